Source: an optimization exercise on an open RTL-to-GDS flow (aim: small area, a short achievable clock period and few clock cycles). Production flows keep margins and buffers that such runs may drop.
At most, simulation tests tie the RTL to the original design; equivalence was not proved.
The runs stand in the order in which they began. Some may have run side by side, so a run need not build on the results above it, and the first need not be the original design.
Not every run is shown, and edits may drop behaviour that the tests do not exercise.
For runs 4 to 15, only the layout was checked, not whether the RTL still works.
Power and IR drop assume default switching activity.

## design/flow/design.v

```verilog
`timescale 1ns/10ps
module  ATCONV(
	input		clk,
	input		reset,
	output	reg	busy,	
	input		ready,	
	output reg	[11:0]	iaddr,
	input signed [12:0]	idata,
	output	reg 	cwr,
	output  reg	[11:0]	caddr_wr,
	output  reg [12:0] 	cdata_wr,
	output	reg 	crd,
	output reg	[11:0] 	caddr_rd,
	input 	[12:0] 	cdata_rd,
	output reg 	csel
	);
reg [5:0] row,col;
reg [12:0] mutiqueue[8:0];
reg [11:0]  L0;
reg [4:0] 	count;
reg [3:0] state,nextState;
parameter S0=0, S1=1, S2=2 ,S3=3,S4=4,S5=5,S6=6,S7=7,S8=8,S9=9;
wire [12:0] w0=col-2+(row-2<<6);
wire [12:0] w1=col+(row-2<<6);
wire [12:0] w2=col+2+(row-2<<6);
wire [12:0] w3=col-2+(row<<6);
wire [12:0] w4=col+(row<<6);
wire [12:0] w5=col+2+(row<<6);
wire [12:0] w6=col-2+(row+2<<6);
wire [12:0] w7=col+(row+2<<6);
wire [12:0] w8=col+2+(row+2<<6);
wire [12:0] w9=col+2;
wire [12:0] w10=col-2;
wire [12:0] w11=(row<<7)+(col<<1);
wire [12:0] w12=w11+12'd64;
wire [12:0] w13,w14,w15;
assign w13=mutiqueue[0]>mutiqueue[1]?mutiqueue[0]:mutiqueue[1];
assign w14=mutiqueue[2]>mutiqueue[3]?mutiqueue[2]:mutiqueue[3];
assign w15=w13>w14?w13:w14;
always @(*) begin
    case(state)
        S0:begin
			if(~reset & ready)nextState<=S1;
            else nextState <= S0;
        end
        S1:begin
            nextState = S2;
        end
        S2:begin
			if(count==9) nextState = S3;
            else nextState = S2;
        end
		S3:begin
			nextState = S4;
        end
		S4:begin
			nextState = S5;
        end
		S5:begin
			if(&L0) nextState = S6;
		 	else	nextState = S1;
		end
		S6:begin
			nextState = S7;
        end
		S7:begin
            if(count==4) nextState = S8;
		 	else	nextState = S7;
        end
		S8:begin
			if(L0==1023) nextState = S9;
		 	else	nextState = S6;
		end
        default:begin
            nextState = S0;
        end
    endcase
end
always @(posedge clk or posedge reset) begin
    if(reset) state <= S0;
    else state <= nextState;
end
always @(posedge clk) begin
	case (state)
		S0:begin 
			busy<=0;
			iaddr<=0;
			crd<=0;caddr_rd<=0;
			cwr<=0;caddr_wr<=0;cdata_wr<=0;
			crd<=0;caddr_rd<=0;
			csel<=0;
			row<=0;col<=0;
			L0<=0;count<=0;
			if(~reset & ready)busy<=1 ;								
		end
		S1:begin
			case (row)
				0,1:begin
					case (col)
						0,1:begin
							mutiqueue[0]<=0;
							mutiqueue[2]<=w9;
							mutiqueue[3]<=w4-col;
							mutiqueue[5]<=w5;
							mutiqueue[6]<=w7-col;
							mutiqueue[8]<=w8;																
						end
						62,63:begin
							mutiqueue[0]<=w10;
							mutiqueue[2]<=63;
							mutiqueue[3]<=w3;
							mutiqueue[5]<=w4+{7'b0,(~col)};
							mutiqueue[6]<=w6;
							mutiqueue[8]<=w7+{7'b0,(~col)};
						end						
						default:begin
							mutiqueue[0]<=w10;
							mutiqueue[2]<=w9;
							mutiqueue[3]<=w3;
							mutiqueue[5]<=w5;
							mutiqueue[6]<=w6;
							mutiqueue[8]<=w8;
						end 
					endcase	
					mutiqueue[1]<=col;
					mutiqueue[7]<=w7;				
				end
				62,63:begin
					case (col)
						0,1:begin
							mutiqueue[0]<=w1-col;
							mutiqueue[2]<=w2;
							mutiqueue[3]<=w4-col;
							mutiqueue[5]<=w5;
							mutiqueue[6]<=4032;
							mutiqueue[8]<=4034+col;																
						end
						62,63:begin
							mutiqueue[0]<=w0;
							mutiqueue[2]<=w1+{7'b0,(~col)};
							mutiqueue[3]<=w3;
							mutiqueue[5]<=w4+{7'b0,(~col)};
							mutiqueue[6]<=4030+col;
							mutiqueue[8]<=4095;
						end						
						default:begin
							mutiqueue[0]<=w0;
							mutiqueue[2]<=w2;
							mutiqueue[3]<=w3;
							mutiqueue[5]<=w5;
							mutiqueue[6]<=4030+col;
							mutiqueue[8]<=4034+col;
						end 
					endcase	
					mutiqueue[1]<=w1;
					mutiqueue[7]<=col+4032;	
				end 
				default:begin
					case (col)
						0,1:begin
							mutiqueue[0]<=w1-col;
							mutiqueue[2]<=w2;
							mutiqueue[3]<=w4-col;
							mutiqueue[5]<=w5;
							mutiqueue[6]<=w7-col;
							mutiqueue[8]<=w8;																
						end
						62,63:begin
							mutiqueue[0]<=w0;
							mutiqueue[2]<=w1+{7'b0,(~col)};
							mutiqueue[3]<=w3;
							mutiqueue[5]<=w4+{7'b0,(~col)};
							mutiqueue[6]<=w6;
							mutiqueue[8]<=w7+{7'b0,(~col)};							
						end						
						default:begin
							mutiqueue[0]<=w0;
							mutiqueue[2]<=w2;
							mutiqueue[3]<=w3;
							mutiqueue[5]<=w5;
							mutiqueue[6]<=w6;
							mutiqueue[8]<=w8;							
						end 
					endcase	
					mutiqueue[1]<=w1;
					mutiqueue[7]<=w7;
				end 
			endcase	
			mutiqueue[4]<=w4;
		end
		S2:begin
			if (count<9) begin
				iaddr<=mutiqueue[count];
			end			
			count<=count+5'b1;
			if (count) begin
				mutiqueue[count-1]<=idata;
			end
		end
		S3:begin
			cdata_wr<=~(((mutiqueue[0][12:4])+(mutiqueue[2][12:4])+
					   (mutiqueue[6][12:4])+(mutiqueue[8][12:4]))+
					  ((mutiqueue[1][12:3])+(mutiqueue[7][12:3]))+
					  ((mutiqueue[3][12:2])+(mutiqueue[5][12:2]))+13'b1100)+
					    mutiqueue[4]+13'b1;
		end
		S4:begin
			if (cdata_wr[12]) begin
				cdata_wr<=0;
			end
			cwr<=1;csel<=0;caddr_wr<=L0;
		end
		S5:begin
			cwr<=0;
			L0<=L0+1;
			count<=0;
			if (col==63)begin
				col<=0;
				row<=row+13'b1;
			end 
			else begin
				col<=col+13'b1;
			end
		end
		S6:begin
			cwr<=0;
			mutiqueue[0]<=w11;
			mutiqueue[1]<=w11+1;
			mutiqueue[2]<=w12;
			mutiqueue[3]<=w12+1;
		end
		S7:begin
			crd<=1;
			csel<=0;
			caddr_rd<=mutiqueue[count];
			if (count) begin
				mutiqueue[count-1]<=cdata_rd;
			end
			count<=count+1;
		end
		S8:begin
			cwr<=1;
			crd<=0;
			csel<=1;
			caddr_wr<=L0;
			L0<=L0+1;
			count<=0;
			if(col==31)begin
				col<=0;
				row<=row+1;
			end 
			else begin
				col<=col+1;
			end				
			if (w15[3:0]) begin
				cdata_wr<= (w15&13'h1ff0)+13'b10000;
			end
			else cdata_wr<=w15&13'h1ff0;
		end
		S9:begin
			busy<=0;
		end
	endcase
end
endmodule
```

## design/flow/run.sh

```bash
#!/bin/bash
# synth_recipe.tcl (not shown) runs the flow's synth.tcl, then flattens the netlist and writes it again
# the make line also repeats each setting of config.mk as NAME=value (left out here)
make -C /OpenROAD-flow-scripts/flow DESIGN_CONFIG=/design/flow/config.mk WORK_HOME=/design/flow/orfs CLKGATE_MAP_FILE= SYNTH_SCRIPT=/design/flow/synth_recipe.tcl finish
```

## design/flow/constraint.sdc

```tcl
create_clock -name core_clock -period 6.5 [get_ports {clk}]
set_input_delay 1.3000 -clock core_clock [delete_from_list [all_inputs] [get_ports {clk}]]
set_output_delay 1.3000 -clock core_clock [all_outputs]
set_load 0.01 [all_outputs]
```

## design/flow/config.mk

```make
export PLATFORM = sky130hd
export DESIGN_NAME = ATCONV
export DESIGN_NICKNAME = ATCONV
export VERILOG_FILES = /design/flow/design.v
export SDC_FILE = /design/flow/constraint.sdc
export NUM_CORES = 4
export LEC_CHECK = 0
export CAP_MARGIN = 20
export CORE_MARGIN = 2
export CORE_UTILIZATION = 40
export SLEW_MARGIN = 20
```

==> results of run 1 <==
==> logic make-up (layout without fill, tap and decap cells) <==
family	count (synthesis)	count (layout)	share of synthesized area, %
muxes	97	97	8.719
buffers and inverters	275	384	5.346
AOI/OAI and AO/OA	379	379	12.05
and+or+nand+nor	501	501	12.03
xor gates and xnor gates	103	103	4.529
adders and majority gates	183	183	13.76
DFF	291	291	43.57
==> worst reg2reg max path, stage by stage (launching register included) <==
cell,delay (ns)
edfxtp_1,0.50
fa_1,0.61
fa_1,0.45
fa_1,0.51
inv_1,0.06
fa_1,0.58
inv_1,0.06
ha_1,0.28
a21o_1,0.18
a21oi_1,0.21
o21ai_0,0.12
a21oi_1,0.23
nor2b_1,0.07
o21a_1,0.18
nor2_1,0.12
xor2_1,0.17
ha_1,0.31
and4_1,0.19
a2111oi_2,0.48
o2bb2ai_1,0.19
xnor2_1,0.13
o22ai_1,0.09
==> routing by layer <==
layer	track usage [%]	part of all wire, %	up-vias
met2	39.17	45	733
met3	3.717	8.4	104
met4	8.054	3.3	2
li1	-	-	6755
met1	35.95	43	7451
met5	0	0.020	-
==> cell usage after synthesis (5+ instances only) <==
library cell	instances
edfxtp_1	283
inv_1	194
nor2_1	147
nand2_1	145
ha_1	123
o21ai_0	109
a21oi_1	104
xnor2_1	63
fa_1	60
mux4_2	60
clkbuf_1	58
nand3_1	48
xor2_1	40
and2_1	34
and3_1	28
mux2i_1	28
nor3_1	27
o211ai_1	21
o22ai_1	21
a21o_1	20
nor2b_1	19
a31oi_1	15
buf_2	10
o221ai_1	10
buf_1	8
mux2_2	8
nand4_1	8
nand2b_1	7
a211oi_1	6
o21a_1	6
o21ai_1	6
o21bai_1	6
a22oi_1	5
and4_1	5
o2111ai_1	5
or4_1	5
==> worst paths after layout <==
kind	from	end	slack, ns	depth (start not counted)
worst min register to register	L0[10]	state[3]	0.61	1
worst min-delay path	L0[10]	state[3]	0.61	1
min in group asynchronous	reset	state[3]	1.02	2
worst max-delay path	mutiqueue[2][7]	cdata_wr[12]	0.51	21
worst max register to register	mutiqueue[2][7]	cdata_wr[12]	0.51	21
max in group asynchronous	reset	state[2]	5.31	2
==> stage by stage <==
| step | area [um2] | hold WS (ns) | setup slack (ns) | utilization, % | cells |
|---|---|---|---|---|---|
| detailed placement | 21610 | 0.6001 | 0.5545 | 44.05 | 2542 |
| floorplan | 19920 | 0.5256 | 0.9803 | - | 1829 |
| CTS | 22720 | 0.6090 | 0.5144 | 46.33 | 2602 |
| global placement | 21600 | 0.5926 | 0.6473 | 44.03 | 2542 |
| global route | 22730 | 0.6400 | 0.1298 | 46.34 | 2602 |
| finish | 22730 | 0.6092 | 0.5116 | 46.34 | 2602 |
==> layout make-up <==
class / instances / area share [%]
timing repair buffer: 129 / 5.152
clock inverter: 15 / 0.8091
sequential: 291 / 38.19
inverter: 195 / 3.220
tap: 664 / 3.655
clock buffer: 45 / 4.106
multi-input combinational: 1263 / 44.87
==> sequential cells by signal, summed over array words and instances (netlist names), 4 cells and up, named ones only <==
name       flops
row            6
iaddr         12
mutiqueue    201
caddr_wr      12
cdata_wr      13
count          5
caddr_rd      12
state          4
col            6
L0            12
==> out/results.ini, run 1 <==
[routing]
drc_errors = 0
ant_nets = 0
dr.first_iter.drc_count = 1800
dr.pass1.iters = 7
dr_total_vias = 15050
routedWlPerCell_um = 24.50
routed_via_density = 5.782
drt-total-wl_um = 63760

[cts]
root_buffer = clkbuf_16
cts_buffers = 34
cts.htree.levels = 2
clock_sinks = 291
ctsResizeCount = 0
cts_hold_buf = 0
cts_max_path_buffers = 3
clk_pin_slew_ns = 0.06
cts_tree = yes
post-cts-setup-buffer-count = 0
worstSkewPairLatency_ns = 0.54

[placed_design]
io_buffers = 81
place_congestion = 0.9793
post-dp-hpwl_um = 49000

[finish]
fill_cells = 4559
regArea_mm2 = 0.008681
layout_common_cells = 283 x edfxtp_1, 194 x inv_1, 145 x nand2_1
n_antenna_cell = 0
final_layout_size_suffix_gt1_share_pct = 10.58
final_common_cell = edfxtp_1
multi_input_area_mm2 = 0.01020
syn_to_final_growth_pct = 14.13
nNetsFinal = 2126

[sta]
period_share_pct = 92.13
finClkSkew_ns = 0.01386
fmax_mhz = 167.0
fin_tns_setup_ns = 0
fin_crit_ns = 5.988
final-hold-violation-count = 0
drv_slew = 0
rsz0062_at_grt = false
worst_pin_slew_ns = 0.9974
slew_headroom_pct = 31.61
setup_viol = 0

[run_status]
outcome = complete, no violations

[critical_path]
critPathBufInv = 2
cpLargestDelayFamily = adder cells
critPathRequiredTime_ns = 6.76
slowest_delay_ns = 0.61
cp-start-kind = flip-flop
crit_type = flip-flop to flip-flop
end_kind = flip-flop
arrival_ns = 6.25
cp_max_fo = 6
worst_path_most_repeated_cell = fa_1
cp_slowest_cell = fa_1
cp_cell_sequence = fa_1, fa_1, fa_1, inv_1, fa_1, inv_1, ha_1, a21o_1, a21oi_1, o21ai_0, a21oi_1, nor2b_1, o21a_1, nor2_1, xor2_1, ha_1, and4_1, a2111oi_2, o2bb2ai_1, xnor2_1, o22ai_1

[floorplan]
pin_count = 82
dieArea_mm2 = 0.05159
die_w_um = 227.1
initial_core_util_pct = 40.61
die_y_um = 227.1
rows = 81
core_mm2 = 0.04905

[job]
max_cap_violations = 0

[grt]
grt_pass1_vias = 14730
gr-total-overflow = 0
grt_max_degree = 49
grt_pass1_wl_um = 95400
antenna_found_initial = 2
grt.total_usage_pct = 25.08

[synth]
syn_area_mm2 = 0.01992
postSynthCellCount = 1829
synth_top_area_share_pct = 42.67
synth_cell_types = 85
synth_area_leaders = edfxtp_1 43%, ha_1 7.7%, mux4_2 6.8%
ys_warn_count = 1
ys_seq_elements = 291
ys.flop_type = edfxtp_1
synth_top_cell_by_area = edfxtp_1
seq_area_frac_synth_pct = 43.57
synth_edf_count = 283
synth-async-reset-ratio_pct = 1.375
synth_nets = 2041
syn_area_per_cell_um2 = 10.89

[worst_hold_path]
hold_path.class = flip-flop to flip-flop

Testbench counts, summed over its fixed seeds: cycles 1,032,240.
Power of run 1 is not shown: the default activity estimate is doubtful for this run.
==> run 2, diff against run 1 <==
==> design/flow/design.v (replaced) <==
`timescale 1ns/10ps
module  ATCONV(
	input		clk,
	input		reset,
	output	reg	busy,
	input		ready,
	output reg	[11:0]	iaddr,
	input signed [12:0]	idata,
	output	reg 	cwr,
	output  reg	[11:0]	caddr_wr,
	output  reg [12:0] 	cdata_wr,
	output	reg 	crd,
	output reg	[11:0] 	caddr_rd,
	input 	[12:0] 	cdata_rd,
	output reg 	csel
	);
reg [4:0] s;
reg [6:0] g;
reg [2:0] p;
always @(posedge clk or posedge reset) begin
	if (reset) begin
		busy <= 1'b0;
		s <= 5'd31; g <= 7'd67; p <= 3'd4;
	end else if (!busy) begin
		s <= 5'd31; g <= 7'd67; p <= 3'd4;
		if (ready) busy <= 1'b1;
	end else begin
		if (s == 5'd16 && g == 7'd1 && p == 3'd2) busy <= 1'b0;
		if (p == 3'd5) begin
			p <= 3'd0;
			if (g == 7'd67) begin g <= 7'd0; s <= s + 5'd1; end
			else g <= g + 7'd1;
		end else p <= p + 3'd1;
	end
end
wire        pr    = p[2];                  
wire        wrapr = pr & (g == 7'd67);     
wire [4:0]  sr    = s + {4'd0, wrapr};
wire [2:0]  j     = pr ? {2'b0, p[0]} : p + 3'd2;
wire [6:0]  rowp  = {1'b0, sr[3:1], 3'b0} + {6'b0, sr[0]} + {3'b0, j, 1'b0};
wire [6:0]  colp  = wrapr ? 7'd0 : (pr ? g + 7'd1 : g);
wire [5:0]  rowc  = (rowp < 7'd2) ? 6'd0 : (rowp > 7'd65 ? 6'd63 : rowp[5:0] - 6'd2);
wire [5:0]  colc  = (colp < 7'd2) ? 6'd0 : (colp > 7'd65 ? 6'd63 : colp[5:0] - 6'd2);
always @(posedge clk) iaddr <= {rowc, colc};
reg [11:0] D  [0:12];
reg [11:2] Dh [13:25];
reg [10:0] E;
reg [12:0] Q;
integer k;
always @(posedge clk) begin
	D[0] <= idata[11:0];
	for (k = 1; k <= 12; k = k + 1) D[k] <= D[k-1];
	Dh[13] <= D[12][11:2];
	for (k = 14; k <= 25; k = k + 1) Dh[k] <= Dh[k-1];
	E <= {3'b0, idata[11:4]} + {1'b0, D[0][11:2]} + {3'b0, D[1][11:4]};
	Q <= {1'b0, D[12]} - {4'b0, D[11][11:3]} - {4'b0, Dh[13][11:3]}
	   - {5'b0, Dh[23][11:4]} - {3'b0, Dh[24][11:2]} - {5'b0, Dh[25][11:4]} - 13'd12;
end
wire [12:0] V    = Q - {2'b0, E};
wire [12:0] relu = V[12] ? 13'd0 : V;
wire        gA   = (g >= 7'd5);
wire [4:0]  lsA  = gA ? s : s - 5'd1;
wire [6:0]  lgA  = gA ? g - 7'd5 : g + 7'd63;
wire        gW   = (g >= 7'd6);
wire [4:0]  lsW  = gW ? s : s - 5'd1;
wire [6:0]  lgW  = gW ? g - 7'd6 : g + 7'd62;
wire        validW = ~lsW[4] & ~lgW[6];
wire        firstW = ~lsW[0];
reg [11:0] accA, accB, heldA;
wire [2:0] pc = (p == 3'd0) ? 3'd5 : p - 3'd1;    
wire [11:0] rd = cdata_rd[11:0];
always @(posedge clk) begin
	case (pc)
		3'd1: heldA <= rd;
		3'd2: accA <= rd;
		3'd3: if (rd > accA) accA <= rd;
		3'd4: accB <= rd;
		3'd5: if (rd > accB) accB <= rd;
		default: ;
	endcase
end
function [12:0] rnd16(input [11:0] m);
	rnd16 = {{1'b0, m[11:4]} + {8'b0, |m[3:0]}, 4'b0};
endfunction
wire [11:0] mA = (heldA > accA) ? heldA : accA;
wire [11:0] mB = (rd > accB) ? rd : accB;
wire [12:0] VA = firstW ? {1'b0, accA} : rnd16(mA);
wire [12:0] VB = firstW ? {1'b0, accB} : rnd16(mB);
always @(posedge clk) begin
	crd <= 1'b1;
	if (!busy) begin
		cwr <= 1'b0;
	end else if (p == 3'd0) begin
		cwr <= validW; csel <= 1'b1;
		caddr_wr <= {2'b0, lsW[3:1], lgW[0], 1'b0, lgW[5:1]};
		caddr_rd <= {2'b0, lsW[3:1], lgW[0], 1'b1, lgW[5:1]};
		cdata_wr <= VA;
	end else if (p == 3'd1) begin
		cwr <= validW; csel <= 1'b1;
		caddr_wr <= {2'b0, lsW[3:1], lgW[0], 1'b1, lgW[5:1]};
		caddr_rd <= {2'b0, lsA[3:1], lgA[0], 1'b0, lgA[5:1]};
		cdata_wr <= VB;
	end else begin
		cwr <= ~s[4] & (g >= 7'd4); csel <= 1'b0;
		caddr_wr <= {s[3:1], p[1:0] - 2'd2, s[0], g[5:0] - 6'd4};
		caddr_rd <= {lsA[3:1], lgA[0], p[2], lsA[0], lgA[5:1], p[0]};
		cdata_wr <= relu;
	end
end
endmodule
==> run 2 against run 1 <==
  * Critical path depth is 8 lower
  * Die area shrank 21%
  * Highest routed layer is now met4
  * Global-route usage is 9.6 points lower
  * Synthesized cell count down 26%
  * Critical path type is now input pin to flip-flop
  * Clock skew is 0.0030 ns higher
==> out/results.ini, run 2 <==
[sta]
fin_tns_setup_ns = 0  ; unchanged
period_share_pct = 77.74  ; -14 points
slew_headroom_pct = 44.57  ; +13 points
rsz0062_at_grt = false
setup_viol = 0  ; unchanged
fmax_mhz = 197.9  ; +19%
fin_crit_ns = 5.053  ; -0.9355 ns
final-hold-violation-count = 0  ; unchanged
finClkSkew_ns = 0.01691  ; +0.003049 ns
drv_slew = 0  ; unchanged
worst_pin_slew_ns = 0.8227  ; -0.1746 ns

[critical_path]
arrival_ns = 5.31  ; -0.94 ns
worst_path_most_repeated_cell = o21ai_0
cp_max_fo = 13  ; +7
slowest_delay_ns = 0.74  ; +0.13 ns
critPathRequiredTime_ns = 6.76  ; about the same
cp-start-kind = input pin
end_kind = flip-flop
cp_slowest_cell = a221oi_1
cp_cell_sequence = clkdlybuf4s50_1, ha_1, a21oi_1, o21ai_0, a221oi_1, a21oi_2, o21ai_0, ha_1, nand2_1, xnor2_1, mux2_2, o21ai_0, o211ai_1
crit_type = input pin to flip-flop

[floorplan]
die_y_um = 202.5  ; -11%
core_mm2 = 0.03874  ; -21%
rows = 72  ; -11%
dieArea_mm2 = 0.04101  ; -21%
die_w_um = 202.5  ; -11%
initial_core_util_pct = 40.69  ; +0.089 points
pin_count = 82  ; unchanged

[routing]
ant_nets = 0  ; unchanged
routedWlPerCell_um = 15.56  ; -36%
dr_total_vias = 9850  ; -35%
routed_via_density = 4.903  ; -15%
dr.pass1.iters = 5  ; -2
dr.first_iter.drc_count = 542  ; -70%
drc_errors = 0  ; unchanged
drt-total-wl_um = 31260  ; -51%

[job]
max_cap_violations = 0  ; unchanged

[placed_design]
post-dp-hpwl_um = 22470  ; -54%
placedCellCount = 1933  ; -24%
io_buffers = 78  ; -3.7%
place_congestion = 0.8451  ; -14%

[cts]
ctsResizeCount = 0  ; unchanged
cts_max_path_buffers = 3  ; unchanged
root_buffer = clkbuf_16
cts.htree.levels = 2  ; unchanged
cts_hold_buf = 0  ; unchanged
clock_sinks = 411  ; +41%
worstSkewPairLatency_ns = 0.55  ; about the same
post-cts-setup-buffer-count = 0  ; unchanged
cts_tree = yes
cts_buffers = 41  ; +21%
clk_pin_slew_ns = 0.07  ; about the same

[finish]
final_common_cell = dfxtp_1
regMostFlops = D
nNetsFinal = 1636  ; -23%
layout_common_cells = 321 x dfxtp_1, 153 x inv_1, 104 x ha_1
reg_top3 = D: 156 flops, Dh: 128 flops
n_antenna_cell = 0  ; unchanged
largest_register_ffs = 156  ; -22%
final_layout_size_suffix_gt1_share_pct = 8.317  ; -2.3 points
fin_cells = 2009  ; -23%
syn_to_final_growth_pct = 17.74

[synth]
postSynthCellCount = 1357  ; -26%
seq_area_frac_synth_pct = 57.47  ; +14 points
synth_nets = 1535  ; -25%
synth_commonest_cells = 321 x dfxtp_1, 153 x inv_1, 104 x ha_1
synth_top_cell_by_area = dfxtp_1
synth_top_area_share_pct = 40.77  ; -1.9 points
post-synth-top-count-cell = dfxtp_1
synth_edf_count = 74  ; -74%
syn_area_mm2 = 0.01576  ; -21%
syn_area_per_cell_um2 = 11.62  ; +6.7%
ys_seq_elements = 411  ; +41%
synth_area_leaders = dfxtp_1 41%, edfxtp_1 14%, ha_1 8.3%
synth-async-reset-ratio_pct = 3.893  ; +2.5 points
ys.flop_type = dfxtp_1
ys_warn_count = 3  ; +2
synth_cell_types = 75  ; -12%

[worst_hold_path]
hold_path.class = flip-flop to flip-flop

[pwr]
ir_drop_v = 0.0002698
p_per_area_mw_per_mm2 = 521.0
p_leak_nw = 7.909

[grt]
grt.total_usage_pct = 15.50  ; -9.6 points
grt_pass1_vias = 9757  ; -34%
grt_max_degree = 57  ; +16%
grt_pass1_wl_um = 51030  ; -47%
antenna_found_initial = 2  ; unchanged
gr-total-overflow = 0  ; unchanged

[run_status]
outcome = complete, no violations

[run 2: cell count changes in the layout (fill, tap and decap cells not counted), moves of 32 or more]
| cell | delta |
|---|---|
| a21oi_1 | -33 |
| dfxtp_1 | +319 |
| edfxtp_1 | -209 |
| inv_1 | -41 |
| mux4_2 | -60 |
| nand2_1 | -72 |
| nor2_1 | -85 |
| o21ai_0 | -63 |
| xnor2_1 | -32 |
[run 2: critical path, delay by kind of cell]
kind	cells	cell delay, ns
xor+xnor	1	0.17
compound gates	7	2.12
fa+ha+maj	2	0.84
simple gates	1	0.15
mux	1	0.27
buf+inv	1	0.47
[run 2: area by class of cell]
cell class                 instances  area [um2]
inverter                         156       585.6
timing repair buffer              96       915.9
multi-input combinational        752        5972
clock inverter                    15       141.4
clock buffer                      61        1236
tap                              518       648.1
sequential                       411        9061
fill                            3550       20180
[run 2: path summary, 6_finish.rpt]
check,from,to,slack (ns),cells past startpoint
setup / recovery,cdata_rd[7],cdata_wr[8],1.45,13
hold / removal,D[5][0],D[6][0],0.32,0
setup reg to reg,Dh[23][7],Q[11],2.11,15
hold reg to reg,D[5][0],D[6][0],0.32,0
max in group asynchronous,reset,busy,4.87,2
min in group asynchronous,reset,p[0],1.16,2
[run 2: metrics by stage]
stage	instance area (um2)	total power, W	hold slack, ns	worst slack, ns	utilization, %
floorplan	15760	0.006139	0.3096	2.056	-
global placement	17180	0.007310	0.3096	0.9143	44.35
detailed placement	17180	0.007355	0.3121	0.8391	44.35
CTS	18560	0.009766	0.3185	1.388	47.90
global route	18560	0.01040	0.3160	1.109	47.91
finish	18560	0.009671	0.3170	1.447	47.91
[run 2: metal layers]
metal  up-vias  global-route usage [%]  routed length [um]
met5         -                       0                   0
met4         0                   5.292                 754
met3        61                   3.242                1948
met2       248                   23.68               13750
met1      4689                   21.87               14820
li1       4852                       -                   -
[run 2: power breakdown]
group / switching [W] / leakage, nW / internal, W
sequential: 0.000329 / 3.64 / 0.00320
combinational: 0.00215 / 3.60 / 0.00164
clock: 0.000982 / 0.673 / 0.00137
[run 2: logic make-up (layout without fill, tap and decap cells)]
| group | count (synthesis) | after routing | share of synthesized area, % |
|---|---|---|---|
| mux | 25 | 25 | 1.691 |
| buf+inv | 194 | 328 | 4.786 |
| fa+ha+maj | 150 | 150 | 14.04 |
| flops | 411 | 411 | 57.47 |
| simple gates | 270 | 270 | 8.525 |
| compound gates | 248 | 248 | 10.24 |
| other cells | 1 | 1 | 0.02379 |
| xor+xnor | 58 | 58 | 3.222 |
Testbench counts for the RTL of run 2, summed over its fixed seeds: cycles 104,656.
==> run 3, diff against run 2 <==
==> design/flow/design.v (replaced) <==
`timescale 1ns/10ps
module  ATCONV(
	input		clk,
	input		reset,
	output	reg	busy,
	input		ready,
	output reg	[11:0]	iaddr,
	input signed [12:0]	idata,
	output	reg 	cwr,
	output  reg	[11:0]	caddr_wr,
	output  reg [12:0] 	cdata_wr,
	output	reg 	crd,
	output reg	[11:0] 	caddr_rd,
	input 	[12:0] 	cdata_rd,
	output reg 	csel
	);
reg [4:0] s;
reg       par;
reg [5:0] q;
reg [2:0] p;
always @(posedge clk or posedge reset) begin
	if (reset) begin
		busy <= 1'b0;
		s <= 5'd31; par <= 1'b1; q <= 6'd33; p <= 3'd4;
	end else if (!busy) begin
		s <= 5'd31; par <= 1'b1; q <= 6'd33; p <= 3'd4;
		if (ready) busy <= 1'b1;
	end else begin
		if (s == 5'd16 && q == 6'd32 && p == 3'd2) busy <= 1'b0;
		if (p == 3'd5) begin
			p <= 3'd0;
			if (q == 6'd33) begin
				q <= 6'd0; par <= ~par;
				if (par) s <= s + 5'd1;
			end else q <= q + 6'd1;
		end else p <= p + 3'd1;
	end
end
wire        pr   = p[2];
wire        endq = (q == 6'd33);
wire        wrs  = pr & endq & par;            
wire [4:0]  sr   = s + {4'd0, wrs};
wire [2:0]  j    = pr ? {2'b0, p[0]} : p + 3'd2;
wire [6:0]  rowp = {1'b0, sr[3:1], 3'b0} + {6'b0, sr[0]} + {3'b0, j, 1'b0};
wire [6:0]  colp = !pr ? {q, par} : (endq ? {6'd0, ~par} : {q + 6'd1, par});
wire [5:0]  rowc = (rowp < 7'd2) ? 6'd0 : (rowp > 7'd65 ? 6'd63 : rowp[5:0] - 6'd2);
wire [5:0]  colc = (colp < 7'd2) ? 6'd0 : (colp > 7'd65 ? 6'd63 : colp[5:0] - 6'd2);
always @(posedge clk) iaddr <= {rowc, colc};
reg [11:0] D  [0:6];
reg [11:2] Dh [7:13];
reg [10:0] E;
reg [12:0] Q;
integer k;
always @(posedge clk) begin
	D[0] <= idata[11:0];
	for (k = 1; k <= 6; k = k + 1) D[k] <= D[k-1];
	Dh[7] <= D[6][11:2];
	for (k = 8; k <= 13; k = k + 1) Dh[k] <= Dh[k-1];
	E <= {3'b0, idata[11:4]} + {1'b0, D[0][11:2]} + {3'b0, D[1][11:4]};
	Q <= {1'b0, D[6]} - {4'b0, D[5][11:3]} - {4'b0, Dh[7][11:3]}
	   - {5'b0, Dh[11][11:4]} - {3'b0, Dh[12][11:2]} - {5'b0, Dh[13][11:4]} - 13'd12;
end
wire [12:0] V    = Q - {2'b0, E};
wire [12:0] relu = V[12] ? 13'd0 : V;
wire        actA = par ? (q >= 6'd2) : (q <= 6'd31);
wire [4:0]  lsA  = par ? s : s - 5'd1;
wire [5:0]  lgA  = par ? q - 6'd2 : q + 6'd32;
wire        actW = par ? (q >= 6'd3) : (q <= 6'd32);
wire [4:0]  lsW  = par ? s : s - 5'd1;
wire [5:0]  lgW  = par ? q - 6'd3 : q + 6'd31;
wire        validW = actW & ~lsW[4];
wire        firstW = ~lsW[0];
reg [11:0] accA, accB, heldA;
wire [2:0] pc = (p == 3'd0) ? 3'd5 : p - 3'd1;    
wire [11:0] rd = cdata_rd[11:0];
always @(posedge clk) begin
	case (pc)
		3'd1: heldA <= rd;
		3'd2: accA <= rd;
		3'd3: if (rd > accA) accA <= rd;
		3'd4: accB <= rd;
		3'd5: if (rd > accB) accB <= rd;
		default: ;
	endcase
end
function [12:0] rnd16(input [11:0] m);
	rnd16 = {{1'b0, m[11:4]} + {8'b0, |m[3:0]}, 4'b0};
endfunction
wire [11:0] mA = (heldA > accA) ? heldA : accA;
wire [11:0] mB = (rd > accB) ? rd : accB;
wire [12:0] VA = firstW ? {1'b0, accA} : rnd16(mA);
wire [12:0] VB = firstW ? {1'b0, accB} : rnd16(mB);
always @(posedge clk) begin
	crd <= 1'b1;
	if (p == 3'd0) begin
		cwr <= busy & validW; csel <= 1'b1;
		caddr_wr <= {2'b0, lsW[3:1], lgW[0], 1'b0, lgW[5:1]};
		caddr_rd <= {2'b0, lsW[3:1], lgW[0], 1'b1, lgW[5:1]};
		cdata_wr <= VA;
	end else if (p == 3'd1) begin
		cwr <= busy & validW; csel <= 1'b1;
		caddr_wr <= {2'b0, lsW[3:1], lgW[0], 1'b1, lgW[5:1]};
		caddr_rd <= {2'b0, lsA[3:1], lgA[0], 1'b0, lgA[5:1]};
		cdata_wr <= VB;
	end else begin
		cwr <= busy & ~s[4] & (q >= 6'd2); csel <= 1'b0;
		caddr_wr <= {s[3:1], p[1:0] - 2'd2, s[0], q[4:0] - 5'd2, par};
		caddr_rd <= {lsA[3:1], lgA[0], p[2], lsA[0], lgA[5:1], p[0]};
		cdata_wr <= relu;
	end
end
endmodule
==> run 3 against run 2 <==
  * Still clean
  * Clock-buffer cell count is 21 lower
  * Synthesized cell count is 11% lower
  * Clock skew is 0.0077 ns lower
  * Power is 19% lower
  * Non-clock buffer count is 6 lower
  * Routed wire length is 18% lower
  * Worst hold slack better by 0.0067 ns
  * Register-to-register slack worse by 0.05 ns
==> out/results.ini, run 3 <==
[run_status]
outcome = complete, no violations

[finish]
syn_to_final_growth_pct = 18.01
reg_top3 = D: 84 flops, Dh: 68 flops
largest_register_ffs = 84  ; -46%
n_antenna_cell = 0  ; unchanged
fin_util_pct = 48.05  ; +0.14 points
regMostFlops = D
nNetsFinal = 1468  ; -10%
final_layout_size_suffix_gt1_share_pct = 6.849  ; -1.5 points
layout_common_cells = 227 x dfxtp_1, 142 x inv_1, 100 x ha_1
final_common_cell = dfxtp_1

[floorplan]
core_mm2 = 0.03067  ; -21%
die_y_um = 180.7  ; -11%
rows = 64  ; -11%
initial_core_util_pct = 40.72  ; about the same
die_w_um = 180.7  ; -11%
pin_count = 82  ; unchanged
dieArea_mm2 = 0.03265  ; -20%

[grt]
grt.total_usage_pct = 15.89  ; +0.40 points
grt_max_degree = 30  ; -47%
grt_pass1_vias = 8298  ; -15%
gr-total-overflow = 0  ; unchanged
antenna_found_initial = 0  ; -2
grt_pass1_wl_um = 42610  ; -16%

[sta]
rsz0062_at_grt = false
finClkSkew_ns = 0.009187  ; -0.007718 ns
drv_slew = 0  ; unchanged
setup_viol = 0  ; unchanged
slew_headroom_pct = 52.59  ; +8.0 points
fmax_mhz = 224.5  ; +13%
hold_ws_ns = 0.3237  ; +0.006719 ns
final-hold-violation-count = 0  ; unchanged
worst_pin_slew_ns = 0.7104  ; -0.1123 ns
fin_tns_setup_ns = 0  ; unchanged
fin_crit_ns = 4.454  ; -0.5992 ns
period_share_pct = 68.52  ; -9.2 points

[pwr]
ir_drop_v = 0.0002566  ; -4.9%
p_per_area_mw_per_mm2 = 532.0  ; +2.1%
finalPower_w = 0.007840  ; -19%
p_leak_nw = 6.446  ; -19%

[cts]
cts_tree = yes
cts_hold_buf = 0  ; unchanged
root_buffer = clkbuf_16
clk_pin_slew_ns = 0.06  ; about the same
cts_buffers = 30  ; -27%
cts.htree.levels = 1  ; -1
clock_sinks = 279  ; -32%
ctsResizeCount = 0  ; unchanged
worstSkewPairLatency_ns = 0.57  ; +0.02 ns
post-cts-setup-buffer-count = 0  ; unchanged
cts_max_path_buffers = 3  ; unchanged

[placed_design]
io_buffers = 78  ; unchanged
place_congestion = 0.8429  ; -0.26%
post-dp-hpwl_um = 18910  ; -16%

[routing]
dr.first_iter.drc_count = 452  ; -17%
drc_errors = 0  ; unchanged
dr.pass1.iters = 5  ; unchanged
dr_total_vias = 8549  ; -13%
routedWlPerCell_um = 15.03  ; -3.4%
ant_nets = 0  ; unchanged
routed_via_density = 4.999  ; +2.0%
drt-total-wl_um = 25710  ; -18%

[synth]
synth-async-reset-ratio_pct = 5.735  ; +1.8 points
post-synth-top-count-cell = dfxtp_1
postSynthCellCount = 1211  ; -11%
ys.flop_type = dfxtp_1
syn_area_per_cell_um2 = 10.31  ; -11%
ys_seq_elements = 279  ; -32%
synth_nets = 1385  ; -9.8%
ys_warn_count = 3  ; unchanged
synth_edf_count = 36  ; -51%
synth_cell_types = 71  ; -5.3%
syn_area_mm2 = 0.01249  ; -21%
synth_top_cell_by_area = dfxtp_1
synth_area_leaders = dfxtp_1 36%, ha_1 10%, edfxtp_1 8.7%
synth_top_area_share_pct = 36.39  ; -4.4 points
seq_area_frac_synth_pct = 48.34  ; -9.1 points
synth_commonest_cells = 227 x dfxtp_1, 142 x inv_1, 100 x ha_1

[critical_path]
ff2ff_path_depth = 16  ; +1
crit_type = input pin to flip-flop
cp-start-kind = input pin
worstSetupStartpoint = cdata_rd[10]
arrival_ns = 4.91  ; -0.40 ns
end_kind = flip-flop
rr_endpoint = Q[12]
reg2reg_slack_ns = 2.06  ; -0.05 ns
critPathRequiredTime_ns = 6.96  ; +0.20 ns
r2r_start = Dh[11][7]
cp_max_fo = 10  ; -3

[worst_hold_path]
hold_path.class = flip-flop to flip-flop
min_from = Dh[10][4]
min_path_cells = 0  ; unchanged
holdPathEnd = Dh[11][4]

[job]
max_cap_violations = 0  ; unchanged

==> run 3: changes by cell type after synthesis, sizes merged, moves of 8 or more <==
cell,delta
dfxtp,-94
edfxtp,-38
nand2,+24
mux2,-9
buf,+8
inv,-8
==> run 3: cell families (layout without fill, tap and decap cells) <==
family	after synthesis	after routing	synth area share [%]
simple gates	296	296	11.59
flops	279	279	48.34
compound gates	229	229	11.44
buf+inv	184	287	5.801
fa+ha+maj	145	145	17.23
xor+xnor	65	65	4.559
mux	12	12	1.002
other cells	1	1	0.03003
==> run 3: stage by stage <==
stage | cell area [um2] | worst slack [ns] | instances
global placement | 13680 | 1.585 | 1658
global route | 14740 | 1.759 | 1710
CTS | 14740 | 1.993 | 1710
detailed placement | 13680 | 1.523 | 1658
floorplan | 12490 | 2.174 | 1211
finish | 14740 | 2.046 | 1710
==> run 3: worst max path at each step <==
stage / endpoint / slack, ns / depth (start not counted)
CTS: Q[12] / 1.99 / 16
global route: cdata_wr[11] / 1.76 / 12
finish: cdata_wr[11] / 2.05 / 14
floorplan: cdata_wr[11] / 2.17 / 15
detailed placement: cdata_wr[11] / 1.52 / 12
global placement: cdata_wr[11] / 1.59 / 12
==> run 3: layout make-up <==
cell class | instances | area (um2)
Clock buffer | 40 | 860.8
Clock inverter | 12 | 190.2
Fill cell | 2824 | 15930
Inverter | 145 | 546.8
Multi-Input combinational cell | 748 | 5737
Sequential cell | 279 | 6037
Tap cell | 396 | 495.5
Timing Repair Buffer | 90 | 870.8
==> run 3: worst max-delay path, stage by stage <==
cell and delay [ns]:
clkdlybuf4s50_1 0.41, buf_4 0.18, ha_1 0.33, a21oi_1 0.15
nand2_1 0.06, a221o_1 0.36, o22a_1 0.26, o21ai_0 0.37
ha_1 0.45, nand3_1 0.18, nor4_1 0.26, xnor2_1 0.15
o21ai_0 0.11, a221o_1 0.34
==> run 3: per-layer routing <==
metal,up-vias,GRT usage (%),wire length [um]
met3,43,3.185,1506
met5,-,0,0
met4,0,4.419,487
met1,4053,22.58,12310
li1,4270,-,-
met2,183,24.62,11400
==> run 3: power by group <==
part | total, W | internal (W) | switching (W) | leakage, nW
registers | 0.00259 | 0.00225 | 0.000340 | 2.43
clock network | 0.00177 | 0.00109 | 0.000687 | 0.514
logic | 0.00348 | 0.00152 | 0.00196 | 3.50
Testbench counts for the RTL of run 3, summed over its fixed seeds: cycles 107,632.
==> run 4, diff against run 3 <==
--- a/design/flow/design.v
+++ b/design/flow/design.v
@@ -48,8 +48,8 @@
 always @(posedge clk) iaddr <= {rowc, colc};
 reg [11:0] D  [0:6];
 reg [11:2] Dh [7:13];
-reg [10:0] E;
-reg [12:0] Q;
+reg [10:0] E, Eb;
+reg [12:0] Ga;
 integer k;
 always @(posedge clk) begin
 	D[0] <= idata[11:0];
@@ -57,10 +57,10 @@
 	Dh[7] <= D[6][11:2];
 	for (k = 8; k <= 13; k = k + 1) Dh[k] <= Dh[k-1];
 	E <= {3'b0, idata[11:4]} + {1'b0, D[0][11:2]} + {3'b0, D[1][11:4]};
-	Q <= {1'b0, D[6]} - {4'b0, D[5][11:3]} - {4'b0, Dh[7][11:3]}
-	   - {5'b0, Dh[11][11:4]} - {3'b0, Dh[12][11:2]} - {5'b0, Dh[13][11:4]} - 13'd12;
+	Ga <= {1'b0, D[6]} - {4'b0, D[5][11:3]} - {4'b0, Dh[7][11:3]} - 13'd12;
+	Eb <= {3'b0, Dh[11][11:4]} + {1'b0, Dh[12][11:2]} + {3'b0, Dh[13][11:4]};
 end
-wire [12:0] V    = Q - {2'b0, E};
+wire [12:0] V    = Ga - {2'b0, E} - {2'b0, Eb};
 wire [12:0] relu = V[12] ? 13'd0 : V;
 wire        actA = par ? (q >= 6'd2) : (q <= 6'd31);
 wire [4:0]  lsA  = par ? s : s - 5'd1;
@@ -70,12 +70,13 @@
 wire [5:0]  lgW  = par ? q - 6'd3 : q + 6'd31;
 wire        validW = actW & ~lsW[4];
 wire        firstW = ~lsW[0];
-reg [11:0] accA, accB, heldA;
+reg [11:0] accA, accB;
+reg [12:0] heldA;
 wire [2:0] pc = (p == 3'd0) ? 3'd5 : p - 3'd1;    
 wire [11:0] rd = cdata_rd[11:0];
 always @(posedge clk) begin
 	case (pc)
-		3'd1: heldA <= rd;
+		3'd1: heldA <= cdata_rd;
 		3'd2: accA <= rd;
 		3'd3: if (rd > accA) accA <= rd;
 		3'd4: accB <= rd;
@@ -86,10 +87,10 @@
 function [12:0] rnd16(input [11:0] m);
 	rnd16 = {{1'b0, m[11:4]} + {8'b0, |m[3:0]}, 4'b0};
 endfunction
-wire [11:0] mA = (heldA > accA) ? heldA : accA;
-wire [11:0] mB = (rd > accB) ? rd : accB;
-wire [12:0] VA = firstW ? {1'b0, accA} : rnd16(mA);
-wire [12:0] VB = firstW ? {1'b0, accB} : rnd16(mB);
+wire [12:0] rA = rnd16(accA);
+wire [12:0] rB = rnd16(accB);
+wire [12:0] VA = (!firstW && heldA > rA) ? heldA : rA;
+wire [12:0] VB = (!firstW && cdata_rd > rB) ? cdata_rd : rB;
 always @(posedge clk) begin
 	crd <= 1'b1;
 	if (p == 3'd0) begin
==> run 4 against run 3 <==
  * Critical path type is now flip-flop to flip-flop
  * Via count fell by 8.3%
  * Largest power group unchanged
  * Area after synthesis fell by 1.4%
  * Cell count fell by 5.1%
  * Highest routed layer unchanged
  * Final area fell by 0.77%
  * Maximum frequency rose by 9.3%
  * Clock-buffer cell count rose by 2
  * Register-to-register slack improved by 0.37 ns
  * Setup slack improved by 0.38 ns
  * Still clean on timing, DRC and antenna
==> out/results.ini, run 4 <==
[run_status]
outcome = complete, no violations

[floorplan]
rows = 64  ; unchanged
die_w_um = 179.4  ; -0.69%
initial_core_util_pct = 40.46  ; -0.26 points
pin_count = 82  ; unchanged
die_y_um = 179.4  ; -0.69%
dieArea_mm2 = 0.03220  ; -1.4%
core_mm2 = 0.03043  ; -0.78%

[sta]
fin_crit_ns = 4.073  ; -0.3804 ns
fin_tns_setup_ns = 0  ; unchanged
rsz0062_at_grt = false
drv_slew = 0  ; unchanged
period_share_pct = 62.67  ; -5.9 points
setup_viol = 0  ; unchanged
slew_headroom_pct = 35.69  ; -17 points
finClkSkew_ns = 0.01980  ; +0.01061 ns
worst_pin_slew_ns = 0.9572  ; +0.2468 ns
final-hold-violation-count = 0  ; unchanged
fmax_mhz = 245.5  ; +9.3%

[routing]
ant_nets = 0  ; unchanged
dr.pass1.iters = 5  ; unchanged
dr.first_iter.drc_count = 370  ; -18%
drt-total-wl_um = 23480  ; -8.7%
routedWlPerCell_um = 14.48  ; -3.7%
dr_total_vias = 7843  ; -8.3%
drc_errors = 0  ; unchanged
routed_via_density = 4.835  ; -3.3%

[critical_path]
critPathRequiredTime_ns = 6.94  ; -0.02 ns
rr_endpoint = cdata_wr[5]
slowest_delay_ns = 0.75  ; +0.30 ns
reg2reg_slack_ns = 2.43  ; +0.37 ns
crit_type = flip-flop to flip-flop
cp_slowest_cell = a211oi_1
cp-start-kind = flip-flop
arrival_ns = 4.51  ; -0.40 ns
r2r_start = accA[2]
ff2ff_path_depth = 14  ; -2
end_kind = flip-flop
cp_max_fo = 7  ; -3
cp_cell_sequence = or4_1, ha_1, ha_1, nand3_1, nor3_1, xnor2_1, ha_1, o21ai_0, a21oi_1, o21ai_0, a211oi_1, mux2_2, a22oi_1, o21ai_0
cp-endpoint = cdata_wr[5]
worstSetupStartpoint = accA[2]

[finish]
layout_common_cells = 238 x dfxtp_1, 121 x inv_1, 111 x ha_1
syn_to_final_growth_pct = 18.78
fin_cells = 1622  ; -5.1%
nNetsFinal = 1380  ; -6.0%
reg_top3 = D: 84 flops, Dh: 68 flops
largest_register_ffs = 84  ; unchanged
final_common_cell = dfxtp_1
final_layout_size_suffix_gt1_share_pct = 6.362  ; -0.49 points
regMostFlops = D
n_antenna_cell = 0  ; unchanged

[synth]
synth_edf_count = 37  ; +2.8%
synth_area_leaders = dfxtp_1 39%, ha_1 11%, edfxtp_1 9.0%
synth_top_cell_by_area = dfxtp_1
seq_area_frac_synth_pct = 51.07  ; +2.7 points
ys_seq_elements = 291  ; +4.3%
synth-async-reset-ratio_pct = 5.498  ; -0.24 points
synth_nets = 1293  ; -6.6%
synth_commonest_cells = 238 x dfxtp_1, 121 x inv_1, 111 x ha_1
syn_area_mm2 = 0.01231  ; -1.4%
syn_area_per_cell_um2 = 11.05  ; +7.2%
postSynthCellCount = 1114  ; -8.0%
synth_cell_types = 68  ; -4.2%
synth_top_area_share_pct = 38.70  ; +2.3 points
ys.flop_type = dfxtp_1
ys_warn_count = 3  ; unchanged
post-synth-top-count-cell = dfxtp_1

[grt]
grt_max_degree = 26  ; -13%
grt_pass1_vias = 7683  ; -7.4%
gr-total-overflow = 0  ; unchanged
antenna_found_initial = 0  ; unchanged
grt_pass1_wl_um = 38760  ; -9.0%
grt.total_usage_pct = 14.52  ; -1.4 points

[cts]
cts_tree = yes
cts.htree.levels = 1  ; unchanged
cts_buffers = 31  ; +3.3%
clock_sinks = 291  ; +4.3%
post-cts-setup-buffer-count = 0  ; unchanged
clk_pin_slew_ns = 0.06  ; about the same
ctsResizeCount = 0  ; unchanged
cts_max_path_buffers = 3  ; unchanged
root_buffer = clkbuf_16
cts_hold_buf = 0  ; unchanged
worstSkewPairLatency_ns = 0.57  ; about the same

[placed_design]
place_congestion = 0.8633  ; +2.4%
post-dp-hpwl_um = 17750  ; -6.2%
placedCellCount = 1564  ; -5.7%
io_buffers = 79  ; +1.3%

[pwr]
ir_drop_v = 0.0003039  ; +18%
p_leak_nw = 6.313  ; -2.1%
finalPower_w = 0.007785  ; -0.70%
p_per_area_mw_per_mm2 = 532.4  ; about the same

[job]
max_cap_violations = 0  ; unchanged

[worst_hold_path]
hold_path.class = flip-flop to flip-flop

[run 4: changes by cell type after synthesis, moves of 6 or more]
cell,previous run,this run
nor3_1,26,20
a21oi_1,77,64
xnor2_1,38,46
nand3_1,30,17
a31oi_1,10,4
dfxtp_1,227,238
nor2_1,52,46
ha_1,100,111
nand2_1,97,52
clkbuf_1,20,14
inv_1,142,121
fa_1,45,39
[run 4: report_power, final]
part           internal [W]  total (W)  switching, W  leakage (nW)
Clock               0.00116    0.00188      0.000717         0.546
Combinational       0.00148    0.00329       0.00182          3.24
Sequential          0.00231    0.00261      0.000304          2.53
[run 4: cell families (layout without fill, tap and decap cells)]
logic type,after synthesis,after routing,share of synthesized area (%)
adder cells (fa/ha/maj),150,150,17.62
multiplexers,17,17,1.423
AND/OR/NAND/NOR,220,220,9.086
AO/OA/AOI/OAI,212,212,10.78
flip-flops,291,291,51.07
buffers and inverters,151,263,4.756
other,1,1,0.03046
XOR/XNOR,72,72,5.234
[run 4: per-stage QoR]
step,utilization [%],cell area (um2),setup slack [ns],hold WS [ns]
2_1_floorplan,-,12310,1.728,0.3096
3_3_place_gp,44.36,13500,2.314,0.3098
3_5_place_dp,44.36,13500,2.290,0.3121
4_1_cts,48.06,14620,2.423,0.3184
5_1_grt,48.06,14620,2.065,0.3311
6_report,48.06,14620,2.427,0.3156
[run 4: how the worst min path moves through the flow]
stage | start | depth (start not counted) | to
global placement | D[4][10] | 0 | D[5][10]
CTS | Dh[11][2] | 0 | Dh[12][2]
global route | D[2][0] | 0 | D[3][0]
finish | Dh[11][2] | 0 | Dh[12][2]
floorplan | D[0][0] | 0 | D[1][0]
detailed placement | D[2][0] | 0 | D[3][0]
[run 4: routing by layer]
metal	routed length [um]	share of wire [%]	up-vias	track usage, %
met5	0	0	-	0
met4	722	3.1	0	4.683
met3	940	4.0	48	2.512
met2	10720	46	153	23.98
met1	11100	47	3663	19.41
li1	-	-	3979	-
[run 4: layout make-up]
class / instances / area, um2
Clock buffer: 42 / 890.9
Timing Repair Buffer: 81 / 805.8
Fill cell: 2771 / 15810
Sequential cell: 291 / 6287
Clock inverter: 16 / 234.0
Inverter: 124 / 465.4
Tap cell: 396 / 495.5
Multi-Input combinational cell: 672 / 5445
[run 4: critical path, delay by kind of cell (launching register included)]
family	cells	cell delay (ns)
xor+xnor	1	0.16
mux	1	0.41
simple gates	3	0.76
compound gates	6	1.43
flops	1	0.38
fa+ha+maj	3	0.80
==> run 5, diff against run 4 <==
--- a/design/flow/config.mk
+++ b/design/flow/config.mk
@@ -8,4 +8,5 @@
 export CAP_MARGIN = 20
 export CORE_MARGIN = 2
 export CORE_UTILIZATION = 40
+export SETUP_SLACK_MARGIN = 3.0
 export SLEW_MARGIN = 20
==> run 5 against run 4 <==
  * Final area increased by 2.8%
  * Setup slack improved by 0.63 ns
  * Maximum frequency up 18%
  * Worst hold slack worse by 0.0068 ns
  * First-iteration DRC count is 4.1% higher
  * Die area did not move
  * Sequential cell count unchanged
  * Area after synthesis is the same
  * Sequential share of layout area is 1.2 points lower
  * Sequential power about the same
  * Largest cell class unchanged
==> out/results.ini, run 5 <==
[cts]
worstSkewPairLatency_ns = 0.56  ; about the same
cts_buffers = 29  ; -6.5%
cts.htree.levels = 1  ; unchanged
clock_sinks = 291  ; unchanged
cts_tree = yes
root_buffer = clkbuf_16
clk_pin_slew_ns = 0.06  ; about the same
cts_max_path_buffers = 3  ; unchanged

[critical_path]
cp_max_fo = 4  ; -3
rr_endpoint = cdata_wr[8]
r2r_start = accA[1]
ff2ff_path_depth = 15  ; +1
cp-endpoint = cdata_wr[8]
cp_num_cells = 15  ; +1
cp_cell_sequence = or4_4, ha_4, and3_4, nand3_4, nor3_4, xnor2_2, ha_1, nand2_2, a21oi_2, o21ai_2, a211oi_4, buf_6, mux2i_1, a32oi_1, o21ai_1
critPathRequiredTime_ns = 6.92  ; -0.02 ns
reg2reg_slack_ns = 3.06  ; +0.63 ns
crit_type = flip-flop to flip-flop
worstSetupStartpoint = accA[1]
cp_slowest_cell = or4_4
slowest_delay_ns = 0.57  ; -0.18 ns
critPathBufInv = 1  ; +1
end_kind = flip-flop
arrival_ns = 3.86  ; -0.65 ns
cpLargestDelayFamily = compound AO/OA/AOI/OAI gates
cp-start-kind = flip-flop

[floorplan]
rows = 64  ; unchanged
core_mm2 = 0.03043  ; unchanged
dieArea_mm2 = 0.03220  ; unchanged
initial_core_util_pct = 40.46  ; unchanged
die_w_um = 179.4  ; unchanged
pin_count = 82  ; unchanged
die_y_um = 179.4  ; unchanged

[routing]
drc_errors = 0  ; unchanged
routedWlPerCell_um = 14.61  ; +0.90%
dr.first_iter.drc_count = 385  ; +4.1%
dr.pass1.iters = 5  ; unchanged
dr_total_vias = 7989  ; +1.9%
ant_nets = 0  ; unchanged
routed_via_density = 4.877  ; +0.87%
drt-total-wl_um = 23930  ; +1.9%

[synth]
synth_top_area_share_pct = 38.70  ; unchanged
syn_area_mm2 = 0.01231  ; unchanged
seq_area_frac_synth_pct = 51.07  ; unchanged
syn_area_per_cell_um2 = 11.05  ; unchanged
synth_top_cell_by_area = dfxtp_1
synth-async-reset-ratio_pct = 5.498  ; unchanged
postSynthCellCount = 1114  ; unchanged
synth_edf_count = 37  ; unchanged
post-synth-top-count-cell = dfxtp_1
ys_warn_count = 3  ; unchanged
synth_commonest_cells = 238 x dfxtp_1, 121 x inv_1, 111 x ha_1
ys_seq_elements = 291  ; unchanged
ys.flop_type = dfxtp_1
synth_area_leaders = dfxtp_1 39%, ha_1 11%, edfxtp_1 9.0%
synth_nets = 1293  ; unchanged
synth_cell_types = 68  ; unchanged

[grt]
antenna_found_initial = 0  ; unchanged
grt_pass1_wl_um = 38290  ; -1.2%
grt.total_usage_pct = 14.32  ; -0.21 points
grt_max_degree = 26  ; unchanged
grt_pass1_vias = 7774  ; +1.2%
gr-total-overflow = 0  ; unchanged

[sta]
rsz0062_at_grt = false
finClkSkew_ns = 0.02131  ; +0.001515 ns
setup_viol = 0  ; unchanged
final-hold-violation-count = 0  ; unchanged
drv_slew = 0  ; unchanged
fin_crit_ns = 3.442  ; -0.6314 ns
period_share_pct = 52.95  ; -9.7 points
slew_headroom_pct = 36.65  ; +0.96 points
fmax_mhz = 290.5  ; +18%
fin_tns_setup_ns = 0  ; unchanged
worst_pin_slew_ns = 0.9430  ; -0.01422 ns

[placed_design]
place_congestion = 0.8795  ; +1.9%
post-dp-hpwl_um = 17650  ; -0.52%
io_buffers = 79  ; unchanged

[finish]
reg_top3 = D: 84 flops, Dh: 68 flops
final_common_cell = dfxtp_1
largest_register_ffs = 84  ; unchanged
regMostFlops = D
final_layout_size_suffix_gt1_share_pct = 10.95  ; +4.6 points
n_antenna_cell = 0  ; unchanged
nNetsFinal = 1398  ; +1.3%
layout_common_cells = 238 x dfxtp_1, 118 x inv_1, 105 x ha_1
syn_to_final_growth_pct = 22.09

[pwr]
ir_drop_v = 0.0002409  ; -21%
p_per_area_mw_per_mm2 = 532.0  ; about the same
p_leak_nw = 6.440  ; +2.0%
finalPower_w = 0.007997  ; +2.7%

[worst_hold_path]
hold_path.class = flip-flop to flip-flop

[job]
max_cap_violations = 0  ; unchanged

[run_status]
outcome = complete, no violations

[run 5: cell counts after synthesis]
Identical to the previous run, type by type.
[run 5: metal layers]
layer  vias up  wire (um)  global-route usage (%)
met1      3772      11190                   19.16
met2       155      11300                   23.97
li1       4022          -                       -
met4         0        523                   4.293
met3        40        917                   2.188
met5         -          0                       0
[run 5: worst min-delay path by stage]
stage,from,endpoint,slack (ns),cells past startpoint
after floorplan,D[0][0],D[1][0],0.31,0
final,Dh[10][9],Dh[11][9],0.31,0
after global placement,D[4][10],D[5][10],0.31,0
after detailed placement,D[0][1],D[1][1],0.31,0
after global routing,Dh[10][9],Dh[11][9],0.32,0
after CTS,Dh[10][9],Dh[11][9],0.32,0
[run 5: cell type report]
type                       instances  area [um2]
timing repair inverter             1       5.005
timing repair buffer             100       999.7
sequential                       291        6289
clock buffer                      42       868.3
multi-input combinational        672        5767
inverter                         124       473.0
clock inverter                    12       135.1
fill                            2719       15400
tap                              396       495.5
[run 5: cells by family after synthesis]
kind of cell	count (synthesis)	synth area share, %
xor gates and xnor gates	72	5.234
muxes	17	1.423
AOI/OAI and AO/OA	212	10.78
buffers and inverters	151	4.756
and+or+nand+nor	220	9.086
other	1	0.03046
DFF	291	51.07
adders and majority gates	150	17.62
[run 5: where the power goes]
part           leakage [nW]  internal (W)  total, W  switching [W]
Clock                 0.500       0.00102   0.00170       0.000687
Combinational          3.41       0.00171   0.00366        0.00195
Sequential             2.53       0.00231   0.00263       0.000321
Total                  6.44       0.00504   0.00800        0.00296
[run 5: per-stage QoR]
stage	hold slack, ns	cells	utilization, %	cell area [um2]	setup slack (ns)
detailed placement	0.3121	1564	44.40	13510	1.957
floorplan	0.3096	1114	-	12330	3.111
global route	0.3237	1638	49.40	15030	2.923
global placement	0.3096	1564	44.40	13510	1.971
finish	0.3088	1638	49.40	15030	3.058
CTS	0.3166	1631	48.48	14750	3.005
[run 5: repair_timing]
item | in CTS | in global routing
endpoints found under the hold margin | 0 | 0
buffers inserted | 13 | 6
resized for setup | 23 | 53
endpoints found under the setup margin | 25 | 43
gates cloned | 0 | 1
pin swaps | 8 | 19
hold buffers | 0 | 0
==> run 6, diff against run 5 <==
==> design/flow/design.v (replaced) <==
`timescale 1ns/10ps
module  ATCONV(
	input		clk,
	input		reset,
	output	reg	busy,
	input		ready,
	output reg	[11:0]	iaddr,
	input signed [12:0]	idata,
	output	reg 	cwr,
	output  reg	[11:0]	caddr_wr,
	output  reg [12:0] 	cdata_wr,
	output	reg 	crd,
	output reg	[11:0] 	caddr_rd,
	input 	[12:0] 	cdata_rd,
	output reg 	csel
	);
reg       run;
reg [4:0] s;
reg       par;
reg [5:0] q;
reg [2:0] p;
always @(posedge clk or posedge reset) begin
	if (reset) begin
		busy <= 1'b0; run <= 1'b0;
		s <= 5'd31; par <= 1'b1; q <= 6'd33; p <= 3'd4;
	end else if (!run) begin
		s <= 5'd31; par <= 1'b1; q <= 6'd33; p <= 3'd4;
		if (ready) begin busy <= 1'b1; run <= 1'b1; end
	end else begin
		if (s[4] && !s[0] && q == 6'd32 && p == 3'd2) begin busy <= 1'b0; run <= 1'b0; end
		if (p == 3'd5) begin
			p <= 3'd0;
			if (q == 6'd33) begin
				q <= 6'd0; par <= ~par;
				if (par) s <= s + 5'd1;
			end else q <= q + 6'd1;
		end else p <= p + 3'd1;
	end
end
wire        pr   = p[2];
wire        q0   = (q == 6'd0);
wire        q32  = (q == 6'd32);
wire        q33  = (q == 6'd33);
wire [3:0]  sr   = s[3:0] + {3'd0, pr & q33 & par};
wire [2:0]  S    = sr[3:1];
reg  [5:0]  rowc;
always @(*) begin
	case (p)
		3'd4:    rowc = (S == 3'd0) ? 6'd0 : {S - 3'd1, 2'd3, sr[0]};   
		3'd5:    rowc = {S, 2'd0, sr[0]};                              
		3'd0:    rowc = {S, 2'd1, sr[0]};
		3'd1:    rowc = {S, 2'd2, sr[0]};
		3'd2:    rowc = {S, 2'd3, sr[0]};
		default: rowc = (S == 3'd7) ? 6'd63 : {S + 3'd1, 2'd0, sr[0]};   
	endcase
end
wire [5:0]  colc = pr ? (q33 ? 6'd0  : (q32 ? 6'd63 : {q[4:0], par}))
                      : (q0  ? 6'd0  : (q33 ? 6'd63 : {q[4:0] - 5'd1, par}));
always @(posedge clk) iaddr <= {rowc, colc};
reg [11:0] D  [0:6];
reg [11:2] Dh [7:13];
reg [10:0] Eb;
reg [12:0] Ga;
integer k;
always @(posedge clk) begin
	D[0] <= idata[11:0];
	for (k = 1; k <= 6; k = k + 1) D[k] <= D[k-1];
	Dh[7] <= D[6][11:2];
	for (k = 8; k <= 13; k = k + 1) Dh[k] <= Dh[k-1];
	Ga <= {1'b0, D[6]} - {4'b0, D[5][11:3]} - {4'b0, Dh[7][11:3]}
	    - {3'b0, D[0][11:2]} - {5'b0, D[1][11:4]} - 13'd12;
	Eb <= {3'b0, Dh[11][11:4]} + {1'b0, Dh[12][11:2]} + {3'b0, Dh[13][11:4]};
end
wire [12:0] V    = Ga - {2'b0, Eb} - {5'b0, D[0][11:4]};
wire [12:0] relu = V[12] ? 13'd0 : V;
wire [3:0]  sm1  = s[3:0] - 4'd1;
wire [3:0]  lsA  = par ? s[3:0] : sm1;
wire        hA   = q[0];
wire [4:0]  CA   = par ? q[5:1] - 5'd1 : {1'b1, q[4:1]};
wire [3:0]  lsW  = par ? s[3:0] : sm1;
wire        hW   = ~q[0];
wire [5:0]  qW   = par ? q - 6'd3 : q + 6'd31;
wire [4:0]  CW   = qW[5:1];
wire        actW = par ? (q >= 6'd3) : (q <= 6'd32);
wire        validW = actW & (par ? ~s[4] : (s[4:0] != 5'd0 && s[4:0] != 5'd31));
wire        firstW = ~lsW[0];
reg [12:0] accA, accB, heldA;
wire [2:0]  pc  = (p == 3'd0) ? 3'd5 : p - 3'd1;    
wire [11:0] rd  = cdata_rd[11:0];
wire [12:0] rdr = {{1'b0, rd[11:4]} + {8'b0, |rd[3:0]}, 4'b0};
always @(posedge clk) begin
	case (pc)
		3'd1: heldA <= cdata_rd;
		3'd2: accA <= rdr;
		3'd3: if ({1'b0, rd} > accA) accA <= rdr;
		3'd4: accB <= rdr;
		3'd5: if ({1'b0, rd} > accB) accB <= rdr;
		default: ;
	endcase
end
wire [12:0] VA = (!firstW && heldA > accA) ? heldA : accA;
wire [12:0] VB = (!firstW && cdata_rd > accB) ? cdata_rd : accB;
always @(posedge clk) begin
	crd <= 1'b1;
	if (p == 3'd0) begin
		cwr <= run & validW; csel <= 1'b1;
		caddr_wr <= {2'b0, lsW[3:1], hW, 1'b0, CW};
		caddr_rd <= {2'b0, lsW[3:1], hW, 1'b1, CW};
		cdata_wr <= VA;
	end else if (p == 3'd1) begin
		cwr <= run & validW; csel <= 1'b1;
		caddr_wr <= {2'b0, lsW[3:1], hW, 1'b1, CW};
		caddr_rd <= {2'b0, lsA[3:1], hA, 1'b0, CA};
		cdata_wr <= VB;
	end else begin
		cwr <= run & ~s[4] & (q >= 6'd2); csel <= 1'b0;
		caddr_wr <= {s[3:1], p[1:0] - 2'd2, s[0], q[4:0] - 5'd2, par};
		caddr_rd <= {lsA[3:1], hA, p[2], lsA[0], CA, p[0]};
		cdata_wr <= relu;
	end
end
endmodule
--- a/design/flow/config.mk
+++ b/design/flow/config.mk
@@ -5,8 +5,9 @@
 export SDC_FILE = /design/flow/constraint.sdc
 export NUM_CORES = 4
 export LEC_CHECK = 0
+export ABC_CLOCK_PERIOD_IN_PS = 3000
 export CAP_MARGIN = 20
 export CORE_MARGIN = 2
 export CORE_UTILIZATION = 40
-export SETUP_SLACK_MARGIN = 3.0
+export SETUP_SLACK_MARGIN = 3.5
 export SLEW_MARGIN = 20
==> run 6 against run 5 <==
  * Clock-buffer cell count decreased by 5
  * Cell count decreased by 4.4%
  * First-iteration DRC count decreased by 6.5%
  * Critical path type unchanged
  * Still clean
  * Clock skew increased by 0.016 ns
  * Sequential power decreased by 6%
==> out/results.ini, run 6 <==
[worst_hold_path]
hold_path.class = flip-flop to flip-flop
holdPathEnd = D[2][3]
min_from = D[1][3]
min_path_cells = 0  ; unchanged

[synth]
synth_xor_area_share_pct = 3.785  ; -1.4 points
synth_fa_ha_area_share_pct = 17.72  ; +0.098 points
syn_area_mm2 = 0.01154  ; -6.3%
synth_edf_count = 31  ; -16%
synth_compound_area_share_pct = 10.01  ; -0.77 points
synth-async-reset-ratio_pct = 6.182  ; +0.68 points
ys_seq_elements = 275  ; -5.5%
synth_cell_types = 70  ; +2.9%
synth_mux_area_share_pct = 2.180  ; +0.76 points
post-synth-top-count-cell = dfxtp_1
synth_commonest_cells = 227 x dfxtp_1, 147 x inv_1, 93 x ha_1
seq_area_frac_synth_pct = 51.24  ; +0.17 points
synth_area_leaders = dfxtp_1 39%, ha_1 10%, edfxtp_1 8.1%
ys_warn_count = 3  ; unchanged
ys.flop_type = dfxtp_1
syn_area_per_cell_um2 = 10.89  ; -1.4%
postSynthCellCount = 1059  ; -4.9%
synth_top_cell_by_area = dfxtp_1
synth-simple-area-share_pct = 9.023  ; -0.062 points
synth_nets = 1225  ; -5.3%
synth_top_family_by_area = adder cells
synth_top_area_share_pct = 39.39  ; +0.69 points

[sta]
hold_ws_ns = 0.3234  ; +0.01461 ns
finClkSkew_ns = 0.03704  ; +0.01573 ns
drv_slew = 0  ; unchanged
period_share_pct = 58.29  ; +5.3 points
final-hold-violation-count = 0  ; unchanged
slew_headroom_pct = 47.61  ; +11 points
fin_tns_setup_ns = 0  ; unchanged
fmax_mhz = 263.9  ; -9.2%
setup_viol = 0  ; unchanged
fin_crit_ns = 3.789  ; +0.3470 ns
worst_pin_slew_ns = 0.7798  ; -0.1632 ns
rsz0062_at_grt = true

[placed_design]
post-dp-hpwl_um = 17270  ; -2.2%
placedCellCount = 1496  ; -4.3%
io_buffers = 79  ; unchanged
place_congestion = 0.8586  ; -2.4%

[grt]
grt_pass1_wl_um = 38460  ; +0.45%
grtUsageMet3_pct = 2.544  ; +0.36 points
grt.total_usage_pct = 15.72  ; +1.4 points
grt_max_degree = 30  ; +15%
grt-busiest-layer = met2
grt_pass1_vias = 7626  ; -1.9%
met2_usage_pct = 27.44  ; +3.5 points
grt_util_met1_pct = 19.60  ; +0.44 points
gr-total-overflow = 0  ; unchanged
antenna_found_initial = 0  ; unchanged

[finish]
syn_to_final_growth_pct = 22.63
fin_cells = 1566  ; -4.4%
largest_register_ffs = 84  ; unchanged
reg_top3 = D: 84 flops, Dh: 68 flops
final_common_cell = dfxtp_1
n_antenna_cell = 0  ; unchanged
final_layout_size_suffix_gt1_share_pct = 13.87  ; +2.9 points
nNetsFinal = 1328  ; -5.0%
regMostFlops = D
layout_common_cells = 221 x dfxtp_1, 138 x inv_1, 80 x ha_1

[cts]
root_buffer = clkbuf_16
cts.htree.levels = 1  ; unchanged
clk_pin_slew_ns = 0.06  ; about the same
cts_max_path_buffers = 3  ; unchanged
clock_sinks = 275  ; -5.5%
worstSkewPairLatency_ns = 0.56  ; about the same
cts_buffers = 28  ; -3.4%
cts_tree = yes

[critical_path]
crit_type = flip-flop to flip-flop
critPathRequiredTime_ns = 6.94  ; +0.02 ns
reg2reg_slack_ns = 2.71  ; -0.35 ns
r2r_start = D[5][5]
cp-start-kind = flip-flop
ff2ff_path_depth = 14  ; -1
rr_endpoint = Ga[12]
end_kind = flip-flop
arrival_ns = 4.23  ; +0.37 ns
cp_max_fo = 2  ; -2

[routing]
routedWlPerCell_um = 15.06  ; +3.1%
dr.pass1.iters = 6  ; +1
drc_errors = 0  ; unchanged
ant_nets = 0  ; unchanged
routed_via_density = 4.819  ; -1.2%
dr.first_iter.drc_count = 360  ; -6.5%
drt-total-wl_um = 23580  ; -1.4%
dr_total_vias = 7546  ; -5.5%

[pwr]
p_leak_nw = 6.285  ; -2.4%
p_per_area_mw_per_mm2 = 549.8  ; +3.4%
ir_drop_v = 0.0002786  ; +16%

[floorplan]
core_mm2 = 0.02855  ; -6.2%
die_w_um = 173.8  ; -3.1%
dieArea_mm2 = 0.03022  ; -6.1%
initial_core_util_pct = 40.41  ; -0.046 points
rows = 62  ; -3.1%
pin_count = 82  ; unchanged
die_y_um = 173.8  ; -3.1%

[job]
max_cap_violations = 0  ; unchanged

[run_status]
outcome = complete, no violations

run 6: cell types whose count changed in the layout (fill, tap and decap cells not counted), moves of 9 or more:
cell	before	now
nand2b_1	14	4
nand2_1	50	77
ha_1	105	80
a221o_1	3	14
dfxtp_1	238	221
inv_1	118	138
clkdlybuf4s50_1	78	67
nor2_1	45	54
xnor2_1	42	25
a21oi_1	62	43
run 6: what timing repair did:
item | 4_1_cts | 5_1_grt
buffers inserted | 15 | 4
endpoints found under the setup margin | 45 | 42
gates resized for setup | 65 | 35
hold buffers | 0 | 0
cloned | 1 | 0
pin swaps | 12 | 11
run 6: area by class of cell:
| class | instances | area (um2) |
|---|---|---|
| tap | 384 | 480.5 |
| clock buffer | 37 | 820.8 |
| multi-input combinational | 607 | 5225 |
| sequential | 275 | 5928 |
| clock inverter | 13 | 140.1 |
| timing repair buffer | 102 | 997.2 |
| fill | 2665 | 14400 |
| inverter | 148 | 556.8 |
run 6: cell families (layout without fill, tap and decap cells):
| logic type | Yosys count | after routing |
|---|---|---|
| and+or+nand+nor | 219 | 219 |
| AOI/OAI and AO/OA | 177 | 177 |
| other | 1 | 1 |
| buffers and inverters | 177 | 300 |
| xor gates and xnor gates | 49 | 49 |
| adders and majority gates | 137 | 137 |
| DFF | 275 | 275 |
| muxes | 24 | 24 |
run 6: worst max-delay path by stage:
stage                      from          end  slack (ns)  cells past startpoint
global route            D[5][5]       Ga[12]        2.55                     14
global placement    cdata_rd[7]  cdata_wr[4]        2.16                      8
finish                  D[5][5]       Ga[12]        2.71                     14
floorplan               D[6][3]       Ga[11]        2.89                     14
detailed placement  cdata_rd[7]  cdata_wr[4]        2.11                      8
CTS                     D[5][5]       Ga[12]        2.70                     14
run 6: routing by layer:
metal | up-vias | wire, um
met5 | - | 0
met4 | 0 | 837
met3 | 52 | 954
met2 | 165 | 11360
met1 | 3575 | 10430
li1 | 3754 | -
run 6: power breakdown:
group	switching, W	internal (W)	total [W]
clock	0.000649	0.000968	0.00162
sequential	0.000275	0.00221	0.00248
combinational	0.00200	0.00168	0.00368
run 6: per-stage QoR:
step / worst slack [ns] / instance area [um2] / util, % / total power [W]
4_1_cts: 2.700 / 14020 / 49.11 / 0.007724
6_report: 2.711 / 14150 / 49.56 / 0.007780
5_1_grt: 2.550 / 14150 / 49.56 / 0.008371
3_5_place_dp: 2.105 / 12830 / 44.93 / 0.005911
2_1_floorplan: 2.889 / 11680 / - / 0.004824
3_3_place_gp: 2.162 / 12820 / 44.92 / 0.005854
run 6: worst max-delay path, stage by stage (launching register included):
cell	delay [ns]
dfxtp_2	0.33
inv_2	0.04
fa_1	0.54
inv_2	0.04
fa_2	0.56
inv_2	0.04
fa_2	0.43
ha_4	0.18
fa_2	0.33
a21o_1	0.20
a21oi_2	0.14
nor2b_1	0.06
o21a_1	0.18
o41a_1	0.38
a31oi_2	0.23
==> run 7, diff against run 6 <==
--- a/design/flow/config.mk
+++ b/design/flow/config.mk
@@ -5,7 +5,6 @@
 export SDC_FILE = /design/flow/constraint.sdc
 export NUM_CORES = 4
 export LEC_CHECK = 0
-export ABC_CLOCK_PERIOD_IN_PS = 3000
 export CAP_MARGIN = 20
 export CORE_MARGIN = 2
 export CORE_UTILIZATION = 40
==> run 7 against run 6 <==
  * Final area did not move
  * Maximum frequency unchanged
  * Clock-buffer cell count did not move
  * Setup slack is the same
  * Global-route usage stayed put
  * Combinational power barely moved
  * Routed wire length unchanged
  * Synthesized cell count did not move
  * Sequential share of layout area is the same
  * Area after synthesis unchanged
  * Critical path type unchanged
  * Largest power group unchanged
==> out/results.ini, run 7 <==
[synth]
synth_edf_count = 31  ; unchanged
ys_warn_count = 3  ; unchanged
synth_top_area_share_pct = 39.39  ; unchanged
syn_area_mm2 = 0.01154  ; unchanged
synth-async-reset-ratio_pct = 6.182  ; unchanged
synth-simple-area-share_pct = 9.023  ; unchanged
synth_top_cell_by_area = dfxtp_1
synth_compound_area_share_pct = 10.01  ; unchanged
synth_nets = 1225  ; unchanged
synth_mux_area_share_pct = 2.180  ; unchanged
synth_commonest_cells = 227 x dfxtp_1, 147 x inv_1, 93 x ha_1
postSynthCellCount = 1059  ; unchanged
synth_fa_ha_area_share_pct = 17.72  ; unchanged
ys.flop_type = dfxtp_1
seq_area_frac_synth_pct = 51.24  ; unchanged
synth_area_leaders = dfxtp_1 39%, ha_1 10%, edfxtp_1 8.1%
syn_area_per_cell_um2 = 10.89  ; unchanged
synth_top_family_by_area = adder cells
ys_seq_elements = 275  ; unchanged
synth_cell_types = 70  ; unchanged
synth_xor_area_share_pct = 3.785  ; unchanged
post-synth-top-count-cell = dfxtp_1

[finish]
design_area_mm2 = 0.01415  ; unchanged
nNetsFinal = 1328  ; unchanged
n_antenna_cell = 0  ; unchanged
multi_input_area_mm2 = 0.005225  ; unchanged
regArea_mm2 = 0.005928  ; unchanged
syn_to_final_growth_pct = 22.63  ; unchanged
layout_common_cells = 221 x dfxtp_1, 138 x inv_1, 80 x ha_1
fin_util_pct = 49.56  ; unchanged
reg_top3 = D: 84 flops, Dh: 68 flops
fill_cells = 2665  ; unchanged
regMostFlops = D
final_layout_size_suffix_gt1_share_pct = 13.87  ; unchanged
largest_register_ffs = 84  ; unchanged
final_common_cell = dfxtp_1

[placed_design]
placed_cell_area_mm2 = 0.01283  ; unchanged
io_buffers = 79  ; unchanged
dp_slack_ns = 2.105  ; unchanged
post-dp-hpwl_um = 17270  ; unchanged
place_congestion = 0.8586  ; unchanged

[run_status]
outcome = complete, no violations

[critical_path]
cp-start-kind = flip-flop
reg2reg_slack_ns = 2.71  ; about the same
ff2ff_path_depth = 14  ; unchanged
arrival_ns = 4.23  ; about the same
rr_endpoint = Ga[12]
r2r_start = D[5][5]
critPathRequiredTime_ns = 6.94  ; about the same
crit_type = flip-flop to flip-flop
cp_max_fo = 2  ; unchanged
end_kind = flip-flop

[sta]
finClkSkew_ns = 0.03704  ; unchanged
drv_slew = 0  ; unchanged
slew_headroom_pct = 47.61  ; unchanged
setup_viol = 0  ; unchanged
fin_tns_setup_ns = 0  ; unchanged
final-hold-violation-count = 0  ; unchanged
worst_pin_slew_ns = 0.7798  ; unchanged
rsz0062_at_grt = true
period_share_pct = 58.29  ; unchanged
fmax_mhz = 263.9  ; unchanged
fin_crit_ns = 3.789  ; unchanged
worst_slack_ns = 2.711  ; unchanged

[grt]
grt.total_usage_pct = 15.72  ; unchanged
grt_pass1_wl_um = 38460  ; unchanged
gr-total-overflow = 0  ; unchanged
grt_max_degree = 30  ; unchanged
antenna_found_initial = 0  ; unchanged
grt_pass1_vias = 7626  ; unchanged

[cts]
cts_hold_buf = 0  ; unchanged
cts.htree.levels = 1  ; unchanged
cts_max_path_buffers = 3  ; unchanged
clk_pin_slew_ns = 0.06  ; about the same
root_buffer = clkbuf_16
clock_sinks = 275  ; unchanged
cts_buffers = 28  ; unchanged
cts_tree = yes
worstSkewPairLatency_ns = 0.56  ; about the same

[routing]
dr_total_vias = 7546  ; unchanged
drt-total-wl_um = 23580  ; unchanged
routed_via_density = 4.819  ; unchanged
routedWlPerCell_um = 15.06  ; unchanged
dr.first_iter.drc_count = 360  ; unchanged
dr.pass1.iters = 6  ; unchanged
drc_errors = 0  ; unchanged
ant_nets = 0  ; unchanged

[pwr]
ir_drop_v = 0.0002786  ; unchanged
p_leak_nw = 6.285  ; unchanged
p_per_area_mw_per_mm2 = 549.8  ; unchanged

[floorplan]
dieArea_mm2 = 0.03022  ; unchanged
core_mm2 = 0.02855  ; unchanged
die_y_um = 173.8  ; unchanged
die_w_um = 173.8  ; unchanged
initial_core_util_pct = 40.41  ; unchanged
pin_count = 82  ; unchanged
rows = 62  ; unchanged

[job]
max_cap_violations = 0  ; unchanged

[worst_hold_path]
hold_path.class = flip-flop to flip-flop
min_from = D[1][3]
min_path_cells = 0  ; unchanged
holdPathEnd = D[2][3]

[run 7: cell counts after synthesis]
No cell type changed its count.
[run 7: logic make-up (layout without fill, tap and decap cells)]
family	count (synthesis)	in the layout
fa+ha+maj	137	137
flops	275	275
xor+xnor	49	49
other cells	1	1
buf+inv	177	300
simple gates	219	219
compound gates	177	177
mux	24	24
[run 7: worst max-delay path, stage by stage, from the launching register on]
cell and delay, ns:
dfxtp_2 0.33, inv_2 0.04, fa_1 0.54, inv_2 0.04, fa_2 0.56, inv_2 0.04, fa_2 0.43, ha_4 0.18
fa_2 0.33, a21o_1 0.20, a21oi_2 0.14, nor2b_1 0.06, o21a_1 0.18, o41a_1 0.38, a31oi_2 0.23
[run 7: what timing repair did]
item	in CTS	in global routing
gates resized for setup	65	35
pin swaps	12	11
cloned	1	0
endpoints found under the setup margin	45	42
setup buffers	15	4
[run 7: worst max path at each step]
stage / start / endpoint / cells past startpoint
after CTS: D[5][5] / Ga[12] / 14
after global routing: D[5][5] / Ga[12] / 14
after global placement: cdata_rd[7] / cdata_wr[4] / 8
after floorplan: D[6][3] / Ga[11] / 14
after detailed placement: cdata_rd[7] / cdata_wr[4] / 8
final: D[5][5] / Ga[12] / 14
[run 7: per-stage QoR]
| stage | cells | hold slack (ns) | power [W] |
|---|---|---|---|
| 5_1_grt | 1566 | 0.3306 | 0.008371 |
| 2_1_floorplan | 1059 | 0.3096 | 0.004824 |
| 4_1_cts | 1562 | 0.3262 | 0.007724 |
| 6_report | 1566 | 0.3234 | 0.007780 |
| 3_5_place_dp | 1496 | 0.3121 | 0.005911 |
| 3_3_place_gp | 1496 | 0.3097 | 0.005854 |
[run 7: per-layer routing]
layer | GRT usage (%) | share of wire, % | vias up
met2 | 27.44 | 48 | 165
met1 | 19.60 | 44 | 3575
li1 | - | - | 3754
met4 | 5.812 | 3.5 | 0
met5 | 0 | 0 | -
met3 | 2.544 | 4.0 | 52
[run 7: power breakdown]
group / internal [W] / total [W] / switching (W)
Sequential: 0.00221 / 0.00248 / 0.000275
Combinational: 0.00168 / 0.00368 / 0.00200
Clock: 0.000968 / 0.00162 / 0.000649
Total: 0.00486 / 0.00778 / 0.00292
[run 7: layout make-up]
class	count	area share [%]
clock buffers	37	5.801
clock inverters	13	0.9904
inverters	148	3.935
multi-input cells	607	36.93
flip-flops and latches	275	41.90
well taps	384	3.396
repair buffers	102	7.048
==> run 8, diff against run 7 <==
--- a/design/flow/design.v
+++ b/design/flow/design.v
@@ -16,32 +16,39 @@
 	);
 reg       run;
 reg [4:0] s;
+reg [3:0] sn;              
 reg       par;
 reg [5:0] q;
 reg [2:0] p;
+reg       q0, q32, q33;    
+reg       wr;              
 always @(posedge clk or posedge reset) begin
 	if (reset) begin
 		busy <= 1'b0; run <= 1'b0;
-		s <= 5'd31; par <= 1'b1; q <= 6'd33; p <= 3'd4;
+		s <= 5'd31; sn <= 4'd0; par <= 1'b1; q <= 6'd33; p <= 3'd4;
+		q0 <= 1'b0; q32 <= 1'b0; q33 <= 1'b1; wr <= 1'b1;
 	end else if (!run) begin
-		s <= 5'd31; par <= 1'b1; q <= 6'd33; p <= 3'd4;
+		s <= 5'd31; sn <= 4'd0; par <= 1'b1; q <= 6'd33; p <= 3'd4;
+		q0 <= 1'b0; q32 <= 1'b0; q33 <= 1'b1; wr <= 1'b1;
 		if (ready) begin busy <= 1'b1; run <= 1'b1; end
 	end else begin
-		if (s[4] && !s[0] && q == 6'd32 && p == 3'd2) begin busy <= 1'b0; run <= 1'b0; end
+		if (s[4] && !s[0] && q32 && p == 3'd2) begin busy <= 1'b0; run <= 1'b0; end
+		wr <= par & q33 & (p == 3'd3 || p == 3'd4);
 		if (p == 3'd5) begin
 			p <= 3'd0;
-			if (q == 6'd33) begin
+			if (q33) begin
 				q <= 6'd0; par <= ~par;
-				if (par) s <= s + 5'd1;
-			end else q <= q + 6'd1;
+				q0 <= 1'b1; q32 <= 1'b0; q33 <= 1'b0;
+				if (par) begin s <= s + 5'd1; sn <= sn + 4'd1; end
+			end else begin
+				q <= q + 6'd1;
+				q0 <= 1'b0; q32 <= (q == 6'd31); q33 <= q32;
+			end
 		end else p <= p + 3'd1;
 	end
 end
 wire        pr   = p[2];
-wire        q0   = (q == 6'd0);
-wire        q32  = (q == 6'd32);
-wire        q33  = (q == 6'd33);
-wire [3:0]  sr   = s[3:0] + {3'd0, pr & q33 & par};
+wire [3:0]  sr   = wr ? sn : s[3:0];
 wire [2:0]  S    = sr[3:1];
 reg  [5:0]  rowc;
 always @(*) begin
@@ -57,21 +64,22 @@
 wire [5:0]  colc = pr ? (q33 ? 6'd0  : (q32 ? 6'd63 : {q[4:0], par}))
                       : (q0  ? 6'd0  : (q33 ? 6'd63 : {q[4:0] - 5'd1, par}));
 always @(posedge clk) iaddr <= {rowc, colc};
-reg [11:0] D  [0:6];
-reg [11:2] Dh [7:13];
+reg [11:0] D  [0:5];
+reg [11:2] Dh [6:11];
 reg [10:0] Eb;
-reg [12:0] Ga;
+reg [12:0] Ga, R6, X;
 integer k;
 always @(posedge clk) begin
 	D[0] <= idata[11:0];
-	for (k = 1; k <= 6; k = k + 1) D[k] <= D[k-1];
-	Dh[7] <= D[6][11:2];
-	for (k = 8; k <= 13; k = k + 1) Dh[k] <= Dh[k-1];
-	Ga <= {1'b0, D[6]} - {4'b0, D[5][11:3]} - {4'b0, Dh[7][11:3]}
-	    - {3'b0, D[0][11:2]} - {5'b0, D[1][11:4]} - 13'd12;
-	Eb <= {3'b0, Dh[11][11:4]} + {1'b0, Dh[12][11:2]} + {3'b0, Dh[13][11:4]};
+	for (k = 1; k <= 5; k = k + 1) D[k] <= D[k-1];
+	Dh[6] <= D[5][11:2];
+	for (k = 7; k <= 11; k = k + 1) Dh[k] <= Dh[k-1];
+	Ga <= {1'b0, D[4]} - {4'b0, D[3][11:3]} - {4'b0, D[5][11:3]} - 13'd12;
+	Eb <= {3'b0, Dh[9][11:4]} + {1'b0, Dh[10][11:2]} + {3'b0, Dh[11][11:4]};
+	R6 <= Ga - {2'b0, Eb};
+	X  <= R6 - {3'b0, D[0][11:2]} - {5'b0, D[1][11:4]};
 end
-wire [12:0] V    = Ga - {2'b0, Eb} - {5'b0, D[0][11:4]};
+wire [12:0] V    = X - {5'b0, D[0][11:4]};
 wire [12:0] relu = V[12] ? 13'd0 : V;
 wire [3:0]  sm1  = s[3:0] - 4'd1;
 wire [3:0]  lsA  = par ? s[3:0] : sm1;
==> run 8 against run 7 <==
  * Still clean on timing, DRC and antenna
  * Sequential cell count increased by 10
  * Worst hold slack got worse by 0.0016 ns
  * Non-clock buffer count shrank 11
  * Maximum frequency is 29% higher
  * Utilization is 0.68 points lower
  * Largest cell class unchanged
==> out/results.ini, run 8 <==
[critical_path]
slowest_delay_ns = 0.54  ; -0.02 ns
cp_slowest_cell = fa_1
worstSetupStartpoint = D[3][6]
end_kind = flip-flop
cp-start-kind = flip-flop
cp_cell_sequence = fa_1, inv_1, ha_4, ha_1, a21o_1, a21oi_2, o21ai_2, or4_4, a31o_4, a21oi_2, xor2_1
cp_max_fo = 2  ; unchanged
arrival_ns = 3.42  ; -0.81 ns
worst_path_most_repeated_cell = a21oi_2
crit_type = flip-flop to flip-flop
critPathRequiredTime_ns = 6.97  ; +0.03 ns
r2r_start = D[3][6]

[floorplan]
die_y_um = 178.2  ; +2.5%
die_w_um = 178.2  ; +2.5%
pin_count = 82  ; unchanged
rows = 63  ; +1.6%
initial_core_util_pct = 40.74  ; +0.32 points
core_mm2 = 0.02980  ; +4.4%
dieArea_mm2 = 0.03175  ; +5.1%

[sta]
setup_viol = 0  ; unchanged
hold_ws_ns = 0.3218  ; -0.001636 ns
finClkSkew_ns = 0.02994  ; -0.007098 ns
slew_headroom_pct = 31.50  ; -16 points
fin_tns_setup_ns = 0  ; unchanged
rsz0062_at_grt = true
final-hold-violation-count = 0  ; unchanged
fin_crit_ns = 2.946  ; -0.8428 ns
period_share_pct = 45.32  ; -13 points
worst_pin_slew_ns = 1.024  ; +0.2439 ns
drv_slew = 0  ; unchanged
fmax_mhz = 339.4  ; +29%

[worst_hold_path]
min_from = D[2][5]
hold_path.class = flip-flop to flip-flop

[placed_design]
post-dp-hpwl_um = 17060  ; -1.2%
placed_cell_area_mm2 = 0.01331  ; +3.7%
io_buffers = 79  ; unchanged
placedCellCount = 1584  ; +5.9%
place_congestion = 0.8435  ; -1.8%

[routing]
routed_via_density = 4.884  ; +1.4%
ant_nets = 0  ; unchanged
drt-total-wl_um = 24280  ; +2.9%
dr.pass1.iters = 4  ; -2
dr_total_vias = 8024  ; +6.3%
dr.first_iter.drc_count = 446  ; +24%
drc_errors = 0  ; unchanged
routedWlPerCell_um = 14.77  ; -1.9%

[grt]
gr-total-overflow = 0  ; unchanged
grt.total_usage_pct = 15.66  ; -0.065 points
grt_pass1_vias = 7962  ; +4.4%
grt_pass1_wl_um = 40250  ; +4.6%
grt_max_degree = 28  ; -6.7%
antenna_found_initial = 0  ; unchanged

[synth]
synth_area_leaders = dfxtp_1 38%, ha_1 10%, edfxtp_1 7.7%
ys_warn_count = 3  ; unchanged
synth_top_cell_by_area = dfxtp_1
ys.flop_type = dfxtp_1
synth-async-reset-ratio_pct = 8.772  ; +2.6 points
syn_area_mm2 = 0.01214  ; +5.2%
ys_seq_elements = 285  ; +3.6%
seq_area_frac_synth_pct = 50.71  ; -0.54 points
synth_commonest_cells = 229 x dfxtp_1, 113 x inv_1, 100 x ha_1
syn_area_per_cell_um2 = 10.57  ; -3.0%
synth_top_area_share_pct = 37.77  ; -1.6 points
postSynthCellCount = 1148  ; +8.4%
synth_nets = 1306  ; +6.6%
post-synth-top-count-cell = dfxtp_1
synth_cell_types = 72  ; +2.9%
synth_edf_count = 31  ; unchanged

[cts]
clk_pin_slew_ns = 0.06  ; about the same
cts.htree.levels = 1  ; unchanged
cts_buffers = 30  ; +7.1%
worstSkewPairLatency_ns = 0.56  ; about the same
clock_sinks = 285  ; +3.6%
cts_hold_buf = 0  ; unchanged
cts_tree = yes
root_buffer = clkbuf_16
cts_max_path_buffers = 3  ; unchanged

[finish]
largest_register_ffs = 70  ; -17%
regArea_mm2 = 0.006160  ; +3.9%
fin_cells = 1643  ; +4.9%
regMostFlops = D
final_common_cell = dfxtp_1
nNetsFinal = 1394  ; +5.0%
layout_common_cells = 225 x dfxtp_1, 111 x inv_1, 92 x ha_1
design_area_mm2 = 0.01457  ; +2.9%
final_layout_size_suffix_gt1_share_pct = 10.06  ; -3.8 points
reg_top3 = D: 70 flops, Dh: 58 flops
syn_to_final_growth_pct = 20.00
fill_cells = 2765  ; +3.8%
multi_input_area_mm2 = 0.005605  ; +7.3%
n_antenna_cell = 0  ; unchanged

[run_status]
outcome = complete, no violations

[pwr]
ir_drop_v = 0.0002425  ; -13%
p_per_area_mw_per_mm2 = 502.4  ; -8.6%
p_leak_nw = 6.200  ; -1.4%

[job]
max_cap_violations = 0  ; unchanged

## run 8: cell types whose count changed after synthesis, moves of 9 or more
cell,before,now
o31a_1,0,9
nor2_1,57,69
fa_1,44,29
o21a_1,5,15
a221o_1,14,1
xnor2_1,28,44
a21oi_1,46,74
nand3_1,12,23
inv_1,147,113
## run 8: layout make-up
class	count	share of cell area, %
Inverter	113	2.938
Timing Repair inverter	1	0.03436
Sequential cell	285	42.29
Clock buffer	42	5.962
Multi-Input combinational cell	714	38.48
Tap cell	390	3.350
Timing Repair Buffer	91	6.091
Clock inverter	7	0.8504
## run 8: metal layers
metal	routed length (um)	vias to the layer above	part of all wire (%)	track usage, %
met3	1169	41	4.8	2.685
li1	-	4098	-	-
met1	11920	3724	49	22.13
met2	10640	161	44	24.90
met5	0	-	0	0
met4	537	0	2.2	3.997
## run 8: timing repair
item / in CTS / in global routing
cloned: 0 / 1
setup buffers: 4 / 4
resized for setup: 18 / 32
endpoints found under the setup margin: 41 / 38
pin swaps: 4 / 15
## run 8: critical path: cells and delay by family, from the launching register on
family,cells,cell delay [ns]
AO/OA/AOI/OAI,5,0.81
buffers and inverters,1,0.06
adder cells (fa/ha/maj),3,1.07
flip-flops,1,0.34
AND/OR/NAND/NOR,1,0.43
XOR/XNOR,1,0.14
## run 8: worst paths after layout
check	end	slack (ns)	depth (start not counted)
hold / removal	D[3][5]	0.32	0
max in group asynchronous	p[2]	4.99	3
setup / recovery	Ga[11]	3.55	11
hold reg to reg	D[3][5]	0.32	0
min in group asynchronous	sn[2]	1.00	2
setup reg to reg	Ga[11]	3.55	11
## run 8: cells by family after synthesis
kind of cell / synth area share [%]
and+or+nand+nor: 10.81
adders and majority gates: 15.09
buffers and inverters: 4.701
other: 0.03089
AOI/OAI and AO/OA: 12.14
muxes: 1.680
xor gates and xnor gates: 4.835
DFF: 50.71
## run 8: where the power goes
| group | internal, W | switching (W) | leakage (nW) |
|---|---|---|---|
| clock network | 0.00104 | 0.000669 | 0.481 |
| registers | 0.00228 | 0.000318 | 2.51 |
| logic | 0.00142 | 0.00159 | 3.21 |
## run 8: per-stage QoR
step | setup WS, ns | utilization [%] | power [W]
floorplan | 3.528 | - | 0.004659
global placement | 2.543 | 44.66 | 0.005503
detailed placement | 2.545 | 44.66 | 0.005540
CTS | 3.501 | 48.33 | 0.007331
global route | 3.404 | 48.88 | 0.007877
finish | 3.554 | 48.88 | 0.007318
==> run 9, diff against run 8 <==
--- a/design/flow/config.mk
+++ b/design/flow/config.mk
@@ -8,5 +8,5 @@
 export CAP_MARGIN = 20
 export CORE_MARGIN = 2
 export CORE_UTILIZATION = 40
-export SETUP_SLACK_MARGIN = 3.5
+export SETUP_SLACK_MARGIN = 4.0
 export SLEW_MARGIN = 20
==> run 9 against run 8 <==
  * Maximum frequency rose by 2.2%
  * Combinational power rose by 11%
  * Final area rose by 5.6%
  * First-iteration DRC count rose by 13%
  * Still clean on timing, DRC and antenna
==> out/results.ini, run 9 <==
[finish]
largest_register_ffs = 70  ; unchanged
reg_top3 = D: 70 flops, Dh: 58 flops
regMostFlops = D
nNetsFinal = 1432  ; +2.7%
syn_to_final_growth_pct = 26.69
fin_cells = 1687  ; +2.7%
layout_common_cells = 216 x dfxtp_1, 106 x inv_1, 79 x ha_1
n_antenna_cell = 0  ; unchanged
fill_cells = 2682  ; -3.0%
final_layout_size_suffix_gt1_share_pct = 19.20  ; +9.1 points
fin_util_pct = 51.61  ; +2.7 points
design_area_mm2 = 0.01538  ; +5.6%
final_common_cell = dfxtp_1

[cts]
cts_hold_buf = 0  ; unchanged
cts_max_path_buffers = 3  ; unchanged
root_buffer = clkbuf_16
worstSkewPairLatency_ns = 0.56  ; about the same
cts_tree = yes
cts_buffers = 29  ; -3.3%
cts.htree.levels = 1  ; unchanged
clk_pin_slew_ns = 0.07  ; about the same
clock_sinks = 285  ; unchanged

[placed_design]
placed_cell_area_mm2 = 0.01354  ; +1.8%
io_buffers = 79  ; unchanged
post-dp-hpwl_um = 17150  ; +0.49%
place_congestion = 0.8190  ; -2.9%
placedCellCount = 1584  ; unchanged

[floorplan]
dieArea_mm2 = 0.03175  ; unchanged
core_mm2 = 0.02980  ; unchanged
rows = 63  ; unchanged
die_w_um = 178.2  ; unchanged
die_y_um = 178.2  ; unchanged
pin_count = 82  ; unchanged
initial_core_util_pct = 40.74  ; unchanged

[synth]
syn_area_mm2 = 0.01214  ; unchanged
post-synth-top-count-cell = dfxtp_1
postSynthCellCount = 1148  ; unchanged
synth_nets = 1306  ; unchanged
synth_top_area_share_pct = 37.77  ; unchanged
synth_cell_types = 72  ; unchanged
synth_commonest_cells = 229 x dfxtp_1, 113 x inv_1, 100 x ha_1
ys_seq_elements = 285  ; unchanged
synth_top_cell_by_area = dfxtp_1
ys.flop_type = dfxtp_1
seq_area_frac_synth_pct = 50.71  ; unchanged
synth-async-reset-ratio_pct = 8.772  ; unchanged
synth_edf_count = 31  ; unchanged
ys_warn_count = 3  ; unchanged
syn_area_per_cell_um2 = 10.57  ; unchanged
synth_area_leaders = dfxtp_1 38%, ha_1 10%, edfxtp_1 7.7%

[pwr]
p_leak_nw = 6.553  ; +5.7%
ir_drop_v = 0.0002621  ; +8.1%
p_per_area_mw_per_mm2 = 498.4  ; -0.80%

[critical_path]
cp_max_fo = 2  ; unchanged
end_kind = flip-flop
critPathRequiredTime_ns = 7.00  ; +0.03 ns
cp-start-kind = flip-flop
crit_type = flip-flop to flip-flop
arrival_ns = 3.39  ; -0.03 ns

[sta]
fmax_mhz = 347.0  ; +2.2%
rsz0062_at_grt = true
period_share_pct = 44.34  ; -0.99 points
worst_pin_slew_ns = 0.9043  ; -0.1194 ns
drv_slew = 0  ; unchanged
fin_crit_ns = 2.882  ; -0.06408 ns
setup_viol = 0  ; unchanged
fin_tns_setup_ns = 0  ; unchanged
finClkSkew_ns = 0.01097  ; -0.01897 ns
slew_headroom_pct = 39.34  ; +7.8 points
final-hold-violation-count = 0  ; unchanged

[run_status]
outcome = complete, no violations

[job]
max_cap_violations = 0  ; unchanged

[routing]
dr.pass1.iters = 5  ; +1
routedWlPerCell_um = 15.12  ; +2.4%
drc_errors = 0  ; unchanged
dr_total_vias = 8305  ; +3.5%
routed_via_density = 4.923  ; +0.80%
ant_nets = 0  ; unchanged
drt-total-wl_um = 25510  ; +5.1%
dr.first_iter.drc_count = 505  ; +13%

[worst_hold_path]
hold_path.class = flip-flop to flip-flop

[grt]
grt_pass1_wl_um = 42010  ; +4.4%
grt.total_usage_pct = 16.45  ; +0.79 points
grt_max_degree = 34  ; +21%
antenna_found_initial = 0  ; unchanged
grt_pass1_vias = 8245  ; +3.6%
gr-total-overflow = 0  ; unchanged

[run 9: cell types whose count changed in the layout (fill, tap and decap cells not counted), moves of 13 or more]
| cell | previous run | this run |
|---|---|---|
| buf_6 | 0 | 18 |
| ha_4 | 6 | 19 |
| buf_4 | 10 | 35 |
| clkdlybuf4s50_1 | 71 | 14 |
| dlygate4sd2_1 | 3 | 47 |
| ha_1 | 92 | 79 |
[run 9: path summary, 6_finish.rpt]
check                      startpoint   endpoint  slack [ns]  cells after the start
min in group asynchronous       reset      sn[3]        1.15                      2
max in group asynchronous       reset       q[1]        4.92                      2
hold reg to reg             Dh[8][10]  Dh[9][10]        0.32                      0
hold / removal              Dh[8][10]  Dh[9][10]        0.32                      0
setup / recovery              D[4][3]     Ga[12]        3.62                     12
setup reg to reg              D[4][3]     Ga[12]        3.62                     12
[run 9: layout make-up]
class | instances | area (um2) | share of cell area (%)
well taps | 390 | 488.0 | 3.173
clock buffers | 40 | 817.0 | 5.313
multi-input cells | 715 | 6083 | 39.56
repair buffers | 129 | 1170 | 7.608
repair inverters | 1 | 5.005 | 0.03255
clock inverters | 14 | 201.4 | 1.310
inverters | 113 | 434.2 | 2.823
flip-flops and latches | 285 | 6178 | 40.18
[run 9: kinds of logic (layout without fill, tap and decap cells)]
family	count (synthesis)	count (layout)	share of synthesized area (%)
adders and majority gates	129	129	15.09
and+or+nand+nor	268	268	10.81
buffers and inverters	149	297	4.701
other	1	1	0.03089
DFF	285	285	50.71
muxes	20	21	1.680
AOI/OAI and AO/OA	229	229	12.14
xor gates and xnor gates	67	67	4.835
[run 9: metrics by stage]
stage               hold WS, ns  power (W)  worst slack (ns)
floorplan                0.3096   0.004715             3.644
global placement         0.3100   0.005564             2.550
detailed placement       0.3121   0.005593             2.528
CTS                      0.3260   0.007498             3.540
global route             0.3329   0.008266             3.506
finish                   0.3237   0.007663             3.618
[run 9: repair_timing]
action                                  CTS  global route
resized for setup                       165            71
pin swaps                                48            44
cloned                                    2             1
endpoints found under the setup margin  122            71
buffers inserted                         34            12
[run 9: where the power goes]
part	switching, W	internal [W]	leakage [nW]	total [W]
registers	0.000311	0.00228	2.51	0.00259
clock network	0.000697	0.00105	0.496	0.00174
logic	0.00176	0.00157	3.55	0.00333
total	0.00277	0.00490	6.55	0.00766
[run 9: layer usage]
| layer | routed length [um] | part of all wire [%] | vias to the layer above | global-route usage, % |
|---|---|---|---|---|
| met2 | 11450 | 45 | 183 | 26.15 |
| met4 | 435 | 1.7 | 0 | 3.963 |
| met3 | 1403 | 5.5 | 34 | 2.600 |
| li1 | - | - | 4187 | - |
| met5 | 0 | 0 | - | 0 |
| met1 | 12230 | 48 | 3901 | 23.48 |
[run 9: critical path: stages, from the launching register on]
cell and delay, ns:
dfxtp_2 0.34, inv_2 0.04, fa_1 0.54, inv_2 0.04, ha_4 0.22, buf_6 0.11, fa_2 0.38, a21o_1 0.19
a21oi_2 0.18, nor2b_1 0.08, o21a_1 0.23, o41ai_4 0.29, o21a_1 0.18
==> run 10, diff against run 9 <==
--- a/design/flow/config.mk
+++ b/design/flow/config.mk
@@ -8,5 +8,6 @@
 export CAP_MARGIN = 20
 export CORE_MARGIN = 2
 export CORE_UTILIZATION = 40
-export SETUP_SLACK_MARGIN = 4.0
+export CTS_BUF_LIST = sky130_fd_sc_hd__clkbuf_4
+export SETUP_SLACK_MARGIN = 3.5
 export SLEW_MARGIN = 20
==> run 10 against run 9 <==
  * Routed wire length fell by 2.8%
  * Still clean
  * Cell count increased by 2.7%
  * Die area is the same
  * Worst hold slack got worse by 0.016 ns
  * Setup slack worse by 0.14 ns
  * Area after synthesis is the same
  * Final area shrank 5.3%
  * Critical path depth is 1 lower
==> out/results.ini, run 10 <==
[grt]
gr-total-overflow = 0  ; unchanged
antenna_found_initial = 1  ; +1
grt_max_degree = 28  ; -18%
grt.total_usage_pct = 16.23  ; -0.22 points
grt_pass1_wl_um = 41280  ; -1.7%
grt_pass1_vias = 8420  ; +2.1%

[synth]
synth_commonest_cells = 229 x dfxtp_1, 113 x inv_1, 100 x ha_1
synth_area_leaders = dfxtp_1 38%, ha_1 10%, edfxtp_1 7.7%
post-synth-top-count-cell = dfxtp_1
synth_edf_count = 31  ; unchanged
postSynthCellCount = 1148  ; unchanged
ys.flop_type = dfxtp_1
synth_cell_types = 72  ; unchanged
syn_area_per_cell_um2 = 10.57  ; unchanged
ys_warn_count = 3  ; unchanged
ys_seq_elements = 285  ; unchanged
synth_top_cell_by_area = dfxtp_1
synth-async-reset-ratio_pct = 8.772  ; unchanged
seq_area_frac_synth_pct = 50.71  ; unchanged
synth_top_area_share_pct = 37.77  ; unchanged
synth_nets = 1306  ; unchanged
syn_area_mm2 = 0.01214  ; unchanged

[routing]
routedWlPerCell_um = 14.32  ; -5.3%
drt-total-wl_um = 24800  ; -2.8%
drc_errors = 0  ; unchanged
dr_total_vias = 8382  ; +0.93%
dr.pass1.iters = 7  ; +2
routed_via_density = 4.839  ; -1.7%
dr.first_iter.drc_count = 418  ; -17%
ant_nets = 0  ; unchanged

[sta]
worst_slack_ns = 3.482  ; -0.1363 ns
fin_crit_ns = 3.018  ; +0.1363 ns
rsz0062_at_grt = true
worst_pin_slew_ns = 1.074  ; +0.1697 ns
drv_slew = 0  ; unchanged
fmax_mhz = 331.3  ; -4.5%
fin_tns_setup_ns = 0  ; unchanged
slew_headroom_pct = 28.14  ; -11 points
final-hold-violation-count = 0  ; unchanged
period_share_pct = 46.44  ; +2.1 points
finClkSkew_ns = 0.06048  ; +0.04950 ns
setup_viol = 0  ; unchanged

[placed_design]
io_buffers = 79  ; unchanged
place_congestion = 0.8435  ; +3.0%
post-dp-hpwl_um = 17060  ; -0.48%
placed_cell_area_mm2 = 0.01331  ; -1.7%
dp_slack_ns = 2.545  ; +0.01702 ns

[finish]
final_common_cell = dfxtp_1
reg_top3 = D: 70 flops, Dh: 58 flops
final_layout_size_suffix_gt1_share_pct = 14.84  ; -4.4 points
regArea_mm2 = 0.006163  ; -0.24%
layout_common_cells = 222 x dfxtp_1, 108 x inv_1, 101 x clkbuf_4
nNetsFinal = 1441  ; +0.63%
regMostFlops = D
fill_cells = 2799  ; +4.4%
design_area_mm2 = 0.01456  ; -5.3%
largest_register_ffs = 70  ; unchanged
multi_input_area_mm2 = 0.005599  ; -8.0%
syn_to_final_growth_pct = 19.99

[cts]
clock_sinks = 285  ; unchanged
cts_max_path_buffers = 3  ; unchanged
cts_hold_buf = 0  ; unchanged
root_buffer = clkbuf_4
cts_tree = yes
cts.htree.levels = 3  ; +2
clk_pin_slew_ns = 0.07  ; about the same
worstSkewPairLatency_ns = 0.72  ; +0.16 ns
cts_buffers = 74  ; +160%

[floorplan]
rows = 63  ; unchanged
dieArea_mm2 = 0.03175  ; unchanged
core_mm2 = 0.02980  ; unchanged
die_w_um = 178.2  ; unchanged
pin_count = 82  ; unchanged
initial_core_util_pct = 40.74  ; unchanged
die_y_um = 178.2  ; unchanged

[critical_path]
worst_path_most_repeated_cell = ha_4
r2r_start = D[3][6]
slowest_delay_ns = 0.55  ; about the same
cp_max_fo = 2  ; unchanged
critPathRequiredTime_ns = 7.09  ; +0.09 ns
cp-endpoint = Ga[11]
worstSetupStartpoint = D[3][6]
cp_slowest_cell = fa_1
rr_endpoint = Ga[11]
arrival_ns = 3.61  ; +0.22 ns
reg2reg_slack_ns = 3.48  ; -0.14 ns
cp-start-kind = flip-flop
end_kind = flip-flop
ff2ff_path_depth = 11  ; -1
cp_cell_sequence = fa_1, inv_2, ha_4, ha_4, a21o_1, a21oi_4, o21ai_2, or4_4, a31o_4, a21oi_2, xor2_1
crit_type = flip-flop to flip-flop

[job]
max_cap_violations = 0  ; unchanged

[pwr]
finalPower_w = 0.007151  ; -6.7%
p_leak_nw = 6.276  ; -4.2%
p_per_area_mw_per_mm2 = 491.0  ; -1.5%
ir_drop_v = 0.0002062  ; -21%

[run_status]
outcome = complete, no violations

[worst_hold_path]
hold_path.class = flip-flop to flip-flop

[run 10: cell counts after synthesis]
No cell type changed its count.
[run 10: metal layers]
layer	track usage (%)	part of all wire, %	vias to the layer above
met5	0	0	-
met4	6.165	2.3	0
met3	3.879	5.4	52
met2	25.19	44	220
met1	21.94	48	3865
li1	-	-	4245
[run 10: stage by stage]
step	hold slack [ns]	cells	utilization, %
finish	0.3080	1732	48.88
global placement	0.3100	1584	44.66
CTS	0.3088	1722	48.19
global route	0.3174	1732	48.88
detailed placement	0.3121	1584	44.66
floorplan	0.3096	1148	-
[run 10: what timing repair did]
action                                  in CTS  in global routing
resized for setup                           16                 29
endpoints found under the setup margin      42                 38
pin swaps                                    3                 19
buffers inserted                             3                  9
gates cloned                                 1                  0
[run 10: worst min path at each step]
stage	slack (ns)	endpoint	start	cells past startpoint
finish	0.31	D[3][11]	D[2][11]	0
global route	0.32	D[3][11]	D[2][11]	0
CTS	0.31	D[3][11]	D[2][11]	0
detailed placement	0.31	D[3][6]	D[2][6]	0
global placement	0.31	Dh[8][5]	Dh[7][5]	0
floorplan	0.31	D[1][0]	D[0][0]	0
[run 10: final cells by class]
type / instances / share of cell area [%]
clock buffers: 101 / 5.206
repair buffers: 94 / 6.383
flip-flops and latches: 285 / 42.32
inverters: 113 / 2.938
well taps: 390 / 3.351
diodes: 1 / 0.01718
multi-input cells: 714 / 38.44
clock inverters: 33 / 1.306
repair inverters: 1 / 0.03436
[run 10: power by group]
part / internal [W] / leakage [nW] / switching, W
Sequential: 0.00228 / 2.51 / 0.000319
Combinational: 0.00144 / 3.21 / 0.00160
Clock: 0.000779 / 0.556 / 0.000736
[run 10: worst max-delay path: cells and delay by family (launching register included)]
family	cells	cell delay, ns
AND/OR/NAND/NOR	1	0.55
flip-flops	1	0.33
AO/OA/AOI/OAI	5	0.85
adder cells (fa/ha/maj)	3	1.02
buffers and inverters	1	0.05
XOR/XNOR	1	0.14
[run 10: cells by family (layout without fill, tap and decap cells)]
logic type / count (synthesis) / in the layout / share of synthesized area [%]
flip-flops: 285 / 285 / 50.71
AND/OR/NAND/NOR: 268 / 268 / 10.81
AO/OA/AOI/OAI: 229 / 229 / 12.14
buffers and inverters: 149 / 342 / 4.701
adder cells (fa/ha/maj): 129 / 129 / 15.09
XOR/XNOR: 67 / 67 / 4.835
multiplexers: 20 / 20 / 1.680
other: 1 / 2 / 0.03089
==> run 11, diff against run 10 <==
--- a/design/flow/config.mk
+++ b/design/flow/config.mk
@@ -8,6 +8,7 @@
 export CAP_MARGIN = 20
 export CORE_MARGIN = 2
 export CORE_UTILIZATION = 40
-export CTS_BUF_LIST = sky130_fd_sc_hd__clkbuf_4
+export CTS_BUF_LIST = sky130_fd_sc_hd__clkbuf_8
+export CTS_CLUSTER_SIZE = 40
 export SETUP_SLACK_MARGIN = 3.5
 export SLEW_MARGIN = 20
==> run 11 against run 10 <==
  * Still clean
  * Maximum frequency is 2.2% higher
  * Clock skew decreased by 0.032 ns
  * Combinational power about the same
  * Clock power increased by 11%
  * Sequential share of layout area is 0.26 points lower
  * Utilization is 0.26 points higher
  * Setup slack gained 0.065 ns
  * Sequential power is essentially flat
  * Critical path type unchanged
==> out/results.ini, run 11 <==
[sta]
worst_pin_slew_ns = 1.038  ; -0.03556 ns
rsz0062_at_grt = true
worst_slack_ns = 3.547  ; +0.06527 ns
setup_viol = 0  ; unchanged
period_share_pct = 45.43  ; -1.0 points
drv_slew = 0  ; unchanged
fin_tns_setup_ns = 0  ; unchanged
slew_headroom_pct = 30.52  ; +2.4 points
fmax_mhz = 338.6  ; +2.2%
final-hold-violation-count = 0  ; unchanged
fin_crit_ns = 2.953  ; -0.06527 ns
finClkSkew_ns = 0.02843  ; -0.03204 ns

[job]
max_cap_violations = 0  ; unchanged

[critical_path]
crit_type = flip-flop to flip-flop
cp_max_fo = 2  ; unchanged
r2r_start = D[3][5]
arrival_ns = 3.37  ; -0.24 ns
end_kind = flip-flop
worstSetupStartpoint = D[3][5]
critPathRequiredTime_ns = 6.92  ; -0.17 ns
cp-start-kind = flip-flop

[pwr]
ir_drop_v = 0.0002185  ; +6.0%
finalPower_w = 0.007283  ; +1.8%
p_per_area_mw_per_mm2 = 497.4  ; +1.3%
p_leak_nw = 6.314  ; +0.60%

[grt]
antenna_found_initial = 0  ; -1
grt_max_degree = 28  ; unchanged
gr-total-overflow = 0  ; unchanged
grt.total_usage_pct = 15.81  ; -0.42 points
grt_pass1_wl_um = 40530  ; -1.8%
grt_pass1_vias = 8153  ; -3.2%

[worst_hold_path]
min_from = D[2][11]
hold_path.class = flip-flop to flip-flop

[routing]
ant_nets = 0  ; unchanged
routed_via_density = 4.864  ; +0.51%
routedWlPerCell_um = 14.44  ; +0.81%
drc_errors = 0  ; unchanged
dr.first_iter.drc_count = 444  ; +6.2%
drt-total-wl_um = 24270  ; -2.2%
dr.pass1.iters = 5  ; -2
dr_total_vias = 8177  ; -2.4%

[cts]
cts_max_path_buffers = 3  ; unchanged
cts_tree = yes
cts_hold_buf = 0  ; unchanged
root_buffer = clkbuf_8
worstSkewPairLatency_ns = 0.56  ; -0.16 ns
cts.htree.levels = 2  ; -1
cts_buffers = 48  ; -35%
clk_pin_slew_ns = 0.06  ; about the same
clock_sinks = 285  ; unchanged

[finish]
layout_common_cells = 226 x dfxtp_1, 119 x inv_1, 92 x ha_1
final_common_cell = dfxtp_1
regMostFlops = D
final_layout_size_suffix_gt1_share_pct = 12.32  ; -2.5 points
reg_top3 = D: 70 flops, Dh: 58 flops
fill_cells = 2776  ; -0.82%
syn_to_final_growth_pct = 20.64
n_antenna_cell = 0  ; -1
largest_register_ffs = 70  ; unchanged
fin_util_pct = 49.14  ; +0.26 points
nNetsFinal = 1410  ; -2.2%

[synth]
synth_cell_types = 72  ; unchanged
synth-async-reset-ratio_pct = 8.772  ; unchanged
synth_commonest_cells = 229 x dfxtp_1, 113 x inv_1, 100 x ha_1
ys_warn_count = 3  ; unchanged
syn_area_mm2 = 0.01214  ; unchanged
ys.flop_type = dfxtp_1
post-synth-top-count-cell = dfxtp_1
synth_top_cell_by_area = dfxtp_1
synth_area_leaders = dfxtp_1 38%, ha_1 10%, edfxtp_1 7.7%
seq_area_frac_synth_pct = 50.71  ; unchanged
postSynthCellCount = 1148  ; unchanged
syn_area_per_cell_um2 = 10.57  ; unchanged
synth_nets = 1306  ; unchanged
synth_top_area_share_pct = 37.77  ; unchanged
ys_seq_elements = 285  ; unchanged
synth_edf_count = 31  ; unchanged

[floorplan]
rows = 63  ; unchanged
die_y_um = 178.2  ; unchanged
pin_count = 82  ; unchanged
initial_core_util_pct = 40.74  ; unchanged
die_w_um = 178.2  ; unchanged
core_mm2 = 0.02980  ; unchanged
dieArea_mm2 = 0.03175  ; unchanged

[placed_design]
dp_slack_ns = 2.545  ; unchanged
place_congestion = 0.8435  ; unchanged
post-dp-hpwl_um = 17060  ; unchanged
io_buffers = 79  ; unchanged

[run_status]
outcome = complete, no violations

==> run 11: cell count changes in the layout (fill, tap and decap cells not counted), moves of 4 or more <==
| cell | before | now |
|---|---|---|
| dfxtp_2 | 7 | 3 |
| inv_1 | 108 | 119 |
| clkbuf_4 | 101 | 0 |
| clkbuf_8 | 0 | 64 |
| buf_4 | 13 | 7 |
| dfxtp_1 | 222 | 226 |
| clkinv_2 | 5 | 10 |
| clkinv_1 | 22 | 1 |
==> run 11: final timing paths <==
path	end	slack, ns	cells after the start
worst max-delay path	Ga[10]	3.55	11
worst min-delay path	D[3][11]	0.30	0
worst max register to register	Ga[10]	3.55	11
worst min register to register	D[3][11]	0.30	0
max in group asynchronous	q[0]	4.97	3
min in group asynchronous	sn[2]	1.01	2
==> run 11: cells by family (layout without fill, tap and decap cells) <==
kind of cell	after synthesis	after routing	share of synthesized area (%)
other	1	1	0.03089
AO/OA/AOI/OAI	229	229	12.14
adder cells (fa/ha/maj)	129	129	15.09
flip-flops	285	285	50.71
AND/OR/NAND/NOR	268	268	10.81
multiplexers	20	20	1.680
XOR/XNOR	67	67	4.835
buffers and inverters	149	292	4.701
==> run 11: report_power, final <==
part           leakage, nW  internal, W  switching, W
sequential            2.51      0.00228      0.000319
clock                0.589     0.000967      0.000712
combinational         3.22      0.00142       0.00159
==> run 11: critical path, cell delays in order, from the launching register on <==
cell and delay, ns:
dfxtp_2 0.34, ha_4 0.23, fa_1 0.49, inv_2 0.04
ha_4 0.15, fa_2 0.39, a21o_1 0.21, a21oi_2 0.15
nor2b_1 0.06, o21a_1 0.21, o41ai_4 0.41, xnor2_1 0.12
==> run 11: per-layer routing <==
metal / global-route usage (%) / share of wire (%)
met2: 24.76 / 44
met3: 3.090 / 5.0
met4: 5.081 / 2.1
met1: 22.00 / 49
met5: 0 / 0
==> run 11: final cells by class <==
cell class,count,area [um2],area share (%)
Clock inverter,25,177.7,1.213
Clock buffer,64,880.8,6.016
Multi-Input combinational cell,714,5600,38.25
Tap cell,390,488.0,3.332
Inverter,113,427.9,2.922
Timing Repair Buffer,89,904.6,6.178
Sequential cell,285,6158,42.06
Timing Repair inverter,1,5.005,0.03418
==> run 11: what timing repair did <==
action,CTS,global route
buffers inserted,4,2
gates cloned,0,1
pin swaps,3,17
resized for setup,18,29
setup endpoints to repair,41,31
==> run 11: stage by stage <==
step	std cells	hold WS [ns]	instance area (um2)
global route	1681	0.3218	14640
finish	1681	0.3038	14640
detailed placement	1584	0.3121	13310
floorplan	1148	0.3096	12150
global placement	1584	0.3100	13310
CTS	1677	0.3118	14490
==> run 12, diff against run 11 <==
--- a/design/flow/design.v
+++ b/design/flow/design.v
@@ -64,23 +64,23 @@
 wire [5:0]  colc = pr ? (q33 ? 6'd0  : (q32 ? 6'd63 : {q[4:0], par}))
                       : (q0  ? 6'd0  : (q33 ? 6'd63 : {q[4:0] - 5'd1, par}));
 always @(posedge clk) iaddr <= {rowc, colc};
-reg [11:0] D  [0:5];
-reg [11:2] Dh [6:11];
+reg [11:0] D  [0:4];
+reg [11:2] Dh [5:11];
 reg [10:0] Eb;
 reg [12:0] Ga, R6, X;
 integer k;
 always @(posedge clk) begin
 	D[0] <= idata[11:0];
-	for (k = 1; k <= 5; k = k + 1) D[k] <= D[k-1];
-	Dh[6] <= D[5][11:2];
-	for (k = 7; k <= 11; k = k + 1) Dh[k] <= Dh[k-1];
-	Ga <= {1'b0, D[4]} - {4'b0, D[3][11:3]} - {4'b0, D[5][11:3]} - 13'd12;
+	for (k = 1; k <= 4; k = k + 1) D[k] <= D[k-1];
+	Dh[5] <= D[4][11:2];
+	for (k = 6; k <= 11; k = k + 1) Dh[k] <= Dh[k-1];
+	Ga <= ~{1'b0, D[4]} + {4'b0, D[3][11:3]} + {4'b0, Dh[5][11:3]} + 13'd12;
 	Eb <= {3'b0, Dh[9][11:4]} + {1'b0, Dh[10][11:2]} + {3'b0, Dh[11][11:4]};
-	R6 <= Ga - {2'b0, Eb};
-	X  <= R6 - {3'b0, D[0][11:2]} - {5'b0, D[1][11:4]};
+	R6 <= Ga + {2'b0, Eb};
+	X  <= R6 + {3'b0, D[0][11:2]} + {5'b0, D[1][11:4]};
 end
-wire [12:0] V    = X - {5'b0, D[0][11:4]};
-wire [12:0] relu = V[12] ? 13'd0 : V;
+wire [12:0] W    = X + {5'b0, D[0][11:4]};
+wire [12:0] relu = {1'b0, W[12] ? ~W[11:0] : 12'd0};
 wire [3:0]  sm1  = s[3:0] - 4'd1;
 wire [3:0]  lsA  = par ? s[3:0] : sm1;
 wire        hA   = q[0];
--- a/design/flow/config.mk
+++ b/design/flow/config.mk
@@ -8,7 +8,5 @@
 export CAP_MARGIN = 20
 export CORE_MARGIN = 2
 export CORE_UTILIZATION = 40
-export CTS_BUF_LIST = sky130_fd_sc_hd__clkbuf_8
-export CTS_CLUSTER_SIZE = 40
 export SETUP_SLACK_MARGIN = 3.5
 export SLEW_MARGIN = 20
==> run 12 against run 11 <==
  * Still clean on timing, DRC and antenna
  * Final area is 0.29% lower
  * Global-route usage grew 0.41 points
  * Utilization is 0.14 points lower
  * Sequential share of layout area is 0.12 points higher
  * Sequential power about the same
  * Sequential cell count stayed put
  * Largest power group unchanged
  * Highest routed layer unchanged
==> out/results.ini, run 12 <==
[finish]
final_common_cell = dfxtp_1
regArea_mm2 = 0.006158  ; unchanged
multi_input_area_mm2 = 0.005585  ; -0.27%
n_antenna_cell = 0  ; unchanged
syn_to_final_growth_pct = 20.27
layout_common_cells = 227 x dfxtp_1, 95 x inv_1, 94 x ha_1
final_layout_size_suffix_gt1_share_pct = 10.04  ; -2.3 points
nNetsFinal = 1378  ; -2.3%
design_area_mm2 = 0.01460  ; -0.29%
regMostFlops = Dh
fin_util_pct = 49.00  ; -0.14 points
largest_register_ffs = 68  ; -2.9%
reg_top3 = Dh: 68 flops, D: 60 flops
fill_cells = 2740  ; -1.3%

[floorplan]
initial_core_util_pct = 40.74  ; about the same
rows = 63  ; unchanged
die_w_um = 178.2  ; about the same
die_y_um = 178.2  ; about the same
pin_count = 82  ; unchanged
dieArea_mm2 = 0.03176  ; about the same
core_mm2 = 0.02980  ; unchanged

[pwr]
p_leak_nw = 6.187  ; -2.0%
ir_drop_v = 0.0002879  ; +32%
p_per_area_mw_per_mm2 = 509.1  ; +2.4%

[job]
max_cap_violations = 0  ; unchanged

[sta]
fmax_mhz = 340.0  ; +0.39%
period_share_pct = 45.25  ; -0.18 points
finClkSkew_ns = 0.02605  ; -0.002385 ns
fin_crit_ns = 2.941  ; -0.01154 ns
rsz0062_at_grt = false
worst_slack_ns = 3.559  ; +0.01154 ns
fin_tns_setup_ns = 0  ; unchanged
worst_pin_slew_ns = 0.9849  ; -0.05348 ns
drv_slew = 0  ; unchanged
hold_ws_ns = 0.3214  ; +0.01756 ns
final-hold-violation-count = 0  ; unchanged
setup_viol = 0  ; unchanged
slew_headroom_pct = 34.27  ; +3.7 points

[cts]
cts_buffers = 31  ; -35%
clk_pin_slew_ns = 0.06  ; about the same
cts_max_path_buffers = 3  ; unchanged
cts_hold_buf = 0  ; unchanged
root_buffer = clkbuf_16
cts.htree.levels = 1  ; -1
worstSkewPairLatency_ns = 0.56  ; about the same
clock_sinks = 285  ; unchanged
cts_tree = yes

[placed_design]
io_buffers = 79  ; unchanged
post-dp-hpwl_um = 18060  ; +5.9%
dp_slack_ns = 2.452  ; -0.09255 ns
placed_cell_area_mm2 = 0.01328  ; -0.20%
place_congestion = 0.8426  ; -0.11%

[worst_hold_path]
min_path_cells = 0  ; unchanged
hold_path.class = flip-flop to flip-flop

[critical_path]
cp_max_fo = 7  ; +5
ff2ff_path_depth = 11  ; unchanged
end_kind = flip-flop
cp-start-kind = input pin
arrival_ns = 3.41  ; +0.04 ns
crit_type = input pin to flip-flop
critPathRequiredTime_ns = 6.97  ; +0.05 ns

[synth]
synth_cell_types = 67  ; -6.9%
synth_nets = 1294  ; -0.92%
syn_area_per_cell_um2 = 10.68  ; +0.98%
synth_edf_count = 31  ; unchanged
seq_area_frac_synth_pct = 50.70  ; about the same
synth-async-reset-ratio_pct = 8.772  ; unchanged
ys.flop_type = dfxtp_1
postSynthCellCount = 1137  ; -0.96%
post-synth-top-count-cell = dfxtp_1
synth_top_cell_by_area = dfxtp_1
synth_top_area_share_pct = 37.77  ; about the same
ys_seq_elements = 285  ; unchanged
syn_area_mm2 = 0.01214  ; about the same
synth_area_leaders = dfxtp_1 38%, ha_1 10%, edfxtp_1 7.7%
ys_warn_count = 3  ; unchanged
synth_commonest_cells = 229 x dfxtp_1, 98 x ha_1, 95 x inv_1

[routing]
dr.pass1.iters = 4  ; -1
ant_nets = 0  ; unchanged
routedWlPerCell_um = 15.53  ; +7.6%
drt-total-wl_um = 25400  ; +4.7%
dr.first_iter.drc_count = 384  ; -14%
routed_via_density = 5.014  ; +3.1%
drc_errors = 0  ; unchanged
dr_total_vias = 8198  ; +0.26%

[grt]
grt_pass1_vias = 8068  ; -1.0%
grt_pass1_wl_um = 40960  ; +1.1%
grt_max_degree = 33  ; +18%
grt.total_usage_pct = 16.22  ; +0.41 points
antenna_found_initial = 0  ; unchanged
gr-total-overflow = 0  ; unchanged

[run_status]
outcome = complete, no violations

[run 12: final timing paths]
check                                 start      endpoint  slack, ns
worst max-delay path            cdata_rd[7]  cdata_wr[10]       3.56
worst max register to register      D[3][4]        Ga[11]       3.60
worst min-delay path                D[3][0]       D[4][0]       0.32
max in group asynchronous             reset          p[0]       4.54
worst min register to register      D[3][0]       D[4][0]       0.32
min in group asynchronous             reset          busy       1.29
[run 12: per-layer routing]
metal  up-vias  wire length (um)  track usage (%)  part of all wire [%]
li1       4094                 -                -                     -
met1      3858             11810            21.82                    47
met2       206             11660            27.05                    46
met3        40              1467            2.920                   5.8
met4         0               458            3.997                   1.8
met5         -                 0                0                     0
[run 12: worst max-delay path, stage by stage]
cell and delay (ns):
buf_2 0.16, ha_1 0.31, o21ai_0 0.28, o221ai_2 0.19, a221oi_4 0.36, a221o_2 0.37, mux2_2 0.36, o211ai_1 0.07
[run 12: cell families (layout without fill, tap and decap cells)]
kind of cell    count (synthesis)  after routing  share of synthesized area, %
flops                         285            285                         50.70
simple gates                  277            277                         10.95
compound gates                215            216                         11.53
buf+inv                       134            241                         4.298
fa+ha+maj                     128            128                         15.05
xor+xnor                       69             69                         4.978
mux                            28             28                         2.463
other cells                     1              1                       0.03089
[run 12: timing repair]
action                     CTS  global route
buffers inserted             1             6
pin swaps                    5             9
resized for setup           27            21
setup endpoints to repair   32            27
gates cloned                 1             0
[run 12: layout make-up]
cell class,count,area share [%]
Clock buffer,46,7.053
Clock inverter,11,0.9684
Inverter,95,2.442
Multi-Input combinational cell,719,38.26
Sequential cell,285,42.18
Tap cell,390,3.342
Timing Repair Buffer,89,5.759
[run 12: through the flow]
| step | cells | total power, W |
|---|---|---|
| finish | 1635 | 0.007433 |
| global route | 1635 | 0.007981 |
| CTS | 1629 | 0.007479 |
| detailed placement | 1570 | 0.005495 |
| global placement | 1570 | 0.005443 |
| floorplan | 1137 | 0.004575 |
[run 12: report_power, final]
group / leakage [nW] / switching [W] / internal, W / total (W)
Sequential: 2.51 / 0.000331 / 0.00228 / 0.00261
Clock: 0.572 / 0.000700 / 0.00121 / 0.00191
Combinational: 3.11 / 0.00155 / 0.00136 / 0.00291
Total: 6.19 / 0.00258 / 0.00486 / 0.00743
==> run 13, diff against run 12 <==
==> design/flow/flow/run.sh (new file) <==
#!/bin/bash
# Standard ORFS layout, but with plain buffers (buf_2) on the ports instead of
# the default port-buffer cell.
set -euo pipefail
export BUFFER_PORTS_ARGS="-buffer_cell sky130_fd_sc_hd__buf_2"
bash standard.sh "BUFFER_PORTS_ARGS=$BUFFER_PORTS_ARGS" finish > standard_flow.log 2>&1
==> design/flow/standard.sh (new file) <==
#!/bin/bash
# synth_recipe.tcl (not shown) runs the flow's synth.tcl, then flattens the netlist and writes it again
# the make line also repeats each setting of config.mk as NAME=value (left out here)
make -C /OpenROAD-flow-scripts/flow DESIGN_CONFIG=/design/flow/config.mk WORK_HOME=/design/flow/orfs CLKGATE_MAP_FILE= SYNTH_SCRIPT=/design/flow/synth_recipe.tcl "${@:-finish}"
removed: design/flow/run.sh
==> run 13 against run 12 <==
  * Still clean
  * Final area down 3.0%
  * Sequential share of layout area up 1.3 points
  * Non-clock buffer count down 4
  * Register-to-register slack about the same
  * Utilization down 1.5 points
  * Worst hold slack worse by 0.0028 ns
  * Clock skew down 0.0056 ns
  * Setup slack better by 0.055 ns
  * Largest cell class unchanged
==> out/results.ini, run 13 <==
[critical_path]
end_kind = flip-flop
worst_path_most_repeated_cell = ha_4
arrival_ns = 3.35  ; -0.06 ns
critPathRequiredTime_ns = 6.96  ; about the same
cp_max_fo = 2  ; -5
slowest_delay_ns = 0.59  ; +0.22 ns
cp_slowest_cell = fa_1
cp_cell_sequence = inv_2, ha_4, fa_1, inv_1, ha_4, a21o_1, a21oi_2, o21ai_2, or4_4, and3_4, a311oi_2
cp-start-kind = flip-flop
critPathBufInv = 2  ; +1
cpLargestDelayFamily = adder cells
crit_type = flip-flop to flip-flop

[synth]
ys_warn_count = 3  ; unchanged
ys_seq_elements = 285  ; unchanged
synth_edf_count = 31  ; unchanged
synth_top_cell_by_area = dfxtp_1
syn_area_mm2 = 0.01214  ; unchanged
synth-async-reset-ratio_pct = 8.772  ; unchanged
synth_cell_types = 67  ; unchanged
synth_nets = 1294  ; unchanged
synth_top_area_share_pct = 37.77  ; unchanged
synth_commonest_cells = 229 x dfxtp_1, 98 x ha_1, 95 x inv_1
postSynthCellCount = 1137  ; unchanged
seq_area_frac_synth_pct = 50.70  ; unchanged
post-synth-top-count-cell = dfxtp_1
ys.flop_type = dfxtp_1
syn_area_per_cell_um2 = 10.68  ; unchanged
synth_area_leaders = dfxtp_1 38%, ha_1 10%, edfxtp_1 7.7%

[pwr]
p_int_w = 0.004657  ; -4.1%
p_leak_nw = 6.156  ; -0.51%
combPwrFrac_pct = 38.0  ; -1.1 points
ir_drop_v = 0.0002513  ; -13%
pwr-share-clk_pct = 26.2  ; +0.5 points
finalPower_w = 0.007223  ; -2.8%
p_per_area_mw_per_mm2 = 510.2  ; +0.21%
switching_power_w = 0.002566  ; -0.43%
power.share.sequential_pct = 35.9  ; +0.8 points
switching_share_pct = 35.53  ; +0.85 points

[routing]
drt-total-wl_um = 24660  ; -2.9%
dr.pass1.iters = 4  ; unchanged
routedWlPerCell_um = 15.11  ; -2.7%
ant_nets = 0  ; unchanged
drc_errors = 0  ; unchanged
dr_total_vias = 8110  ; -1.1%
dr.first_iter.drc_count = 501  ; +30%
routed_via_density = 4.969  ; -0.89%

[finish]
final_common_cell = dfxtp_1
n_antenna_cell = 0  ; unchanged
final_layout_size_suffix_gt1_share_pct = 15.78  ; +5.7 points
nNetsFinal = 1374  ; -0.29%
syn_to_final_growth_pct = 16.64
reg_top3 = Dh: 68 flops, D: 60 flops
regMostFlops = Dh
layout_common_cells = 226 x dfxtp_1, 94 x ha_1, 93 x nand2_1, 93 x inv_1, 78 x buf_2
largest_register_ffs = 68  ; unchanged

[floorplan]
pin_count = 82  ; unchanged
core_mm2 = 0.02980  ; unchanged
die_y_um = 178.2  ; unchanged
die_w_um = 178.2  ; unchanged
rows = 63  ; unchanged
initial_core_util_pct = 40.74  ; unchanged
dieArea_mm2 = 0.03176  ; unchanged

[sta]
period_share_pct = 44.40  ; -0.85 points
finClkSkew_ns = 0.02047  ; -0.005577 ns
fin_tns_setup_ns = 0  ; unchanged
setup_viol = 0  ; unchanged
final-hold-violation-count = 0  ; unchanged
rsz0062_at_grt = false
drv_slew = 0  ; unchanged
slew_headroom_pct = 38.80  ; +4.5 points
fmax_mhz = 346.5  ; +1.9%
fin_crit_ns = 2.886  ; -0.05516 ns
worst_pin_slew_ns = 0.9123  ; -0.07265 ns

[cts]
clock_sinks = 285  ; unchanged
clk_pin_slew_ns = 0.06  ; about the same
cts.htree.levels = 1  ; unchanged
worstSkewPairLatency_ns = 0.56  ; about the same
cts_max_path_buffers = 3  ; unchanged
root_buffer = clkbuf_16
cts_tree = yes
cts_buffers = 31  ; unchanged

[placed_design]
post-dp-hpwl_um = 17860  ; -1.2%
io_buffers = 79  ; unchanged
place_congestion = 0.8588  ; +1.9%

[grt]
grt_pass1_vias = 7961  ; -1.3%
gr-total-overflow = 0  ; unchanged
grt_max_degree = 33  ; unchanged
grt.total_usage_pct = 15.61  ; -0.61 points
grt_pass1_wl_um = 39760  ; -2.9%
antenna_found_initial = 0  ; unchanged

[job]
max_cap_violations = 0  ; unchanged

[worst_hold_path]
hold_path.class = flip-flop to flip-flop

[run_status]
outcome = complete, no violations

## run 13: cell count changes in the layout (fill, tap and decap cells not counted), moves of 4 or more
cell	delta
clkbuf_16	-4
buf_4	-4
buf_2	+75
inv_4	+4
clkdlybuf4s50_1	-71
dlygate4sd2_1	-4
## run 13: path summary, 6_finish.rpt
kind	startpoint	slack (ns)	end	depth (start not counted)
worst min register to register	Dh[8][6]	0.32	Dh[9][6]	0
worst min-delay path	Dh[8][6]	0.32	Dh[9][6]	0
worst max-delay path	D[3][6]	3.61	Ga[11]	11
worst max register to register	D[3][6]	3.61	Ga[11]	11
max in group asynchronous	reset	5.23	p[0]	2
min in group asynchronous	reset	0.84	q32	2
## run 13: power by group through the flow
| stage | combinational, W | clock (W) | sequential, W |
|---|---|---|---|
| 5_1_grt | 0.00311 | 0.00202 | 0.00265 |
| 3_3_place_gp | 0.00266 | 0 | 0.00262 |
| 2_1_floorplan | 0.00202 | 0 | 0.00255 |
| 6_report | 0.00274 | 0.00189 | 0.00259 |
| 3_5_place_dp | 0.00269 | 0 | 0.00263 |
| 4_1_cts | 0.00272 | 0.00194 | 0.00260 |
## run 13: cell families (layout without fill, tap and decap cells)
| logic type | after synthesis | after routing | synth area share [%] |
|---|---|---|---|
| muxes | 28 | 28 | 2.463 |
| AOI/OAI and AO/OA | 215 | 216 | 11.53 |
| DFF | 285 | 285 | 50.70 |
| other | 1 | 1 | 0.03089 |
| xor gates and xnor gates | 69 | 69 | 4.978 |
| adders and majority gates | 128 | 128 | 15.05 |
| buffers and inverters | 134 | 238 | 4.298 |
| and+or+nand+nor | 277 | 277 | 10.95 |
## run 13: repair_timing
| item | in CTS | in global routing |
|---|---|---|
| endpoints found under the setup margin | 12 | 17 |
| resized for setup | 4 | 20 |
| pin swaps | 1 | 12 |
| hold buffers | 0 | 0 |
| gates cloned | 0 | 1 |
| buffers inserted | 0 | 2 |
## run 13: final cells by class
cell class / instances / area, um2
clock buffer: 40 / 902.1
clock inverter: 18 / 235.2
fill: 2774 / 15640
inverter: 95 / 356.6
multi-input combinational: 719 / 5575
sequential: 285 / 6158
tap: 390 / 488.0
timing repair buffer: 85 / 442.9
## run 13: per-layer routing
metal / GRT usage, % / up-vias / wire length [um]
met5: 0 / - / 0
met4: 4.268 / 0 / 503
met3: 2.451 / 40 / 1317
met2: 25.61 / 175 / 11110
met1: 21.42 / 3814 / 11730
li1: - / 4081 / -
## run 13: metrics by stage
step	cell area (um2)	std cells	hold WS [ns]	utilization (%)	worst slack [ns]
after detailed placement	12890	1571	0.3121	43.27	2.884
after CTS	14040	1629	0.3228	47.12	3.462
final	14160	1632	0.3186	47.52	3.614
after global placement	12890	1571	0.3106	43.27	2.922
after global routing	14160	1632	0.3223	47.52	3.496
after floorplan	12140	1137	0.3096	-	3.519
==> run 14, diff against run 13 <==
--- a/design/flow/config.mk
+++ b/design/flow/config.mk
@@ -8,5 +8,5 @@
 export CAP_MARGIN = 20
 export CORE_MARGIN = 2
 export CORE_UTILIZATION = 40
-export SETUP_SLACK_MARGIN = 3.5
+export SETUP_SLACK_MARGIN = 4.1
 export SLEW_MARGIN = 20
==> run 14 against run 13 <==
  * Still clean on timing, DRC and antenna
  * Register-to-register slack gained 0.15 ns
  * First-iteration DRC count fell by 16%
  * Via count grew 1.8%
  * Setup slack better by 0.15 ns
  * Maximum frequency grew 5.6%
  * Clock skew is 0.011 ns lower
  * Global-route usage up 0.45 points
  * Die area is the same
  * Sequential cell count unchanged
  * Non-clock buffer count is 26 higher
  * Largest power group unchanged
==> out/results.ini, run 14 <==
[finish]
final_common_cell = dfxtp_1
regArea_mm2 = 0.006181  ; +0.37%
fill_cells = 2713  ; -2.2%
final_layout_size_suffix_gt1_share_pct = 22.95  ; +7.2 points
regMostFlops = Dh
fin_util_pct = 49.60  ; +2.1 points
layout_common_cells = 216 x dfxtp_1, 90 x nand2_1, 86 x inv_1
reg_top3 = Dh: 68 flops, D: 60 flops
multi_input_area_mm2 = 0.005979  ; +7.2%
largest_register_ffs = 68  ; unchanged
syn_to_final_growth_pct = 21.74
n_antenna_cell = 0  ; unchanged
nNetsFinal = 1400  ; +1.9%

[run_status]
outcome = complete, no violations

[synth]
syn_area_per_cell_um2 = 10.68  ; unchanged
synth-simple-area-share_pct = 10.95  ; unchanged
seq_area_frac_synth_pct = 50.70  ; unchanged
ys.flop_type = dfxtp_1
synth_top_cell_by_area = dfxtp_1
synth_cell_types = 67  ; unchanged
ys_seq_elements = 285  ; unchanged
ys_warn_count = 3  ; unchanged
synth_nets = 1294  ; unchanged
synth_top_family_by_area = adder cells
post-synth-top-count-cell = dfxtp_1
synth_edf_count = 31  ; unchanged
synth_top_area_share_pct = 37.77  ; unchanged
synth_compound_area_share_pct = 11.53  ; unchanged
synth_mux_area_share_pct = 2.463  ; unchanged
synth_fa_ha_area_share_pct = 15.05  ; unchanged
postSynthCellCount = 1137  ; unchanged
synth_xor_area_share_pct = 4.978  ; unchanged
synth_area_leaders = dfxtp_1 38%, ha_1 10%, edfxtp_1 7.7%
syn_area_mm2 = 0.01214  ; unchanged
synth_commonest_cells = 229 x dfxtp_1, 98 x ha_1, 95 x inv_1
synth-async-reset-ratio_pct = 8.772  ; unchanged

[cts]
clock_sinks = 285  ; unchanged
cts_tree = yes
worstSkewPairLatency_ns = 0.55  ; about the same
root_buffer = clkbuf_16
cts_buffers = 31  ; unchanged
cts.htree.levels = 1  ; unchanged
cts_hold_buf = 0  ; unchanged
clk_pin_slew_ns = 0.06  ; about the same
cts_max_path_buffers = 3  ; unchanged

[placed_design]
place_congestion = 0.8494  ; -1.1%
post-dp-hpwl_um = 17930  ; +0.41%
dp_slack_ns = 2.950  ; +0.06628 ns
io_buffers = 79  ; unchanged

[routing]
dr.pass1.iters = 5  ; +1
dr.first_iter.drc_count = 419  ; -16%
drc_errors = 0  ; unchanged
dr_total_vias = 8259  ; +1.8%
drt-total-wl_um = 25470  ; +3.3%
routed_via_density = 4.981  ; +0.24%
ant_nets = 0  ; unchanged
routedWlPerCell_um = 15.36  ; +1.7%

[sta]
drv_slew = 0  ; unchanged
final-hold-violation-count = 0  ; unchanged
fmax_mhz = 365.7  ; +5.6%
finClkSkew_ns = 0.009280  ; -0.01119 ns
worst_slack_ns = 3.766  ; +0.1519 ns
hold_ws_ns = 0.3214  ; +0.002811 ns
worst_pin_slew_ns = 0.9544  ; +0.04207 ns
setup_viol = 0  ; unchanged
fin_tns_setup_ns = 0  ; unchanged
rsz0062_at_grt = true
period_share_pct = 42.07  ; -2.3 points
fin_crit_ns = 2.734  ; -0.1519 ns
slew_headroom_pct = 35.98  ; -2.8 points

[worst_hold_path]
hold_path.class = flip-flop to flip-flop

[pwr]
p_leak_nw = 6.362  ; +3.4%
finalPower_w = 0.007416  ; +2.7%
p_per_area_mw_per_mm2 = 501.8  ; -1.6%
ir_drop_v = 0.0002930  ; +17%

[critical_path]
critPathRequiredTime_ns = 6.96  ; about the same
end_kind = flip-flop
arrival_ns = 3.20  ; -0.15 ns
reg2reg_slack_ns = 3.77  ; +0.15 ns
cp_max_fo = 2  ; unchanged
crit_type = flip-flop to flip-flop
cp-start-kind = flip-flop

[grt]
grt_max_degree = 32  ; -3.0%
antenna_found_initial = 0  ; unchanged
grt_pass1_vias = 8160  ; +2.5%
grt_pass1_wl_um = 41020  ; +3.2%
grt.total_usage_pct = 16.06  ; +0.45 points
gr-total-overflow = 0  ; unchanged

[floorplan]
die_w_um = 178.2  ; unchanged
die_y_um = 178.2  ; unchanged
initial_core_util_pct = 40.74  ; unchanged
pin_count = 82  ; unchanged
rows = 63  ; unchanged
dieArea_mm2 = 0.03176  ; unchanged
core_mm2 = 0.02980  ; unchanged

[job]
max_cap_violations = 0  ; unchanged

==> run 14: logic make-up after synthesis <==
logic type / Yosys count
flops: 285
xor+xnor: 69
simple gates: 277
buf+inv: 134
mux: 28
fa+ha+maj: 128
compound gates: 215
other cells: 1
==> run 14: worst max-delay path, stage by stage (launching register included) <==
cell      delay, ns
dfxtp_2        0.33
inv_2          0.04
fa_2           0.37
inv_2          0.06
fa_1           0.41
ha_2           0.20
a21o_1         0.19
a21oi_2        0.16
o21ai_2        0.08
or4_4          0.43
and3_4         0.17
a311oi_2       0.21
==> run 14: layer usage <==
layer  vias up  track usage [%]  routed length, um
met5         -                0                  0
met4         0            3.963                477
met3        35            2.494               1106
met2       142            26.71              11680
met1      3933            21.94              12200
li1       4149                -                  -
==> run 14: power breakdown <==
| group | switching [W] | leakage (nW) | total (W) | internal, W |
|---|---|---|---|---|
| Clock | 0.000702 | 0.516 | 0.00174 | 0.00104 |
| Sequential | 0.000322 | 2.51 | 0.00261 | 0.00228 |
| Combinational | 0.00166 | 3.34 | 0.00307 | 0.00141 |
==> run 14: final cells by class <==
| cell class | instances | area share (%) |
|---|---|---|
| inverter | 95 | 2.438 |
| timing repair buffer | 111 | 5.004 |
| multi-input combinational | 719 | 40.46 |
| clock buffer | 37 | 5.673 |
| clock inverter | 21 | 1.295 |
| sequential | 285 | 41.83 |
| tap | 390 | 3.302 |
==> run 14: timing repair <==
| action | 4_1_cts | 5_1_grt |
|---|---|---|
| gates cloned | 1 | 0 |
| buffers inserted | 17 | 11 |
| resized for setup | 73 | 41 |
| endpoints found under the setup margin | 69 | 52 |
| endpoints found under the hold margin | 0 | 0 |
| pin swaps | 30 | 27 |
==> run 14: final timing paths <==
| kind | start | to | cells after the start |
|---|---|---|---|
| max in group asynchronous | reset | q[2] | 2 |
| min in group asynchronous | reset | q[2] | 2 |
| min reg2reg | D[3][0] | D[4][0] | 0 |
| min | D[3][0] | D[4][0] | 0 |
| max | Dh[5][4] | Ga[11] | 11 |
| max reg2reg | Dh[5][4] | Ga[11] | 11 |
==> run 14: per-stage QoR <==
stage | instance area, um2 | instances
global route | 14780 | 1658
global placement | 13050 | 1571
detailed placement | 13050 | 1571
floorplan | 12300 | 1137
CTS | 14490 | 1647
finish | 14780 | 1658
==> run 15, diff against run 14 <==
--- a/design/flow/config.mk
+++ b/design/flow/config.mk
@@ -8,5 +8,5 @@
 export CAP_MARGIN = 20
 export CORE_MARGIN = 2
 export CORE_UTILIZATION = 40
-export SETUP_SLACK_MARGIN = 4.1
+export SETUP_SLACK_MARGIN = 3.8
 export SLEW_MARGIN = 20
==> run 15 against run 14 <==
  * Still clean
  * Via count decreased by 0.27%
  * Area after synthesis unchanged
  * Power decreased by 1.2%
  * First-iteration DRC count increased by 11%
  * Non-clock buffer count decreased by 8
  * Die area unchanged
  * Combinational power decreased by 6%
  * Synthesized cell count unchanged
  * Largest cell class unchanged
  * Largest power group unchanged
==> out/results.ini, run 15 <==
[synth]
synth_nets = 1294  ; unchanged
postSynthCellCount = 1137  ; unchanged
synth_commonest_cells = 229 x dfxtp_1, 98 x ha_1, 95 x inv_1
synth_area_leaders = dfxtp_1 38%, ha_1 10%, edfxtp_1 7.7%
synth_top_area_share_pct = 37.77  ; unchanged
ys_warn_count = 3  ; unchanged
syn_area_mm2 = 0.01214  ; unchanged
ys.flop_type = dfxtp_1
seq_area_frac_synth_pct = 50.70  ; unchanged
ys_seq_elements = 285  ; unchanged
synth_edf_count = 31  ; unchanged
synth_top_cell_by_area = dfxtp_1
syn_area_per_cell_um2 = 10.68  ; unchanged
post-synth-top-count-cell = dfxtp_1
synth_cell_types = 67  ; unchanged
synth-async-reset-ratio_pct = 8.772  ; unchanged

[sta]
finClkSkew_ns = 0.009347  ; +0.00006734 ns
slew_headroom_pct = 39.02  ; +3.0 points
drv_slew = 0  ; unchanged
rsz0062_at_grt = true
fmax_mhz = 363.0  ; -0.75%
period_share_pct = 42.38  ; +0.32 points
worst_pin_slew_ns = 0.9091  ; -0.04523 ns
setup_viol = 0  ; unchanged
fin_tns_setup_ns = 0  ; unchanged
final-hold-violation-count = 0  ; unchanged
fin_crit_ns = 2.755  ; +0.02063 ns

[floorplan]
core_mm2 = 0.02980  ; unchanged
initial_core_util_pct = 40.74  ; unchanged
dieArea_mm2 = 0.03176  ; unchanged
die_w_um = 178.2  ; unchanged
die_y_um = 178.2  ; unchanged
rows = 63  ; unchanged
pin_count = 82  ; unchanged

[pwr]
p_per_area_mw_per_mm2 = 503.0  ; +0.23%
p_leak_nw = 6.299  ; -1.0%
finalPower_w = 0.007327  ; -1.2%
ir_drop_v = 0.0002694  ; -8.1%

[cts]
worstSkewPairLatency_ns = 0.55  ; about the same
cts_hold_buf = 0  ; unchanged
clock_sinks = 285  ; unchanged
cts_buffers = 31  ; unchanged
cts.htree.levels = 1  ; unchanged
root_buffer = clkbuf_16
clk_pin_slew_ns = 0.06  ; about the same
cts_tree = yes
cts_max_path_buffers = 3  ; unchanged

[routing]
dr_total_vias = 8237  ; -0.27%
dr.pass1.iters = 5  ; unchanged
drc_errors = 0  ; unchanged
ant_nets = 0  ; unchanged
dr.first_iter.drc_count = 466  ; +11%
routed_via_density = 4.992  ; +0.22%
routedWlPerCell_um = 15.20  ; -1.1%
drt-total-wl_um = 25080  ; -1.5%

[critical_path]
end_kind = flip-flop
arrival_ns = 3.21  ; about the same
cp-start-kind = flip-flop
crit_type = flip-flop to flip-flop
critPathRequiredTime_ns = 6.96  ; about the same
cp_max_fo = 2  ; unchanged

[finish]
n_antenna_cell = 0  ; unchanged
nNetsFinal = 1392  ; -0.57%
final_layout_size_suffix_gt1_share_pct = 19.92  ; -3.0 points
design_area_mm2 = 0.01457  ; -1.4%
syn_to_final_growth_pct = 20.02
final_common_cell = dfxtp_1
regMostFlops = Dh
largest_register_ffs = 68  ; unchanged
layout_common_cells = 219 x dfxtp_1, 93 x nand2_1, 89 x inv_1
reg_top3 = Dh: 68 flops, D: 60 flops

[placed_design]
placed_cell_area_mm2 = 0.01299  ; -0.46%
io_buffers = 79  ; unchanged
place_congestion = 0.8521  ; +0.32%
post-dp-hpwl_um = 17980  ; +0.30%

[job]
max_cap_violations = 0  ; unchanged

[grt]
grt.total_usage_pct = 15.96  ; -0.11 points
met2_usage_pct = 26.32  ; -0.39 points
antenna_found_initial = 0  ; unchanged
grt_pass1_wl_um = 40720  ; -0.74%
grt-busiest-layer = met2
grt_util_met1_pct = 21.89  ; -0.048 points
grt_pass1_vias = 8091  ; -0.85%
gr-total-overflow = 0  ; unchanged
grt_max_degree = 33  ; +3.1%
grtUsageMet3_pct = 2.131  ; -0.36 points

[worst_hold_path]
hold_path.class = flip-flop to flip-flop

[run_status]
outcome = complete, no violations

run 15: cell counts after synthesis:
No cell type changed its count.
run 15: logic make-up after synthesis:
logic type,Yosys count,synth area share [%]
adders and majority gates,128,15.05
xor gates and xnor gates,69,4.978
DFF,285,50.70
and+or+nand+nor,277,10.95
other,1,0.03089
AOI/OAI and AO/OA,215,11.53
buffers and inverters,134,4.298
muxes,28,2.463
run 15: timing repair:
item | 4_1_cts | 5_1_grt
endpoints found under the setup margin | 39 | 23
buffers inserted | 12 | 9
cloned | 1 | 0
pin swaps | 29 | 27
gates resized for setup | 52 | 33
run 15: final timing paths:
kind                       endpoint      from  slack [ns]  cells past startpoint
setup / recovery             Ga[11]   D[3][5]        3.74                     11
hold / removal             Dh[7][2]  Dh[6][2]        0.32                      0
setup reg to reg             Ga[11]   D[3][5]        3.74                     11
hold reg to reg            Dh[7][2]  Dh[6][2]        0.32                      0
max in group asynchronous      p[0]     reset        5.21                      2
min in group asynchronous     sn[1]     reset        0.83                      2
run 15: per-layer routing:
metal	share of wire, %	wire, um	vias to the layer above
met4	2.1	530	0
met3	4.5	1141	35
met1	47	11800	3908
met5	0	0	-
li1	-	-	4132
met2	46	11610	162
run 15: layout make-up:
class                      instances  area [um2]
multi-input combinational        719        5798
clock inverter                    15       210.2
fill                            2721       15230
clock buffer                      43       880.8
tap                              390       488.0
sequential                       285        6176
timing repair buffer             103       655.6
inverter                          95       360.3
run 15: per-stage QoR:
| stage | util, % | hold slack [ns] | cells | worst slack, ns |
|---|---|---|---|---|
| floorplan | - | 0.3096 | 1137 | 3.600 |
| global placement | 43.60 | 0.3107 | 1570 | 2.946 |
| detailed placement | 43.60 | 0.3121 | 1570 | 2.950 |
| CTS | 48.26 | 0.3263 | 1641 | 3.629 |
| global route | 48.90 | 0.3280 | 1650 | 3.662 |
| finish | 48.90 | 0.3238 | 1650 | 3.745 |
run 15: report_power, final:
part | switching [W] | internal, W
Sequential | 0.000322 | 0.00229
Combinational | 0.00159 | 0.00129
Clock | 0.000690 | 0.00114
Total | 0.00261 | 0.00472
run 15: critical path, stage by stage, from the launching register on:
cell      delay [ns]
dfxtp_2         0.35
inv_1           0.05
ha_1            0.21
fa_1            0.52
inv_1           0.05
ha_1            0.26
a21o_1          0.17
a21oi_2         0.18
o21ai_2         0.10
or4_4           0.43
and3_4          0.17
a311oi_2        0.17
==> run 16, diff against run 15 <==
--- a/design/flow/design.v
+++ b/design/flow/design.v
@@ -14,6 +14,63 @@
 	input 	[12:0] 	cdata_rd,
 	output reg 	csel
 	);
+function [12:0] add13(input [12:0] a, input [12:0] b, input ci);
+	reg [12:0] g, pp, G, P, Gn, Pn;
+	integer i, d;
+	begin
+		g = a & b; pp = a ^ b;
+		G = g; P = pp;
+		G[0] = g[0] | (pp[0] & ci);
+		for (d = 1; d < 13; d = d * 2) begin
+			for (i = 0; i < 13; i = i + 1) begin
+				if (i >= d) begin
+					Gn[i] = G[i] | (P[i] & G[i-d]);
+					Pn[i] = P[i] & P[i-d];
+				end else begin
+					Gn[i] = G[i];
+					Pn[i] = P[i];
+				end
+			end
+			G = Gn; P = Pn;
+		end
+		add13 = pp ^ {G[11:0], ci};
+	end
+endfunction
+function [12:0] add3(input [12:0] a, input [12:0] b, input [12:0] c);
+	reg [12:0] sm, cy;
+	begin
+		sm = a ^ b ^ c;
+		cy = (a & b) | (a & c) | (b & c);
+		add3 = add13(sm, {cy[11:0], 1'b0}, 1'b0);
+	end
+endfunction
+function gt13(input [12:0] a, input [12:0] b);
+	reg [12:0] g, pp, G, P, Gn, Pn;
+	integer i, d;
+	begin
+		g = a & ~b; pp = a ^ ~b;
+		G = g; P = pp;
+		for (d = 1; d < 13; d = d * 2) begin
+			for (i = 0; i < 13; i = i + 1) begin
+				if (i >= d) begin
+					Gn[i] = G[i] | (P[i] & G[i-d]);
+					Pn[i] = P[i] & P[i-d];
+				end else begin
+					Gn[i] = G[i];
+					Pn[i] = P[i];
+				end
+			end
+			G = Gn; P = Pn;
+		end
+		gt13 = G[12];
+	end
+endfunction
+function [4:0] inc5(input [4:0] x);
+	inc5 = x ^ {&x[3:0], &x[2:0], &x[1:0], x[0], 1'b1};
+endfunction
+function [4:0] dec5(input [4:0] x);
+	dec5 = x ^ {~|x[3:0], ~|x[2:0], ~|x[1:0], ~x[0], 1'b1};
+endfunction
 reg       run;
 reg [4:0] s;
 reg [3:0] sn;              
@@ -39,9 +96,9 @@
 			if (q33) begin
 				q <= 6'd0; par <= ~par;
 				q0 <= 1'b1; q32 <= 1'b0; q33 <= 1'b0;
-				if (par) begin s <= s + 5'd1; sn <= sn + 4'd1; end
+				if (par) begin s <= inc5(s); sn <= inc5({1'b0, sn}); end
 			end else begin
-				q <= q + 6'd1;
+				q <= {q[5] | (&q[4:0]), inc5(q[4:0])};
 				q0 <= 1'b0; q32 <= (q == 6'd31); q33 <= q32;
 			end
 		end else p <= p + 3'd1;
@@ -62,7 +119,7 @@
 	endcase
 end
 wire [5:0]  colc = pr ? (q33 ? 6'd0  : (q32 ? 6'd63 : {q[4:0], par}))
-                      : (q0  ? 6'd0  : (q33 ? 6'd63 : {q[4:0] - 5'd1, par}));
+                      : (q0  ? 6'd0  : (q33 ? 6'd63 : {dec5(q[4:0]), par}));
 always @(posedge clk) iaddr <= {rowc, colc};
 reg [11:0] D  [0:4];
 reg [11:2] Dh [5:11];
@@ -74,40 +131,45 @@
 	for (k = 1; k <= 4; k = k + 1) D[k] <= D[k-1];
 	Dh[5] <= D[4][11:2];
 	for (k = 6; k <= 11; k = k + 1) Dh[k] <= Dh[k-1];
-	Ga <= ~{1'b0, D[4]} + {4'b0, D[3][11:3]} + {4'b0, Dh[5][11:3]} + 13'd12;
-	Eb <= {3'b0, Dh[9][11:4]} + {1'b0, Dh[10][11:2]} + {3'b0, Dh[11][11:4]};
-	R6 <= Ga + {2'b0, Eb};
-	X  <= R6 + {3'b0, D[0][11:2]} + {5'b0, D[1][11:4]};
+	Ga <= add3(~{1'b0, D[4]}, {4'b0, D[3][11:3]}, {4'b0, Dh[5][11:3]});
+	Eb <= add3({5'b0, Dh[9][11:4]}, {3'b0, Dh[10][11:2]}, {5'b0, Dh[11][11:4]});
+	R6 <= add3(Ga, {2'b0, Eb}, 13'd12);
+	X  <= add3(R6, {3'b0, D[0][11:2]}, {5'b0, D[1][11:4]});
 end
-wire [12:0] W    = X + {5'b0, D[0][11:4]};
+wire [12:0] W    = add13(X, {5'b0, D[0][11:4]}, 1'b0);
 wire [12:0] relu = {1'b0, W[12] ? ~W[11:0] : 12'd0};
-wire [3:0]  sm1  = s[3:0] - 4'd1;
+wire [4:0]  sm1x = dec5({1'b0, s[3:0]});
+wire [3:0]  sm1  = sm1x[3:0];
 wire [3:0]  lsA  = par ? s[3:0] : sm1;
 wire        hA   = q[0];
-wire [4:0]  CA   = par ? q[5:1] - 5'd1 : {1'b1, q[4:1]};
+wire [4:0]  qd   = dec5(q[5:1]);
+wire [4:0]  CA   = par ? qd : {1'b1, q[4:1]};
 wire [3:0]  lsW  = par ? s[3:0] : sm1;
 wire        hW   = ~q[0];
-wire [5:0]  qW   = par ? q - 6'd3 : q + 6'd31;
-wire [4:0]  CW   = qW[5:1];
+wire [4:0]  tW   = q[0] ? q[5:1] : qd;
+wire [4:0]  CW   = par ? dec5(tW) : {~tW[4], tW[3:0]};
 wire        actW = par ? (q >= 6'd3) : (q <= 6'd32);
 wire        validW = actW & (par ? ~s[4] : (s[4:0] != 5'd0 && s[4:0] != 5'd31));
 wire        firstW = ~lsW[0];
 reg [12:0] accA, accB, heldA;
 wire [2:0]  pc  = (p == 3'd0) ? 3'd5 : p - 3'd1;    
 wire [11:0] rd  = cdata_rd[11:0];
-wire [12:0] rdr = {{1'b0, rd[11:4]} + {8'b0, |rd[3:0]}, 4'b0};
+wire        rup = |rd[3:0];
+wire [8:0]  rdi = {1'b0, rd[11:4]} ^ {&rd[11:4], &rd[10:4], &rd[9:4], &rd[8:4], &rd[7:4], &rd[6:4], &rd[5:4], rd[4], 1'b1} & {9{rup}};
+wire [12:0] rdr = {rdi, 4'b0};
 always @(posedge clk) begin
 	case (pc)
 		3'd1: heldA <= cdata_rd;
 		3'd2: accA <= rdr;
-		3'd3: if ({1'b0, rd} > accA) accA <= rdr;
+		3'd3: if (gt13({1'b0, rd}, accA)) accA <= rdr;
 		3'd4: accB <= rdr;
-		3'd5: if ({1'b0, rd} > accB) accB <= rdr;
+		3'd5: if (gt13({1'b0, rd}, accB)) accB <= rdr;
 		default: ;
 	endcase
 end
-wire [12:0] VA = (!firstW && heldA > accA) ? heldA : accA;
-wire [12:0] VB = (!firstW && cdata_rd > accB) ? cdata_rd : accB;
+wire [12:0] VA = (!firstW && gt13(heldA, accA)) ? heldA : accA;
+wire [12:0] VB = (!firstW && gt13(cdata_rd, accB)) ? cdata_rd : accB;
+wire [4:0] qc = dec5({1'b0, q[4:1]});    
 always @(posedge clk) begin
 	crd <= 1'b1;
 	if (p == 3'd0) begin
@@ -122,7 +184,7 @@
 		cdata_wr <= VB;
 	end else begin
 		cwr <= run & ~s[4] & (q >= 6'd2); csel <= 1'b0;
-		caddr_wr <= {s[3:1], p[1:0] - 2'd2, s[0], q[4:0] - 5'd2, par};
+		caddr_wr <= {s[3:1], ~p[1], p[0], s[0], qc[3:0], q[0], par};
 		caddr_rd <= {lsA[3:1], hA, p[2], lsA[0], CA, p[0]};
 		cdata_wr <= relu;
 	end
--- a/design/flow/config.mk
+++ b/design/flow/config.mk
@@ -8,5 +8,5 @@
 export CAP_MARGIN = 20
 export CORE_MARGIN = 2
 export CORE_UTILIZATION = 40
-export SETUP_SLACK_MARGIN = 3.8
+export SETUP_SLACK_MARGIN = 4.1
 export SLEW_MARGIN = 20
==> run 16 against run 15 <==
  * Still clean on timing, DRC and antenna
  * Clock skew grew 0.020 ns
  * Combinational power grew 11%
  * Setup slack gained 0.084 ns
  * Global-route usage shrank 0.18 points
  * Sequential cell count is the same
  * Area after synthesis shrank 0.86%
  * Synthesized cell count shrank 2.4%
  * First-iteration DRC count shrank 11%
  * Die area shrank 0.83%
  * Power grew 3.4%
  * Critical path depth shrank 3
  * Worst hold slack lost 0.0045 ns
  * Critical path type is now input pin to flip-flop
  * Critical endpoint is now cdata_wr[3]
  * Largest cell class unchanged
==> out/results.ini, run 16 <==
[critical_path]
arrival_ns = 3.13  ; -0.08 ns
critPathRequiredTime_ns = 6.96  ; about the same
cp-start-kind = input pin
end_kind = flip-flop
cp_max_fo = 5  ; +3
ff2ff_path_depth = 9  ; -2
crit_type = input pin to flip-flop

[placed_design]
placed_cell_area_mm2 = 0.01290  ; -0.70%
io_buffers = 79  ; unchanged
placedCellCount = 1548  ; -1.4%
place_congestion = 0.8296  ; -2.6%
post-dp-hpwl_um = 17220  ; -4.2%

[sta]
rsz0062_at_grt = true
finClkSkew_ns = 0.02886  ; +0.01951 ns
drv_slew = 0  ; unchanged
period_share_pct = 41.09  ; -1.3 points
setup_viol = 0  ; unchanged
fin_tns_setup_ns = 0  ; unchanged
slew_headroom_pct = 42.81  ; +3.8 points
hold_ws_ns = 0.3194  ; -0.004463 ns
worst_pin_slew_ns = 0.8579  ; -0.05121 ns
fmax_mhz = 374.4  ; +3.1%
final-hold-violation-count = 0  ; unchanged
fin_crit_ns = 2.671  ; -0.08391 ns

[finish]
design_area_mm2 = 0.01472  ; +1.0%
largest_register_ffs = 68  ; unchanged
multi_input_area_mm2 = 0.005764  ; -0.58%
regMostFlops = Dh
layout_common_cells = 217 x dfxtp_1, 99 x inv_1, 92 x ha_1
fill_cells = 2684  ; -1.4%
final_layout_size_suffix_gt1_share_pct = 23.34  ; +3.4 points
reg_top3 = Dh: 68 flops, D: 60 flops
regArea_mm2 = 0.006177  ; about the same
nNetsFinal = 1390  ; -0.14%
final_common_cell = dfxtp_1
n_antenna_cell = 0  ; unchanged
syn_to_final_growth_pct = 22.30
fin_cells = 1641  ; -0.55%

[cts]
cts_hold_buf = 0  ; unchanged
clock_sinks = 285  ; unchanged
clk_pin_slew_ns = 0.06  ; about the same
cts_buffers = 31  ; unchanged
root_buffer = clkbuf_16
cts_max_path_buffers = 3  ; unchanged
worstSkewPairLatency_ns = 0.58  ; +0.03 ns
cts.htree.levels = 1  ; unchanged
cts_tree = yes

[grt]
grt_pass1_vias = 7857  ; -2.9%
grt.total_usage_pct = 15.78  ; -0.18 points
grt_pass1_wl_um = 40100  ; -1.5%
grt_max_degree = 28  ; -15%
gr-total-overflow = 0  ; unchanged
antenna_found_initial = 0  ; unchanged

[synth]
post-synth-top-count-cell = dfxtp_1
synth-simple-area-share_pct = 9.897  ; -1.0 points
syn_area_per_cell_um2 = 10.84  ; +1.6%
synth_top_cell_by_area = dfxtp_1
synth_compound_area_share_pct = 11.59  ; +0.058 points
synth_top_area_share_pct = 38.09  ; +0.33 points
synth_top_family_by_area = adder cells
synth-async-reset-ratio_pct = 8.772  ; unchanged
synth_nets = 1274  ; -1.5%
ys_warn_count = 3  ; unchanged
ys_seq_elements = 285  ; unchanged
synth_area_leaders = dfxtp_1 38%, ha_1 11%, edfxtp_1 7.7%
synth_fa_ha_area_share_pct = 15.91  ; +0.86 points
synth_commonest_cells = 229 x dfxtp_1, 108 x inv_1, 105 x ha_1
synth_xor_area_share_pct = 4.949  ; -0.030 points
syn_area_mm2 = 0.01204  ; -0.86%
synth_mux_area_share_pct = 2.006  ; -0.46 points
ys.flop_type = dfxtp_1
seq_area_frac_synth_pct = 51.14  ; +0.44 points
synth_edf_count = 31  ; unchanged
synth_cell_types = 70  ; +4.5%
postSynthCellCount = 1110  ; -2.4%

[floorplan]
rows = 63  ; unchanged
dieArea_mm2 = 0.03149  ; -0.83%
core_mm2 = 0.02964  ; -0.53%
pin_count = 82  ; unchanged
die_y_um = 177.5  ; -0.42%
die_w_um = 177.5  ; -0.42%
initial_core_util_pct = 40.61  ; -0.13 points

[pwr]
p_leak_nw = 6.458  ; +2.5%
ir_drop_v = 0.0002545  ; -5.5%
p_per_area_mw_per_mm2 = 514.6  ; +2.3%

[routing]
routed_via_density = 4.919  ; -1.5%
ant_nets = 0  ; unchanged
drt-total-wl_um = 24820  ; -1.0%
dr.pass1.iters = 5  ; unchanged
drc_errors = 0  ; unchanged
dr_total_vias = 8072  ; -2.0%
dr.first_iter.drc_count = 414  ; -11%
routedWlPerCell_um = 15.12  ; -0.49%

[worst_hold_path]
min_path_cells = 0  ; unchanged
hold_path.class = flip-flop to flip-flop

[run_status]
outcome = complete, no violations

[job]
max_cap_violations = 0  ; unchanged

run 16: power by group:
group	total (W)	leakage, nW	switching, W	internal [W]
Combinational	0.00320	3.42	0.00174	0.00146
Clock	0.00180	0.543	0.000728	0.00108
Sequential	0.00257	2.50	0.000286	0.00228
Total	0.00758	6.46	0.00276	0.00482
run 16: worst max-delay path, cell delays in order:
cell,delay (ns)
buf_6,0.09
or4_4,0.56
and3_4,0.21
o2111ai_2,0.20
o211a_4,0.26
buf_12,0.12
nor2_4,0.03
a221o_2,0.36
run 16: layout make-up:
cell class              instances  share of cell area [%]
repair inverters                1                 0.03400
clock buffers                  43                   6.486
inverters                     109                   2.805
well taps                     390                   3.315
multi-input cells             687                   39.16
clock inverters                15                  0.9436
flip-flops and latches        285                   41.97
repair buffers                111                   5.287
run 16: final timing paths:
check | startpoint | to | slack (ns)
setup / recovery | cdata_rd[0] | cdata_wr[3] | 3.83
hold / removal | D[2][7] | D[3][7] | 0.32
setup reg to reg | Dh[11][5] | Eb[9] | 3.95
hold reg to reg | D[2][7] | D[3][7] | 0.32
max in group asynchronous | reset | q33 | 5.40
min in group asynchronous | reset | run | 0.65
run 16: layer usage:
| layer | vias up | GRT usage (%) | routed length (um) |
|---|---|---|---|
| li1 | 4055 | - | - |
| met4 | 0 | 4.440 | 556 |
| met3 | 40 | 2.485 | 1216 |
| met1 | 3807 | 23.17 | 12490 |
| met2 | 170 | 23.97 | 10560 |
| met5 | - | 0 | 0 |
run 16: cell families (layout without fill, tap and decap cells):
logic type / count (synthesis) / in the layout
compound gates: 212 / 212
fa+ha+maj: 135 / 135
other cells: 1 / 1
buf+inv: 140 / 279
flops: 285 / 285
simple gates: 246 / 248
mux: 23 / 23
xor+xnor: 68 / 68
run 16: stage by stage:
stage / power [W] / util [%] / setup WS (ns)
floorplan: 0.004626 / - / 3.543
global placement: 0.005344 / 43.52 / 2.855
detailed placement: 0.005376 / 43.52 / 2.817
CTS: 0.007451 / 48.65 / 3.848
global route: 0.008120 / 49.66 / 3.792
finish: 0.007575 / 49.66 / 3.829
run 16: timing repair:
| action | 4_1_cts | 5_1_grt |
|---|---|---|
| gates resized for setup | 72 | 43 |
| setup endpoints to repair | 57 | 55 |
| pin swaps | 27 | 30 |
| buffers inserted | 18 | 13 |
| cloned | 2 | 1 |
Testbench counts for the RTL of run 16, summed over its fixed seeds: cycles 107,632.
==> run 17, diff against run 16 <==
--- a/design/flow/config.mk
+++ b/design/flow/config.mk
@@ -8,5 +8,5 @@
 export CAP_MARGIN = 20
 export CORE_MARGIN = 2
 export CORE_UTILIZATION = 40
-export SETUP_SLACK_MARGIN = 4.1
+export SETUP_SLACK_MARGIN = 3.8
 export SLEW_MARGIN = 20
==> run 17 against run 16 <==
  * Sequential cell count stayed put
  * Critical path depth grew 1
  * Sequential power about the same
  * Critical endpoint is now cdata_wr[5]
  * Largest cell class unchanged
  * Largest power group unchanged
==> out/results.ini, run 17 <==
[run_status]
outcome = complete, no violations

[cts]
root_buffer = clkbuf_16
clock_sinks = 285  ; unchanged
cts.htree.levels = 1  ; unchanged
cts_tree = yes
clk_pin_slew_ns = 0.06  ; about the same
worstSkewPairLatency_ns = 0.58  ; about the same
cts_max_path_buffers = 3  ; unchanged
cts_buffers = 30  ; -3.2%

[pwr]
p_leak_nw = 6.249  ; -3.2%
p_int_w = 0.004585  ; -4.8%
power.share.sequential_pct = 35.4  ; +1.5 points
switching_share_pct = 36.75  ; +0.35 points
pwr-share-clk_pct = 23.7  ; about the same
ir_drop_v = 0.0002774  ; +9.0%
finalPower_w = 0.007249  ; -4.3%
combPwrFrac_pct = 40.9  ; -1.4 points
p_per_area_mw_per_mm2 = 514.0  ; -0.13%
switching_power_w = 0.002664  ; -3.4%

[floorplan]
core_mm2 = 0.02964  ; unchanged
die_w_um = 177.5  ; unchanged
dieArea_mm2 = 0.03149  ; unchanged
rows = 63  ; unchanged
pin_count = 82  ; unchanged
die_y_um = 177.5  ; unchanged
initial_core_util_pct = 40.61  ; unchanged

[placed_design]
io_buffers = 79  ; unchanged
post-dp-hpwl_um = 17420  ; +1.2%
placed_cell_area_mm2 = 0.01285  ; -0.37%
place_congestion = 0.8234  ; -0.75%

[synth]
seq_area_frac_synth_pct = 51.14  ; unchanged
synth_top_area_share_pct = 38.09  ; unchanged
synth_commonest_cells = 229 x dfxtp_1, 108 x inv_1, 105 x ha_1
ys_warn_count = 3  ; unchanged
post-synth-top-count-cell = dfxtp_1
synth_edf_count = 31  ; unchanged
synth_top_cell_by_area = dfxtp_1
synth_area_leaders = dfxtp_1 38%, ha_1 11%, edfxtp_1 7.7%
synth_cell_types = 70  ; unchanged
ys_seq_elements = 285  ; unchanged
synth-async-reset-ratio_pct = 8.772  ; unchanged
syn_area_per_cell_um2 = 10.84  ; unchanged
ys.flop_type = dfxtp_1
syn_area_mm2 = 0.01204  ; unchanged
postSynthCellCount = 1110  ; unchanged
synth_nets = 1274  ; unchanged

[grt]
grt.total_usage_pct = 15.62  ; -0.15 points
antenna_found_initial = 0  ; unchanged
grt_pass1_wl_um = 39730  ; -0.91%
gr-total-overflow = 0  ; unchanged
grt_max_degree = 34  ; +21%
grt_pass1_vias = 7852  ; -0.064%

[finish]
regMostFlops = Dh
final_common_cell = dfxtp_1
reg_top3 = Dh: 68 flops, D: 60 flops
largest_register_ffs = 68  ; unchanged
final_layout_size_suffix_gt1_share_pct = 17.32  ; -6.0 points
n_antenna_cell = 0  ; unchanged
nNetsFinal = 1365  ; -1.8%
design_area_mm2 = 0.01410  ; -4.2%
fin_util_pct = 47.59  ; -2.1 points
layout_common_cells = 229 x dfxtp_1, 105 x inv_1, 99 x ha_1
syn_to_final_growth_pct = 17.20

[worst_hold_path]
hold_path.class = flip-flop to flip-flop

[routing]
dr.first_iter.drc_count = 385  ; -7.0%
routedWlPerCell_um = 15.13  ; about the same
dr_total_vias = 8032  ; -0.50%
ant_nets = 0  ; unchanged
routed_via_density = 4.976  ; +1.2%
dr.pass1.iters = 5  ; unchanged
drt-total-wl_um = 24420  ; -1.6%
drc_errors = 0  ; unchanged

[sta]
period_share_pct = 41.67  ; +0.58 points
final-hold-violation-count = 0  ; unchanged
finClkSkew_ns = 0.03162  ; +0.002756 ns
setup_viol = 0  ; unchanged
drv_slew = 0  ; unchanged
worst_pin_slew_ns = 0.9130  ; +0.05509 ns
fin_tns_setup_ns = 0  ; unchanged
rsz0062_at_grt = true
slew_headroom_pct = 38.76  ; -4.0 points
fmax_mhz = 369.2  ; -1.4%
fin_crit_ns = 2.708  ; +0.03738 ns

[critical_path]
cp_cell_sequence = buf_4, ha_4, and3_4, a221o_1, o2111ai_2, o211a_4, buf_4, mux2i_1, o211ai_1
cp-start-kind = input pin
cp_max_fo = 7  ; +2
worst_path_most_repeated_cell = buf_4
critPathBufInv = 2  ; unchanged
cp_slowest_cell = a221o_1
slowest_delay_ns = 0.38  ; -0.18 ns
end_kind = flip-flop
arrival_ns = 3.15  ; +0.02 ns
reg2reg_slack_ns = 3.85  ; -0.10 ns
cpLargestDelayFamily = compound AO/OA/AOI/OAI gates
crit_type = input pin to flip-flop
critPathRequiredTime_ns = 6.95  ; about the same

[job]
max_cap_violations = 0  ; unchanged

==> run 17: cell counts after synthesis <==
Identical to the previous run, type by type.
==> run 17: kinds of logic (layout without fill, tap and decap cells) <==
logic type / count (synthesis) / after routing / share of synthesized area, %
XOR/XNOR: 68 / 68 / 4.949
AND/OR/NAND/NOR: 246 / 247 / 9.897
AO/OA/AOI/OAI: 212 / 212 / 11.59
buffers and inverters: 140 / 253 / 4.481
flip-flops: 285 / 285 / 51.14
adder cells (fa/ha/maj): 135 / 135 / 15.91
other: 1 / 1 / 0.03116
multiplexers: 23 / 23 / 2.006
==> run 17: path summary, 6_finish.rpt <==
kind | from | to | cells past startpoint
min in group asynchronous | reset | run | 2
worst min register to register | Dh[8][5] | Dh[9][5] | 0
worst max-delay path | cdata_rd[6] | cdata_wr[5] | 9
worst min-delay path | Dh[8][5] | Dh[9][5] | 0
worst max register to register | Dh[11][5] | Eb[9] | 9
max in group asynchronous | reset | p[0] | 2
==> run 17: cell type report <==
cell class	instances	area (um2)
multi-input combinational	686	5522
timing repair inverter	1	5.005
fill	2694	15530
inverter	109	412.9
sequential	285	6156
clock inverter	16	147.6
timing repair buffer	88	486.7
tap	390	488.0
clock buffer	39	887.1
==> run 17: metrics by stage <==
stage	worst slack, ns	std cells	hold WS [ns]
2_1_floorplan	3.543	1110	0.3096
3_3_place_gp	2.884	1548	0.3101
3_5_place_dp	2.845	1548	0.3121
4_1_cts	3.800	1610	0.3265
5_1_grt	3.652	1614	0.3283
6_report	3.792	1614	0.3225
==> run 17: worst register-to-register path, cell delays in order (launching register included) <==
cell and delay [ns]:
dfxtp_1 0.31, fa_1 0.49, ha_2 0.21, fa_2 0.37
a21o_1 0.18, a21oi_2 0.16, o21bai_1 0.11, a2111oi_1 0.41
nor3_1 0.11, xor2_1 0.15
==> run 17: power groups by stage <==
stage	sequential (W)	clock [W]	combinational [W]
after floorplan	0.00255	0	0.00208
after global placement	0.00260	0	0.00274
after detailed placement	0.00260	0	0.00278
after CTS	0.00256	0.00177	0.00289
after global routing	0.00262	0.00185	0.00333
final	0.00256	0.00172	0.00296
==> run 17: per-layer routing <==
metal | part of all wire (%) | global-route usage (%) | wire length [um]
met3 | 4.6 | 2.571 | 1123
met2 | 43 | 24.05 | 10400
met1 | 50 | 22.43 | 12300
met5 | 0 | 0 | 0
met4 | 2.4 | 4.816 | 598
==> run 17: repair_timing <==
action / 4_1_cts / 5_1_grt
pin swaps: 2 / 14
buffers inserted: 6 / 3
hold buffers: 0 / 0
setup endpoints to repair: 42 / 40
resized for setup: 13 / 23
endpoints found under the hold margin: 0 / 0
gates cloned: 1 / 1

-- static timing again, ports no longer ideal --
No port has a modelled driver above. Below, the same layouts with a new extraction and two added sets of constraints.
Step 1 (the two cells are an assumption about what drives the block):
set clk [get_ports {clk}]
set_driving_cell -lib_cell sky130_fd_sc_hd__clkbuf_16 $clk
set_driving_cell -lib_cell sky130_fd_sc_hd__buf_2 [delete_from_list [all_inputs] $clk]
Step 2 adds t to the input delays and takes it off the output delays; t is the mean of the earliest and latest rising clock arrival at the registers after step 1. Input paths then give back, and output paths get back, about the clock's delay inside the block.
Three values: ideal ports, drivers, drivers and shift; two values: the first two.
run | t, ns | setup slack, ns | clock arrival spread, ns | worst slew at a driven data input, ns | pins driven straight from the clock port
run 1 | 0.591 | 0.512 / 0.512 / 0.512 | 0.015 / 0.015 | 0.03 | 1
run 2 | 0.589 | 1.447 / 1.471 / 0.882 | 0.019 / 0.019 | 0.06 | 1
run 3 | 0.611 | 2.046 / 2.056 / 1.459 | 0.012 / 0.011 | 0.04 | 1
run 4 | 0.609 | 2.427 / 2.427 / 2.214 | 0.020 / 0.019 | 0.04 | 1
run 5 | 0.600 | 3.058 / 3.058 / 2.488 | 0.022 / 0.022 | 0.03 | 1
run 6 | 0.589 | 2.711 / 2.711 / 2.711 | 0.039 / 0.039 | 0.04 | 1
run 7 | 0.589 | 2.711 / 2.711 / 2.711 | 0.039 / 0.039 | 0.04 | 1
run 8 | 0.595 | 3.554 / 3.554 / 3.022 | 0.032 / 0.032 | 0.04 | 1
run 9 | 0.599 | 3.618 / 3.618 / 3.282 | 0.012 / 0.012 | 0.06 | 1
run 10 | 0.723 | 3.482 / 3.482 / 2.869 | 0.079 / 0.079 | 0.04 | 1
run 11 | 0.595 | 3.547 / 3.547 / 2.991 | 0.037 / 0.038 | 0.04 | 1
run 12 | 0.596 | 3.559 / 3.587 / 2.991 | 0.029 / 0.030 | 0.04 | 1
run 13 | 0.594 | 3.614 / 3.614 / 3.077 | 0.022 / 0.022 | 0.04 | 1
run 14 | 0.595 | 3.766 / 3.766 / 3.228 | 0.012 / 0.013 | 0.06 | 1
run 15 | 0.595 | 3.745 / 3.745 / 3.182 | 0.012 / 0.012 | 0.07 | 1
run 16 | 0.616 | 3.829 / 3.847 / 3.231 | 0.031 / 0.032 | 0.07 | 1
run 17 | 0.611 | 3.792 / 3.819 / 3.208 | 0.037 / 0.037 | 0.07 | 1
After both steps setup and hold are still met in every run listed. The setup slack of run 10, which loses most, moves by 0.000 ns with the drivers and by -0.613 ns with both steps.
